From an optimization exercise on the open Yosys and OpenROAD flow, aimed at small area; shortcuts taken in it are not production practice. Where RTL was checked, it was by simulation tests only, not by an equivalence proof against the original. The runs stand in the order in which they began. Some may have run side by side, so a run need not build on the results above it, and the first need not be the original design. The series may have gaps, and a smaller design here may also do less where the tests do not look. Function not checked in runs 2 to 4: the RTL went through the layout flow alone. The flow treats the clock pin as an ideal source. Dropping or thinning the clock tree relies on that and would not hold on a real chip. Power figures rest on the tool's default switching activity, not on a simulated workload.

**flow/design.v**
```verilog
`timescale 1ns / 1ps
module TOP_MODULE(
    input CLK100MHZ,
    input rst,
    input SW,
    input BTNL, BTNR,
    output [7:0] AN,
    output CA,CB,CC,CD,CE,CF,CG, DP,
    output LED
    );
    assign DP = 1'b1;
    reg [13:0] cnt, cnt1, cnt2;
    wire c_top  = cnt[13]  & cnt[10]  & cnt[9]  & cnt[8]  & cnt[4];    
    wire c1_top = cnt1[13] & cnt1[10] & cnt1[9] & cnt1[8] & cnt1[4];
    wire c2_top = cnt2[13] & cnt2[10] & cnt2[9] & cnt2[8] & cnt2[4];
    wire tick   = c_top & ~cnt[0];           
    wire c_wrap = c_top & cnt[0];            
    wire c1_wrap = c1_top & cnt1[0];
    wire c2_wrap = c2_top & cnt2[0];
    wire c1_ev = (c1_top & ~cnt1[0]) | (cnt1 == 14'd1);
    wire c2_ev = (c2_top & ~cnt2[0]) | (cnt2 == 14'd1);
    always_ff @(posedge CLK100MHZ) begin
        if (rst | c_wrap) cnt <= 14'd0;
        else              cnt <= cnt + 14'd1;
        if (rst | ~BTNR)  cnt1 <= 14'd0;
        else if (c1_wrap) cnt1 <= 14'd5001;
        else              cnt1 <= cnt1 + 14'd1;
        if (rst | ~BTNL)  cnt2 <= 14'd0;
        else if (c2_wrap) cnt2 <= 14'd5001;
        else              cnt2 <= cnt2 + 14'd1;
    end
    reg [3:0] su, mu, hu;
    reg [2:0] st, mt;
    reg [1:0] ht;
    wire s59 = (st == 3'd5) & (su == 4'd9);
    wire m59 = (mt == 3'd5) & (mu == 4'd9);
    wire h23 = (ht == 2'd2) & (hu == 4'd3);
    wire s_inc = tick;
    wire m_inc = c1_ev | (tick & s59);
    wire h_inc = c2_ev | (tick & s59 & m59);
    always_ff @(posedge CLK100MHZ) begin
        if (rst) begin
            st <= 3'd5; su <= 4'd0;
            mt <= 3'd1; mu <= 4'd2;
            ht <= 2'd1; hu <= 4'd2;
        end else begin
            if (s_inc) begin
                if (su == 4'd9) begin
                    su <= 4'd0;
                    st <= (st == 3'd5) ? 3'd0 : st + 3'd1;
                end else su <= su + 4'd1;
            end
            if (m_inc) begin
                if (mu == 4'd9) begin
                    mu <= 4'd0;
                    mt <= (mt == 3'd5) ? 3'd0 : mt + 3'd1;
                end else mu <= mu + 4'd1;
            end
            if (h_inc) begin
                if (h23) begin
                    hu <= 4'd0; ht <= 2'd0;
                end else if (hu == 4'd9) begin
                    hu <= 4'd0; ht <= ht + 2'd1;
                end else hu <= hu + 4'd1;
            end
        end
    end
    wire gt12 = ht[1] | (ht[0] & (hu > 4'd2));
    wire pm = SW & gt12;
    assign LED = pm;
    reg [1:0] htd;
    reg [3:0] hud;
    always_comb begin
        htd = ht; hud = hu;
        if (pm) begin
            if (ht[0])           begin htd = 2'd0; hud = hu - 4'd2; end
            else if (hu < 4'd2)  begin htd = 2'd0; hud = hu + 4'd8; end
            else                 begin htd = 2'd1; hud = hu - 4'd2; end
        end
    end
    reg [4:0] dc;       
    reg [2:0] dig;
    wire dc_end = (dc[4] & dc[1] & dc[0]);    
    always_ff @(posedge CLK100MHZ) begin
        if (rst) begin
            dc <= 5'd9; dig <= 3'd0;
        end else begin
            dc <= dc_end ? 5'd0 : dc + 5'd1;
            if (dc_end) dig <= dig + 3'd1;
        end
    end
    assign AN = ~(8'd1 << dig);
    reg [3:0] val;
    always_comb begin
        case (dig)
            3'd0: val = su;
            3'd1: val = {1'b0, st};
            3'd2: val = mu;
            3'd3: val = {1'b0, mt};
            3'd4: val = hud;
            3'd5: val = {2'b0, htd};
            default: val = 4'd15;
        endcase
    end
    reg [6:0] seg;
    always_comb begin
        case (val)
            4'd0: seg = 7'b0000001;
            4'd1: seg = 7'b1001111;
            4'd2: seg = 7'b0010010;
            4'd3: seg = 7'b0000110;
            4'd4: seg = 7'b1001100;
            4'd5: seg = 7'b0100100;
            4'd6: seg = 7'b0100000;
            4'd7: seg = 7'b0001111;
            4'd8: seg = 7'b0000000;
            4'd9: seg = 7'b0001100;
            default: seg = 7'b1111111;
        endcase
    end
    assign {CA,CB,CC,CD,CE,CF,CG} = seg;
endmodule
```
**flow/run.sh**
```bash
#!/bin/bash
# synth_recipe.tcl (not shown) runs the flow's synth.tcl, then flattens the netlist and writes it again
# the make line also repeats each setting of config.mk as NAME=value (left out here)
make -C /OpenROAD-flow-scripts/flow DESIGN_CONFIG=/design/flow/config.mk WORK_HOME=/design/flow/orfs CLKGATE_MAP_FILE= SYNTH_SCRIPT=/design/flow/synth_recipe.tcl finish
```
**flow/config.mk**
```make
export PLATFORM = sky130hd
export DESIGN_NAME = TOP_MODULE
export DESIGN_NICKNAME = TOP_MODULE
export VERILOG_FILES = /design/flow/design.v
export SDC_FILE = /design/flow/constraint.sdc
export NUM_CORES = 4
export LEC_CHECK = 0
export CAP_MARGIN = 20
export CORE_MARGIN = 2
export CORE_UTILIZATION = 40
export PLACE_DENSITY = 0.6
export SLEW_MARGIN = 20
```
**flow/constraint.sdc**
```tcl
create_clock -name core_clock -period 10.0 [get_ports {CLK100MHZ}]
set_input_delay 2.0000 -clock core_clock [delete_from_list [all_inputs] [get_ports {CLK100MHZ}]]
set_output_delay 2.0000 -clock core_clock [all_outputs]
set_load 0.01 [all_outputs]
```
==> results of run 1 <==
-- per-stage QoR --
| step | worst slack, ns | power (mW) | hold slack, ns |
|---|---|---|---|
| floorplan | 4.43 | 0.323 | 0.384 |
| global placement | 3.30 | 0.332 | 0.404 |
| detailed placement | 3.20 | 0.333 | 0.403 |
| CTS | 3.19 | 0.592 | 0.424 |
| global route | 3.00 | 0.607 | 0.434 |
| finish | 3.18 | 0.581 | 0.424 |
-- placed cells by master (no fill, tap or decap), drive strengths merged, types with 3 or more instances in the layout --
cell           count
a211o              3
nand4             13
nor2              55
o21ai             12
dfxtp             70
inv               21
a31oi              3
a222oi             3
and2               5
clkbuf            12
a31o               3
ha                20
clkdlybuf4s50     20
a211oi             4
or3                4
a311oi             3
nor3b              8
a21oi             29
nand3             24
xnor2             15
nor4               5
mux2i              3
xor2              26
nor2b              7
nor3              13
and3              13
nand2             46
-- sequential cells by signal, summed over array words and instances, names as in the netlist --
| name | flops |
|---|---|
| cnt1 | 14 |
| cnt2 | 14 |
| cnt | 14 |
| dc | 5 |
| hu | 4 |
| mu | 4 |
| su | 4 |
| dig | 3 |
| mt | 3 |
| st | 3 |
| ht | 2 |
-- routing by layer --
metal  part of all wire (%)  GRT usage (%)  vias up
met5                      0              0        -
met4                   0.90           4.41        0
met3                    3.1           3.19        8
met2                     45           25.9       34
met1                     51           21.2     1457
li1                       -              -     1602
-- area by class of cell --
cell class	count	area (µm²)
Clock inverter	3	67.6
Timing Repair Buffer	22	215
Multi-Input combinational cell	343	2270
Tap cell	129	161
Inverter	22	82.6
Clock buffer	12	155
Fill cell	943	4970
Sequential cell	70	1400
-- cells by family after synthesis --
kind of cell,count (synthesis),share of synthesized area (%)
AND/OR/NAND/NOR,205,28.5
AO/OA/AOI/OAI,72,13.2
adder cells (fa/ha/maj),20,6.45
XOR/XNOR,41,9.25
buffers and inverters,40,5.32
multiplexers,4,1.06
other,1,0.0966
flip-flops,70,36.1
-- worst paths after layout --
check	start	endpoint	cells after the start
worst max register to register	cnt1[0]	mt[2]	7
worst max-delay path	SW	CD	10
worst min-delay path	dc[0]	dc[0]	1
worst min register to register	dc[0]	dc[0]	1
-- critical path: stages --
cell and delay [ns]:
clkdlybuf4s50_1 0.56, nand2_1 0.11, o21ai_4 0.21, mux2i_1 0.10, o21ai_1 0.45, inv_1 0.19, ha_1 0.26, and3_1 0.15
a211oi_1 0.21, clkdlybuf4s50_1 0.57
-- power by group --
| part | total, mW | internal, mW | switching [mW] |
|---|---|---|---|
| logic | 0.0342 | 0.0163 | 0.0179 |
| clock network | 0.255 | 0.153 | 0.102 |
| registers | 0.292 | 0.284 | 0.00843 |
==> metrics.cfg, run 1 <==
[status]
status = complete, no violations

[sta]
hold_viol_final = 0
drv_slew = 0
slew_headroom_pct = 64.7
tns_ns = 0
fin_crit_sh_pct = 68.2
fin_worst_skew_ns = 0.00824
period_needed_ns = 6.82
fmax_mhz = 147
worst_pin_slew_ns = 0.528
finalSetupViolCount = 0
rsz0062_at_grt = false

[route]
wire_per_inst_um = 12.5
viasPerCell = 5.16
drtAntennaViolNets = 0
dr_total_vias = 3101
drt-initial-drc-count = 119
route.detailed.drc = 0
dr.pass1.iters = 4
routed_wl_um = 7540

[clocking]
cts_tree = yes
cts_made_buffers = 9
h-tree-depth = 3
post_cts_buffers = 0
clockBufferDepth = 2
cts_resized = 0
numClockSinks = 70
cts_hold_buffers = 0
clk_pin_slew_ns = 0.07
clk_latency_ns = 0.33
cts-root-buf = clkbuf_8

[global_routing]
grt_antenna_before_repair = 0
grt_usage_pct = 15.8
grt_overflow = 0
grt_start_max_net_pins = 27
grt_pass1_wl_um = 13600
first_global_vias = 3052

[pwr]
p_leak_nw = 1.63
cellPowerDensity_nw_per_um2 = 133
peakVddDrop_mv = 0.0799

[critical_path]
arrival_ns = 4.82
crit_path_end_kind = output port
worstPathRequired_ns = 8.00
path_max_fanout = 6
r2r_slack_ns = 7.94
crit_type = in -> out
worstSetupStartpointType = input port

[synthesis]
synth_area_leader_cell = dfxtp_1
synth.area.top_cells = dfxtp_1 36%, ha_1 6.4%, xor2_1 5.9%, nor2_1 5.3%, nand2_1 4.4%
yosysSeqAreaShare_pct = 36.1
netlist_top_cells_count = 70 x dfxtp_1, 55 x nor2_1, 45 x nand2_1, 29 x a21oi_1, 26 x xor2_1
synth.net_count = 478
ys.flop_type = dfxtp_1
synth_top_area_share_pct = 36.1
ys_seq_elements = 70
yosysMostFrequentCell = dfxtp_1
yosysWarnings = 1
synth.avg_cell_area_um2 = 8.57
synth_edf_count = 0
syn_inst = 453
netlist_area_um2 = 3880
synth_cell_types = 66
async_reset_ff_share_pct = 0

[floorplan]
fp.dieArea_um2 = 10500
die-height_um = 103
num_io_pins = 22
rows = 35
initial_core_util_pct = 41.6
die-width_um = 103
core_um2 = 9330

[placed_design]
portBuffers = 20
dpl.cell_count = 586
dp_hpwl_um = 5490
place.gp.congestion = 0.833
dpl_cell_area_um2 = 4130

[cells_and_area]
stdcell_count = 601
fin_nets = 493
final_util_pct = 46.7
area_growth_pct = 12.3
design_area_um2 = 4360
num_antenna_cells = 0
drive_gt1_share_pct = 8.26

[job]
cap_violations = 0

[min_path]
hold_class = reg -> reg

==> run 2, diff against run 1 <==
==> flow/design.v (replaced) <==
`timescale 1ns / 1ps
module TOP_MODULE(
    input CLK100MHZ,
    input rst,
    input SW,
    input BTNL, BTNR,
    output [7:0] AN,
    output CA,CB,CC,CD,CE,CF,CG, DP,
    output LED
    );
    assign DP = 1'b1;
    localparam [13:0] C_TAPS = 14'd8213, C_S0 = 14'd896;
    localparam [13:0] B_TAPS = 14'd8213, B_S0 = 14'd896, B_S5001 = 14'd15486;
    reg [13:0] cnt, cnt1, cnt2;
    wire tick    = cnt[0] & cnt[1] & cnt[2] & ~cnt[3] & cnt[5] & cnt[6] & cnt[7] & cnt[10] & cnt[11] & ~cnt[12] & cnt[13];    
    wire c_wrap  = cnt[1] & cnt[2] & cnt[3] & ~cnt[4] & ~cnt[5] & cnt[6] & cnt[7] & cnt[8] & cnt[11] & cnt[12] & ~cnt[13];    
    wire cnt1_one  = cnt1[0] & ~cnt1[2] & ~cnt1[3] & ~cnt1[4] & ~cnt1[5] & ~cnt1[6] & cnt1[8] & cnt1[9] & cnt1[10] & ~cnt1[11] & ~cnt1[12];    
    wire cnt1_top  = cnt1[0] & cnt1[1] & cnt1[2] & ~cnt1[3] & cnt1[5] & cnt1[6] & cnt1[7] & cnt1[10] & cnt1[11] & ~cnt1[12] & cnt1[13];    
    wire cnt1_wrap = cnt1[1] & cnt1[2] & cnt1[3] & ~cnt1[4] & ~cnt1[5] & cnt1[6] & cnt1[7] & cnt1[8] & cnt1[11] & cnt1[12] & ~cnt1[13];    
    wire cnt2_one  = cnt2[0] & ~cnt2[2] & ~cnt2[3] & ~cnt2[4] & ~cnt2[5] & ~cnt2[6] & cnt2[8] & cnt2[9] & cnt2[10] & ~cnt2[11] & ~cnt2[12];    
    wire cnt2_top  = cnt2[0] & cnt2[1] & cnt2[2] & ~cnt2[3] & cnt2[5] & cnt2[6] & cnt2[7] & cnt2[10] & cnt2[11] & ~cnt2[12] & cnt2[13];    
    wire cnt2_wrap = cnt2[1] & cnt2[2] & cnt2[3] & ~cnt2[4] & ~cnt2[5] & cnt2[6] & cnt2[7] & cnt2[8] & cnt2[11] & cnt2[12] & ~cnt2[13];    
    wire c1_ev = cnt1_one | cnt1_top;
    wire c2_ev = cnt2_one | cnt2_top;
    always_ff @(posedge CLK100MHZ) begin
        if (rst | c_wrap) cnt <= C_S0;
        else              cnt <= {cnt[12:0], ~^(cnt & C_TAPS)};
        if (rst | ~BTNR)    cnt1 <= B_S0;
        else if (cnt1_wrap) cnt1 <= B_S5001;
        else                cnt1 <= {cnt1[12:0], ~^(cnt1 & B_TAPS)};
        if (rst | ~BTNL)    cnt2 <= B_S0;
        else if (cnt2_wrap) cnt2 <= B_S5001;
        else                cnt2 <= {cnt2[12:0], ~^(cnt2 & B_TAPS)};
    end
    reg [3:0] su, mu, hu;
    reg [2:0] st, mt;
    reg [1:0] ht;
    wire s59 = (st == 3'd5) & (su == 4'd9);
    wire m59 = (mt == 3'd5) & (mu == 4'd9);
    wire h23 = (ht == 2'd2) & (hu == 4'd3);
    wire s_inc = tick;
    wire m_inc = c1_ev | (tick & s59);
    wire h_inc = c2_ev | (tick & s59 & m59);
    wire [3:0] su_n = {(su[3] & ~su[0]) | (su[2] & su[1] & su[0]),
                          su[2] ^ (su[1] & su[0]),
                          (su[1] ^ su[0]) & ~su[3],
                          ~su[0]};
    wire [3:0] mu_n = {(mu[3] & ~mu[0]) | (mu[2] & mu[1] & mu[0]),
                          mu[2] ^ (mu[1] & mu[0]),
                          (mu[1] ^ mu[0]) & ~mu[3],
                          ~mu[0]};
    wire [3:0] hu_n = {(hu[3] & ~hu[0]) | (hu[2] & hu[1] & hu[0]),
                          hu[2] ^ (hu[1] & hu[0]),
                          (hu[1] ^ hu[0]) & ~hu[3],
                          ~hu[0]};
    wire [2:0] st_n = {(st[2] & ~st[0]) | (st[1] & st[0]),
                          (st[1] ^ st[0]) & ~st[2],
                          ~st[0]};
    wire [2:0] mt_n = {(mt[2] & ~mt[0]) | (mt[1] & mt[0]),
                          (mt[1] ^ mt[0]) & ~mt[2],
                          ~mt[0]};
    always_ff @(posedge CLK100MHZ) begin
        if (rst) begin
            st <= 3'd5; su <= 4'd0;
            mt <= 3'd1; mu <= 4'd2;
            ht <= 2'd1; hu <= 4'd2;
        end else begin
            if (s_inc) begin
                su <= su_n;
                if (su == 4'd9) st <= st_n;
            end
            if (m_inc) begin
                mu <= mu_n;
                if (mu == 4'd9) mt <= mt_n;
            end
            if (h_inc) begin
                if (h23) begin
                    hu <= 4'd0; ht <= 2'd0;
                end else begin
                    hu <= hu_n;
                    if (hu == 4'd9) ht <= {ht[0], ~ht[0]};    
                end
            end
        end
    end
    wire gt12 = ht[1] | (ht[0] & (hu > 4'd2));
    wire pm = SW & gt12;
    assign LED = pm;
    reg [1:0] htd;
    reg [3:0] hud;
    always_comb begin
        htd = ht; hud = hu;
        if (pm) begin
            if (ht[0])           begin htd = 2'd0; hud = hu - 4'd2; end
            else if (hu < 4'd2)  begin htd = 2'd0; hud = hu + 4'd8; end
            else                 begin htd = 2'd1; hud = hu - 4'd2; end
        end
    end
    reg [4:0] dc;       
    reg [2:0] dig;
    wire dc_end = (dc[4] & dc[1] & dc[0]);    
    wire [4:0] dc_nxt = dc_end ? 5'd0 : dc + 5'd1;
    wire [2:0] dig_nxt = dig + 3'd1;
    always_ff @(posedge CLK100MHZ) begin
        if (rst) begin
            dc <= 5'd9; dig <= 3'd0;
        end else begin
            dc <= dc_nxt;
            if (dc_end) dig <= dig_nxt;
        end
    end
    assign AN = ~(8'd1 << dig);
    reg [3:0] val;
    always_comb begin
        case (dig)
            3'd0: val = su;
            3'd1: val = {1'b0, st};
            3'd2: val = mu;
            3'd3: val = {1'b0, mt};
            3'd4: val = hud;
            3'd5: val = {2'b0, htd};
            default: val = 4'd15;
        endcase
    end
    localparam [111:0] SEGTAB = {7'b1111111, 7'b1111111, 7'b1111111, 7'b1111111, 7'b1111111, 7'b1111111,
                                 7'b0001100, 7'b0000000, 7'b0001111, 7'b0100000, 7'b0100100,
                                 7'b1001100, 7'b0000110, 7'b0010010, 7'b1001111, 7'b0000001};
    wire [6:0] seg = SEGTAB[val*7 +: 7];
    assign {CA,CB,CC,CD,CE,CF,CG} = seg;
endmodule
==> flow/flow/run.sh (new file) <==
#!/bin/bash
# Layout flow: the standard ORFS flow (standard.sh) with
#  - combinational logic mapped by ABC for area (flow/area.abc) and no separate
#    half/full-adder extraction; registers are untouched, so they keep the
#    standard synthesis's names and cells;
#  - port buffers of the smallest buffer cell;
#  - clock tree synthesis without dummy loads.
set -euo pipefail
W=$PWD
{
  echo 'proc abc {args} {'
  echo '  set i [lsearch -exact $args -script]'
  echo "  if {\$i >= 0} { set args [lreplace \$args [expr {\$i+1}] [expr {\$i+1}] $W/flow/area.abc] }"
  echo '  yosys abc {*}$args'
  echo '}'
  cat synth_recipe.tcl
} > my_synth.tcl
bash standard.sh SYNTH_SCRIPT=$W/my_synth.tcl ADDER_MAP_FILE= \
  BUFFER_PORTS_ARGS="-buffer_cell sky130_fd_sc_hd__buf_1" \
  CTS_ARGS="-sink_clustering_enable -repair_clock_nets -dont_use_dummy_load" \
  finish > standard.log 2>&1
==> flow/flow/area.abc (new file) <==
&get -n
&st
&dch
&nf -a -R 1000
&put
topo
==> flow/standard.sh (new file) <==
#!/bin/bash
# synth_recipe.tcl (not shown) runs the flow's synth.tcl, then flattens the netlist and writes it again
# the make line also repeats each setting of config.mk as NAME=value (left out here)
make -C /OpenROAD-flow-scripts/flow DESIGN_CONFIG=/design/flow/config.mk WORK_HOME=/design/flow/orfs CLKGATE_MAP_FILE= SYNTH_SCRIPT=/design/flow/synth_recipe.tcl "${@:-finish}"
removed: flow/run.sh
==> metrics.cfg, run 2 <==
[status]
status = complete, no violations

[critical_path]
regToRegStartpoint = cnt[3]
r2r-end = ht[0]
r2r_slack_ns = 7.07  ; -0.87 ns
ff2ff_path_depth = 9  ; +2
crit_type = in -> out
arrival_ns = 4.42  ; -0.40 ns
crit_path_end_kind = output port
worstPathRequired_ns = 8.00  ; about the same
path_max_fanout = 9  ; +3
worstSetupStartpointType = input port

[floorplan]
die-height_um = 89.1  ; -13%
fp.dieArea_um2 = 7930  ; -24%
num_io_pins = 22  ; unchanged
core_um2 = 7140  ; -23%
rows = 31  ; -11%
initial_core_util_pct = 40.6  ; -1.0 points
die-width_um = 89.1  ; -13%

[cells_and_area]
num_antenna_cells = 0  ; unchanged
top_regs = cnt1: 14 flops, cnt2: 14 flops, cnt: 14 flops
fin_nets = 360  ; -27%
stdcell_count = 452  ; -25%
layout_common_cells = 70 x dfxtp_1, 29 x nand2_1, 29 x nor2_1, 28 x and2_0, 20 x buf_1
multiInputGateArea_um2 = 1430  ; -37%
seq_area_um2 = 1400  ; unchanged
final_common_cell = dfxtp_1
drive_gt1_share_pct = 2.83  ; -5.4 points
area_growth_pct = 11.1
n_fill_cell = 725  ; -23%

[clocking]
cts_made_buffers = 9  ; unchanged
cts_hold_buffers = 0  ; unchanged
h-tree-depth = 3  ; unchanged
clockBufferDepth = 2  ; unchanged
cts_resized = 0  ; unchanged
numClockSinks = 70  ; unchanged
clk_latency_ns = 0.34  ; about the same
cts_tree = yes
post_cts_buffers = 0  ; unchanged
cts-root-buf = clkbuf_8
clk_pin_slew_ns = 0.06  ; about the same

[synthesis]
netlist_area_um2 = 2900  ; -25%
synth.net_count = 329  ; -31%
synth_compound_area_share_pct = 16.4  ; +3.2 points
synth_edf_count = 0  ; unchanged
syn_inst = 324  ; -28%
ys_seq_elements = 70  ; unchanged
synth.area.top_cells = dfxtp_1 48%, and2_0 6.1%, nand2_1 3.8%, nor2_1 3.8%, o21ai_0 3.1%
yosysWarnings = 1  ; unchanged
synth_area_leader_cell = dfxtp_1
synth.avg_cell_area_um2 = 8.94  ; +4.3%
synth_cell_types = 46  ; -30%
synthXorXnorAreaFrac_pct = 4.24  ; -5.0 points
synth-simple-area-share_pct = 27.7  ; -0.83 points
async_reset_ff_share_pct = 0  ; unchanged
yosysSeqAreaShare_pct = 48.4  ; +12 points
synthAdderAreaFrac_pct = 0  ; -6.4 points
synth_mux_area_share_pct = 1.04  ; -0.027 points
netlist_top_cells_count = 70 x dfxtp_1, 29 x nand2_1, 29 x nor2_1, 28 x and2_0, 18 x o21ai_0
synth_top_area_share_pct = 48.4  ; +12 points
ys.flop_type = dfxtp_1
yosysMostFrequentCell = dfxtp_1
synth_top_family_by_area = simple AND/OR/NAND/NOR gates

[sta]
rsz0062_at_grt = false
whs_ns = 0.415  ; -0.00905 ns
fin_crit_sh_pct = 64.2  ; -4.0 points
drv_slew = 0  ; unchanged
fin_worst_skew_ns = 0.0170  ; +0.00877 ns
period_needed_ns = 6.42  ; -0.404 ns
worst_pin_slew_ns = 0.908  ; +0.379 ns
finalSetupViolCount = 0  ; unchanged
slew_headroom_pct = 39.0  ; -26 points
tns_ns = 0  ; unchanged
fmax_mhz = 156  ; +6.3%
hold_viol_final = 0  ; unchanged

[min_path]
hold_class = reg -> reg
hold_depth = 1  ; unchanged
hp-start = cnt[9]
holdPathEnd = cnt[10]

[route]
drt-initial-drc-count = 115  ; -3.4%
route.detailed.drc = 0  ; unchanged
wire_per_inst_um = 12.5  ; -0.26%
viasPerCell = 5.19  ; +0.59%
routed_wl_um = 5660  ; -25%
dr_total_vias = 2346  ; -24%
drtAntennaViolNets = 0  ; unchanged
dr.pass1.iters = 5  ; +1

[placed_design]
dpl.cell_count = 443  ; -24%
portBuffers = 20  ; unchanged
place.gp.congestion = 0.797  ; -4.4%
dp_hpwl_um = 3900  ; -29%

[pwr]
p_leak_nw = 1.13  ; -30%
cellPowerDensity_nw_per_um2 = 150  ; +12%
peakVddDrop_mv = 0.0850  ; +6.3%

[global_routing]
first_global_vias = 1988  ; -35%
grt_pass1_wl_um = 9080  ; -33%
grt_usage_pct = 14.8  ; -0.94 points
grt_start_max_net_pins = 34  ; +26%
grt_antenna_before_repair = 0  ; unchanged
grt_overflow = 0  ; unchanged

[job]
cap_violations = 0  ; unchanged

[run 2: cell types whose count changed after synthesis, sizes merged, moves of 13 or more]
cell / change
nor2: -26
and2: +23
a21oi: -21
inv: -21
ha: -20
nand3: -18
xor2: -18
nand2: -17
clkinv: +13
[run 2: worst max-delay path by stage]
stage / startpoint / to / slack [ns] / cells after the start
after floorplan: SW / CD / 3.95 / 9
after global placement: SW / CD / 3.76 / 11
after detailed placement: SW / CD / 3.64 / 11
after CTS: SW / CD / 3.64 / 11
after global routing: SW / CD / 3.26 / 11
final: SW / CD / 3.58 / 11
[run 2: kinds of logic (layout without fill, tap and decap cells)]
logic type | count (synthesis) | count (layout)
xor gates and xnor gates | 14 | 14
DFF | 70 | 70
buffers and inverters | 15 | 44
muxes | 3 | 3
AOI/OAI and AO/OA | 70 | 70
and+or+nand+nor | 151 | 151
other | 1 | 1
[run 2: power breakdown]
part	switching, mW	total (mW)	internal (mW)
Sequential	0.00637	0.293	0.286
Clock	0.0884	0.169	0.0801
Combinational	0.0112	0.0205	0.00935
Total	0.106	0.482	0.376
[run 2: area by class of cell]
cell class / count / share of cell area, %
repair buffers: 21 / 2.57
flip-flops and latches: 70 / 43.5
well taps: 99 / 3.85
clock buffers: 9 / 3.85
multi-input cells: 239 / 44.6
inverters: 14 / 1.63
[run 2: routing by layer]
layer  routed length (µm)  track usage [%]  vias to the layer above
met5                    0                0                        -
met4                   80             5.97                        0
met3                  299             5.72                        8
met2                 2330             21.5                       53
li1                     -                -                     1217
met1                 2950             19.8                     1068
[run 2: metrics by stage]
step	setup WS, ns	utilization, %	area (µm²)	power (mW)
2_1_floorplan	3.95	-	2900	0.312
3_3_place_gp	3.76	43.4	3090	0.319
3_5_place_dp	3.64	43.4	3090	0.319
4_1_cts	3.64	45.1	3220	0.493
5_1_grt	3.26	45.1	3220	0.503
6_report	3.58	45.1	3220	0.482
[run 2: critical path: stages]
cell and delay (ns):
buf_1 0.10, a21boi_0 0.64, o21ai_0 0.20, o211ai_1 0.12, o311ai_0 0.18, nor3_1 0.40, nand2_1 0.21, o22ai_1 0.20
nand3_1 0.11, o21ai_0 0.10, buf_1 0.17
==> run 3, diff against run 2 <==
==> flow/run.sh (new file) <==
#!/bin/bash
# synth_recipe.tcl (not shown) runs the flow's synth.tcl, then flattens the netlist and writes it again
# the make line also repeats each setting of config.mk as NAME=value (left out here)
make -C /OpenROAD-flow-scripts/flow DESIGN_CONFIG=/design/flow/config.mk WORK_HOME=/design/flow/orfs CLKGATE_MAP_FILE= SYNTH_SCRIPT=/design/flow/synth_recipe.tcl finish
removed: flow/flow/run.sh
removed: flow/flow/area.abc
removed: flow/standard.sh
==> metrics.cfg, run 3 <==
[status]
status = complete, no violations

[floorplan]
die-width_um = 95.5  ; +7.3%
num_io_pins = 22  ; unchanged
fp.dieArea_um2 = 9130  ; +15%
rows = 33  ; +6.5%
die-height_um = 95.5  ; +7.3%
initial_core_util_pct = 41.0  ; +0.43 points
core_um2 = 8180  ; +15%

[route]
dr_total_vias = 2561  ; +9.2%
route.detailed.drc = 0  ; unchanged
routed_wl_um = 6090  ; +7.7%
wire_per_inst_um = 12.2  ; -2.7%
dr.pass1.iters = 4  ; -1
drt-initial-drc-count = 103  ; -10%
drtAntennaViolNets = 0  ; unchanged
viasPerCell = 5.12  ; -1.3%

[critical_path]
worstSetupStartpointType = input port
arrival_ns = 4.82  ; +0.40 ns
critical_path_buf_inv_count = 4  ; +2
crit_type = in -> out
cp_top_family = compound AO/OA/AOI/OAI gates
path_max_fanout = 8  ; -1
worstPathRequired_ns = 8.00  ; about the same
r2r_slack_ns = 7.77  ; +0.70 ns
crit_path_end_kind = output port
slowest_delay_ns = 0.69  ; +0.05 ns
cpMaxStageDelayCell = o311ai_2
path_cells = clkdlybuf4s50_1 > o21a_1 > nand4_1 > o311ai_2 > inv_1 > ha_1 > inv_1 > a21oi_1 > a221o_1 > clkdlybuf4s50_1

[sta]
slew_headroom_pct = 41.0  ; +2.0 points
drv_slew = 0  ; unchanged
worst_pin_slew_ns = 0.878  ; -0.0290 ns
fmax_mhz = 147  ; -5.9%
period_needed_ns = 6.82  ; +0.401 ns
whs_ns = 0.436  ; +0.0215 ns
tns_ns = 0  ; unchanged
rsz0062_at_grt = false
finalSetupViolCount = 0  ; unchanged
hold_viol_final = 0  ; unchanged
fin_crit_sh_pct = 68.2  ; +4.0 points
fin_worst_skew_ns = 0.00993  ; -0.00708 ns

[global_routing]
grt_antenna_before_repair = 0  ; unchanged
grt_usage_pct = 14.9  ; +0.032 points
grt_overflow = 0  ; unchanged
grt_pass1_wl_um = 10700  ; +18%
first_global_vias = 2337  ; +18%
grt_start_max_net_pins = 31  ; -8.8%

[pwr]
p_comb_share_pct = 5.3  ; +1.0 points
internal-power_mw = 0.456  ; +21%
p_leak_nw = 1.54  ; +36%
p_sw_mw = 0.125  ; +18%
sw_frac_of_total_pct = 21.5  ; -0.46 points
cellPowerDensity_nw_per_um2 = 150  ; +0.26%
clkPwrFrac_pct = 44.4  ; +9.4 points
seq_power_share_pct = 50.3  ; -10 points
peakVddDrop_mv = 0.0826  ; -2.9%

[synthesis]
synth_edf_count = 0  ; unchanged
synth_top_area_share_pct = 41.8  ; -6.6 points
netlist_area_um2 = 3350  ; +16%
yosysSeqAreaShare_pct = 41.8  ; -6.6 points
netlist_top_cells_count = 70 x dfxtp_1, 36 x nor2_1, 29 x nand2_1, 26 x inv_1, 23 x ha_1
ys_seq_elements = 70  ; unchanged
yosysWarnings = 1  ; unchanged
synth.avg_cell_area_um2 = 9.08  ; +1.7%
async_reset_ff_share_pct = 0  ; unchanged
synth.net_count = 397  ; +21%
synth_area_leader_cell = dfxtp_1
yosysMostFrequentCell = dfxtp_1
syn_inst = 369  ; +14%
synth_cell_types = 61  ; +33%
synth.area.top_cells = dfxtp_1 42%, ha_1 8.6%, nor2_1 4.0%, and2_1 3.5%, nand2_1 3.2%
ys.flop_type = dfxtp_1

[clocking]
clockBufferDepth = 2  ; unchanged
cts_made_buffers = 9  ; unchanged
cts-root-buf = clkbuf_8
h-tree-depth = 3  ; unchanged
post_cts_buffers = 0  ; unchanged
cts_hold_buffers = 0  ; unchanged
cts_tree = yes
clk_latency_ns = 0.33  ; about the same
numClockSinks = 70  ; unchanged
cts_resized = 0  ; unchanged
clk_pin_slew_ns = 0.07  ; about the same

[min_path]
hold_class = reg -> reg

[placed_design]
place.gp.congestion = 0.904  ; +13%
dp_hpwl_um = 4360  ; +12%
portBuffers = 20  ; unchanged

[cells_and_area]
fin_nets = 418  ; +16%
final_common_cell = dfxtp_1
layout_common_cells = 70 x dfxtp_1, 36 x nor2_1, 29 x nand2_1, 26 x inv_1, 23 x ha_1
drive_gt1_share_pct = 9.62  ; +6.8 points
num_antenna_cells = 0  ; unchanged
top_regs = cnt1: 14 flops, cnt2: 14 flops, cnt: 14 flops
area_growth_pct = 15.5

[job]
cap_violations = 0  ; unchanged

run 3: cell count changes after synthesis, moves of 6 or more:
cell,before,now
a21oi_1,8,17
and2_0,28,0
and2_1,0,19
clkbuf_1,0,7
clkinv_1,14,0
ha_1,0,23
inv_1,0,26
nor2_1,29,36
nor3_1,17,5
o21ai_0,18,12
run 3: final timing paths:
path              depth (start not counted)      end    from
hold reg to reg                           1  cnt[10]  cnt[9]
setup / recovery                         10       CA      SW
setup reg to reg                          6    hu[1]  cnt[2]
hold / removal                            1  cnt[10]  cnt[9]
run 3: power groups by stage:
stage | Sequential [mW] | Clock, mW | Combinational [mW]
5_1_grt | 0.293 | 0.280 | 0.0351
3_5_place_dp | 0.299 | 0 | 0.0311
4_1_cts | 0.292 | 0.265 | 0.0314
3_3_place_gp | 0.299 | 0 | 0.0306
2_1_floorplan | 0.297 | 0 | 0.0231
6_report | 0.292 | 0.258 | 0.0307
run 3: final cells by class:
type	instances	area (µm²)
Fill cell	793	4300
Multi-Input combinational cell	261	1790
Sequential cell	70	1400
Timing Repair Buffer	22	215
Clock buffer	11	151
Tap cell	105	131
Inverter	26	97.6
Clock inverter	5	81.3
run 3: logic make-up after synthesis:
group | Yosys count | share of synthesized area [%]
mux | 5 | 1.57
simple gates | 146 | 23.4
buf+inv | 38 | 4.70
fa+ha+maj | 23 | 8.59
compound gates | 70 | 15.7
flops | 70 | 41.8
xor+xnor | 16 | 4.18
other cells | 1 | 0.112
run 3: layer usage:
metal | routed length (µm) | GRT usage (%)
met5 | 0 | 0
met4 | 55 | 4.05
met3 | 229 | 4.27
met2 | 2810 | 23.4
met1 | 2990 | 19.9
run 3: metrics by stage:
| step | util, % | total power [mW] | instances | setup WS (ns) | area (µm²) |
|---|---|---|---|---|---|
| final | 47.4 | 0.581 | 500 | 3.18 | 3870 |
| after global routing | 47.4 | 0.608 | 500 | 2.98 | 3870 |
| after CTS | 47.4 | 0.589 | 500 | 3.20 | 3870 |
| after detailed placement | 44.5 | 0.330 | 484 | 3.20 | 3640 |
| after global placement | 44.5 | 0.329 | 484 | 3.32 | 3640 |
| after floorplan | - | 0.320 | 369 | 4.47 | 3350 |
==> run 4, diff against run 3 <==
==> flow/flow/run.sh (new file) <==
#!/bin/bash
# Layout flow: the standard ORFS flow (standard.sh) with
#  - combinational logic mapped by ABC for area (flow/area.abc) and no separate
#    half/full-adder extraction; registers are untouched, so they keep the
#    standard synthesis's names and cells;
#  - port buffers of the smallest buffer cell;
#  - clock tree synthesis without dummy loads.
set -euo pipefail
W=$PWD
{
  echo 'proc abc {args} {'
  echo '  set i [lsearch -exact $args -script]'
  echo "  if {\$i >= 0} { set args [lreplace \$args [expr {\$i+1}] [expr {\$i+1}] $W/flow/area.abc] }"
  echo '  yosys abc {*}$args'
  echo '}'
  cat synth_recipe.tcl
} > my_synth.tcl
bash standard.sh SYNTH_SCRIPT=$W/my_synth.tcl ADDER_MAP_FILE= \
  BUFFER_PORTS_ARGS="-buffer_cell sky130_fd_sc_hd__buf_1" \
  CTS_ARGS="-sink_clustering_enable -repair_clock_nets -dont_use_dummy_load -buf_list sky130_fd_sc_hd__clkbuf_4 -sink_clustering_size 40 -sink_clustering_max_diameter 200" \
  finish > standard.log 2>&1
==> flow/flow/area.abc (new file) <==
&get -n
&st
&dch
&nf -a -R 1000
&put
topo
==> flow/standard.sh (new file) <==
#!/bin/bash
# synth_recipe.tcl (not shown) runs the flow's synth.tcl, then flattens the netlist and writes it again
# the make line also repeats each setting of config.mk as NAME=value (left out here)
make -C /OpenROAD-flow-scripts/flow DESIGN_CONFIG=/design/flow/config.mk WORK_HOME=/design/flow/orfs CLKGATE_MAP_FILE= SYNTH_SCRIPT=/design/flow/synth_recipe.tcl "${@:-finish}"
removed: flow/run.sh
==> metrics.cfg, run 4 <==
[status]
status = complete, no violations

[synthesis]
synth_top_area_share_pct = 48.4  ; +6.6 points
netlist_area_um2 = 2900  ; -14%
synth_cell_types = 46  ; -25%
yosysWarnings = 1  ; unchanged
synth-simple-area-share_pct = 27.7  ; +4.3 points
netlist_top_cells_count = 70 x dfxtp_1, 29 x nand2_1, 29 x nor2_1, 28 x and2_0, 18 x o21ai_0
yosysMostFrequentCell = dfxtp_1
synthAdderAreaFrac_pct = 0  ; -8.6 points
synthXorXnorAreaFrac_pct = 4.24  ; +0.054 points
ys_seq_elements = 70  ; unchanged
async_reset_ff_share_pct = 0  ; unchanged
synth.net_count = 329  ; -17%
synth_top_family_by_area = simple AND/OR/NAND/NOR gates
synth_compound_area_share_pct = 16.4  ; +0.74 points
syn_inst = 324  ; -12%
ys.flop_type = dfxtp_1
synth.avg_cell_area_um2 = 8.94  ; -1.6%
synth_edf_count = 0  ; unchanged
yosysSeqAreaShare_pct = 48.4  ; +6.6 points
synth.area.top_cells = dfxtp_1 48%, and2_0 6.1%, nand2_1 3.8%, nor2_1 3.8%, o21ai_0 3.1%
synth_mux_area_share_pct = 1.04  ; -0.53 points
synth_area_leader_cell = dfxtp_1

[placed_design]
dp_hpwl_um = 3900  ; -10%
dpl_cell_area_um2 = 3090  ; -15%
place.gp.congestion = 0.797  ; -12%
portBuffers = 20  ; unchanged

[floorplan]
fp.dieArea_um2 = 7930  ; -13%
initial_core_util_pct = 40.6  ; -0.43 points
die-width_um = 89.1  ; -6.8%
rows = 31  ; -6.1%
core_um2 = 7140  ; -13%
die-height_um = 89.1  ; -6.8%
num_io_pins = 22  ; unchanged

[sta]
slew_headroom_pct = 38.4  ; -2.6 points
worst_pin_slew_ns = 0.917  ; +0.0386 ns
fmax_mhz = 156  ; +6.4%
hold_viol_final = 0  ; unchanged
tns_ns = 0  ; unchanged
fin_worst_skew_ns = 0.0298  ; +0.0199 ns
fin_crit_sh_pct = 64.1  ; -4.1 points
finalSetupViolCount = 0  ; unchanged
rsz0062_at_grt = false
drv_slew = 0  ; unchanged
period_needed_ns = 6.41  ; -0.409 ns

[global_routing]
grt_overflow = 0  ; unchanged
grt_pass1_wl_um = 9010  ; -16%
grt_start_max_net_pins = 34  ; +9.7%
first_global_vias = 1963  ; -16%
grt_usage_pct = 14.7  ; -0.15 points
grt_antenna_before_repair = 0  ; unchanged

[route]
wire_per_inst_um = 12.4  ; +1.7%
route.detailed.drc = 0  ; unchanged
routed_wl_um = 5600  ; -8.1%
dr_total_vias = 2308  ; -9.9%
viasPerCell = 5.11  ; -0.31%
dr.pass1.iters = 5  ; +1
drtAntennaViolNets = 0  ; unchanged
drt-initial-drc-count = 128  ; +24%

[cells_and_area]
top_regs = cnt1: 14 flops, cnt2: 14 flops, cnt: 14 flops
area_growth_pct = 9.20
layout_common_cells = 70 x dfxtp_1, 29 x nand2_1, 29 x nor2_1, 28 x and2_0, 20 x buf_1
final_common_cell = dfxtp_1
drive_gt1_share_pct = 2.83  ; -6.8 points
fin_nets = 360  ; -14%
num_antenna_cells = 0  ; unchanged
design_area_um2 = 3160  ; -18%

[critical_path]
path_cells = buf_1 > a21boi_0 > o21ai_0 > o211ai_1 > o311ai_0 > nor3_1 > nand2_1 > o22ai_1 > nand3_1 > o21ai_0 > buf_1
cp_top_family = compound AO/OA/AOI/OAI gates
critical_path_buf_inv_count = 2  ; -2
worstPathRequired_ns = 8.00  ; about the same
worstSetupStartpointType = input port
slowest_delay_ns = 0.64  ; -0.05 ns
crit_type = in -> out
cpMaxStageDelayCell = a21boi_0
path_max_fanout = 9  ; +1
crit_path_end_kind = output port
arrival_ns = 4.41  ; -0.41 ns

[clocking]
numClockSinks = 70  ; unchanged
cts-root-buf = clkbuf_4
cts_resized = 0  ; unchanged
cts_tree = yes
clk_latency_ns = 0.41  ; +0.08 ns
clk_pin_slew_ns = 0.10  ; +0.03 ns
h-tree-depth = 3  ; unchanged
cts_hold_buffers = 0  ; unchanged
post_cts_buffers = 0  ; unchanged
cts_made_buffers = 9  ; unchanged
clockBufferDepth = 2  ; unchanged

[pwr]
peakVddDrop_mv = 0.0751  ; -9.1%
cellPowerDensity_nw_per_um2 = 139  ; -7.6%
p_leak_nw = 1.11  ; -28%

[job]
cap_violations = 0  ; unchanged

[min_path]
hold_class = reg -> reg

==> run 4: cell count changes in the layout (fill, tap and decap cells not counted), sizes merged, moves of 5 or more <==
| cell | delta |
|---|---|
| ha | -23 |
| xnor2 | -5 |
| nor2 | -7 |
| and2 | +7 |
| clkdlybuf4s50 | -20 |
| a21oi | -9 |
| inv | -26 |
| nor3 | +11 |
| buf | +19 |
| clkinv | +12 |
| nor2b | -5 |
| o21ai | +5 |
==> run 4: through the flow <==
step	hold slack (ns)	power [mW]	worst slack, ns	util (%)	instances
3_5_place_dp	0.407	0.319	3.64	43.4	443
4_1_cts	0.413	0.447	3.64	44.3	452
6_report	0.413	0.438	3.59	44.3	452
2_1_floorplan	0.387	0.312	3.95	-	324
5_1_grt	0.441	0.460	3.26	44.3	452
3_3_place_gp	0.400	0.319	3.76	43.4	443
==> run 4: cell families after synthesis <==
| kind of cell | Yosys count |
|---|---|
| flops | 70 |
| xor+xnor | 14 |
| simple gates | 151 |
| mux | 3 |
| compound gates | 70 |
| buf+inv | 15 |
| other cells | 1 |
==> run 4: per-layer routing <==
layer	up-vias	part of all wire, %	global-route usage, %
li1	1218	-	-
met1	1042	53	19.8
met2	39	41	21.2
met3	9	4.5	6.28
met4	0	1.3	5.16
met5	-	0	0
==> run 4: final timing paths <==
| kind | endpoint | slack [ns] | startpoint | cells after the start |
|---|---|---|---|---|
| max reg2reg | ht[0] | 7.09 | cnt[3] | 9 |
| max | CD | 3.59 | SW | 11 |
| min reg2reg | cnt[10] | 0.41 | cnt[9] | 1 |
| min | cnt[10] | 0.41 | cnt[9] | 1 |
==> run 4: area by class of cell <==
type                    count  area, µm²
flip-flops and latches     70       1400
clock buffers               9       67.6
repair buffers             21       82.6
multi-input cells         239       1430
inverters                  14       52.6
fillers                   729       3980
well taps                  99        124
==> run 4: where the power goes <==
part	total, mW	internal, mW	switching, mW
registers	0.292	0.286	0.00635
logic	0.0205	0.00935	0.0112
clock network	0.125	0.0418	0.0836
total	0.438	0.337	0.101
==> run 5, diff against run 4 <==
--- a/flow/design.v
+++ b/flow/design.v
@@ -11,13 +11,15 @@
     assign DP = 1'b1;
-    localparam [13:0] C_TAPS = 14'd8213, C_S0 = 14'd896;
-    localparam [13:0] B_TAPS = 14'd8213, B_S0 = 14'd896, B_S5001 = 14'd15486;
-    reg [13:0] cnt, cnt1, cnt2;
-    wire tick    = cnt[0] & cnt[1] & cnt[2] & ~cnt[3] & cnt[5] & cnt[6] & cnt[7] & cnt[10] & cnt[11] & ~cnt[12] & cnt[13];    
-    wire c_wrap  = cnt[1] & cnt[2] & cnt[3] & ~cnt[4] & ~cnt[5] & cnt[6] & cnt[7] & cnt[8] & cnt[11] & cnt[12] & ~cnt[13];    
-    wire cnt1_one  = cnt1[0] & ~cnt1[2] & ~cnt1[3] & ~cnt1[4] & ~cnt1[5] & ~cnt1[6] & cnt1[8] & cnt1[9] & cnt1[10] & ~cnt1[11] & ~cnt1[12];    
-    wire cnt1_top  = cnt1[0] & cnt1[1] & cnt1[2] & ~cnt1[3] & cnt1[5] & cnt1[6] & cnt1[7] & cnt1[10] & cnt1[11] & ~cnt1[12] & cnt1[13];    
-    wire cnt1_wrap = cnt1[1] & cnt1[2] & cnt1[3] & ~cnt1[4] & ~cnt1[5] & cnt1[6] & cnt1[7] & cnt1[8] & cnt1[11] & cnt1[12] & ~cnt1[13];    
-    wire cnt2_one  = cnt2[0] & ~cnt2[2] & ~cnt2[3] & ~cnt2[4] & ~cnt2[5] & ~cnt2[6] & cnt2[8] & cnt2[9] & cnt2[10] & ~cnt2[11] & ~cnt2[12];    
-    wire cnt2_top  = cnt2[0] & cnt2[1] & cnt2[2] & ~cnt2[3] & cnt2[5] & cnt2[6] & cnt2[7] & cnt2[10] & cnt2[11] & ~cnt2[12] & cnt2[13];    
-    wire cnt2_wrap = cnt2[1] & cnt2[2] & cnt2[3] & ~cnt2[4] & ~cnt2[5] & cnt2[6] & cnt2[7] & cnt2[8] & cnt2[11] & cnt2[12] & ~cnt2[13];    
+    localparam [13:0] C_TAPS = 14'd8353, C_S0 = 14'd10811;
+    localparam [13:0] B_TAPS = 14'd9228, B_S0 = 14'd8397, B_S5001 = 14'd431;
+    localparam [13:0] MASK = 14'd10922;
+    reg [13:0] cnt_r, cnt1_r, cnt2_r;
+    wire [13:0] cnt = cnt_r ^ MASK, cnt1 = cnt1_r ^ MASK, cnt2 = cnt2_r ^ MASK;
+    wire tick    = ~cnt[0] & cnt[1] & cnt[2] & cnt[4] & ~cnt[6] & cnt[7] & cnt[8] & cnt[9] & cnt[10] & ~cnt[12];    
+    wire c_wrap  = ~cnt[1] & cnt[2] & cnt[3] & cnt[5] & ~cnt[7] & cnt[8] & cnt[9] & cnt[10] & cnt[11] & ~cnt[13];    
+    wire cnt1_one  = cnt1[1] & cnt1[3] & ~cnt1[5] & ~cnt1[6] & cnt1[7] & cnt1[8] & ~cnt1[9] & ~cnt1[10] & ~cnt1[11] & ~cnt1[12] & ~cnt1[13];    
+    wire cnt1_top  = ~cnt1[0] & ~cnt1[1] & ~cnt1[3] & ~cnt1[4] & ~cnt1[5] & cnt1[7] & cnt1[8] & cnt1[9] & ~cnt1[11] & cnt1[12] & cnt1[13];    
+    wire cnt1_wrap = ~cnt1[0] & ~cnt1[1] & ~cnt1[2] & cnt1[3] & cnt1[8] & cnt1[9] & cnt1[10] & cnt1[11] & ~cnt1[12] & cnt1[13];    
+    wire cnt2_one  = cnt2[1] & cnt2[3] & ~cnt2[5] & ~cnt2[6] & cnt2[7] & cnt2[8] & ~cnt2[9] & ~cnt2[10] & ~cnt2[11] & ~cnt2[12] & ~cnt2[13];    
+    wire cnt2_top  = ~cnt2[0] & ~cnt2[1] & ~cnt2[3] & ~cnt2[4] & ~cnt2[5] & cnt2[7] & cnt2[8] & cnt2[9] & ~cnt2[11] & cnt2[12] & cnt2[13];    
+    wire cnt2_wrap = ~cnt2[0] & ~cnt2[1] & ~cnt2[2] & cnt2[3] & cnt2[8] & cnt2[9] & cnt2[10] & cnt2[11] & ~cnt2[12] & cnt2[13];    
     wire c1_ev = cnt1_one | cnt1_top;
@@ -25,10 +27,10 @@
     always_ff @(posedge CLK100MHZ) begin
-        if (rst | c_wrap) cnt <= C_S0;
-        else              cnt <= {cnt[12:0], ~^(cnt & C_TAPS)};
-        if (rst | ~BTNR)    cnt1 <= B_S0;
-        else if (cnt1_wrap) cnt1 <= B_S5001;
-        else                cnt1 <= {cnt1[12:0], ~^(cnt1 & B_TAPS)};
-        if (rst | ~BTNL)    cnt2 <= B_S0;
-        else if (cnt2_wrap) cnt2 <= B_S5001;
-        else                cnt2 <= {cnt2[12:0], ~^(cnt2 & B_TAPS)};
+        if (rst | c_wrap) cnt_r <= C_S0 ^ MASK;
+        else              cnt_r <= {cnt[12:0], ~^(cnt & C_TAPS)} ^ MASK;
+        if (rst | ~BTNR)    cnt1_r <= B_S0 ^ MASK;
+        else if (cnt1_wrap) cnt1_r <= B_S5001 ^ MASK;
+        else                cnt1_r <= {cnt1[12:0], ~^(cnt1 & B_TAPS)} ^ MASK;
+        if (rst | ~BTNL)    cnt2_r <= B_S0 ^ MASK;
+        else if (cnt2_wrap) cnt2_r <= B_S5001 ^ MASK;
+        else                cnt2_r <= {cnt2[12:0], ~^(cnt2 & B_TAPS)} ^ MASK;
     end
@@ -43,3 +45,3 @@
     wire h_inc = c2_ev | (tick & s59 & m59);
-    wire [3:0] su_n = {(su[3] & ~su[0]) | (su[2] & su[1] & su[0]),
+    wire [3:0] su_n = {su[3] ^ (su[0] & (su[3] | (su[2] & su[1]))),
                           su[2] ^ (su[1] & su[0]),
@@ -47,3 +49,3 @@
                           ~su[0]};
-    wire [3:0] mu_n = {(mu[3] & ~mu[0]) | (mu[2] & mu[1] & mu[0]),
+    wire [3:0] mu_n = {mu[3] ^ (mu[0] & (mu[3] | (mu[2] & mu[1]))),
                           mu[2] ^ (mu[1] & mu[0]),
@@ -51,3 +53,3 @@
                           ~mu[0]};
-    wire [3:0] hu_n = {(hu[3] & ~hu[0]) | (hu[2] & hu[1] & hu[0]),
+    wire [3:0] hu_n = {hu[3] ^ (hu[0] & (hu[3] | (hu[2] & hu[1]))),
                           hu[2] ^ (hu[1] & hu[0]),
@@ -55,6 +57,6 @@
                           ~hu[0]};
-    wire [2:0] st_n = {(st[2] & ~st[0]) | (st[1] & st[0]),
+    wire [2:0] st_n = {st[2] ^ (st[0] & (st[2] | st[1])),
                           (st[1] ^ st[0]) & ~st[2],
                           ~st[0]};
-    wire [2:0] mt_n = {(mt[2] & ~mt[0]) | (mt[1] & mt[0]),
+    wire [2:0] mt_n = {mt[2] ^ (mt[0] & (mt[2] | mt[1])),
                           (mt[1] ^ mt[0]) & ~mt[2],
@@ -98,6 +100,7 @@
     end
-    reg [4:0] dc;       
+    localparam [4:0] D_TAPS = 5'd18, D_RST = 5'd27, D_MASK = 5'b01010;
+    reg [4:0] dc_r;
     reg [2:0] dig;
-    wire dc_end = (dc[4] & dc[1] & dc[0]);    
-    wire [4:0] dc_nxt = dc_end ? 5'd0 : dc + 5'd1;
+    wire [4:0] dc = dc_r ^ D_MASK;
+    wire dc_end = ~dc[1] & ~dc[2] & ~dc[3];    
     wire [2:0] dig_nxt = dig + 3'd1;
@@ -105,5 +108,5 @@
         if (rst) begin
-            dc <= 5'd9; dig <= 3'd0;
+            dc_r <= D_RST ^ D_MASK; dig <= 3'd0;
         end else begin
-            dc <= dc_nxt;
+            dc_r <= {dc[3:0], (~^(dc & D_TAPS)) ^ dc_end} ^ D_MASK;
             if (dc_end) dig <= dig_nxt;
==> metrics.cfg, run 5 <==
[global_routing]
grt_antenna_before_repair = 0  ; unchanged
grt_overflow = 0  ; unchanged
grt_usage_pct = 15.9  ; +1.1 points
first_global_vias = 2022  ; +3.0%
grt_pass1_wl_um = 9540  ; +5.9%
grt_start_max_net_pins = 39  ; +15%

[job]
cap_violations = 0  ; unchanged

[sta]
worst_pin_slew_ns = 0.822  ; -0.0955 ns
fin_worst_skew_ns = 0.0291  ; -0.000771 ns
rsz0062_at_grt = false
slew_headroom_pct = 44.7  ; +6.3 points
tns_ns = 0  ; unchanged
setup_ws_ns = 3.45  ; -0.146 ns
finalSetupViolCount = 0  ; unchanged
whs_ns = 0.382  ; -0.0305 ns
hold_viol_final = 0  ; unchanged
fmax_mhz = 153  ; -2.2%
drv_slew = 0  ; unchanged
fin_crit_sh_pct = 65.5  ; +1.5 points
period_needed_ns = 6.55  ; +0.146 ns

[route]
dr_total_vias = 2312  ; +0.17%
viasPerCell = 5.15  ; +0.84%
drt-initial-drc-count = 89  ; -30%
drtAntennaViolNets = 0  ; unchanged
wire_per_inst_um = 12.5  ; +1.1%
dr.pass1.iters = 4  ; -1
routed_wl_um = 5620  ; +0.45%
route.detailed.drc = 0  ; unchanged

[pwr]
cellPowerDensity_nw_per_um2 = 144  ; +3.9%
p_leak_nw = 1.11  ; about the same
peakVddDrop_mv = 0.0687  ; -8.5%
power_mw = 0.449  ; +2.4%

[placed_design]
dpl_cell_area_um2 = 3050  ; -1.5%
dp_slack_ns = 3.50  ; -0.145 ns
dp_hpwl_um = 4040  ; +3.6%
dpl.cell_count = 440  ; -0.68%
portBuffers = 20  ; unchanged
place.gp.congestion = 0.808  ; +1.4%

[floorplan]
fp.dieArea_um2 = 7800  ; -1.6%
rows = 30  ; -3.2%
num_io_pins = 22  ; unchanged
core_um2 = 6830  ; -4.3%
die-height_um = 88.3  ; -0.83%
die-width_um = 88.3  ; -0.83%
initial_core_util_pct = 41.6  ; +1.1 points

[clocking]
numClockSinks = 70  ; unchanged
cts_made_buffers = 9  ; unchanged
cts_resized = 0  ; unchanged
clk_latency_ns = 0.40  ; about the same
clockBufferDepth = 2  ; unchanged
cts_hold_buffers = 0  ; unchanged
post_cts_buffers = 0  ; unchanged
clk_pin_slew_ns = 0.10  ; about the same
h-tree-depth = 3  ; unchanged
cts-root-buf = clkbuf_4
cts_tree = yes

[synthesis]
yosysWarnings = 1  ; unchanged
synth.avg_cell_area_um2 = 8.81  ; -1.4%
yosysSeqAreaShare_pct = 49.3  ; +0.85 points
async_reset_ff_share_pct = 0  ; unchanged
synth_top_area_share_pct = 49.3  ; +0.85 points
netlist_top_cells_count = 70 x dfxtp_1, 46 x nor2_1, 39 x nand2_1, 18 x a21oi_1, 14 x o21ai_0
yosysMostFrequentCell = dfxtp_1
syn_inst = 323  ; -0.31%
synth.area.top_cells = dfxtp_1 49%, nor2_1 6.1%, nand2_1 5.1%, a21oi_1 3.2%, xnor2_1 3.1%
netlist_area_um2 = 2850  ; -1.7%
ys_seq_elements = 70  ; unchanged
ys.flop_type = dfxtp_1
synth_cell_types = 48  ; +4.3%
synth_area_leader_cell = dfxtp_1
synth.net_count = 328  ; -0.30%
synth_edf_count = 0  ; unchanged

[critical_path]
slowest_delay_ns = 0.67  ; +0.03 ns
path_cells = buf_1 > a21boi_0 > o21ai_0 > o21ai_0 > o32ai_1 > a221oi_1 > nand3_1 > nand2_1 > clkinv_1 > o21ai_0 > o31ai_1 > mux2_1 > buf_1
ff2ff_path_depth = 10  ; +1
crit_type = in -> out
worstPathRequired_ns = 8.00  ; about the same
path_max_fanout = 9  ; unchanged
cp_common_cell = o21ai_0
worstSetupStartpointType = input port
cpMaxStageDelayCell = a21boi_0
arrival_ns = 4.55  ; +0.14 ns
crit_path_end_kind = output port

[status]
status = complete, no violations

[min_path]
hold_class = reg -> reg
hold_depth = 1  ; unchanged

[cells_and_area]
layout_common_cells = 70 x dfxtp_1, 46 x nor2_1, 39 x nand2_1, 20 x buf_1, 18 x a21oi_1
design_area_um2 = 3120  ; -1.5%
top_regs = cnt1_r: 14 flops, cnt2_r: 14 flops, cnt_r: 14 flops
drive_gt1_share_pct = 3.12  ; +0.28 points
n_fill_cell = 684  ; -6.2%
fin_nets = 360  ; unchanged
area_growth_pct = 9.50
num_antenna_cells = 0  ; unchanged
final_common_cell = dfxtp_1
final_util_pct = 45.6  ; +1.3 points
stdcell_count = 449  ; -0.66%

-- run 5: cell count changes in the layout (fill, tap and decap cells not counted), moves of 4 or more --
cell / before / now
xnor2_1: 6 / 10
a21oi_1: 8 / 18
nand2_1: 29 / 39
and2_0: 28 / 5
nor2b_1: 3 / 7
a211oi_1: 2 / 6
nor3_1: 17 / 12
o21a_1: 12 / 4
nor2_1: 29 / 46
o21ai_0: 18 / 14
-- run 5: cell type report --
type                       instances  area [µm²]  area share, %
sequential                        70        1400           45.0
multi-input combinational        241        1400           44.8
timing repair buffer              22        90.1           2.89
clock buffer                       9        67.6           2.17
inverter                          11        41.3           1.33
tap                               96         120           3.86
-- run 5: per-layer routing --
layer	global-route usage, %	wire length [µm]	vias up
li1	-	-	1213
met1	20.6	2820	1052
met2	24.7	2490	39
met3	5.69	240	8
met4	4.96	71	0
met5	0	0	-
-- run 5: worst paths after layout --
kind                                start         to  slack [ns]
worst max-delay path                   SW         CD        3.45
worst min register to register  cnt2_r[8]  cnt2_r[9]        0.38
worst min-delay path            cnt2_r[8]  cnt2_r[9]        0.38
worst max register to register   cnt_r[4]      mt[1]        7.28
-- run 5: power breakdown --
group          internal, mW  switching, mW  leakage, nW
clock network        0.0419         0.0852       0.0414
registers             0.289        0.00891        0.574
logic                0.0111         0.0128        0.494
-- run 5: kinds of logic after synthesis --
logic type	count (synthesis)	synth area share, %
AOI/OAI and AO/OA	70	16.1
muxes	2	0.748
buffers and inverters	12	1.72
other	1	0.132
xor gates and xnor gates	16	4.93
and+or+nand+nor	152	27.1
DFF	70	49.3
-- run 5: worst max-delay path: cells and delay by family --
family,cells,cell delay [ns]
mux,1,0.29
buf+inv,3,0.31
compound gates,7,1.54
simple gates,2,0.42
==> run 6, diff against run 5 <==
--- a/flow/design.v
+++ b/flow/design.v
@@ -11,4 +11,4 @@
     assign DP = 1'b1;
-    localparam [13:0] C_TAPS = 14'd8353, C_S0 = 14'd10811;
-    localparam [13:0] B_TAPS = 14'd9228, B_S0 = 14'd8397, B_S5001 = 14'd431;
+    localparam [13:0] C_TAPS = 14'd8220, C_S0 = 14'd11179;
+    localparam [13:0] B_TAPS = 14'd13568, B_S0 = 14'd9588, B_S5001 = 14'd6650;
     localparam [13:0] MASK = 14'd10922;
@@ -16,10 +16,10 @@
     wire [13:0] cnt = cnt_r ^ MASK, cnt1 = cnt1_r ^ MASK, cnt2 = cnt2_r ^ MASK;
-    wire tick    = ~cnt[0] & cnt[1] & cnt[2] & cnt[4] & ~cnt[6] & cnt[7] & cnt[8] & cnt[9] & cnt[10] & ~cnt[12];    
-    wire c_wrap  = ~cnt[1] & cnt[2] & cnt[3] & cnt[5] & ~cnt[7] & cnt[8] & cnt[9] & cnt[10] & cnt[11] & ~cnt[13];    
-    wire cnt1_one  = cnt1[1] & cnt1[3] & ~cnt1[5] & ~cnt1[6] & cnt1[7] & cnt1[8] & ~cnt1[9] & ~cnt1[10] & ~cnt1[11] & ~cnt1[12] & ~cnt1[13];    
-    wire cnt1_top  = ~cnt1[0] & ~cnt1[1] & ~cnt1[3] & ~cnt1[4] & ~cnt1[5] & cnt1[7] & cnt1[8] & cnt1[9] & ~cnt1[11] & cnt1[12] & cnt1[13];    
-    wire cnt1_wrap = ~cnt1[0] & ~cnt1[1] & ~cnt1[2] & cnt1[3] & cnt1[8] & cnt1[9] & cnt1[10] & cnt1[11] & ~cnt1[12] & cnt1[13];    
-    wire cnt2_one  = cnt2[1] & cnt2[3] & ~cnt2[5] & ~cnt2[6] & cnt2[7] & cnt2[8] & ~cnt2[9] & ~cnt2[10] & ~cnt2[11] & ~cnt2[12] & ~cnt2[13];    
-    wire cnt2_top  = ~cnt2[0] & ~cnt2[1] & ~cnt2[3] & ~cnt2[4] & ~cnt2[5] & cnt2[7] & cnt2[8] & cnt2[9] & ~cnt2[11] & cnt2[12] & cnt2[13];    
-    wire cnt2_wrap = ~cnt2[0] & ~cnt2[1] & ~cnt2[2] & cnt2[3] & cnt2[8] & cnt2[9] & cnt2[10] & cnt2[11] & ~cnt2[12] & cnt2[13];    
+    wire tick    = cnt[3] & cnt[4] & cnt[5] & cnt[6] & cnt[7] & cnt[8] & cnt[9] & cnt[10] & cnt[11] & cnt[12];    
+    wire c_wrap  = cnt[4] & cnt[5] & cnt[6] & cnt[7] & cnt[8] & cnt[9] & cnt[10] & cnt[11] & cnt[12] & cnt[13];    
+    wire cnt1_one  = ~cnt1[0] & ~cnt1[2] & cnt1[3] & ~cnt1[4] & cnt1[5] & cnt1[6] & cnt1[7] & cnt1[9] & cnt1[11] & ~cnt1[12] & ~cnt1[13];    
+    wire cnt1_top  = cnt1[0] & cnt1[1] & cnt1[2] & cnt1[3] & cnt1[5] & cnt1[6] & cnt1[7] & cnt1[8] & cnt1[9] & cnt1[10] & cnt1[11];    
+    wire cnt1_wrap = cnt1[0] & cnt1[2] & cnt1[4] & cnt1[6] & cnt1[7] & cnt1[8] & cnt1[9] & cnt1[10] & cnt1[11] & cnt1[12];    
+    wire cnt2_one  = ~cnt2[0] & ~cnt2[2] & cnt2[3] & ~cnt2[4] & cnt2[5] & cnt2[6] & cnt2[7] & cnt2[9] & cnt2[11] & ~cnt2[12] & ~cnt2[13];    
+    wire cnt2_top  = cnt2[0] & cnt2[1] & cnt2[2] & cnt2[3] & cnt2[5] & cnt2[6] & cnt2[7] & cnt2[8] & cnt2[9] & cnt2[10] & cnt2[11];    
+    wire cnt2_wrap = cnt2[0] & cnt2[2] & cnt2[4] & cnt2[6] & cnt2[7] & cnt2[8] & cnt2[9] & cnt2[10] & cnt2[11] & cnt2[12];    
     wire c1_ev = cnt1_one | cnt1_top;
@@ -127,5 +127,6 @@
     end
-    localparam [111:0] SEGTAB = {7'b1111111, 7'b1111111, 7'b1111111, 7'b1111111, 7'b1111111, 7'b1111111,
-                                 7'b0001100, 7'b0000000, 7'b0001111, 7'b0100000, 7'b0100100,
-                                 7'b1001100, 7'b0000110, 7'b0010010, 7'b1001111, 7'b0000001};
+    localparam [111:0] SEGTAB = {7'b1111111, 7'b1110000, 7'b1110100, 7'b1011100,
+                                 7'b0000110, 7'b0010010, 7'b0001100, 7'b0000000,
+                                 7'b0001111, 7'b0100000, 7'b0100100, 7'b1001100,
+                                 7'b0000110, 7'b0010010, 7'b1001111, 7'b0000001};
     wire [6:0] seg = SEGTAB[val*7 +: 7];
==> metrics.cfg, run 6 <==
[sta]
worst_pin_slew_ns = 0.679  ; -0.142 ns
fmax_mhz = 176  ; +15%
slew_headroom_pct = 54.4  ; +9.7 points
fin_worst_skew_ns = 0.0315  ; +0.00247 ns
tns_ns = 0  ; unchanged
rsz0062_at_grt = false
hold_viol_final = 0  ; unchanged
period_needed_ns = 5.70  ; -0.859 ns
setup_ws_ns = 4.30  ; +0.859 ns
finalSetupViolCount = 0  ; unchanged
fin_crit_sh_pct = 57.0  ; -8.6 points
drv_slew = 0  ; unchanged

[clocking]
cts_tree = yes
numClockSinks = 70  ; unchanged
clk_latency_ns = 0.40  ; about the same
cts-root-buf = clkbuf_4
clockBufferDepth = 2  ; unchanged
post_cts_buffers = 0  ; unchanged
cts_hold_buffers = 0  ; unchanged
clk_pin_slew_ns = 0.10  ; about the same
cts_made_buffers = 9  ; unchanged
h-tree-depth = 3  ; unchanged
cts_resized = 0  ; unchanged

[route]
drt-initial-drc-count = 71  ; -20%
dr_total_vias = 2199  ; -4.9%
route.detailed.drc = 0  ; unchanged
dr.pass1.iters = 7  ; +3
drtAntennaViolNets = 0  ; unchanged
viasPerCell = 5.14  ; -0.22%
routed_wl_um = 5220  ; -7.2%
wire_per_inst_um = 12.2  ; -2.7%

[synthesis]
synth_mux_area_share_pct = 0  ; -0.75 points
synth_top_area_share_pct = 50.8  ; +1.6 points
synth.area.top_cells = dfxtp_1 51%, nor2_1 6.7%, nand2_1 4.8%, nor3_1 3.4%, xor2_1 3.2%
synth.net_count = 324  ; -1.2%
syn_inst = 319  ; -1.2%
synth_edf_count = 0  ; unchanged
ys.flop_type = dfxtp_1
async_reset_ff_share_pct = 0  ; unchanged
yosysMostFrequentCell = dfxtp_1
ys_seq_elements = 70  ; unchanged
synth-simple-area-share_pct = 26.7  ; -0.41 points
netlist_top_cells_count = 70 x dfxtp_1, 49 x nor2_1, 35 x nand2_1, 19 x nor3_1, 17 x o21ai_0
synth_cell_types = 37  ; -23%
synth_top_family_by_area = simple AND/OR/NAND/NOR gates
netlist_area_um2 = 2760  ; -3.1%
synthAdderAreaFrac_pct = 0  ; unchanged
yosysSeqAreaShare_pct = 50.8  ; +1.6 points
synth_area_leader_cell = dfxtp_1
yosysWarnings = 1  ; unchanged
synthXorXnorAreaFrac_pct = 5.40  ; +0.47 points
synth_compound_area_share_pct = 15.5  ; -0.67 points
synth.avg_cell_area_um2 = 8.64  ; -1.9%

[floorplan]
initial_core_util_pct = 41.0  ; -0.61 points
die-height_um = 87.0  ; -1.5%
die-width_um = 87.0  ; -1.5%
fp.dieArea_um2 = 7570  ; -2.9%
num_io_pins = 22  ; unchanged
rows = 30  ; unchanged
core_um2 = 6720  ; -1.6%

[placed_design]
dpl.cell_count = 419  ; -4.8%
place.gp.congestion = 0.810  ; +0.24%
dp_hpwl_um = 3720  ; -8.0%
portBuffers = 20  ; unchanged
dp_slack_ns = 4.32  ; +0.823 ns

[global_routing]
grt_usage_pct = 15.4  ; -0.45 points
grt_start_max_net_pins = 38  ; -2.6%
grt_overflow = 0  ; unchanged
grt_pass1_wl_um = 9110  ; -4.5%
first_global_vias = 1995  ; -1.3%
grt_antenna_before_repair = 0  ; unchanged

[critical_path]
worstPathRequired_ns = 8.00  ; about the same
worstSetupStartpointType = input port
critical_path_buf_inv_count = 3  ; unchanged
slowest_delay_ns = 0.41  ; -0.26 ns
path_max_fanout = 8  ; -1
cp_top_family = compound AO/OA/AOI/OAI gates
crit_type = in -> out
path_cells = buf_1 > o21a_1 > o21ai_0 > o21ai_0 > clkinv_1 > nor2_1 > a21oi_1 > a21oi_1 > buf_1
crit_path_end_kind = output port
arrival_ns = 3.70  ; -0.85 ns
r2r_slack_ns = 6.85  ; -0.43 ns
cpMaxStageDelayCell = o21ai_0

[cells_and_area]
fin_nets = 355  ; -1.4%
multiInputGateArea_um2 = 1320  ; -5.7%
layout_common_cells = 70 x dfxtp_1, 49 x nor2_1, 35 x nand2_1, 20 x buf_1, 19 x nor3_1
n_fill_cell = 691  ; +1.0%
top_regs = cnt1_r: 14 flops, cnt2_r: 14 flops, cnt_r: 14 flops
final_util_pct = 44.7  ; -0.95 points
num_antenna_cells = 0  ; unchanged
stdcell_count = 428  ; -4.7%
drive_gt1_share_pct = 2.87  ; -0.24 points
seq_area_um2 = 1400  ; unchanged
final_common_cell = dfxtp_1
area_growth_pct = 8.80

[pwr]
power_mw = 0.442  ; -1.6%
peakVddDrop_mv = 0.0920  ; +34%
p_leak_nw = 1.05  ; -5.6%
cellPowerDensity_nw_per_um2 = 147  ; +2.1%

[status]
status = complete, no violations

[job]
cap_violations = 0  ; unchanged

[min_path]
hold_class = reg -> reg

-- run 6: cell types whose count changed after synthesis, moves of 4 or more --
| cell | delta |
|---|---|
| nand2b_1 | +4 |
| a21oi_1 | -5 |
| nand3_1 | +7 |
| o211ai_1 | -4 |
| and4_1 | -4 |
| a21o_1 | +4 |
| nand2_1 | -4 |
| xor2_1 | +4 |
| nor3_1 | +7 |
-- run 6: area by class of cell --
cell class,instances,share of cell area [%]
well taps,80,3.34
inverters,9,1.13
flip-flops and latches,70,46.7
clock buffers,9,2.25
multi-input cells,239,43.8
repair buffers,21,2.75
-- run 6: kinds of logic after synthesis --
kind of cell    after synthesis
simple gates                155
xor+xnor                     17
compound gates               66
buf+inv                      10
other cells                   1
flops                        70
-- run 6: final timing paths --
| kind | startpoint | endpoint | cells after the start |
|---|---|---|---|
| max | SW | CG | 9 |
| min | cnt_r[7] | cnt_r[8] | 1 |
| max reg2reg | cnt_r[9] | ht[0] | 8 |
| min reg2reg | cnt_r[7] | cnt_r[8] | 1 |
-- run 6: per-layer routing --
| metal | track usage (%) | routed length, µm | vias up |
|---|---|---|---|
| met5 | 0 | 0 | - |
| met3 | 4.74 | 168 | 9 |
| met4 | 6.82 | 95 | 0 |
| li1 | - | - | 1168 |
| met2 | 23.4 | 2300 | 21 |
| met1 | 20.1 | 2650 | 1001 |
-- run 6: where the power goes --
group	switching, mW	internal (mW)
clock network	0.0826	0.0419
registers	0.00748	0.290
logic	0.0113	0.00878
-- run 6: worst register-to-register path: stages (launching register included) --
cell and delay, ns:
dfxtp_1 0.35, nor4b_1 0.34, nand4_1 0.14, nor4b_1 0.56
nor2b_1 0.36, nand3_1 0.19, o21ai_1 0.59, nand2_1 0.20
a211o_1 0.33
-- run 6: per-stage QoR --
step | instance area [µm²] | hold slack [ns]
global placement | 2930 | 0.364
floorplan | 2760 | 0.353
finish | 3000 | 0.375
detailed placement | 2930 | 0.367
global route | 3000 | 0.397
CTS | 3000 | 0.374
==> run 7, diff against run 6 <==
==> flow/design.v (replaced) <==
`timescale 1ns / 1ps
module TOP_MODULE(
    input CLK100MHZ,
    input rst,
    input SW,
    input BTNL, BTNR,
    output [7:0] AN,
    output CA,CB,CC,CD,CE,CF,CG, DP,
    output LED
    );
    assign DP = 1'b1;
    localparam [13:0] C_TAPS = 14'd8193, C_S0 = 14'd10349;
    localparam [13:0] B_TAPS = 14'd12288, B_S0 = 14'd3060, B_S5001 = 14'd10160;
    localparam [13:0] MASK = 14'd10922;
    reg [13:0] cnt_r, cnt1_r, cnt2_r;
    wire [13:0] cnt = cnt_r ^ MASK, cnt1 = cnt1_r ^ MASK, cnt2 = cnt2_r ^ MASK;
    wire tick    = cnt[0] & cnt[1] & cnt[2] & cnt[3] & cnt[4] & cnt[5] & cnt[6] & cnt[8] & cnt[10] & cnt[12];    
    wire c_wrap  = cnt[1] & cnt[2] & cnt[3] & cnt[4] & cnt[5] & cnt[6] & cnt[7] & cnt[9] & cnt[11] & cnt[13];    
    wire cnt1_one  = cnt1[0] & ~cnt1[1] & ~cnt1[2] & cnt1[3] & ~cnt1[4] & cnt1[6] & cnt1[7] & cnt1[8] & cnt1[9] & cnt1[10] & cnt1[12] & ~cnt1[13];    
    wire cnt1_top  = cnt1[0] & cnt1[1] & cnt1[2] & cnt1[4] & cnt1[6] & cnt1[8] & cnt1[10] & cnt1[11] & cnt1[12] & cnt1[13];    
    wire cnt1_wrap = cnt1[0] & cnt1[1] & cnt1[2] & cnt1[3] & cnt1[5] & cnt1[7] & cnt1[9] & cnt1[11] & cnt1[12] & cnt1[13];    
    wire cnt2_one  = cnt2[0] & ~cnt2[1] & ~cnt2[2] & cnt2[3] & ~cnt2[4] & cnt2[6] & cnt2[7] & cnt2[8] & cnt2[9] & cnt2[10] & cnt2[12] & ~cnt2[13];    
    wire cnt2_top  = cnt2[0] & cnt2[1] & cnt2[2] & cnt2[4] & cnt2[6] & cnt2[8] & cnt2[10] & cnt2[11] & cnt2[12] & cnt2[13];    
    wire cnt2_wrap = cnt2[0] & cnt2[1] & cnt2[2] & cnt2[3] & cnt2[5] & cnt2[7] & cnt2[9] & cnt2[11] & cnt2[12] & cnt2[13];    
    wire c1_ev = cnt1_one | cnt1_top;
    wire c2_ev = cnt2_one | cnt2_top;
    always_ff @(posedge CLK100MHZ) begin
        if (rst | c_wrap) cnt_r <= C_S0 ^ MASK;
        else              cnt_r <= {cnt[12:0], ~^(cnt & C_TAPS)} ^ MASK;
        if (rst | ~BTNR)    cnt1_r <= B_S0 ^ MASK;
        else if (cnt1_wrap) cnt1_r <= B_S5001 ^ MASK;
        else                cnt1_r <= {cnt1[12:0], ~^(cnt1 & B_TAPS)} ^ MASK;
        if (rst | ~BTNL)    cnt2_r <= B_S0 ^ MASK;
        else if (cnt2_wrap) cnt2_r <= B_S5001 ^ MASK;
        else                cnt2_r <= {cnt2[12:0], ~^(cnt2 & B_TAPS)} ^ MASK;
    end
    reg [3:0] su, mu, hu;
    reg [2:0] st, mt;
    reg [1:0] ht;
    wire su9 = su[3] & su[0], mu9 = mu[3] & mu[0], hu9 = hu[3] & hu[0];
    wire s59 = st[2] & st[0] & su9;
    wire m59 = mt[2] & mt[0] & mu9;
    wire h23 = ht[1] & hu[1] & hu[0];
    wire s_inc = tick;
    wire m_inc = c1_ev | (tick & s59);
    wire h_inc = c2_ev | (tick & s59 & m59);
    function automatic [3:0] t10(input [3:0] x);
        t10 = {x[0] & (x[3] | (x[2] & x[1])), x[1] & x[0], x[0] & ~x[3], 1'b1};
    endfunction
    function automatic [2:0] t6(input [2:0] x);
        t6 = {x[0] & (x[2] | x[1]), x[0] & ~x[2], 1'b1};
    endfunction
    wire [3:0] su_t = t10(su), mu_t = t10(mu), hu_t = t10(hu);
    wire [2:0] st_t = t6(st), mt_t = t6(mt);
    always_ff @(posedge CLK100MHZ) begin
        if (rst) begin
            st <= 3'd5; su <= 4'd0;
            mt <= 3'd1; mu <= 4'd2;
            ht <= 2'd1; hu <= 4'd2;
        end else begin
            su <= su ^ ({4{s_inc}} & su_t);
            st <= st ^ ({3{s_inc & su9}} & st_t);
            mu <= mu ^ ({4{m_inc}} & mu_t);
            mt <= mt ^ ({3{m_inc & mu9}} & mt_t);
            if (h23) begin
                if (h_inc) begin hu <= 4'd0; ht <= 2'd0; end
            end else begin
                hu <= hu ^ ({4{h_inc}} & hu_t);
                ht <= ht ^ ({2{h_inc & hu9}} & {ht[0], 1'b1});    
            end
        end
    end
    wire gt12 = ht[1] | (ht[0] & (hu > 4'd2));
    wire pm = SW & gt12;
    assign LED = pm;
    reg [1:0] htd;
    reg [3:0] hud;
    always_comb begin
        htd = ht; hud = hu;
        if (pm) begin
            if (ht[0])           begin htd = 2'd0; hud = hu - 4'd2; end
            else if (hu < 4'd2)  begin htd = 2'd0; hud = hu + 4'd8; end
            else                 begin htd = 2'd1; hud = hu - 4'd2; end
        end
    end
    localparam [4:0] D_TAPS = 5'd18, D_RST = 5'd27, D_MASK = 5'b01010;
    reg [4:0] dc_r;
    reg [2:0] dig;
    wire [4:0] dc = dc_r ^ D_MASK;
    wire dc_end = ~dc[1] & ~dc[2] & ~dc[3];    
    wire [2:0] dig_nxt = dig + 3'd1;
    always_ff @(posedge CLK100MHZ) begin
        if (rst) begin
            dc_r <= D_RST ^ D_MASK; dig <= 3'd0;
        end else begin
            dc_r <= {dc[3:0], (~^(dc & D_TAPS)) ^ dc_end} ^ D_MASK;
            if (dc_end) dig <= dig_nxt;
        end
    end
    assign AN = ~(8'd1 << dig);
    reg [3:0] val;
    always_comb begin
        case (dig)
            3'd0: val = su;
            3'd1: val = {1'b0, st};
            3'd2: val = mu;
            3'd3: val = {1'b0, mt};
            3'd4: val = hud;
            3'd5: val = {2'b0, htd};
            default: val = 4'd15;
        endcase
    end
    localparam [111:0] SEGTAB = {7'b1111111, 7'b1110000, 7'b1110100, 7'b1011100,
                                 7'b0000110, 7'b0010010, 7'b0001100, 7'b0000000,
                                 7'b0001111, 7'b0100000, 7'b0100100, 7'b1001100,
                                 7'b0000110, 7'b0010010, 7'b1001111, 7'b0000001};
    wire [6:0] seg = SEGTAB[val*7 +: 7];
    assign {CA,CB,CC,CD,CE,CF,CG} = seg;
endmodule
==> metrics.cfg, run 7 <==
[floorplan]
core_um2 = 6390  ; -5.0%
fp.dieArea_um2 = 7270  ; -4.0%
die-width_um = 85.3  ; -2.0%
rows = 29  ; -3.3%
num_io_pins = 22  ; unchanged
initial_core_util_pct = 41.4  ; +0.34 points
die-height_um = 85.3  ; -2.0%

[global_routing]
first_global_vias = 2093  ; +4.9%
grt_start_max_net_pins = 22  ; -42%
grt_pass1_wl_um = 9300  ; +2.1%
grt_antenna_before_repair = 0  ; unchanged
grt_overflow = 0  ; unchanged
grt_usage_pct = 16.2  ; +0.81 points

[sta]
rsz0062_at_grt = false
fin_worst_skew_ns = 0.0391  ; +0.00758 ns
whs_ns = 0.373  ; -0.00242 ns
drv_slew = 0  ; unchanged
finalSetupViolCount = 0  ; unchanged
tns_ns = 0  ; unchanged
worst_pin_slew_ns = 0.867  ; +0.188 ns
fin_crit_sh_pct = 57.7  ; +0.79 points
hold_viol_final = 0  ; unchanged
slew_headroom_pct = 41.6  ; -13 points
period_needed_ns = 5.77  ; +0.0788 ns
fmax_mhz = 173  ; -1.4%

[pwr]
p_leak_nw = 1.07  ; +2.1%
cellPowerDensity_nw_per_um2 = 151  ; +2.4%
peakVddDrop_mv = 0.0967  ; +5.1%
power_mw = 0.434  ; -1.7%

[cells_and_area]
multiInputGateArea_um2 = 1200  ; -9.0%
layout_common_cells = 70 x dfxtp_1, 57 x nor2_1, 53 x nand2_1, 21 x o21ai_0, 20 x buf_1
area_growth_pct = 9.04
top_regs = cnt1_r: 14 flops, cnt2_r: 14 flops, cnt_r: 14 flops
n_fill_cell = 658  ; -4.8%
seq_area_um2 = 1400  ; unchanged
num_antenna_cells = 0  ; unchanged
final_common_cell = dfxtp_1
stdcell_count = 420  ; -1.9%
final_util_pct = 45.1  ; +0.47 points
drive_gt1_share_pct = 2.92  ; +0.042 points
fin_nets = 350  ; -1.4%

[clocking]
cts_made_buffers = 9  ; unchanged
h-tree-depth = 3  ; unchanged
clk_latency_ns = 0.41  ; about the same
numClockSinks = 70  ; unchanged
clockBufferDepth = 2  ; unchanged
cts_resized = 0  ; unchanged
cts_hold_buffers = 0  ; unchanged
post_cts_buffers = 0  ; unchanged
cts_tree = yes
clk_pin_slew_ns = 0.11  ; about the same
cts-root-buf = clkbuf_4

[min_path]
hold_class = reg -> reg
hold_depth = 1  ; unchanged
holdPathEnd = cnt_r[9]
hp-start = cnt_r[8]

[route]
drtAntennaViolNets = 0  ; unchanged
dr_total_vias = 2200  ; +0.045%
route.detailed.drc = 0  ; unchanged
dr.pass1.iters = 4  ; -3
viasPerCell = 5.24  ; +2.0%
drt-initial-drc-count = 143  ; +100%
wire_per_inst_um = 12.6  ; +3.7%
routed_wl_um = 5310  ; +1.8%

[placed_design]
dp_hpwl_um = 3740  ; +0.60%
portBuffers = 20  ; unchanged
dpl.cell_count = 411  ; -1.9%
place.gp.congestion = 0.828  ; +2.3%

[synthesis]
synth_area_leader_cell = dfxtp_1
synth_top_area_share_pct = 53.0  ; +2.2 points
yosysWarnings = 1  ; unchanged
netlist_top_cells_count = 70 x dfxtp_1, 57 x nor2_1, 53 x nand2_1, 21 x o21ai_0, 13 x a21oi_1
yosysMostFrequentCell = dfxtp_1
synth_cell_types = 37  ; unchanged
synth_edf_count = 0  ; unchanged
synth.net_count = 319  ; -1.5%
netlist_area_um2 = 2640  ; -4.2%
synth.area.top_cells = dfxtp_1 53%, nor2_1 8.1%, nand2_1 7.5%, o21ai_0 4.0%, a21oi_1 2.5%
ys_seq_elements = 70  ; unchanged
syn_inst = 314  ; -1.6%
synth.avg_cell_area_um2 = 8.42  ; -2.6%
ys.flop_type = dfxtp_1
yosysSeqAreaShare_pct = 53.0  ; +2.2 points
async_reset_ff_share_pct = 0  ; unchanged

[critical_path]
r2r-end = ht[0]
crit_path_end_kind = output port
arrival_ns = 3.77  ; +0.07 ns
path_max_fanout = 9  ; +1
worstPathRequired_ns = 8.00  ; about the same
crit_type = in -> out
r2r_slack_ns = 7.10  ; +0.25 ns
ff2ff_path_depth = 8  ; unchanged
worstSetupStartpointType = input port
regToRegStartpoint = cnt_r[5]

[status]
status = complete, no violations

[job]
cap_violations = 0  ; unchanged

[run 7: cell count changes in the layout (fill, tap and decap cells not counted), sizes merged, moves of 6 or more]
cell,previous run,this run
xor2,10,2
a21o,6,0
nor3,19,11
nor2,49,57
a211oi,9,2
nand2,35,53
nand2b,8,2
[run 7: per-layer routing]
layer / vias up / GRT usage, % / share of wire, %
met1: 1012 / 20.0 / 49
met3: 11 / 5.35 / 4.8
met4: 0 / 8.37 / 2.1
li1: 1141 / - / -
met5: - / 0 / 0
met2: 36 / 25.2 / 45
[run 7: kinds of logic after synthesis]
group,synth area share (%)
AOI/OAI and AO/OA,12.7
and+or+nand+nor,29.4
DFF,53.0
xor gates and xnor gates,2.65
other,0.142
buffers and inverters,1.70
muxes,0.379
[run 7: worst max-delay path by stage]
stage	start	to
2_1_floorplan	SW	CA
3_3_place_gp	SW	CA
3_5_place_dp	SW	CA
4_1_cts	SW	CA
5_1_grt	SW	CG
6_report	SW	CA
[run 7: final cells by class]
cell class                 instances  share of cell area [%]
clock buffer                       9                    2.34
inverter                          10                    1.30
multi-input combinational        233                    41.5
sequential                        70                    48.6
tap                               77                    3.34
timing repair buffer              21                    2.87
[run 7: worst max-delay path: stages]
cell and delay (ns):
buf_1 0.09, nor2b_1 0.37, nand2_1 0.08, o21ai_0 0.09
nor2_1 0.05, a221oi_1 0.20, nand3_1 0.24, nand2_1 0.16
clkinv_1 0.09, o31ai_1 0.23, buf_1 0.17
[run 7: stage by stage]
| stage | worst slack (ns) | instance area, µm² |
|---|---|---|
| final | 4.23 | 2880 |
| after global routing | 3.95 | 2880 |
| after CTS | 4.21 | 2880 |
| after detailed placement | 4.22 | 2810 |
| after global placement | 4.28 | 2810 |
| after floorplan | 4.40 | 2640 |
[run 7: where the power goes]
| part | internal (mW) | switching [mW] |
|---|---|---|
| Combinational | 0.00611 | 0.0101 |
| Clock | 0.0418 | 0.0828 |
| Sequential | 0.288 | 0.00596 |
==> run 8, diff against run 7 <==
==> flow/flow/area.abc (replaced) <==
&get -n
&st
&dch
&nf -a -R 1000
&st
&dch
&nf -a -R 1000
&st
&dch
&nf -a -R 1000
&st
&dch
&nf -a -R 1000
&st
&dch
&nf -a -R 1000
&put
topo
==> metrics.cfg, run 8 <==
[cells_and_area]
num_antenna_cells = 0  ; unchanged
final_common_cell = dfxtp_1
multiInputGateArea_um2 = 1150  ; -3.6%
stdcell_count = 407  ; -3.1%
n_fill_cell = 675  ; +2.6%
drive_gt1_share_pct = 3.03  ; +0.11 points
top_regs = cnt1_r: 14 flops, cnt2_r: 14 flops, cnt_r: 14 flops
area_growth_pct = 9.22
layout_common_cells = 70 x dfxtp_1, 44 x nor2_1, 44 x nand2_1, 27 x a21oi_1, 20 x buf_1
final_util_pct = 44.8  ; -0.27 points
seq_area_um2 = 1400  ; unchanged
fin_nets = 337  ; -3.7%

[floorplan]
die-width_um = 84.5  ; -0.91%
initial_core_util_pct = 41.1  ; -0.32 points
rows = 29  ; unchanged
num_io_pins = 22  ; unchanged
fp.dieArea_um2 = 7140  ; -1.8%
core_um2 = 6310  ; -1.1%
die-height_um = 84.5  ; -0.91%

[sta]
setup_ws_ns = 4.29  ; +0.0617 ns
rsz0062_at_grt = false
drv_slew = 0  ; unchanged
fin_crit_sh_pct = 57.1  ; -0.62 points
finalSetupViolCount = 0  ; unchanged
hold_viol_final = 0  ; unchanged
fin_worst_skew_ns = 0.0310  ; -0.00808 ns
period_needed_ns = 5.71  ; -0.0617 ns
worst_pin_slew_ns = 0.789  ; -0.0779 ns
slew_headroom_pct = 46.7  ; +5.1 points
tns_ns = 0  ; unchanged
fmax_mhz = 175  ; +1.1%

[synthesis]
synth.area.top_cells = dfxtp_1 54%, nand2_1 6.4%, nor2_1 6.4%, a21oi_1 5.2%, o21ai_0 3.5%
yosysWarnings = 1  ; unchanged
synth_edf_count = 0  ; unchanged
synth_top_area_share_pct = 54.1  ; +1.0 points
synth.avg_cell_area_um2 = 8.61  ; +2.3%
synth_cell_types = 38  ; +2.7%
synth_area_leader_cell = dfxtp_1
async_reset_ff_share_pct = 0  ; unchanged
netlist_top_cells_count = 70 x dfxtp_1, 44 x nand2_1, 44 x nor2_1, 27 x a21oi_1, 18 x o21ai_0
syn_inst = 301  ; -4.1%
ys_seq_elements = 70  ; unchanged
yosysMostFrequentCell = dfxtp_1
yosysSeqAreaShare_pct = 54.1  ; +1.0 points
netlist_area_um2 = 2590  ; -1.9%
synth.net_count = 306  ; -4.1%
ys.flop_type = dfxtp_1

[global_routing]
grt_usage_pct = 16.0  ; -0.24 points
grt_start_max_net_pins = 26  ; +18%
grt_pass1_wl_um = 9140  ; -1.7%
grt_overflow = 0  ; unchanged
first_global_vias = 2073  ; -0.96%
grt_antenna_before_repair = 0  ; unchanged

[placed_design]
dp_slack_ns = 4.29  ; +0.0709 ns
place.gp.congestion = 0.824  ; -0.47%
dp_hpwl_um = 3690  ; -1.4%
portBuffers = 20  ; unchanged
dpl.cell_count = 398  ; -3.2%

[clocking]
clk_latency_ns = 0.41  ; about the same
post_cts_buffers = 0  ; unchanged
cts-root-buf = clkbuf_4
cts_made_buffers = 9  ; unchanged
numClockSinks = 70  ; unchanged
clockBufferDepth = 2  ; unchanged
clk_pin_slew_ns = 0.09  ; -0.02 ns
cts_hold_buffers = 0  ; unchanged
cts_tree = yes
cts_resized = 0  ; unchanged
h-tree-depth = 3  ; unchanged

[critical_path]
worstSetupStartpointType = input port
slowest_delay_ns = 0.33  ; -0.04 ns
r2r_slack_ns = 7.13  ; +0.03 ns
arrival_ns = 3.71  ; -0.06 ns
crit_path_end_kind = output port
critical_path_buf_inv_count = 2  ; -1
path_cells = buf_1 > o21ai_0 > nor2_1 > o31a_1 > a21oi_1 > o211ai_1 > nor2_1 > or2_0 > o21a_1 > buf_1
cpMaxStageDelayCell = o211ai_1
worstPathRequired_ns = 8.00  ; about the same
regToRegStartpoint = cnt_r[5]
crit_type = in -> out
r2r-end = hu[1]
ff2ff_path_depth = 9  ; +1
cp_top_family = compound AO/OA/AOI/OAI gates
path_max_fanout = 5  ; -4

[route]
dr.pass1.iters = 4  ; unchanged
drt-initial-drc-count = 104  ; -27%
routed_wl_um = 5140  ; -3.3%
drtAntennaViolNets = 0  ; unchanged
viasPerCell = 5.31  ; +1.5%
dr_total_vias = 2163  ; -1.7%
route.detailed.drc = 0  ; unchanged
wire_per_inst_um = 12.6  ; -0.17%

[pwr]
cellPowerDensity_nw_per_um2 = 153  ; +1.4%
p_leak_nw = 1.02  ; -4.5%
peakVddDrop_mv = 0.0917  ; -5.2%

[min_path]
hold_class = reg -> reg
hold_depth = 1  ; unchanged
holdPathEnd = dc_r[1]
hp-start = dc_r[0]

[status]
status = complete, no violations

[job]
cap_violations = 0  ; unchanged

[run 8: cell count changes in the layout (fill, tap and decap cells not counted), sizes merged, moves of 4 or more]
| cell | previous run | this run |
|---|---|---|
| nand3 | 11 | 5 |
| a21oi | 13 | 27 |
| nand2 | 53 | 44 |
| o21a | 1 | 5 |
| nor2 | 57 | 44 |
| and2 | 3 | 9 |
[run 8: where the power goes]
part | total, mW | switching [mW] | internal (mW) | leakage (nW)
clock | 0.125 | 0.0828 | 0.0418 | 0.0414
sequential | 0.293 | 0.00560 | 0.287 | 0.573
combinational | 0.0153 | 0.00985 | 0.00543 | 0.406
[run 8: logic make-up (layout without fill, tap and decap cells)]
| logic type | after synthesis | in the layout | synth area share [%] |
|---|---|---|---|
| and+or+nand+nor | 149 | 149 | 27.3 |
| DFF | 70 | 70 | 54.1 |
| AOI/OAI and AO/OA | 69 | 69 | 16.1 |
| buffers and inverters | 9 | 38 | 1.45 |
| xor gates and xnor gates | 3 | 3 | 1.01 |
| other | 1 | 1 | 0.145 |
[run 8: routing by layer]
layer  global-route usage (%)  wire length (µm)  vias to the layer above
met1                     20.8              2630                      995
met5                        0                 0                        -
met3                     5.01               220                       13
met2                     24.0              2170                       38
li1                         -                 -                     1117
met4                     8.08               121                        0
[run 8: stage by stage]
stage                     total power, mW  cell area [µm²]  hold slack, ns
after floorplan                     0.308             2590           0.353
after global placement              0.315             2760           0.366
after detailed placement            0.315             2760           0.369
after CTS                           0.439             2830           0.386
after global routing                0.455             2830           0.410
final                               0.433             2830           0.386
[run 8: worst max path at each step]
stage                     from  cells after the start  to  slack (ns)
after floorplan             SW                      8  CD        4.67
after global placement      SW                     10  CD        4.40
after detailed placement    SW                     10  CD        4.29
after CTS                   SW                     10  CD        4.30
after global routing        SW                     10  CB        4.03
final                       SW                     10  CD        4.29
[run 8: layout make-up]
class                      count  share of cell area (%)
sequential                    70                    49.5
multi-input combinational    222                    40.7
tap                           77                    3.40
timing repair buffer          21                    2.92
clock buffer                   9                    2.39
inverter                       8                    1.06
==> run 9, diff against run 8 <==
--- a/flow/design.v
+++ b/flow/design.v
@@ -72,15 +72,7 @@
     end
-    wire gt12 = ht[1] | (ht[0] & (hu > 4'd2));
+    wire gt12 = ht[1] | (ht[0] & (hu[3] | hu[2] | (hu[1] & hu[0])));
     wire pm = SW & gt12;
     assign LED = pm;
-    reg [1:0] htd;
-    reg [3:0] hud;
-    always_comb begin
-        htd = ht; hud = hu;
-        if (pm) begin
-            if (ht[0])           begin htd = 2'd0; hud = hu - 4'd2; end
-            else if (hu < 4'd2)  begin htd = 2'd0; hud = hu + 4'd8; end
-            else                 begin htd = 2'd1; hud = hu - 4'd2; end
-        end
-    end
+    wire [1:0] htd = pm ? {1'b0, ht[1] & hu[1]} : ht;
+    wire [3:0] hud = pm ? {ht[1] & ~hu[1], hu[3] | (hu[2] & hu[1]), hu[3] | (hu[2] & ~hu[1]), hu[0]} : hu;
     localparam [4:0] D_TAPS = 5'd18, D_RST = 5'd27, D_MASK = 5'b01010;
--- a/flow/config.mk
+++ b/flow/config.mk
@@ -9,4 +9,4 @@
 export CORE_MARGIN = 2
-export CORE_UTILIZATION = 40
-export PLACE_DENSITY = 0.6
+export CORE_UTILIZATION = 60
+export PLACE_DENSITY = 0.75
 export SLEW_MARGIN = 20
==> metrics.cfg, run 9 <==
[cells_and_area]
area_growth_pct = 7.87
final_util_pct = 68.8  ; +24 points
drive_gt1_share_pct = 2.97  ; -0.063 points
stdcell_count = 387  ; -4.9%
num_antenna_cells = 0  ; unchanged
final_common_cell = dfxtp_1
fin_nets = 344  ; +2.1%
n_fill_cell = 368  ; -45%
layout_common_cells = 70 x dfxtp_1, 57 x nand2_1, 35 x nor2_1, 28 x a21oi_1, 20 x buf_1
design_area_um2 = 2810  ; -0.71%
top_regs = cnt1_r: 14 flops, cnt2_r: 14 flops, cnt_r: 14 flops

[sta]
hold_viol_final = 0  ; unchanged
drv_slew = 0  ; unchanged
slew_headroom_pct = 50.2  ; +3.5 points
finalSetupViolCount = 0  ; unchanged
rsz0062_at_grt = false
fmax_mhz = 163  ; -6.8%
tns_ns = 0  ; unchanged
fin_worst_skew_ns = 0.0316  ; +0.000550 ns
worst_pin_slew_ns = 0.742  ; -0.0473 ns
whs_ns = 0.384  ; -0.00209 ns
period_needed_ns = 6.13  ; +0.415 ns
fin_crit_sh_pct = 61.3  ; +4.2 points

[synthesis]
syn_inst = 308  ; +2.3%
synth.area.top_cells = dfxtp_1 54%, nand2_1 8.2%, a21oi_1 5.4%, nor2_1 5.0%, o21ai_0 3.5%
synth_cell_types = 33  ; -13%
synth_area_leader_cell = dfxtp_1
yosysMostFrequentCell = dfxtp_1
synth_top_area_share_pct = 53.8  ; -0.29 points
ys.flop_type = dfxtp_1
synth.avg_cell_area_um2 = 8.46  ; -1.8%
ys_seq_elements = 70  ; unchanged
yosysSeqAreaShare_pct = 53.8  ; -0.29 points
yosysWarnings = 1  ; unchanged
netlist_top_cells_count = 70 x dfxtp_1, 57 x nand2_1, 35 x nor2_1, 28 x a21oi_1, 18 x o21ai_0
synth_edf_count = 0  ; unchanged
netlist_area_um2 = 2610  ; +0.53%
async_reset_ff_share_pct = 0  ; unchanged
synth.net_count = 313  ; +2.3%

[placed_design]
dpl_cell_area_um2 = 2740  ; -0.72%
place.gp.congestion = 0.833  ; +1.1%
dp_hpwl_um = 3560  ; -3.5%
portBuffers = 20  ; unchanged
dpl.cell_count = 378  ; -5.0%

[critical_path]
arrival_ns = 4.13  ; +0.42 ns
r2r-end = hu[1]
crit_end = CA
critical_path_buf_inv_count = 3  ; +1
r2r_slack_ns = 7.06  ; -0.07 ns
worstSetupStartpointType = input port
crit_cells = 12  ; +2
slowest_delay_ns = 0.63  ; +0.30 ns
path_cells = buf_1 > nand2_1 > a21oi_1 > a21oi_1 > clkinv_1 > nand2_1 > a21oi_1 > nor3_1 > o21bai_1 > nand4_1 > o21ai_0 > buf_1
path_max_fanout = 8  ; +3
cpMaxStageDelayCell = nor3_1
ff2ff_path_depth = 9  ; unchanged
worstPathRequired_ns = 8.00  ; about the same
regToRegStartpoint = cnt_r[5]
crit_path_end_kind = output port
cp_top_family = simple AND/OR/NAND/NOR gates
crit_type = in -> out
critPathLaunch = SW
cp_common_cell = a21oi_1

[clocking]
cts_resized = 0  ; unchanged
h-tree-depth = 3  ; unchanged
post_cts_buffers = 0  ; unchanged
cts_hold_buffers = 0  ; unchanged
clk_pin_slew_ns = 0.09  ; about the same
clockBufferDepth = 2  ; unchanged
cts_made_buffers = 9  ; unchanged
clk_latency_ns = 0.40  ; about the same
numClockSinks = 70  ; unchanged
cts-root-buf = clkbuf_4
cts_tree = yes

[global_routing]
grt_antenna_before_repair = 0  ; unchanged
grt_overflow = 0  ; unchanged
grt_start_max_net_pins = 23  ; -12%
grt_pass1_wl_um = 8740  ; -4.4%
first_global_vias = 2017  ; -2.7%
grt_usage_pct = 22.4  ; +6.4 points

[floorplan]
num_io_pins = 22  ; unchanged
core_um2 = 4090  ; -35%
initial_core_util_pct = 63.8  ; +23 points
die-height_um = 69.9  ; -17%
fp.dieArea_um2 = 4890  ; -32%
rows = 23  ; -21%
die-width_um = 69.9  ; -17%

[min_path]
hold_class = reg -> reg

[route]
routed_wl_um = 4960  ; -3.4%
route.detailed.drc = 0  ; unchanged
drtAntennaViolNets = 0  ; unchanged
dr_total_vias = 2146  ; -0.79%
wire_per_inst_um = 12.8  ; +1.6%
drt-initial-drc-count = 131  ; +26%
viasPerCell = 5.55  ; +4.3%
dr.pass1.iters = 4  ; unchanged

[status]
status = complete, no violations

[pwr]
cellPowerDensity_nw_per_um2 = 154  ; +0.53%
peakVddDrop_mv = 0.117  ; +28%
p_leak_nw = 1.10  ; +7.5%

[job]
cap_violations = 0  ; unchanged

## run 9: cell count changes after synthesis, moves of 4 or more
cell,delta
nand2_1,+13
nand3_1,+9
nor2_1,-9
and2_0,-5
nor3b_1,+5
a221oi_1,-4
## run 9: metrics by stage
step	total power [mW]	worst slack, ns
final	0.432	3.87
after global routing	0.452	3.49
after floorplan	0.310	4.32
after global placement	0.316	4.02
after detailed placement	0.316	3.91
after CTS	0.434	3.91
## run 9: layer usage
metal / wire (µm) / vias to the layer above / track usage (%)
met4: 115 / 0 / 9.62
met3: 203 / 11 / 6.93
met1: 2520 / 969 / 30.7
met5: 0 / - / 0
met2: 2120 / 41 / 32.7
li1: - / 1125 / -
## run 9: worst min-delay path by stage
stage	from	end	slack (ns)	cells after the start
CTS	cnt2_r[7]	cnt2_r[8]	0.39	1
global route	cnt1_r[3]	cnt1_r[4]	0.41	1
global placement	cnt1_r[3]	cnt1_r[4]	0.36	1
floorplan	cnt_r[5]	cnt_r[6]	0.35	1
detailed placement	cnt2_r[7]	cnt2_r[8]	0.37	1
finish	cnt2_r[7]	cnt2_r[8]	0.38	1
## run 9: logic make-up after synthesis
| group | Yosys count | share of synthesized area, % |
|---|---|---|
| XOR/XNOR | 5 | 1.68 |
| buffers and inverters | 10 | 1.58 |
| flip-flops | 70 | 53.8 |
| other | 1 | 0.144 |
| AND/OR/NAND/NOR | 160 | 29.2 |
| AO/OA/AOI/OAI | 62 | 13.6 |
## run 9: final cells by class
cell class | count | area, µm² | share of cell area [%]
multi-input combinational | 228 | 1160 | 41.4
inverter | 9 | 33.8 | 1.20
sequential | 70 | 1400 | 49.8
tap | 50 | 62.6 | 2.23
clock buffer | 9 | 67.6 | 2.40
timing repair buffer | 21 | 82.6 | 2.94
## run 9: report_power, final
| part | total, mW | internal [mW] | switching [mW] |
|---|---|---|---|
| Sequential | 0.293 | 0.287 | 0.00594 |
| Clock | 0.122 | 0.0418 | 0.0803 |
| Combinational | 0.0165 | 0.00590 | 0.0106 |
## run 9: worst register-to-register path: stages, from the launching register on
cell	delay (ns)
dfxtp_1	0.32
nand4b_1	0.19
nor4_1	0.59
and3_1	0.33
nand3_1	0.15
o21ai_0	0.45
and2_0	0.38
nor2b_1	0.20
xnor2_1	0.13
o21ai_0	0.09
==> run 10, diff against run 9 <==
--- a/flow/flow/run.sh
+++ b/flow/flow/run.sh
@@ -20,2 +20,3 @@
   CTS_ARGS="-sink_clustering_enable -repair_clock_nets -dont_use_dummy_load -buf_list sky130_fd_sc_hd__clkbuf_4 -sink_clustering_size 40 -sink_clustering_max_diameter 200" \
+  POST_CTS_TCL=$W/flow/rootbuf.tcl \
   finish > standard.log 2>&1
==> flow/flow/rootbuf.tcl (new file) <==
# Give the clock tree's root buffer (the one the clock port drives) more drive,
# so the leaf buffers see sharp input edges.
set block [ord::get_db_block]
set clk_net [$block findNet CLK100MHZ]
foreach it [$clk_net getITerms] {
  set inst [$it getInst]
  if {[string match "sky130_fd_sc_hd__clkbuf*" [[$inst getMaster] getName]]} {
    $inst swapMaster [[ord::get_db] findMaster sky130_fd_sc_hd__clkbuf_8]
    puts "rootbuf: [$inst getName] -> sky130_fd_sc_hd__clkbuf_8"
  }
}
detailed_placement
check_placement -verbose
--- a/flow/config.mk
+++ b/flow/config.mk
@@ -9,4 +9,4 @@
 export CORE_MARGIN = 2
-export CORE_UTILIZATION = 60
-export PLACE_DENSITY = 0.75
+export CORE_UTILIZATION = 40
+export PLACE_DENSITY = 0.6
 export SLEW_MARGIN = 20
==> metrics.cfg, run 10 <==
[status]
status = complete, no violations

[sta]
finalSetupViolCount = 0  ; unchanged
tns_ns = 0  ; unchanged
worst_pin_slew_ns = 0.717  ; -0.0246 ns
hold_viol_final = 0  ; unchanged
drv_slew = 0  ; unchanged
rsz0062_at_grt = false
fmax_mhz = 161  ; -1.1%
fin_crit_sh_pct = 62.0  ; +0.71 points
fin_worst_skew_ns = 0.0341  ; +0.00253 ns
slew_headroom_pct = 51.8  ; +1.7 points
period_needed_ns = 6.20  ; +0.0711 ns

[min_path]
hold_class = reg -> reg
hp-start = cnt_r[5]
holdPathEnd = cnt_r[6]
hold_depth = 1  ; unchanged

[global_routing]
grt_overflow = 0  ; unchanged
grt_antenna_before_repair = 0  ; unchanged
first_global_vias = 2100  ; +4.1%
grt_start_max_net_pins = 23  ; unchanged
grt_pass1_wl_um = 9080  ; +3.9%
grt_usage_pct = 15.8  ; -6.6 points

[pwr]
peakVddDrop_mv = 0.0599  ; -49%
power_mw = 0.437  ; +1.0%
p_leak_nw = 1.10  ; +0.24%
cellPowerDensity_nw_per_um2 = 153  ; -0.39%

[synthesis]
synth_top_area_share_pct = 53.8  ; unchanged
ys.flop_type = dfxtp_1
syn_inst = 308  ; unchanged
yosysMostFrequentCell = dfxtp_1
yosysWarnings = 1  ; unchanged
netlist_area_um2 = 2610  ; unchanged
yosysSeqAreaShare_pct = 53.8  ; unchanged
ys_seq_elements = 70  ; unchanged
synth_cell_types = 33  ; unchanged
netlist_top_cells_count = 70 x dfxtp_1, 57 x nand2_1, 35 x nor2_1, 28 x a21oi_1, 18 x o21ai_0
async_reset_ff_share_pct = 0  ; unchanged
synth.area.top_cells = dfxtp_1 54%, nand2_1 8.2%, a21oi_1 5.4%, nor2_1 5.0%, o21ai_0 3.5%
synth.avg_cell_area_um2 = 8.46  ; unchanged
synth_area_leader_cell = dfxtp_1
synth_edf_count = 0  ; unchanged
synth.net_count = 313  ; unchanged

[critical_path]
arrival_ns = 4.20  ; +0.07 ns
r2r-end = hu[1]
path_cells = buf_1 > nand2_1 > a21oi_1 > a21oi_1 > clkinv_1 > nand2_1 > a21oi_1 > nor3_1 > nand2_1 > nand4_1 > o21ai_0 > buf_1
slowest_delay_ns = 0.61  ; -0.02 ns
ff2ff_path_depth = 9  ; unchanged
crit_type = in -> out
crit_path_end_kind = output port
r2r_slack_ns = 7.12  ; +0.06 ns
worstSetupStartpointType = input port
regToRegStartpoint = cnt_r[5]
path_max_fanout = 8  ; unchanged
cpMaxStageDelayCell = nor3_1
worstPathRequired_ns = 8.00  ; about the same

[floorplan]
core_um2 = 6310  ; +55%
rows = 29  ; +26%
die-height_um = 84.7  ; +21%
num_io_pins = 22  ; unchanged
fp.dieArea_um2 = 7180  ; +47%
die-width_um = 84.7  ; +21%
initial_core_util_pct = 41.3  ; -22 points

[clocking]
cts_tree = yes
numClockSinks = 70  ; unchanged
clk_pin_slew_ns = 0.09  ; about the same
clk_latency_ns = 0.34  ; -0.06 ns

[cells_and_area]
num_antenna_cells = 0  ; unchanged
design_area_um2 = 2850  ; +1.4%
final_common_cell = dfxtp_1
top_regs = cnt1_r: 14 flops, cnt2_r: 14 flops, cnt_r: 14 flops
drive_gt1_share_pct = 2.97  ; unchanged
fin_nets = 344  ; unchanged
stdcell_count = 414  ; +7.0%
area_growth_pct = 9.41
layout_common_cells = 70 x dfxtp_1, 57 x nand2_1, 35 x nor2_1, 28 x a21oi_1, 20 x buf_1

[job]
cap_violations = 0  ; unchanged

[route]
viasPerCell = 5.17  ; -6.8%
dr_total_vias = 2140  ; -0.28%
wire_per_inst_um = 12.3  ; -4.3%
route.detailed.drc = 0  ; unchanged
drtAntennaViolNets = 0  ; unchanged
dr.pass1.iters = 5  ; +1
routed_wl_um = 5080  ; +2.3%
drt-initial-drc-count = 91  ; -31%

[placed_design]
dpl.cell_count = 405  ; +7.1%
dpl_cell_area_um2 = 2780  ; +1.2%
portBuffers = 20  ; unchanged
dp_hpwl_um = 3630  ; +2.1%
place.gp.congestion = 0.864  ; +3.7%

## run 10: changes by cell type in the layout (fill, tap and decap cells not counted)
cell and delta:
clkbuf_8 +1, clkbuf_4 -1
## run 10: routing by layer
metal  vias to the layer above  global-route usage [%]  share of wire (%)
li1                       1131                       -                  -
met1                       947                    19.9                 51
met2                        53                    24.6                 42
met3                         9                    5.60                5.1
met4                         0                    6.64                1.7
met5                         -                       0                  0
## run 10: worst max path at each step
stage          from  to  slack, ns  depth (start not counted)
2_1_floorplan    SW  CC       4.32                          9
3_3_place_gp     SW  CA       4.03                         12
3_5_place_dp     SW  CA       3.83                         12
5_1_grt          SW  CA       3.46                         12
6_report         SW  CA       3.80                         12
## run 10: worst max-delay path, delay by kind of cell
family          cells  cell delay (ns)
simple gates        5             1.25
compound gates      4             0.52
buf+inv             3             0.43
## run 10: layout make-up
class	instances	area, µm²
multi-input cells	228	1160
inverters	9	33.8
fillers	648	3460
well taps	77	96.3
clock buffers	9	73.8
flip-flops and latches	70	1400
repair buffers	21	82.6
## run 10: kinds of logic after synthesis
logic type      Yosys count  share of synthesized area [%]
buf+inv                  10                           1.58
other cells               1                          0.144
flops                    70                           53.8
compound gates           62                           13.6
xor+xnor                  5                           1.68
simple gates            160                           29.2
## run 10: power breakdown
group | internal (mW) | total (mW) | switching (mW)
clock | 0.0466 | 0.127 | 0.0804
sequential | 0.288 | 0.293 | 0.00574
combinational | 0.00590 | 0.0164 | 0.0105
## run 10: metrics by stage
stage / utilization (%) / hold slack [ns] / setup WS (ns)
2_1_floorplan: - / 0.353 / 4.32
3_3_place_gp: 44.0 / 0.362 / 4.03
3_5_place_dp: 44.0 / 0.366 / 3.83
5_1_grt: 45.2 / 0.375 / 3.46
6_report: 45.2 / 0.368 / 3.80
==> run 11, diff against run 10 <==
==> flow/flow/run.sh (replaced) <==
#!/bin/bash
# Layout flow: the standard ORFS flow (standard.sh) with
#  - combinational logic mapped by ABC for area: abc runs once with each script
#    in flow/abc/ and the smallest mapping is kept; no separate half/full-adder
#    extraction. Registers are untouched, so they keep the standard synthesis's
#    names and cells;
#  - port buffers of the smallest buffer cell;
#  - clock tree synthesis without dummy loads, with clkbuf_4 buffers.
set -euo pipefail
W=$PWD
cat > my_synth.tcl <<EOF
# The standard flow's synthesis script (appended below), with abc run once per script in
# flow/abc/ and the smallest mapping kept.
proc abc {args} {
  set i [lsearch -exact \$args -script]
  set lib [lindex \$::env(LIB_FILES) 0]
  yosys design -save pre_abc
  set best ""
  foreach s [lsort [glob $W/flow/abc/*.abc]] {
    yosys design -load pre_abc
    yosys abc {*}[lreplace \$args [expr {\$i+1}] [expr {\$i+1}] \$s]
    set st [yosys tee -q -s result.string stat -liberty \$lib]
    regexp {Chip area for module[^:]*: ([0-9.]+)} \$st -> area
    puts "abc script [file tail \$s]: area \$area"
    if {\$best eq "" || \$area < \$best} {
      set best \$area
      set best_s \$s
      yosys design -save best_abc
    }
  }
  yosys design -load best_abc
  puts "abc: kept [file tail \$best_s] (area \$best)"
}
EOF
cat synth_recipe.tcl >> my_synth.tcl
bash standard.sh SYNTH_SCRIPT=$W/my_synth.tcl ADDER_MAP_FILE= \
  BUFFER_PORTS_ARGS="-buffer_cell sky130_fd_sc_hd__buf_1" \
  CTS_ARGS="-sink_clustering_enable -repair_clock_nets -dont_use_dummy_load -buf_list sky130_fd_sc_hd__clkbuf_4 -sink_clustering_size 40 -sink_clustering_max_diameter 200" \
  finish > standard.log 2>&1
==> flow/flow/abc/c7.abc (new file) <==
&get -n
&st
&dch
&nf -a -R 2000 -p
&put
topo
==> flow/flow/abc/d2.abc (new file) <==
&get -n
&st
&dch -f
&nf -a -R 2000 -p
&put
topo
==> flow/flow/abc/d6.abc (new file) <==
&get -n
&st
&dch
&nf -a -R 1000
&put
&get -n
&st
&dch
&nf -a -R 1000
&put
topo
==> flow/flow/abc/e2.abc (new file) <==
&get -n
&st
&dch
&nf -a -R 1000
&st
&dch
&nf -a -R 1000
&st
&dch
&nf -a -R 1000
&st
&dch
&nf -a -R 1000
&st
&dch
&nf -a -R 1000
&put
topo
==> flow/flow/abc/f2.abc (new file) <==
&get -n
&st
&dch
&nf -a -R 1000
&st
&dch
&nf -a -R 1000
&st
&dch
&nf -a -R 1000
&st
&dch
&nf -a -R 1000
&st
&dch
&nf -a -R 1000
&st
&dch
&nf -a -R 1000
&st
&dch
&nf -a -R 1000
&st
&dch
&nf -a -R 1000
&st
&dch
&nf -a -R 1000
&st
&dch
&nf -a -R 1000
&st
&dch
&nf -a -R 1000
&st
&dch
&nf -a -R 1000
&st
&dch
&nf -a -R 1000
&st
&dch
&nf -a -R 1000
&st
&dch
&nf -a -R 1000
&st
&dch
&nf -a -R 1000
&st
&dch
&nf -a -R 1000
&st
&dch
&nf -a -R 1000
&st
&dch
&nf -a -R 1000
&st
&dch
&nf -a -R 1000
&put
topo
==> flow/flow/abc/g1.abc (new file) <==
&get -n
&st
&dch
&nf -a -R 1000
&st
&dch
&nf -a -R 1000
&st
&dch
&nf -a -R 1000
&st
&dch
&nf -a -R 1000
&st
&dch
&nf -a -R 1000
&st
&dch
&nf -a -R 1000
&st
&dch
&nf -a -R 1000
&put
topo
==> flow/flow/abc/g3.abc (new file) <==
&get -n
&st
&dch
&nf -a -R 2000 -p
&st
&dch
&nf -a -R 2000 -p
&st
&dch
&nf -a -R 2000 -p
&st
&dch
&nf -a -R 2000 -p
&st
&dch
&nf -a -R 2000 -p
&put
topo
==> flow/flow/abc/g5.abc (new file) <==
&get -n
&st
&dch
&nf -a -R 500
&st
&dch
&nf -a -R 500
&st
&dch
&nf -a -R 500
&st
&dch
&nf -a -R 500
&st
&dch
&nf -a -R 500
&put
topo
==> flow/flow/abc/g6.abc (new file) <==
&get -n
&st
&dch
&nf -a -R 1000 -p
&st
&dch
&nf -a -R 1000 -p
&st
&dch
&nf -a -R 1000 -p
&st
&dch
&nf -a -R 1000 -p
&st
&dch
&nf -a -R 1000 -p
&st
&dch
&nf -a -R 1000 -p
&st
&dch
&nf -a -R 1000 -p
&st
&dch
&nf -a -R 1000 -p
&put
topo
--- a/flow/config.mk
+++ b/flow/config.mk
@@ -9,4 +9,4 @@
 export CORE_MARGIN = 2
-export CORE_UTILIZATION = 40
-export PLACE_DENSITY = 0.6
+export CORE_UTILIZATION = 60
+export PLACE_DENSITY = 0.75
 export SLEW_MARGIN = 20
removed: flow/flow/area.abc
removed: flow/flow/rootbuf.tcl
==> metrics.cfg, run 11 <==
[global_routing]
grt_pass1_wl_um = 8740  ; -3.7%
grt_overflow = 0  ; unchanged
first_global_vias = 2017  ; -4.0%
grt_usage_pct = 22.4  ; +6.6 points
grt_antenna_before_repair = 0  ; unchanged
grt_start_max_net_pins = 23  ; unchanged

[sta]
worst_pin_slew_ns = 0.742  ; +0.0246 ns
fin_worst_skew_ns = 0.0316  ; -0.00253 ns
whs_ns = 0.384  ; +0.0160 ns
slew_headroom_pct = 50.2  ; -1.7 points
finalSetupViolCount = 0  ; unchanged
hold_viol_final = 0  ; unchanged
fin_crit_sh_pct = 61.3  ; -0.71 points
fmax_mhz = 163  ; +1.2%
period_needed_ns = 6.13  ; -0.0711 ns
rsz0062_at_grt = false
drv_slew = 0  ; unchanged
tns_ns = 0  ; unchanged

[placed_design]
dpl_cell_area_um2 = 2740  ; -1.2%
portBuffers = 20  ; unchanged
place.gp.congestion = 0.833  ; -3.6%
dp_hpwl_um = 3560  ; -2.1%

[floorplan]
num_io_pins = 22  ; unchanged
rows = 23  ; -21%
initial_core_util_pct = 63.8  ; +22 points
die-width_um = 69.9  ; -17%
core_um2 = 4090  ; -35%
die-height_um = 69.9  ; -17%
fp.dieArea_um2 = 4890  ; -32%

[route]
routed_wl_um = 4960  ; -2.3%
route.detailed.drc = 0  ; unchanged
dr_total_vias = 2146  ; +0.28%
wire_per_inst_um = 12.8  ; +4.5%
viasPerCell = 5.55  ; +7.3%
dr.pass1.iters = 4  ; -1
drtAntennaViolNets = 0  ; unchanged
drt-initial-drc-count = 131  ; +44%

[critical_path]
critical_path_buf_inv_count = 3  ; unchanged
crit_path_end_kind = output port
crit_type = in -> out
path_max_fanout = 8  ; unchanged
crit_end = CA
cp_common_cell = a21oi_1
regToRegStartpoint = cnt_r[5]
r2r_slack_ns = 7.06  ; -0.06 ns
ff2ff_path_depth = 9  ; unchanged
path_cells = buf_1 > nand2_1 > a21oi_1 > a21oi_1 > clkinv_1 > nand2_1 > a21oi_1 > nor3_1 > o21bai_1 > nand4_1 > o21ai_0 > buf_1
arrival_ns = 4.13  ; -0.07 ns
r2r-end = hu[1]
crit_cells = 12  ; unchanged
worstSetupStartpointType = input port
cp_top_family = simple AND/OR/NAND/NOR gates
worstPathRequired_ns = 8.00  ; about the same
slowest_delay_ns = 0.63  ; +0.02 ns
critPathLaunch = SW
cpMaxStageDelayCell = nor3_1

[clocking]
h-tree-depth = 3
cts_resized = 0
post_cts_buffers = 0
clk_latency_ns = 0.40  ; +0.06 ns
clockBufferDepth = 2
cts_tree = yes
cts_made_buffers = 9
cts_hold_buffers = 0
clk_pin_slew_ns = 0.09  ; about the same
cts-root-buf = clkbuf_4
numClockSinks = 70  ; unchanged

[pwr]
p_leak_nw = 1.10  ; -0.24%
peakVddDrop_mv = 0.117  ; +96%
cellPowerDensity_nw_per_um2 = 154  ; +0.39%

[cells_and_area]
n_fill_cell = 368  ; -43%
final_common_cell = dfxtp_1
num_antenna_cells = 0  ; unchanged
design_area_um2 = 2810  ; -1.4%
area_growth_pct = 7.87
top_regs = cnt1_r: 14 flops, cnt2_r: 14 flops, cnt_r: 14 flops
fin_nets = 344  ; unchanged
drive_gt1_share_pct = 2.97  ; unchanged
layout_common_cells = 70 x dfxtp_1, 57 x nand2_1, 35 x nor2_1, 28 x a21oi_1, 20 x buf_1

[synthesis]
synth_top_area_share_pct = 53.8  ; unchanged
ys.flop_type = dfxtp_1
yosysSeqAreaShare_pct = 53.8  ; unchanged
netlist_top_cells_count = 70 x dfxtp_1, 57 x nand2_1, 35 x nor2_1, 28 x a21oi_1, 18 x o21ai_0
yosysMostFrequentCell = dfxtp_1
async_reset_ff_share_pct = 0  ; unchanged
syn_inst = 308  ; unchanged
synth.net_count = 313  ; unchanged
ys_seq_elements = 70  ; unchanged
synth_cell_types = 33  ; unchanged
synth.avg_cell_area_um2 = 8.46  ; unchanged
yosysWarnings = 1  ; unchanged
synth_edf_count = 0  ; unchanged
synth.area.top_cells = dfxtp_1 54%, nand2_1 8.2%, a21oi_1 5.4%, nor2_1 5.0%, o21ai_0 3.5%
synth_area_leader_cell = dfxtp_1
netlist_area_um2 = 2610  ; unchanged

[min_path]
hold_class = reg -> reg
hold_depth = 1  ; unchanged

[status]
status = complete, no violations

[job]
cap_violations = 0  ; unchanged

==> run 11: cell counts after synthesis <==
No cell type changed its count.
==> run 11: power by group <==
part | leakage (nW) | internal (mW) | switching [mW]
logic | 0.483 | 0.00590 | 0.0106
clock network | 0.0414 | 0.0418 | 0.0803
registers | 0.574 | 0.287 | 0.00594
total | 1.10 | 0.335 | 0.0969
==> run 11: kinds of logic (layout without fill, tap and decap cells) <==
kind of cell | after synthesis | count (layout) | synth area share, %
buf+inv | 10 | 39 | 1.58
xor+xnor | 5 | 5 | 1.68
other cells | 1 | 1 | 0.144
compound gates | 62 | 62 | 13.6
flops | 70 | 70 | 53.8
simple gates | 160 | 160 | 29.2
==> run 11: how the worst min path moves through the flow <==
| stage | start | end |
|---|---|---|
| 2_1_floorplan | cnt_r[5] | cnt_r[6] |
| 6_report | cnt2_r[7] | cnt2_r[8] |
| 4_1_cts | cnt2_r[7] | cnt2_r[8] |
| 5_1_grt | cnt1_r[3] | cnt1_r[4] |
| 3_3_place_gp | cnt1_r[3] | cnt1_r[4] |
| 3_5_place_dp | cnt2_r[7] | cnt2_r[8] |
==> run 11: per-layer routing <==
metal	global-route usage [%]	up-vias	part of all wire, %
met5	0	-	0
met4	9.62	0	2.3
met3	6.93	11	4.1
met2	32.7	41	43
met1	30.7	969	51
li1	-	1125	-
==> run 11: final cells by class <==
type | count | area (µm²) | share of cell area (%)
flip-flops and latches | 70 | 1400 | 49.8
multi-input cells | 228 | 1160 | 41.4
repair buffers | 21 | 82.6 | 2.94
clock buffers | 9 | 67.6 | 2.40
well taps | 50 | 62.6 | 2.23
inverters | 9 | 33.8 | 1.20
==> run 11: metrics by stage <==
stage | util (%) | total power [mW] | setup WS, ns | cells
4_1_cts | 68.8 | 0.434 | 3.91 | 387
5_1_grt | 68.8 | 0.452 | 3.49 | 387
3_5_place_dp | 67.1 | 0.316 | 3.91 | 378
6_report | 68.8 | 0.432 | 3.87 | 387
3_3_place_gp | 67.1 | 0.316 | 4.02 | 378
2_1_floorplan | - | 0.310 | 4.32 | 308
==> run 12, diff against run 11 <==
--- a/flow/design.v
+++ b/flow/design.v
@@ -11,4 +11,4 @@
     assign DP = 1'b1;
-    localparam [13:0] C_TAPS = 14'd8193, C_S0 = 14'd10349;
-    localparam [13:0] B_TAPS = 14'd12288, B_S0 = 14'd3060, B_S5001 = 14'd10160;
+    localparam [13:0] C_TAPS = 14'd8193, C_S0 = 14'd14560, C_S10001 = 14'd15472;
+    localparam [13:0] B_TAPS = 14'd8193, B_S0 = 14'd2542, B_S5000 = 14'd15997;
     localparam [13:0] MASK = 14'd10922;
@@ -16,10 +16,7 @@
     wire [13:0] cnt = cnt_r ^ MASK, cnt1 = cnt1_r ^ MASK, cnt2 = cnt2_r ^ MASK;
-    wire tick    = cnt[0] & cnt[1] & cnt[2] & cnt[3] & cnt[4] & cnt[5] & cnt[6] & cnt[8] & cnt[10] & cnt[12];    
-    wire c_wrap  = cnt[1] & cnt[2] & cnt[3] & cnt[4] & cnt[5] & cnt[6] & cnt[7] & cnt[9] & cnt[11] & cnt[13];    
-    wire cnt1_one  = cnt1[0] & ~cnt1[1] & ~cnt1[2] & cnt1[3] & ~cnt1[4] & cnt1[6] & cnt1[7] & cnt1[8] & cnt1[9] & cnt1[10] & cnt1[12] & ~cnt1[13];    
-    wire cnt1_top  = cnt1[0] & cnt1[1] & cnt1[2] & cnt1[4] & cnt1[6] & cnt1[8] & cnt1[10] & cnt1[11] & cnt1[12] & cnt1[13];    
-    wire cnt1_wrap = cnt1[0] & cnt1[1] & cnt1[2] & cnt1[3] & cnt1[5] & cnt1[7] & cnt1[9] & cnt1[11] & cnt1[12] & cnt1[13];    
-    wire cnt2_one  = cnt2[0] & ~cnt2[1] & ~cnt2[2] & cnt2[3] & ~cnt2[4] & cnt2[6] & cnt2[7] & cnt2[8] & cnt2[9] & cnt2[10] & cnt2[12] & ~cnt2[13];    
-    wire cnt2_top  = cnt2[0] & cnt2[1] & cnt2[2] & cnt2[4] & cnt2[6] & cnt2[8] & cnt2[10] & cnt2[11] & cnt2[12] & cnt2[13];    
-    wire cnt2_wrap = cnt2[0] & cnt2[1] & cnt2[2] & cnt2[3] & cnt2[5] & cnt2[7] & cnt2[9] & cnt2[11] & cnt2[12] & cnt2[13];    
+    wire tick    = ~cnt[0] & ~cnt[1] & cnt[2] & cnt[3] & ~cnt[5] & ~cnt[6] & cnt[8] & cnt[9] & ~cnt[11] & cnt[12] & ~cnt[13];    
+    wire cnt1_one  = cnt1[0] & cnt1[2] & cnt1[3] & cnt1[4] & cnt1[6] & cnt1[7] & cnt1[8] & cnt1[9] & ~cnt1[10] & ~cnt1[11] & cnt1[12];    
+    wire cnt1_top  = cnt1[0] & cnt1[1] & cnt1[2] & cnt1[3] & cnt1[5] & cnt1[6] & cnt1[8] & ~cnt1[9] & cnt1[10] & ~cnt1[11] & cnt1[12];    
+    wire cnt2_one  = cnt2[0] & cnt2[2] & cnt2[3] & cnt2[4] & cnt2[6] & cnt2[7] & cnt2[8] & cnt2[9] & ~cnt2[10] & ~cnt2[11] & cnt2[12];    
+    wire cnt2_top  = cnt2[0] & cnt2[1] & cnt2[2] & cnt2[3] & cnt2[5] & cnt2[6] & cnt2[8] & ~cnt2[9] & cnt2[10] & ~cnt2[11] & cnt2[12];    
     wire c1_ev = cnt1_one | cnt1_top;
@@ -27,9 +24,10 @@
     always_ff @(posedge CLK100MHZ) begin
-        if (rst | c_wrap) cnt_r <= C_S0 ^ MASK;
-        else              cnt_r <= {cnt[12:0], ~^(cnt & C_TAPS)} ^ MASK;
+        if (rst)       cnt_r <= C_S0 ^ MASK;
+        else if (tick) cnt_r <= C_S10001 ^ MASK;
+        else           cnt_r <= {cnt[12:0], ~^(cnt & C_TAPS)} ^ MASK;
         if (rst | ~BTNR)    cnt1_r <= B_S0 ^ MASK;
-        else if (cnt1_wrap) cnt1_r <= B_S5001 ^ MASK;
+        else if (cnt1_top)  cnt1_r <= B_S5000 ^ MASK;
         else                cnt1_r <= {cnt1[12:0], ~^(cnt1 & B_TAPS)} ^ MASK;
         if (rst | ~BTNL)    cnt2_r <= B_S0 ^ MASK;
-        else if (cnt2_wrap) cnt2_r <= B_S5001 ^ MASK;
+        else if (cnt2_top)  cnt2_r <= B_S5000 ^ MASK;
         else                cnt2_r <= {cnt2[12:0], ~^(cnt2 & B_TAPS)} ^ MASK;
==> metrics.cfg, run 12 <==
[status]
status = complete, no violations

[global_routing]
grt_start_max_net_pins = 31  ; +35%
grt_usage_pct = 22.6  ; +0.20 points
first_global_vias = 1974  ; -2.1%
grt_overflow = 0  ; unchanged
grt_antenna_before_repair = 0  ; unchanged
grt_pass1_wl_um = 8700  ; -0.48%

[route]
routed_wl_um = 4860  ; -2.0%
drt-initial-drc-count = 120  ; -8.4%
dr.pass1.iters = 4  ; unchanged
dr_total_vias = 2119  ; -1.3%
route.detailed.drc = 0  ; unchanged
drtAntennaViolNets = 0  ; unchanged
viasPerCell = 5.58  ; +0.56%
wire_per_inst_um = 12.8  ; -0.17%

[cells_and_area]
stdcell_count = 380  ; -1.8%
layout_common_cells = 70 x dfxtp_1, 46 x nor2_1, 37 x nand2_1, 30 x a21oi_1, 20 x buf_1
area_growth_pct = 8.19
n_fill_cell = 362  ; -1.6%
top_regs = cnt1_r: 14 flops, cnt2_r: 14 flops, cnt_r: 14 flops
final_util_pct = 68.8  ; unchanged
fin_nets = 337  ; -2.0%
drive_gt1_share_pct = 3.33  ; +0.37 points
num_antenna_cells = 0  ; unchanged
final_common_cell = dfxtp_1

[sta]
finalSetupViolCount = 0  ; unchanged
fin_crit_sh_pct = 57.8  ; -3.4 points
drv_slew = 0  ; unchanged
worst_pin_slew_ns = 0.573  ; -0.169 ns
fmax_mhz = 173  ; +5.9%
fin_worst_skew_ns = 0.0369  ; +0.00535 ns
hold_viol_final = 0  ; unchanged
period_needed_ns = 5.78  ; -0.343 ns
tns_ns = 0  ; unchanged
slew_headroom_pct = 61.7  ; +12 points
rsz0062_at_grt = false

[synthesis]
synth_area_leader_cell = dfxtp_1
ys_seq_elements = 70  ; unchanged
yosysWarnings = 1  ; unchanged
ys.flop_type = dfxtp_1
async_reset_ff_share_pct = 0  ; unchanged
synth_edf_count = 0  ; unchanged
yosysSeqAreaShare_pct = 53.9  ; +0.16 points
syn_inst = 300  ; -2.6%
yosysMostFrequentCell = dfxtp_1
netlist_top_cells_count = 70 x dfxtp_1, 46 x nor2_1, 37 x nand2_1, 30 x a21oi_1, 17 x clkinv_1
synth.avg_cell_area_um2 = 8.66  ; +2.4%
synth_cell_types = 37  ; +12%
netlist_area_um2 = 2600  ; -0.29%
synth_top_area_share_pct = 53.9  ; +0.16 points
synth.net_count = 305  ; -2.6%
synth.area.top_cells = dfxtp_1 54%, nor2_1 6.6%, a21oi_1 5.8%, nand2_1 5.3%, clkinv_1 2.5%

[floorplan]
die-width_um = 69.8  ; -0.14%
die-height_um = 69.8  ; -0.14%
core_um2 = 4090  ; unchanged
initial_core_util_pct = 63.6  ; -0.18 points
rows = 23  ; unchanged
num_io_pins = 22  ; unchanged
fp.dieArea_um2 = 4870  ; -0.27%

[pwr]
p_leak_nw = 1.04  ; -5.0%
peakVddDrop_mv = 0.114  ; -3.3%
cellPowerDensity_nw_per_um2 = 152  ; -1.1%

[clocking]
cts-root-buf = clkbuf_4
cts_tree = yes
post_cts_buffers = 0  ; unchanged
cts_hold_buffers = 0  ; unchanged
clk_latency_ns = 0.40  ; about the same
clockBufferDepth = 2  ; unchanged
cts_resized = 0  ; unchanged
numClockSinks = 70  ; unchanged
cts_made_buffers = 9  ; unchanged
clk_pin_slew_ns = 0.11  ; +0.02 ns
h-tree-depth = 3  ; unchanged

[critical_path]
crit_path_end_kind = output port
worstPathRequired_ns = 8.00  ; about the same
crit_type = in -> out
path_max_fanout = 9  ; +1
arrival_ns = 3.78  ; -0.35 ns
worstSetupStartpointType = input port

[placed_design]
dp_hpwl_um = 3520  ; -1.0%
place.gp.congestion = 0.904  ; +8.6%
portBuffers = 20  ; unchanged
dpl.cell_count = 371  ; -1.9%

[min_path]
hold_class = reg -> reg

[job]
cap_violations = 0  ; unchanged

-- run 12: logic make-up after synthesis --
family / synth area share, %
and+or+nand+nor: 25.9
other: 0.144
DFF: 53.9
AOI/OAI and AO/OA: 15.3
buffers and inverters: 2.74
xor gates and xnor gates: 2.02
-- run 12: final cells by class --
cell class / count / area (µm²) / share of cell area (%)
Sequential cell: 70 / 1400 / 49.8
Tap cell: 50 / 62.6 / 2.23
Clock buffer: 9 / 67.6 / 2.40
Multi-Input combinational cell: 212 / 1130 / 40.1
Inverter: 17 / 63.8 / 2.27
Timing Repair Buffer: 22 / 90.1 / 3.20
-- run 12: final timing paths --
| kind | start | endpoint | slack (ns) | cells after the start |
|---|---|---|---|---|
| min | cnt1_r[5] | cnt1_r[6] | 0.37 | 1 |
| min reg2reg | cnt1_r[5] | cnt1_r[6] | 0.37 | 1 |
| max reg2reg | cnt_r[0] | hu[1] | 7.40 | 11 |
| max | SW | CF | 4.22 | 9 |
-- run 12: per-layer routing --
metal / part of all wire [%] / track usage (%) / wire length [µm]
met4: 1.3 / 9.83 / 65
met5: 0 / 0 / 0
met3: 5.2 / 8.43 / 251
met1: 49 / 30.0 / 2410
met2: 44 / 32.9 / 2140
-- run 12: critical path, stage by stage --
cell and delay, ns:
buf_1 0.09, nor2b_1 0.44, o21ai_0 0.13, a21oi_1 0.19
nor2_1 0.13, nor2_1 0.23, clkinv_1 0.11, a221oi_1 0.27
buf_1 0.19
-- run 12: where the power goes --
group	total [mW]	switching (mW)	internal [mW]
clock network	0.119	0.0775	0.0418
registers	0.292	0.00531	0.287
logic	0.0162	0.0101	0.00616
-- run 12: per-stage QoR --
step	power, mW	worst slack, ns	area, µm²	hold WS [ns]
global placement	0.314	4.34	2740	0.363
detailed placement	0.315	4.28	2740	0.362
global route	0.447	4.03	2810	0.401
CTS	0.433	4.28	2810	0.378
floorplan	0.308	4.49	2600	0.353
finish	0.428	4.22	2810	0.374
==> run 13, diff against run 12 <==
--- a/flow/design.v
+++ b/flow/design.v
@@ -34,9 +34,9 @@
     end
-    reg [3:0] su, mu, hu;
+    reg [3:0] su, mu;
     reg [2:0] st, mt;
-    reg [1:0] ht;
-    wire su9 = su[3] & su[0], mu9 = mu[3] & mu[0], hu9 = hu[3] & hu[0];
+    reg [4:0] h;
+    wire su9 = su[3] & su[0], mu9 = mu[3] & mu[0];
     wire s59 = st[2] & st[0] & su9;
     wire m59 = mt[2] & mt[0] & mu9;
-    wire h23 = ht[1] & hu[1] & hu[0];
+    wire h23 = h[4] & h[2] & h[1] & h[0];
     wire s_inc = tick;
@@ -50,3 +50,3 @@
     endfunction
-    wire [3:0] su_t = t10(su), mu_t = t10(mu), hu_t = t10(hu);
+    wire [3:0] su_t = t10(su), mu_t = t10(mu);
     wire [2:0] st_t = t6(st), mt_t = t6(mt);
@@ -56,3 +56,3 @@
             mt <= 3'd1; mu <= 4'd2;
-            ht <= 2'd1; hu <= 4'd2;
+            h <= 5'd12;
         end else begin
@@ -62,15 +62,14 @@
             mt <= mt ^ ({3{m_inc & mu9}} & mt_t);
-            if (h23) begin
-                if (h_inc) begin hu <= 4'd0; ht <= 2'd0; end
-            end else begin
-                hu <= hu ^ ({4{h_inc}} & hu_t);
-                ht <= ht ^ ({2{h_inc & hu9}} & {ht[0], 1'b1});    
-            end
+            if (h_inc) h <= h23 ? 5'd0 : h + 5'd1;
         end
     end
-    wire gt12 = ht[1] | (ht[0] & (hu[3] | hu[2] | (hu[1] & hu[0])));
+    wire gt12 = h[4] | (h[3] & h[2] & (h[1] | h[0]));
     wire pm = SW & gt12;
     assign LED = pm;
-    wire [1:0] htd = pm ? {1'b0, ht[1] & hu[1]} : ht;
-    wire [3:0] hud = pm ? {ht[1] & ~hu[1], hu[3] | (hu[2] & hu[1]), hu[3] | (hu[2] & ~hu[1]), hu[0]} : hu;
+    wire [4:0] hd = pm ? h - 5'd12 : h;
+    wire ht2 = hd[4] & hd[2];                                    
+    wire ht1 = ~ht2 & (hd[4] | (hd[3] & (hd[2] | hd[1])));      
+    wire [1:0] htd = {ht2, ht1};
+    wire [4:0] hu5 = hd - (ht2 ? 5'd20 : ht1 ? 5'd10 : 5'd0);
+    wire [3:0] hud = hu5[3:0];
     localparam [4:0] D_TAPS = 5'd18, D_RST = 5'd27, D_MASK = 5'b01010;
==> metrics.cfg, run 13 <==
[synthesis]
synth_edf_count = 0  ; unchanged
synth_cell_types = 33  ; -11%
synth.avg_cell_area_um2 = 8.78  ; +1.4%
synth_area_leader_cell = dfxtp_1
ys.flop_type = dfxtp_1
yosysWarnings = 1  ; unchanged
synth.area.top_cells = dfxtp_1 55%, nor2_1 6.7%, a21oi_1 5.8%, nand2_1 5.1%, nor3_1 3.2%
syn_inst = 287  ; -4.3%
netlist_area_um2 = 2520  ; -3.0%
netlist_top_cells_count = 69 x dfxtp_1, 45 x nor2_1, 34 x nand2_1, 29 x a21oi_1, 16 x nor3_1
synth_top_area_share_pct = 54.8  ; +0.87 points
yosysSeqAreaShare_pct = 54.8  ; +0.87 points
yosysMostFrequentCell = dfxtp_1
async_reset_ff_share_pct = 0  ; unchanged
synth.net_count = 292  ; -4.3%
ys_seq_elements = 69  ; -1.4%

[floorplan]
die-width_um = 68.8  ; -1.4%
fp.dieArea_um2 = 4740  ; -2.8%
rows = 23  ; unchanged
die-height_um = 68.8  ; -1.4%
core_um2 = 4030  ; -1.4%
num_io_pins = 22  ; unchanged
initial_core_util_pct = 62.6  ; -1.0 points

[placed_design]
portBuffers = 20  ; unchanged
dpl_cell_area_um2 = 2660  ; -3.1%
place.gp.congestion = 0.844  ; -6.7%
dp_hpwl_um = 3250  ; -7.6%

[global_routing]
grt_pass1_wl_um = 7230  ; -17%
first_global_vias = 1717  ; -13%
grt_overflow = 0  ; unchanged
grt_start_max_net_pins = 37  ; +19%
grt_antenna_before_repair = 0  ; unchanged
grt_usage_pct = 21.3  ; -1.3 points

[sta]
tns_ns = 0  ; unchanged
worst_pin_slew_ns = 0.570  ; -0.00280 ns
fin_worst_skew_ns = 0.0486  ; +0.0116 ns
hold_viol_final = 0  ; unchanged
rsz0062_at_grt = false
fin_crit_sh_pct = 62.0  ; +4.2 points
fmax_mhz = 161  ; -6.8%
drv_slew = 0  ; unchanged
slew_headroom_pct = 61.9  ; +0.19 points
finalSetupViolCount = 0  ; unchanged
period_needed_ns = 6.20  ; +0.420 ns

[route]
drt-initial-drc-count = 121  ; +0.83%
routed_wl_um = 4510  ; -7.3%
dr_total_vias = 2025  ; -4.4%
drtAntennaViolNets = 0  ; unchanged
viasPerCell = 5.53  ; -0.78%
dr.pass1.iters = 5  ; +1
wire_per_inst_um = 12.3  ; -3.7%
route.detailed.drc = 0  ; unchanged

[pwr]
p_leak_nw = 1.01  ; -3.2%
cellPowerDensity_nw_per_um2 = 153  ; +0.88%
peakVddDrop_mv = 0.108  ; -4.6%

[clocking]
clockBufferDepth = 2  ; unchanged
cts_tree = yes
cts_made_buffers = 9  ; unchanged
cts_resized = 0  ; unchanged
clk_latency_ns = 0.41  ; about the same
cts_hold_buffers = 0  ; unchanged
h-tree-depth = 3  ; unchanged
numClockSinks = 69  ; -1.4%
cts-root-buf = clkbuf_4
clk_pin_slew_ns = 0.13  ; +0.02 ns
post_cts_buffers = 0  ; unchanged

[cells_and_area]
fin_nets = 323  ; -4.2%
drive_gt1_share_pct = 3.16  ; -0.17 points
n_fill_cell = 353  ; -2.5%
top_regs = cnt1_r: 14 flops, cnt2_r: 14 flops, cnt_r: 14 flops
design_area_um2 = 2730  ; -3.0%
final_common_cell = dfxtp_1
layout_common_cells = 69 x dfxtp_1, 45 x nor2_1, 34 x nand2_1, 29 x a21oi_1, 20 x buf_1
num_antenna_cells = 0  ; unchanged
area_growth_pct = 8.14  ; about the same

[critical_path]
arrival_ns = 4.20  ; +0.42 ns
worstSetupStartpointType = input port
path_cells = buf_1 > o21a_1 > xor2_1 > mux2i_1 > nor2_1 > nor2_1 > xnor2_1 > a221o_1 > o21ai_0 > nand3_1 > o21ai_0 > buf_1
cp_top_family = compound AO/OA/AOI/OAI gates
critical_path_buf_inv_count = 2  ; -1
crit_path_end_kind = output port
path_max_fanout = 7  ; -2
cpMaxStageDelayCell = a221o_1
crit_type = in -> out
slowest_delay_ns = 0.42  ; -0.02 ns
worstPathRequired_ns = 8.00  ; about the same

[job]
cap_violations = 0  ; unchanged

[min_path]
hold_class = reg -> reg

[status]
status = complete, no violations

==> run 13: cells by family after synthesis <==
family / Yosys count / share of synthesized area [%]
other cells: 1 / 0.149
xor+xnor: 7 / 2.43
buf+inv: 9 / 1.49
simple gates: 140 / 26.5
mux: 1 / 0.397
flops: 69 / 54.8
compound gates: 60 / 14.3
==> run 13: area by class of cell <==
type                    instances  area [µm²]  share of cell area, %
multi-input cells             209        1100                   40.4
inverters                       8        30.0                   1.10
flip-flops and latches         69        1380                   50.7
clock buffers                   9        67.6                   2.48
well taps                      50        62.6                   2.29
repair buffers                 21        82.6                   3.03
==> run 13: final timing paths <==
check	end	cells after the start	from	slack, ns
min reg2reg	cnt_r[8]	1	cnt_r[7]	0.32
max reg2reg	mt[1]	10	cnt_r[3]	7.51
max	CA	12	SW	3.80
min	cnt_r[8]	1	cnt_r[7]	0.32
==> run 13: per-layer routing <==
metal  track usage (%)  vias up  part of all wire (%)
met5                 0        -                     0
met4              12.5        0                   1.0
met3              6.82        5                   4.8
met2              33.2       44                    46
met1              25.9      922                    48
li1                  -     1054                     -
==> run 13: worst register-to-register path: stages, from the launching register on <==
cell     delay, ns
dfxtp_1       0.33
or3_1         0.39
nor3_1        0.22
and3_1        0.28
nand3_1       0.15
nand3_1       0.12
and2_0        0.31
nand3_1       0.18
nor2_1        0.15
nand2_1       0.08
nor3b_1       0.13
==> run 13: power by group <==
group / switching [mW] / leakage [nW] / total, mW / internal (mW)
Sequential: 0.00434 / 0.564 / 0.287 / 0.282
Clock: 0.0770 / 0.0414 / 0.119 / 0.0418
Combinational: 0.00784 / 0.404 / 0.0128 / 0.00492
Total: 0.0892 / 1.01 / 0.418 / 0.329
==> run 13: stage by stage <==
step	total power [mW]	cells	setup slack [ns]	util [%]	hold WS, ns
floorplan	0.300	287	4.10	-	0.353
global route	0.437	366	3.46	67.7	0.335
finish	0.418	366	3.80	67.7	0.320
CTS	0.424	366	3.79	67.7	0.322
global placement	0.305	357	3.88	66.0	0.368
detailed placement	0.306	357	3.79	66.0	0.368
==> run 14, diff against run 13 <==
--- a/flow/flow/run.sh
+++ b/flow/flow/run.sh
@@ -7,3 +7,4 @@
 #  - port buffers of the smallest buffer cell;
-#  - clock tree synthesis without dummy loads, with clkbuf_4 buffers.
+#  - clock tree synthesis without dummy loads, with clkbuf_4 buffers; those
+#    whose estimated load slews come close to the limit are upsized (cts_fix.tcl).
 set -euo pipefail
@@ -38,2 +39,3 @@
   CTS_ARGS="-sink_clustering_enable -repair_clock_nets -dont_use_dummy_load -buf_list sky130_fd_sc_hd__clkbuf_4 -sink_clustering_size 40 -sink_clustering_max_diameter 200" \
+  POST_CTS_TCL=$W/flow/cts_fix.tcl \
   finish > standard.log 2>&1
==> flow/flow/cts_fix.tcl (new file) <==
set db [ord::get_db]
proc clk_buf_slew {inst} {
  set m 0
  foreach net [get_nets -of_objects [get_pins -of_objects $inst -filter "direction == output"]] {
    foreach p [get_pins -of_objects $net -filter "direction == input"] {
      set s [get_property $p slew_max]
      if {$s > $m} { set m $s }
    }
  }
  return $m
}
estimate_parasitics -placement
set changed 0
foreach inst [get_cells clkbuf*] {
  set ref [get_property $inst ref_name]
  set s [clk_buf_slew $inst]
  puts "cts_fix: [get_property $inst name] $ref load slew [format %.1f [expr {$s * 1000}]] ps"
  set limit [expr {[string match "clkbuf_0_*" [get_property $inst name]] ? 0.150 : 0.105}]
  if {$s > $limit && $ref eq "sky130_fd_sc_hd__clkbuf_4"} {
    [[ord::get_db_block] findInst [get_property $inst name]] swapMaster [$db findMaster sky130_fd_sc_hd__clkbuf_8]
    puts "cts_fix: [get_property $inst name] -> sky130_fd_sc_hd__clkbuf_8"
    incr changed
  }
}
if {$changed} {
  detailed_placement
  check_placement -verbose
  estimate_parasitics -placement
  foreach inst [get_cells clkbuf*] {
    puts "cts_fix: after: [get_property $inst name] [get_property $inst ref_name] load slew [format %.1f [expr {[clk_buf_slew $inst] * 1000}]] ps"
  }
}
==> metrics.cfg, run 14 <==
[floorplan]
num_io_pins = 22  ; unchanged
rows = 23  ; unchanged
die-width_um = 68.8  ; unchanged
core_um2 = 4030  ; unchanged
initial_core_util_pct = 62.6  ; unchanged
die-height_um = 68.8  ; unchanged
fp.dieArea_um2 = 4740  ; unchanged

[sta]
setup_ws_ns = 3.79  ; -0.00692 ns
fin_crit_sh_pct = 62.1  ; +0.069 points
drv_slew = 0  ; unchanged
rsz0062_at_grt = false
whs_ns = 0.368  ; +0.0476 ns
fin_worst_skew_ns = 0.0193  ; -0.0293 ns
worst_pin_slew_ns = 0.557  ; -0.0135 ns
slew_headroom_pct = 62.8  ; +0.90 points
period_needed_ns = 6.21  ; +0.00692 ns
finalSetupViolCount = 0  ; unchanged
hold_viol_final = 0  ; unchanged
fmax_mhz = 161  ; -0.11%
tns_ns = 0  ; unchanged

[pwr]
p_leak_nw = 1.02  ; +0.77%
peakVddDrop_mv = 0.118  ; +9.4%
cellPowerDensity_nw_per_um2 = 158  ; +2.7%
power_mw = 0.432  ; +3.4%

[cells_and_area]
layout_common_cells = 69 x dfxtp_1, 45 x nor2_1, 34 x nand2_1, 29 x a21oi_1, 20 x buf_1
area_growth_pct = 8.88
drive_gt1_share_pct = 3.16  ; unchanged
final_common_cell = dfxtp_1
num_antenna_cells = 0  ; unchanged
top_regs = cnt1_r: 14 flops, cnt2_r: 14 flops, cnt_r: 14 flops
fin_nets = 323  ; unchanged
final_util_pct = 68.1  ; +0.47 points

[synthesis]
yosysMostFrequentCell = dfxtp_1
netlist_top_cells_count = 69 x dfxtp_1, 45 x nor2_1, 34 x nand2_1, 29 x a21oi_1, 16 x nor3_1
netlist_area_um2 = 2520  ; unchanged
yosysWarnings = 1  ; unchanged
async_reset_ff_share_pct = 0  ; unchanged
synth_area_leader_cell = dfxtp_1
ys.flop_type = dfxtp_1
synth.avg_cell_area_um2 = 8.78  ; unchanged
yosysSeqAreaShare_pct = 54.8  ; unchanged
ys_seq_elements = 69  ; unchanged
synth_cell_types = 33  ; unchanged
syn_inst = 287  ; unchanged
synth_edf_count = 0  ; unchanged
synth.net_count = 292  ; unchanged
synth_top_area_share_pct = 54.8  ; unchanged
synth.area.top_cells = dfxtp_1 55%, nor2_1 6.7%, a21oi_1 5.8%, nand2_1 5.1%, nor3_1 3.2%

[min_path]
hold_class = reg -> reg

[clocking]
clk_latency_ns = 0.33  ; -0.08 ns
numClockSinks = 69  ; unchanged
clk_pin_slew_ns = 0.08  ; -0.05 ns
cts_tree = yes

[route]
dr_total_vias = 2009  ; -0.79%
viasPerCell = 5.49  ; -0.79%
dr.pass1.iters = 4  ; -1
routed_wl_um = 4510  ; about the same
wire_per_inst_um = 12.3  ; about the same
drtAntennaViolNets = 0  ; unchanged
drt-initial-drc-count = 124  ; +2.5%
route.detailed.drc = 0  ; unchanged

[critical_path]
worstSetupStartpointType = input port
path_cells = buf_1 > o21a_1 > xor2_1 > mux2i_1 > nor2_1 > nor2_1 > xnor2_1 > a221o_1 > o21ai_0 > nand3_1 > o21ai_0 > buf_1
crit_type = in -> out
cpMaxStageDelayCell = a221o_1
worstPathRequired_ns = 8.00  ; about the same
arrival_ns = 4.21  ; about the same
slowest_delay_ns = 0.42  ; about the same
crit_path_end_kind = output port
path_max_fanout = 7  ; unchanged

[global_routing]
grt_antenna_before_repair = 0  ; unchanged
grt_usage_pct = 21.4  ; +0.069 points
first_global_vias = 1729  ; +0.70%
grt_start_max_net_pins = 37  ; unchanged
grt_overflow = 0  ; unchanged
grt_pass1_wl_um = 7270  ; +0.47%

[placed_design]
portBuffers = 20  ; unchanged
dp_slack_ns = 3.79  ; unchanged
place.gp.congestion = 0.844  ; unchanged
dp_hpwl_um = 3250  ; unchanged

[job]
cap_violations = 0  ; unchanged

[status]
status = complete, no violations

[run 14: cell counts after synthesis]
Identical to the previous run, type by type.
[run 14: final timing paths]
kind	from	end	slack, ns	depth (start not counted)
worst max register to register	cnt_r[3]	mt[1]	7.58	10
worst min register to register	cnt_r[7]	cnt_r[8]	0.37	1
worst min-delay path	cnt_r[7]	cnt_r[8]	0.37	1
worst max-delay path	SW	CA	3.79	12
[run 14: cell type report]
class,count,area [µm²]
flip-flops and latches,69,1380
well taps,50,62.6
fillers,353,1280
clock buffers,9,86.3
repair buffers,21,82.6
multi-input cells,209,1100
inverters,8,30.0
[run 14: power breakdown]
group          switching [mW]  leakage [nW]  internal, mW  total [mW]
Sequential            0.00433         0.564         0.282       0.287
Combinational         0.00783         0.404       0.00492      0.0128
Clock                  0.0781        0.0492        0.0550       0.133
[run 14: critical path: cells and delay by family]
family,cells,cell delay (ns)
xor+xnor,2,0.45
compound gates,4,0.92
mux,1,0.23
buf+inv,2,0.26
simple gates,3,0.37
[run 14: cell families after synthesis]
logic type,after synthesis,share of synthesized area (%)
buffers and inverters,9,1.49
multiplexers,1,0.397
flip-flops,69,54.8
other,1,0.149
AO/OA/AOI/OAI,60,14.3
XOR/XNOR,7,2.43
AND/OR/NAND/NOR,140,26.5
[run 14: per-stage QoR]
step	std cells	instance area [µm²]
after floorplan	287	2520
after global placement	357	2660
after detailed placement	357	2660
after global routing	366	2750
final	366	2750
[run 14: routing by layer]
| metal | wire (µm) | global-route usage (%) | up-vias |
|---|---|---|---|
| li1 | - | - | 1053 |
| met1 | 2220 | 25.9 | 910 |
| met2 | 2000 | 33.4 | 39 |
| met3 | 218 | 6.82 | 7 |
| met4 | 72 | 12.5 | 0 |
| met5 | 0 | 0 | - |
==> run 15, diff against run 14 <==
--- a/flow/flow/cts_fix.tcl
+++ b/flow/flow/cts_fix.tcl
@@ -17,4 +17,4 @@
   puts "cts_fix: [get_property $inst name] $ref load slew [format %.1f [expr {$s * 1000}]] ps"
-  set limit [expr {[string match "clkbuf_0_*" [get_property $inst name]] ? 0.150 : 0.105}]
-  if {$s > $limit && $ref eq "sky130_fd_sc_hd__clkbuf_4"} {
+  set root [string match "clkbuf_0_*" [get_property $inst name]]
+  if {!$root && $s > 0.105 && $ref eq "sky130_fd_sc_hd__clkbuf_4"} {
     [[ord::get_db_block] findInst [get_property $inst name]] swapMaster [$db findMaster sky130_fd_sc_hd__clkbuf_8]
==> metrics.cfg, run 15 <==
[cells_and_area]
layout_common_cells = 69 x dfxtp_1, 45 x nor2_1, 34 x nand2_1, 29 x a21oi_1, 20 x buf_1
final_common_cell = dfxtp_1
area_growth_pct = 8.64
n_fill_cell = 352  ; -0.28%
drive_gt1_share_pct = 3.16  ; unchanged
num_antenna_cells = 0  ; unchanged
fin_nets = 323  ; unchanged
top_regs = cnt1_r: 14 flops, cnt2_r: 14 flops, cnt_r: 14 flops
final_util_pct = 68.0  ; -0.16 points

[global_routing]
grt_overflow = 0  ; unchanged
grt_usage_pct = 21.4  ; unchanged
grt_pass1_wl_um = 7270  ; unchanged
grt_start_max_net_pins = 37  ; unchanged
grt_antenna_before_repair = 0  ; unchanged
first_global_vias = 1729  ; unchanged

[clocking]
clk_pin_slew_ns = 0.08  ; about the same
numClockSinks = 69  ; unchanged
clk_latency_ns = 0.39  ; +0.06 ns
cts_tree = yes

[critical_path]
worstPathRequired_ns = 8.00  ; about the same
cpMaxStageDelayCell = a221o_1
regToRegStartpoint = cnt_r[3]
slowest_delay_ns = 0.42  ; about the same
path_max_fanout = 7  ; unchanged
worstSetupStartpointType = input port
arrival_ns = 4.20  ; about the same
crit_path_end_kind = output port
path_cells = buf_1 > o21a_1 > xor2_1 > mux2i_1 > nor2_1 > nor2_1 > xnor2_1 > a221o_1 > o21ai_0 > nand3_1 > o21ai_0 > buf_1
ff2ff_path_depth = 10  ; unchanged
critPathLaunch = SW
crit_type = in -> out

[synthesis]
async_reset_ff_share_pct = 0  ; unchanged
synth_edf_count = 0  ; unchanged
netlist_top_cells_count = 69 x dfxtp_1, 45 x nor2_1, 34 x nand2_1, 29 x a21oi_1, 16 x nor3_1
synth_top_area_share_pct = 54.8  ; unchanged
yosysMostFrequentCell = dfxtp_1
synth.avg_cell_area_um2 = 8.78  ; unchanged
ys_seq_elements = 69  ; unchanged
synth_area_leader_cell = dfxtp_1
yosysWarnings = 1  ; unchanged
syn_inst = 287  ; unchanged
ys.flop_type = dfxtp_1
yosysSeqAreaShare_pct = 54.8  ; unchanged
netlist_area_um2 = 2520  ; unchanged
synth_cell_types = 33  ; unchanged
synth.net_count = 292  ; unchanged
synth.area.top_cells = dfxtp_1 55%, nor2_1 6.7%, a21oi_1 5.8%, nand2_1 5.1%, nor3_1 3.2%

[sta]
fin_crit_sh_pct = 62.0  ; -0.077 points
period_needed_ns = 6.20  ; -0.00768 ns
drv_slew = 0  ; unchanged
setup_ws_ns = 3.80  ; +0.00768 ns
tns_ns = 0  ; unchanged
worst_pin_slew_ns = 0.568  ; +0.0110 ns
fmax_mhz = 161  ; +0.12%
finalSetupViolCount = 0  ; unchanged
hold_viol_final = 0  ; unchanged
fin_worst_skew_ns = 0.0182  ; -0.00106 ns
rsz0062_at_grt = false
slew_headroom_pct = 62.1  ; -0.73 points

[route]
route.detailed.drc = 0  ; unchanged
routed-wl-met3_um = 189  ; -13%
wl_met1_um = 2260  ; +1.7%
highest_layer = met4
drtAntennaViolNets = 0  ; unchanged
routed_wl_um = 4540  ; +0.55%
drt-initial-drc-count = 121  ; -2.4%
wire_per_inst_um = 12.4  ; +0.55%
dr.pass1.iters = 4  ; unchanged
viasPerCell = 5.48  ; -0.25%
dr_total_vias = 2004  ; -0.25%
met2WireLength_um = 2040  ; +1.9%

[placed_design]
portBuffers = 20  ; unchanged
place.gp.congestion = 0.844  ; unchanged
dp_slack_ns = 3.79  ; unchanged
dp_hpwl_um = 3250  ; unchanged

[floorplan]
core_um2 = 4030  ; unchanged
die-width_um = 68.8  ; unchanged
die-height_um = 68.8  ; unchanged
rows = 23  ; unchanged
fp.dieArea_um2 = 4740  ; unchanged
initial_core_util_pct = 62.6  ; unchanged
num_io_pins = 22  ; unchanged

[min_path]
hold_depth = 1  ; unchanged
hold_class = reg -> reg
hp-start = cnt_r[7]

[pwr]
p_leak_nw = 1.01  ; -0.25%
cellPowerDensity_nw_per_um2 = 156  ; -0.78%
peakVddDrop_mv = 0.119  ; +0.22%

[status]
status = complete, no violations

[job]
cap_violations = 0  ; unchanged

-- run 15: cell counts after synthesis --
No cell type changed its count.
-- run 15: final timing paths --
kind | slack, ns | to
min reg2reg | 0.37 | cnt_r[8]
max reg2reg | 7.57 | mt[1]
min | 0.37 | cnt_r[8]
max | 3.80 | CA
-- run 15: worst max-delay path: cells and delay by family --
kind | cells | cell delay [ns]
xor gates and xnor gates | 2 | 0.45
buffers and inverters | 2 | 0.26
and+or+nand+nor | 3 | 0.35
AOI/OAI and AO/OA | 4 | 0.92
muxes | 1 | 0.23
-- run 15: final cells by class --
class | instances | area (µm²) | share of cell area, %
inverters | 8 | 30.0 | 1.10
clock buffers | 9 | 80.1 | 2.92
multi-input cells | 209 | 1100 | 40.2
repair buffers | 21 | 82.6 | 3.02
flip-flops and latches | 69 | 1380 | 50.4
well taps | 50 | 62.6 | 2.28
-- run 15: metal layers --
layer | track usage (%) | vias to the layer above
li1 | - | 1050
met1 | 25.9 | 917
met2 | 33.4 | 33
met3 | 6.82 | 4
met4 | 12.5 | 0
met5 | 0 | -
-- run 15: cell families (layout without fill, tap and decap cells) --
group / after synthesis / count (layout) / synth area share (%)
buffers and inverters: 9 / 38 / 1.49
other: 1 / 1 / 0.149
flip-flops: 69 / 69 / 54.8
multiplexers: 1 / 1 / 0.397
XOR/XNOR: 7 / 7 / 2.43
AND/OR/NAND/NOR: 140 / 140 / 26.5
AO/OA/AOI/OAI: 60 / 60 / 14.3
-- run 15: through the flow --
stage | hold WS [ns] | power [mW] | instance area (µm²) | cells
6_report | 0.366 | 0.428 | 2740 | 366
5_1_grt | 0.392 | 0.447 | 2740 | 366
3_5_place_dp | 0.368 | 0.306 | 2660 | 357
3_3_place_gp | 0.368 | 0.305 | 2660 | 357
2_1_floorplan | 0.353 | 0.300 | 2520 | 287
-- run 15: power by group --
part	internal (mW)	switching (mW)	total [mW]
clock	0.0502	0.0785	0.129
combinational	0.00492	0.00785	0.0128
sequential	0.282	0.00433	0.287
total	0.337	0.0907	0.428
==> run 16, diff against run 15 <==
--- a/flow/config.mk
+++ b/flow/config.mk
@@ -7,3 +7,3 @@
 export LEC_CHECK = 0
-export CAP_MARGIN = 20
+export CAP_MARGIN = 5
 export CORE_MARGIN = 2
@@ -11,2 +11,2 @@
 export PLACE_DENSITY = 0.75
-export SLEW_MARGIN = 20
+export SLEW_MARGIN = 5
==> metrics.cfg, run 16 <==
[status]
status = complete, no violations

[sta]
fin_crit_sh_pct = 62.0  ; unchanged
rsz0062_at_grt = false
slew_headroom_pct = 62.1  ; unchanged
worst_pin_slew_ns = 0.568  ; unchanged
tns_ns = 0  ; unchanged
hold_viol_final = 0  ; unchanged
finalSetupViolCount = 0  ; unchanged
drv_slew = 0  ; unchanged
period_needed_ns = 6.20  ; unchanged
fmax_mhz = 161  ; unchanged
fin_worst_skew_ns = 0.0182  ; unchanged
setup_ws_ns = 3.80  ; unchanged

[min_path]
hold_class = reg -> reg
hp-start = cnt_r[7]

[floorplan]
die-width_um = 68.8  ; unchanged
initial_core_util_pct = 62.6  ; unchanged
core_um2 = 4030  ; unchanged
num_io_pins = 22  ; unchanged
die-height_um = 68.8  ; unchanged
fp.dieArea_um2 = 4740  ; unchanged
rows = 23  ; unchanged

[synthesis]
synth.net_count = 292  ; unchanged
synth.area.top_cells = dfxtp_1 55%, nor2_1 6.7%, a21oi_1 5.8%, nand2_1 5.1%, nor3_1 3.2%
yosysMostFrequentCell = dfxtp_1
synth.avg_cell_area_um2 = 8.78  ; unchanged
netlist_area_um2 = 2520  ; unchanged
yosysSeqAreaShare_pct = 54.8  ; unchanged
synth_top_area_share_pct = 54.8  ; unchanged
netlist_top_cells_count = 69 x dfxtp_1, 45 x nor2_1, 34 x nand2_1, 29 x a21oi_1, 16 x nor3_1
ys.flop_type = dfxtp_1
yosysWarnings = 1  ; unchanged
synth_area_leader_cell = dfxtp_1
synth_cell_types = 33  ; unchanged
syn_inst = 287  ; unchanged
synth_edf_count = 0  ; unchanged
ys_seq_elements = 69  ; unchanged
async_reset_ff_share_pct = 0  ; unchanged

[route]
dr.pass1.iters = 4  ; unchanged
drt-initial-drc-count = 121  ; unchanged
routed_wl_um = 4540  ; unchanged
wire_per_inst_um = 12.4  ; unchanged
route.detailed.drc = 0  ; unchanged
drtAntennaViolNets = 0  ; unchanged
viasPerCell = 5.48  ; unchanged
dr_total_vias = 2004  ; unchanged

[global_routing]
grt_overflow = 0  ; unchanged
grt_start_max_net_pins = 37  ; unchanged
grt_pass1_wl_um = 7270  ; unchanged
grt_usage_pct = 21.4  ; unchanged
first_global_vias = 1729  ; unchanged
grt_antenna_before_repair = 0  ; unchanged

[cells_and_area]
final_common_cell = dfxtp_1
num_antenna_cells = 0  ; unchanged
fin_nets = 323  ; unchanged
layout_common_cells = 69 x dfxtp_1, 45 x nor2_1, 34 x nand2_1, 29 x a21oi_1, 20 x buf_1
n_fill_cell = 352  ; unchanged
drive_gt1_share_pct = 3.16  ; unchanged
top_regs = cnt1_r: 14 flops, cnt2_r: 14 flops, cnt_r: 14 flops
area_growth_pct = 8.64  ; unchanged

[pwr]
power_mw = 0.428  ; unchanged
cellPowerDensity_nw_per_um2 = 156  ; unchanged
peakVddDrop_mv = 0.119  ; unchanged
p_leak_nw = 1.01  ; unchanged

[critical_path]
crit_type = in -> out
r2r_slack_ns = 7.57  ; about the same
crit_path_end_kind = output port
regToRegStartpoint = cnt_r[3]
worstPathRequired_ns = 8.00  ; about the same
arrival_ns = 4.20  ; about the same
critPathLaunch = SW
path_max_fanout = 7  ; unchanged
worstSetupStartpointType = input port

[clocking]
clk_latency_ns = 0.39  ; about the same
numClockSinks = 69  ; unchanged
cts_tree = yes
clk_pin_slew_ns = 0.08  ; about the same

[placed_design]
portBuffers = 20  ; unchanged
dp_slack_ns = 3.79  ; unchanged
dp_hpwl_um = 3250  ; unchanged
place.gp.congestion = 0.844  ; unchanged

[job]
cap_violations = 0  ; unchanged

-- run 16: cell counts in the layout (fill, tap and decap cells not counted) --
Identical to the previous run, type by type.
-- run 16: stage by stage --
stage	cells	instance area [µm²]	hold slack (ns)	util (%)
6_report	366	2740	0.366	68.0
5_1_grt	366	2740	0.392	68.0
3_5_place_dp	357	2660	0.368	66.0
3_3_place_gp	357	2660	0.368	66.0
2_1_floorplan	287	2520	0.353	-
-- run 16: path summary, 6_finish.rpt --
| path | cells past startpoint | to |
|---|---|---|
| worst max register to register | 10 | mt[1] |
| worst min register to register | 1 | cnt_r[8] |
| worst min-delay path | 1 | cnt_r[8] |
| worst max-delay path | 12 | CA |
-- run 16: kinds of logic (layout without fill, tap and decap cells) --
group | count (synthesis) | after routing | synth area share, %
xor+xnor | 7 | 7 | 2.43
flops | 69 | 69 | 54.8
buf+inv | 9 | 38 | 1.49
mux | 1 | 1 | 0.397
other cells | 1 | 1 | 0.149
compound gates | 60 | 60 | 14.3
simple gates | 140 | 140 | 26.5
-- run 16: final cells by class --
type                       count  area (µm²)  area share [%]
clock buffer                   9        80.1            2.92
inverter                       8        30.0            1.10
multi-input combinational    209        1100            40.2
sequential                    69        1380            50.4
tap                           50        62.6            2.28
timing repair buffer          21        82.6            3.02
-- run 16: worst max-delay path: stages --
cell and delay [ns]:
buf_1 0.09, o21a_1 0.17, xor2_1 0.36, mux2i_1 0.23
nor2_1 0.06, nor2_1 0.19, xnor2_1 0.09, a221o_1 0.42
o21ai_0 0.24, nand3_1 0.10, o21ai_0 0.09, buf_1 0.17
-- run 16: report_power, final --
| part | switching, mW | internal [mW] | total, mW |
|---|---|---|---|
| Sequential | 0.00433 | 0.282 | 0.287 |
| Clock | 0.0785 | 0.0502 | 0.129 |
| Combinational | 0.00785 | 0.00492 | 0.0128 |
| Total | 0.0907 | 0.337 | 0.428 |
-- run 16: per-layer routing --
| metal | vias up | part of all wire, % | track usage, % |
|---|---|---|---|
| met5 | - | 0 | 0 |
| met4 | 0 | 1.1 | 12.5 |
| met3 | 4 | 4.2 | 6.82 |
| met2 | 33 | 45 | 33.4 |
| met1 | 917 | 50 | 25.9 |
| li1 | 1050 | - | - |
==> run 17, diff against run 16 <==
--- a/flow/flow/cts_fix.tcl
+++ b/flow/flow/cts_fix.tcl
@@ -18,3 +18,8 @@
   set root [string match "clkbuf_0_*" [get_property $inst name]]
-  if {!$root && $s > 0.105 && $ref eq "sky130_fd_sc_hd__clkbuf_4"} {
+  if {$root && $ref eq "sky130_fd_sc_hd__clkbuf_4"} {
+    [[ord::get_db_block] findInst [get_property $inst name]] swapMaster [$db findMaster sky130_fd_sc_hd__clkbuf_2]
+    puts "cts_fix: [get_property $inst name] -> sky130_fd_sc_hd__clkbuf_2"
+    incr changed
+  }
+  if {!$root && $s > 0.115 && $ref eq "sky130_fd_sc_hd__clkbuf_4"} {
     [[ord::get_db_block] findInst [get_property $inst name]] swapMaster [$db findMaster sky130_fd_sc_hd__clkbuf_8]
--- a/flow/config.mk
+++ b/flow/config.mk
@@ -7,3 +7,3 @@
 export LEC_CHECK = 0
-export CAP_MARGIN = 5
+export CAP_MARGIN = 20
 export CORE_MARGIN = 2
@@ -11,2 +11,2 @@
 export PLACE_DENSITY = 0.75
-export SLEW_MARGIN = 5
+export SLEW_MARGIN = 20
==> metrics.cfg, run 17 <==
[pwr]
seq_power_share_pct = 68.3  ; +1.4 points
clkPwrFrac_pct = 28.7  ; -1.4 points
p_comb_share_pct = 3.0  ; about the same
p_sw_mw = 0.0893  ; -1.6%
internal-power_mw = 0.331  ; -2.0%
cellPowerDensity_nw_per_um2 = 154  ; -1.6%
p_leak_nw = 1.01  ; -0.30%
sw_frac_of_total_pct = 21.3  ; +0.068 points
peakVddDrop_mv = 0.108  ; -9.1%
power_mw = 0.420  ; -1.9%

[sta]
slew_headroom_pct = 62.1  ; about the same
fmax_mhz = 161  ; about the same
hold_viol_final = 0  ; unchanged
fin_crit_sh_pct = 62.0  ; about the same
tns_ns = 0  ; unchanged
period_needed_ns = 6.20  ; +0.000330 ns
drv_slew = 0  ; unchanged
fin_worst_skew_ns = 0.0296  ; +0.0113 ns
worst_pin_slew_ns = 0.568  ; +0.0000996 ns
rsz0062_at_grt = false
finalSetupViolCount = 0  ; unchanged

[cells_and_area]
n_fill_cell = 352  ; unchanged
top_regs = cnt1_r: 14 flops, cnt2_r: 14 flops, cnt_r: 14 flops
area_growth_pct = 8.29
num_antenna_cells = 0  ; unchanged
final_util_pct = 67.8  ; -0.22 points
fin_nets = 323  ; unchanged
seq_area_um2 = 1380  ; unchanged
multiInputGateArea_um2 = 1100  ; unchanged
final_common_cell = dfxtp_1
layout_common_cells = 69 x dfxtp_1, 45 x nor2_1, 34 x nand2_1, 29 x a21oi_1, 20 x buf_1
drive_gt1_share_pct = 3.16  ; unchanged

[critical_path]
slowest_delay_ns = 0.42  ; about the same
crit_end = CA
crit_path_end_kind = output port
critPathLaunch = SW
ff2ff_path_depth = 10  ; unchanged
r2r_slack_ns = 7.59  ; +0.02 ns
crit_type = in -> out
worstPathRequired_ns = 8.00  ; about the same
cpMaxStageDelayCell = a221o_1
worstSetupStartpointType = input port
r2r-end = mt[1]
path_cells = buf_1 > o21a_1 > xor2_1 > mux2i_1 > nor2_1 > nor2_1 > xnor2_1 > a221o_1 > o21ai_0 > nand3_1 > o21ai_0 > buf_1
arrival_ns = 4.20  ; about the same
path_max_fanout = 7  ; unchanged
regToRegStartpoint = cnt_r[3]

[floorplan]
initial_core_util_pct = 62.6  ; unchanged
num_io_pins = 22  ; unchanged
core_um2 = 4030  ; unchanged
rows = 23  ; unchanged
die-height_um = 68.8  ; unchanged
fp.dieArea_um2 = 4740  ; unchanged
die-width_um = 68.8  ; unchanged

[global_routing]
grt_usage_pct = 21.4  ; unchanged
grt_antenna_before_repair = 0  ; unchanged
first_global_vias = 1729  ; unchanged
grt_start_max_net_pins = 37  ; unchanged
grt_pass1_wl_um = 7270  ; unchanged
grt_overflow = 0  ; unchanged

[synthesis]
ys.flop_type = dfxtp_1
yosysMostFrequentCell = dfxtp_1
syn_inst = 287  ; unchanged
synth.area.top_cells = dfxtp_1 55%, nor2_1 6.7%, a21oi_1 5.8%, nand2_1 5.1%, nor3_1 3.2%
synth_cell_types = 33  ; unchanged
async_reset_ff_share_pct = 0  ; unchanged
synth_area_leader_cell = dfxtp_1
yosysSeqAreaShare_pct = 54.8  ; unchanged
synth.net_count = 292  ; unchanged
synth_top_area_share_pct = 54.8  ; unchanged
netlist_area_um2 = 2520  ; unchanged
ys_seq_elements = 69  ; unchanged
synth_edf_count = 0  ; unchanged
netlist_top_cells_count = 69 x dfxtp_1, 45 x nor2_1, 34 x nand2_1, 29 x a21oi_1, 16 x nor3_1
synth.avg_cell_area_um2 = 8.78  ; unchanged
yosysWarnings = 1  ; unchanged

[route]
viasPerCell = 5.52  ; +0.80%
dr_total_vias = 2020  ; +0.80%
drtAntennaViolNets = 0  ; unchanged
route.detailed.drc = 0  ; unchanged
dr.pass1.iters = 5  ; +1
wire_per_inst_um = 12.3  ; -0.79%
routed_wl_um = 4500  ; -0.79%
drt-initial-drc-count = 158  ; +31%

[placed_design]
place.gp.congestion = 0.844  ; unchanged
dp_hpwl_um = 3250  ; unchanged
portBuffers = 20  ; unchanged

[clocking]
clk_pin_slew_ns = 0.08  ; about the same
numClockSinks = 69  ; unchanged
clk_latency_ns = 0.46  ; +0.07 ns
cts_tree = yes

[status]
status = complete, no violations

[job]
cap_violations = 0  ; unchanged

[min_path]
hold_class = reg -> reg
hp-start = cnt_r[7]

run 17: cell counts after synthesis:
No cell type changed its count.
run 17: cells by family (layout without fill, tap and decap cells):
kind of cell	after synthesis	in the layout	share of synthesized area (%)
AND/OR/NAND/NOR	140	140	26.5
flip-flops	69	69	54.8
AO/OA/AOI/OAI	60	60	14.3
buffers and inverters	9	38	1.49
XOR/XNOR	7	7	2.43
other	1	1	0.149
multiplexers	1	1	0.397
run 17: through the flow:
step | instances | setup WS (ns) | cell area [µm²] | hold slack, ns
after floorplan | 287 | 4.10 | 2520 | 0.353
after global placement | 357 | 3.88 | 2660 | 0.368
after detailed placement | 357 | 3.79 | 2660 | 0.368
after global routing | 366 | 3.46 | 2730 | 0.389
final | 366 | 3.80 | 2730 | 0.370
run 17: worst min-delay path by stage:
stage,to,slack [ns],cells past startpoint
2_1_floorplan,cnt2_r[13],0.35,1
3_3_place_gp,cnt_r[12],0.37,1
3_5_place_dp,cnt_r[9],0.37,1
5_1_grt,cnt2_r[6],0.39,1
6_report,cnt_r[8],0.37,1
run 17: power by group through the flow:
stage | combinational, mW | sequential, mW | clock [mW]
after floorplan | 0.00837 | 0.292 | 0
after global placement | 0.0125 | 0.293 | 0
after detailed placement | 0.0128 | 0.293 | 0
after global routing | 0.0148 | 0.288 | 0.137
final | 0.0127 | 0.287 | 0.121
run 17: cell type report:
class	count	area share (%)
inverter	8	1.10
clock buffer	9	2.61
multi-input combinational	209	40.4
timing repair buffer	21	3.02
sequential	69	50.6
tap	50	2.29
run 17: critical path, delay by kind of cell:
kind | cells | cell delay, ns
and+or+nand+nor | 3 | 0.35
xor gates and xnor gates | 2 | 0.45
buffers and inverters | 2 | 0.26
muxes | 1 | 0.23
AOI/OAI and AO/OA | 4 | 0.92
run 17: layer usage:
metal | GRT usage, % | routed length [µm] | vias up | share of wire [%]
li1 | - | - | 1053 | -
met1 | 25.9 | 2200 | 923 | 49
met2 | 33.4 | 2050 | 40 | 45
met3 | 6.82 | 211 | 4 | 4.7
met4 | 12.5 | 48 | 0 | 1.1
met5 | 0 | 0 | - | 0
==> run 18, diff against run 17 <==
--- a/flow/flow/run.sh
+++ b/flow/flow/run.sh
@@ -39,3 +39,3 @@
   CTS_ARGS="-sink_clustering_enable -repair_clock_nets -dont_use_dummy_load -buf_list sky130_fd_sc_hd__clkbuf_4 -sink_clustering_size 40 -sink_clustering_max_diameter 200" \
-  POST_CTS_TCL=$W/flow/cts_fix.tcl \
+  POST_CTS_TCL=$W/flow/merge4.tcl \
   finish > standard.log 2>&1
==> flow/flow/merge4.tcl (new file) <==
# Rebuild the clock tree as four buffers fed straight from the clock port:
# CTS's eight leaf buffers are merged in sibling pairs (clkbuf_3_{2k} and
# clkbuf_3_{2k+1}), the merged buffer is placed at the middle of its pair and
# made a clkbuf_8, and the root buffer is removed.
set db [ord::get_db]
set block [ord::get_db_block]
set clk_net [$block findNet CLK100MHZ]
proc out_net {inst} { foreach it [$inst getITerms] { if {[$it isOutputSignal]} { return [$it getNet] } } }
proc in_iterm {inst} { foreach it [$inst getITerms] { if {[$it isInputSignal]} { return $it } } }
set root ""
foreach it [$clk_net getITerms] {
  if {[string match "clkbuf_0_*" [[$it getInst] getName]]} { set root [$it getInst] }
}
if {$root eq ""} { error "merge4: no root buffer" }
set root_net [out_net $root]
set leaves {}
foreach it [$root_net getITerms] { if {[$it getInst] != $root} { lappend leaves [$it getInst] } }
if {[llength $leaves] != 8} { error "merge4: expected 8 leaf buffers, found [llength $leaves]" }
set leaves [lsort -command {apply {{a b} {string compare [$a getName] [$b getName]}}} $leaves]
foreach {a b} $leaves {
  set na [out_net $a]; set nb [out_net $b]
  foreach it [$nb getITerms] {
    if {[$it getInst] == $b} continue
    $it disconnect
    $it connect $na
  }
  set la [$a getLocation]; set lb [$b getLocation]
  odb::dbInst_destroy $b
  odb::dbNet_destroy $nb
  $a swapMaster [$db findMaster sky130_fd_sc_hd__clkbuf_8]
  $a setLocation [expr {([lindex $la 0] + [lindex $lb 0]) / 2}] [expr {([lindex $la 1] + [lindex $lb 1]) / 2}]
  set ia [in_iterm $a]
  $ia disconnect
  $ia connect $clk_net
  puts "merge4: [$a getName] drives [llength [$na getITerms]] pins"
}
odb::dbInst_destroy $root
odb::dbNet_destroy $root_net
detailed_placement
check_placement -verbose
estimate_parasitics -placement
==> metrics.cfg, run 18 <==
[status]
status = complete, no violations

[placed_design]
place.gp.congestion = 0.844  ; unchanged
portBuffers = 20  ; unchanged
dp_hpwl_um = 3250  ; unchanged

[cells_and_area]
drive_gt1_share_pct = 1.61  ; -1.6 points
fin_nets = 318  ; -1.5%
final_util_pct = 67.4  ; -0.40 points
final_common_cell = dfxtp_1
area_growth_pct = 7.64
num_antenna_cells = 0  ; unchanged
layout_common_cells = 69 x dfxtp_1, 45 x nor2_1, 34 x nand2_1, 29 x a21oi_1, 20 x buf_1
top_regs = cnt1_r: 14 flops, cnt2_r: 14 flops, cnt_r: 14 flops

[min_path]
holdPathEnd = cnt_r[8]
hold_class = reg -> reg
hold_depth = 1  ; unchanged
hp-start = cnt_r[7]

[sta]
finalSetupViolCount = 0  ; unchanged
fmax_mhz = 161  ; about the same
fin_worst_skew_ns = 0.0266  ; -0.00294 ns
worst_pin_slew_ns = 0.572  ; +0.00390 ns
tns_ns = 0  ; unchanged
drv_slew = 0  ; unchanged
whs_ns = 0.356  ; -0.0137 ns
hold_viol_final = 0  ; unchanged
fin_crit_sh_pct = 62.1  ; about the same
period_needed_ns = 6.21  ; +0.00209 ns
slew_headroom_pct = 61.8  ; -0.26 points
rsz0062_at_grt = false

[synthesis]
synth_area_leader_cell = dfxtp_1
yosysWarnings = 1  ; unchanged
ys_seq_elements = 69  ; unchanged
synth_cell_types = 33  ; unchanged
synth.net_count = 292  ; unchanged
syn_inst = 287  ; unchanged
async_reset_ff_share_pct = 0  ; unchanged
yosysSeqAreaShare_pct = 54.8  ; unchanged
yosysMostFrequentCell = dfxtp_1
ys.flop_type = dfxtp_1
synth.area.top_cells = dfxtp_1 55%, nor2_1 6.7%, a21oi_1 5.8%, nand2_1 5.1%, nor3_1 3.2%
synth_edf_count = 0  ; unchanged
synth.avg_cell_area_um2 = 8.78  ; unchanged
netlist_area_um2 = 2520  ; unchanged
netlist_top_cells_count = 69 x dfxtp_1, 45 x nor2_1, 34 x nand2_1, 29 x a21oi_1, 16 x nor3_1
synth_top_area_share_pct = 54.8  ; unchanged

[global_routing]
grt_pass1_wl_um = 7220  ; -0.56%
first_global_vias = 1693  ; -2.1%
grt_overflow = 0  ; unchanged
grt_usage_pct = 19.8  ; -1.6 points
grt_antenna_before_repair = 0  ; unchanged
grt_start_max_net_pins = 37  ; unchanged

[floorplan]
core_um2 = 4030  ; unchanged
num_io_pins = 22  ; unchanged
die-width_um = 68.8  ; unchanged
initial_core_util_pct = 62.6  ; unchanged
die-height_um = 68.8  ; unchanged
rows = 23  ; unchanged
fp.dieArea_um2 = 4740  ; unchanged

[clocking]
numClockSinks = 69  ; unchanged
clk_latency_ns = 0.17  ; -0.29 ns
clk_pin_slew_ns = 0.12  ; +0.04 ns

[pwr]
cellPowerDensity_nw_per_um2 = 148  ; -3.9%
p_leak_nw = 0.997  ; -1.5%
peakVddDrop_mv = 0.140  ; +30%

[route]
routed_wl_um = 4450  ; -1.1%
viasPerCell = 5.44  ; -1.4%
drt-initial-drc-count = 135  ; -15%
drtAntennaViolNets = 0  ; unchanged
dr.pass1.iters = 4  ; -1
wire_per_inst_um = 12.3  ; +0.24%
route.detailed.drc = 0  ; unchanged
dr_total_vias = 1964  ; -2.8%

[critical_path]
worstPathRequired_ns = 8.00  ; about the same
r2r-end = mt[1]
arrival_ns = 4.21  ; about the same
crit_path_end_kind = output port
regToRegStartpoint = cnt_r[3]
ff2ff_path_depth = 10  ; unchanged
crit_type = in -> out
path_max_fanout = 7  ; unchanged
r2r_slack_ns = 7.51  ; -0.08 ns
critPathLaunch = SW
worstSetupStartpointType = input port

[job]
cap_violations = 0  ; unchanged

-- run 18: cell count changes in the layout (fill, tap and decap cells not counted), sizes merged --
cell | before | now
clkbuf | 9 | 4
-- run 18: per-layer routing --
metal / global-route usage (%) / up-vias / share of wire, %
li1: - / 1037 / -
met1: 25.8 / 897 / 49
met2: 34.7 / 28 / 46
met3: 3.41 / 2 / 3.5
met4: 3.68 / 0 / 0.70
met5: 0 / - / 0
-- run 18: final cells by class --
cell class,count,area (µm²)
Sequential cell,69,1380
Multi-Input combinational cell,209,1100
Tap cell,50,62.6
Clock buffer,4,55.1
Timing Repair Buffer,21,82.6
Inverter,8,30.0
Fill cell,354,1320
-- run 18: kinds of logic after synthesis --
logic type	count (synthesis)	synth area share, %
muxes	1	0.397
and+or+nand+nor	140	26.5
xor gates and xnor gates	7	2.43
other	1	0.149
buffers and inverters	9	1.49
AOI/OAI and AO/OA	60	14.3
DFF	69	54.8
-- run 18: critical path: stages --
cell and delay [ns]:
buf_1 0.09, o21a_1 0.17, xor2_1 0.36, mux2i_1 0.23, nor2_1 0.06, nor2_1 0.19
xnor2_1 0.09, a221o_1 0.43, o21ai_0 0.24, nand3_1 0.10, o21ai_0 0.09, buf_1 0.17
-- run 18: how the worst max path moves through the flow --
| stage | end | slack, ns | cells after the start |
|---|---|---|---|
| 2_1_floorplan | CB | 4.10 | 9 |
| 3_3_place_gp | CA | 3.88 | 12 |
| 3_5_place_dp | CA | 3.79 | 12 |
| 5_1_grt | CA | 3.46 | 12 |
| 6_report | CA | 3.79 | 12 |
-- run 18: metrics by stage --
step | std cells | total power [mW] | instance area (µm²) | setup slack, ns
5_1_grt | 361 | 0.417 | 2710 | 3.46
3_3_place_gp | 357 | 0.305 | 2660 | 3.88
2_1_floorplan | 287 | 0.300 | 2520 | 4.10
3_5_place_dp | 357 | 0.306 | 2660 | 3.79
6_report | 361 | 0.401 | 2710 | 3.79
-- run 18: where the power goes --
group	total (mW)	leakage (nW)	internal, mW	switching (mW)
registers	0.287	0.564	0.282	0.00430
clock network	0.102	0.0288	0.0371	0.0646
logic	0.0128	0.404	0.00492	0.00791
==> run 19, diff against run 18 <==
--- a/flow/flow/merge4.tcl
+++ b/flow/flow/merge4.tcl
@@ -41 +41,22 @@
 estimate_parasitics -placement
+set changed 0
+foreach inst [get_cells clkbuf*] {
+  set m 0
+  foreach net [get_nets -of_objects [get_pins -of_objects $inst -filter "direction == output"]] {
+    foreach p [get_pins -of_objects $net -filter "direction == input"] {
+      set s [get_property $p slew_max]
+      if {$s > $m} { set m $s }
+    }
+  }
+  puts "merge4: [get_property $inst name] [get_property $inst ref_name] load slew [format %.1f [expr {$m * 1000}]] ps"
+  if {$m > 0.112} {
+    [$block findInst [get_property $inst name]] swapMaster [$db findMaster sky130_fd_sc_hd__clkbuf_16]
+    puts "merge4: [get_property $inst name] -> sky130_fd_sc_hd__clkbuf_16"
+    incr changed
+  }
+}
+if {$changed} {
+  detailed_placement
+  check_placement -verbose
+  estimate_parasitics -placement
+}
==> metrics.cfg, run 19 <==
[synthesis]
yosysWarnings = 1  ; unchanged
synth.avg_cell_area_um2 = 8.78  ; unchanged
netlist_top_cells_count = 69 x dfxtp_1, 45 x nor2_1, 34 x nand2_1, 29 x a21oi_1, 16 x nor3_1
yosysSeqAreaShare_pct = 54.8  ; unchanged
synth_edf_count = 0  ; unchanged
netlist_area_um2 = 2520  ; unchanged
synth.net_count = 292  ; unchanged
synth_area_leader_cell = dfxtp_1
synth_top_area_share_pct = 54.8  ; unchanged
async_reset_ff_share_pct = 0  ; unchanged
synth.area.top_cells = dfxtp_1 55%, nor2_1 6.7%, a21oi_1 5.8%, nand2_1 5.1%, nor3_1 3.2%
syn_inst = 287  ; unchanged
yosysMostFrequentCell = dfxtp_1
ys.flop_type = dfxtp_1
synth_cell_types = 33  ; unchanged
ys_seq_elements = 69  ; unchanged

[job]
cap_violations = 0  ; unchanged

[pwr]
seq_power_share_pct = 69.9  ; -1.5 points
p_sw_mw = 0.0771  ; +0.46%
p_comb_share_pct = 3.1  ; about the same
sw_frac_of_total_pct = 18.8  ; -0.34 points
clkPwrFrac_pct = 27.0  ; +1.6 points
peakVddDrop_mv = 0.141  ; +0.34%
internal-power_mw = 0.333  ; +2.7%
cellPowerDensity_nw_per_um2 = 151  ; +1.8%
p_leak_nw = 1.00  ; +0.51%

[placed_design]
portBuffers = 20  ; unchanged
dpl_cell_area_um2 = 2660  ; unchanged
dp_slack_ns = 3.79  ; unchanged
place.gp.congestion = 0.844  ; unchanged
dp_hpwl_um = 3250  ; unchanged

[floorplan]
core_um2 = 4030  ; unchanged
num_io_pins = 22  ; unchanged
initial_core_util_pct = 62.6  ; unchanged
fp.dieArea_um2 = 4740  ; unchanged
die-height_um = 68.8  ; unchanged
rows = 23  ; unchanged
die-width_um = 68.8  ; unchanged

[sta]
period_needed_ns = 6.21  ; +0.000470 ns
worst_pin_slew_ns = 0.554  ; -0.0178 ns
hold_viol_final = 0  ; unchanged
drv_slew = 0  ; unchanged
fmax_mhz = 161  ; about the same
rsz0062_at_grt = false
slew_headroom_pct = 63.0  ; +1.2 points
setup_ws_ns = 3.79  ; -0.000470 ns
fin_crit_sh_pct = 62.1  ; about the same
tns_ns = 0  ; unchanged
whs_ns = 0.385  ; +0.0285 ns
fin_worst_skew_ns = 0.0165  ; -0.0101 ns
finalSetupViolCount = 0  ; unchanged

[critical_path]
crit_path_end_kind = output port
ff2ff_path_depth = 10  ; unchanged
worstPathRequired_ns = 8.00  ; about the same
path_max_fanout = 7  ; unchanged
r2r-end = mt[1]
arrival_ns = 4.21  ; about the same
r2r_slack_ns = 7.55  ; +0.04 ns
crit_type = in -> out
regToRegStartpoint = cnt_r[3]
worstSetupStartpointType = input port

[global_routing]
grt_overflow = 0  ; unchanged
first_global_vias = 1693  ; unchanged
grt_usage_pct = 19.8  ; unchanged
grt_antenna_before_repair = 0  ; unchanged
grt_pass1_wl_um = 7220  ; unchanged
grt_start_max_net_pins = 37  ; unchanged

[status]
status = complete, no violations

[clocking]
clk_latency_ns = 0.16  ; about the same
clk_pin_slew_ns = 0.08  ; -0.04 ns
numClockSinks = 69  ; unchanged

[route]
routed_wl_um = 4450  ; about the same
wire_per_inst_um = 12.3  ; about the same
dr_total_vias = 1983  ; +0.97%
drt-initial-drc-count = 133  ; -1.5%
dr.pass1.iters = 5  ; +1
drtAntennaViolNets = 0  ; unchanged
viasPerCell = 5.49  ; +0.97%
route.detailed.drc = 0  ; unchanged

[cells_and_area]
fin_nets = 318  ; unchanged
design_area_um2 = 2730  ; +0.41%
final_common_cell = dfxtp_1
layout_common_cells = 69 x dfxtp_1, 45 x nor2_1, 34 x nand2_1, 29 x a21oi_1, 20 x buf_1
area_growth_pct = 8.09
final_util_pct = 67.6  ; +0.28 points
top_regs = cnt1_r: 14 flops, cnt2_r: 14 flops, cnt_r: 14 flops
drive_gt1_share_pct = 1.61  ; unchanged
num_antenna_cells = 0  ; unchanged
multiInputGateArea_um2 = 1100  ; unchanged
n_fill_cell = 351  ; -0.85%
seq_area_um2 = 1380  ; unchanged

[min_path]
hp-start = cnt_r[10]
holdPathEnd = cnt_r[11]
hold_class = reg -> reg
hold_depth = 1  ; unchanged

-- run 19: cell counts after synthesis --
No cell type changed its count.
-- run 19: critical path, stage by stage --
cell and delay (ns):
buf_1 0.09, o21a_1 0.17, xor2_1 0.36, mux2i_1 0.23, nor2_1 0.06, nor2_1 0.19
xnor2_1 0.09, a221o_1 0.43, o21ai_0 0.24, nand3_1 0.10, o21ai_0 0.09, buf_1 0.17
-- run 19: worst max path at each step --
stage / start / to / slack, ns / cells after the start
after floorplan: SW / CB / 4.10 / 9
after global placement: SW / CA / 3.88 / 12
after detailed placement: SW / CA / 3.79 / 12
after global routing: SW / CA / 3.46 / 12
final: SW / CA / 3.79 / 12
-- run 19: power by group through the flow --
stage / combinational [mW] / sequential, mW / clock (mW)
6_report: 0.0128 / 0.287 / 0.111
5_1_grt: 0.0148 / 0.288 / 0.123
3_5_place_dp: 0.0128 / 0.293 / 0
3_3_place_gp: 0.0125 / 0.293 / 0
2_1_floorplan: 0.00837 / 0.292 / 0
-- run 19: cells by family after synthesis --
logic type	after synthesis	synth area share (%)
buffers and inverters	9	1.49
DFF	69	54.8
xor gates and xnor gates	7	2.43
and+or+nand+nor	140	26.5
AOI/OAI and AO/OA	60	14.3
muxes	1	0.397
other	1	0.149
-- run 19: area by class of cell --
cell class              count  area share, %
clock buffers               4           2.43
inverters                   8           1.10
multi-input cells         209           40.5
flip-flops and latches     69           50.7
well taps                  50           2.30
repair buffers             21           3.03
-- run 19: per-stage QoR --
stage | std cells | power, mW
after global placement | 357 | 0.305
after global routing | 361 | 0.425
after detailed placement | 357 | 0.306
final | 361 | 0.410
after floorplan | 287 | 0.300
-- run 19: layer usage --
layer | share of wire [%] | global-route usage [%] | routed length (µm)
met5 | 0 | 0 | 0
met4 | 0.74 | 3.68 | 33
met3 | 3.8 | 3.41 | 168
met2 | 46 | 34.7 | 2070
met1 | 49 | 25.8 | 2180
==> run 20, diff against run 19 <==
--- a/flow/flow/run.sh
+++ b/flow/flow/run.sh
@@ -7,4 +7,4 @@
 #  - port buffers of the smallest buffer cell;
-#  - clock tree synthesis without dummy loads, with clkbuf_4 buffers; those
-#    whose estimated load slews come close to the limit are upsized (cts_fix.tcl).
+#  - clock tree synthesis without dummy loads, then rebuilt as four larger
+#    buffers fed straight from the clock port (merge4.tcl).
 set -euo pipefail
removed: flow/flow/cts_fix.tcl
==> metrics.cfg, run 20 <==
[floorplan]
die-height_um = 68.8  ; unchanged
fp.dieArea_um2 = 4740  ; unchanged
die-width_um = 68.8  ; unchanged
rows = 23  ; unchanged
core_um2 = 4030  ; unchanged
initial_core_util_pct = 62.6  ; unchanged
num_io_pins = 22  ; unchanged

[synthesis]
yosysSeqAreaShare_pct = 54.8  ; unchanged
synth_edf_count = 0  ; unchanged
synth_top_area_share_pct = 54.8  ; unchanged
netlist_area_um2 = 2520  ; unchanged
synth.net_count = 292  ; unchanged
async_reset_ff_share_pct = 0  ; unchanged
synth_area_leader_cell = dfxtp_1
synth_cell_types = 33  ; unchanged
ys_seq_elements = 69  ; unchanged
yosysWarnings = 1  ; unchanged
syn_inst = 287  ; unchanged
ys.flop_type = dfxtp_1
netlist_top_cells_count = 69 x dfxtp_1, 45 x nor2_1, 34 x nand2_1, 29 x a21oi_1, 16 x nor3_1
synth.area.top_cells = dfxtp_1 55%, nor2_1 6.7%, a21oi_1 5.8%, nand2_1 5.1%, nor3_1 3.2%
synth.avg_cell_area_um2 = 8.78  ; unchanged
yosysMostFrequentCell = dfxtp_1

[status]
status = complete, no violations

[placed_design]
dp_hpwl_um = 3250  ; unchanged
portBuffers = 20  ; unchanged
dp_slack_ns = 3.79  ; unchanged
dpl.cell_count = 357  ; unchanged
place.gp.congestion = 0.844  ; unchanged

[sta]
fmax_mhz = 161  ; unchanged
hold_viol_final = 0  ; unchanged
tns_ns = 0  ; unchanged
rsz0062_at_grt = false
worst_pin_slew_ns = 0.554  ; unchanged
setup_ws_ns = 3.79  ; unchanged
fin_worst_skew_ns = 0.0165  ; unchanged
finalSetupViolCount = 0  ; unchanged
fin_crit_sh_pct = 62.1  ; unchanged
period_needed_ns = 6.21  ; unchanged
slew_headroom_pct = 63.0  ; unchanged
drv_slew = 0  ; unchanged

[cells_and_area]
n_fill_cell = 351  ; unchanged
stdcell_count = 361  ; unchanged
final_common_cell = dfxtp_1
num_antenna_cells = 0  ; unchanged
fin_nets = 318  ; unchanged
area_growth_pct = 8.09  ; unchanged
top_regs = cnt1_r: 14 flops, cnt2_r: 14 flops, cnt_r: 14 flops
final_util_pct = 67.6  ; unchanged
drive_gt1_share_pct = 1.61  ; unchanged
layout_common_cells = 69 x dfxtp_1, 45 x nor2_1, 34 x nand2_1, 29 x a21oi_1, 20 x buf_1

[pwr]
power_mw = 0.410  ; unchanged
p_leak_nw = 1.00  ; unchanged
cellPowerDensity_nw_per_um2 = 151  ; unchanged
peakVddDrop_mv = 0.141  ; unchanged

[route]
dr.pass1.iters = 5  ; unchanged
viasPerCell = 5.49  ; unchanged
route.detailed.drc = 0  ; unchanged
routed_wl_um = 4450  ; unchanged
wire_per_inst_um = 12.3  ; unchanged
drtAntennaViolNets = 0  ; unchanged
drt-initial-drc-count = 133  ; unchanged
dr_total_vias = 1983  ; unchanged

[global_routing]
grt_start_max_net_pins = 37  ; unchanged
grt_usage_pct = 19.8  ; unchanged
first_global_vias = 1693  ; unchanged
grt_overflow = 0  ; unchanged
grt_pass1_wl_um = 7220  ; unchanged
grt_antenna_before_repair = 0  ; unchanged

[critical_path]
path_cells = buf_1 > o21a_1 > xor2_1 > mux2i_1 > nor2_1 > nor2_1 > xnor2_1 > a221o_1 > o21ai_0 > nand3_1 > o21ai_0 > buf_1
cp_top_family = compound AO/OA/AOI/OAI gates
path_max_fanout = 7  ; unchanged
cpMaxStageDelayCell = a221o_1
crit_path_end_kind = output port
crit_type = in -> out
arrival_ns = 4.21  ; about the same
worstPathRequired_ns = 8.00  ; about the same
slowest_delay_ns = 0.43  ; about the same
critical_path_buf_inv_count = 2  ; unchanged
worstSetupStartpointType = input port

[clocking]
clk_latency_ns = 0.16  ; about the same
clk_pin_slew_ns = 0.08  ; about the same
numClockSinks = 69  ; unchanged

[min_path]
hold_class = reg -> reg

[job]
cap_violations = 0  ; unchanged

[run 20: cell counts in the layout (fill, tap and decap cells not counted)]
No cell type changed its count.
[run 20: per-stage QoR]
| step | area [µm²] | hold WS, ns |
|---|---|---|
| finish | 2730 | 0.385 |
| global route | 2730 | 0.399 |
| detailed placement | 2660 | 0.368 |
| global placement | 2660 | 0.368 |
| floorplan | 2520 | 0.353 |
[run 20: report_power, final]
part | total (mW) | internal (mW) | switching, mW
clock | 0.111 | 0.0459 | 0.0649
combinational | 0.0128 | 0.00492 | 0.00791
sequential | 0.287 | 0.282 | 0.00435
total | 0.410 | 0.333 | 0.0771
[run 20: path summary, 6_finish.rpt]
path | startpoint | end | slack [ns] | cells past startpoint
setup / recovery | SW | CA | 3.79 | 12
setup reg to reg | cnt_r[3] | mt[1] | 7.55 | 10
hold reg to reg | cnt_r[10] | cnt_r[11] | 0.38 | 1
hold / removal | cnt_r[10] | cnt_r[11] | 0.38 | 1
[run 20: cell type report]
cell class,count,area [µm²],area share [%]
Timing Repair Buffer,21,82.6,3.03
Inverter,8,30.0,1.10
Multi-Input combinational cell,209,1100,40.5
Sequential cell,69,1380,50.7
Tap cell,50,62.6,2.30
Clock buffer,4,66.3,2.43
[run 20: cell families after synthesis]
| family | synth area share [%] |
|---|---|
| multiplexers | 0.397 |
| AO/OA/AOI/OAI | 14.3 |
| buffers and inverters | 1.49 |
| other | 0.149 |
| XOR/XNOR | 2.43 |
| AND/OR/NAND/NOR | 26.5 |
| flip-flops | 54.8 |
[run 20: worst register-to-register path, cell delays in order (launching register included)]
cell,delay (ns)
dfxtp_1,0.31
or3_1,0.39
nor3_1,0.23
and3_1,0.28
nand3_1,0.15
nand3_1,0.12
and2_0,0.31
nand3_1,0.18
nor2_1,0.15
nand2_1,0.08
nor3b_1,0.13
[run 20: per-layer routing]
layer / up-vias / global-route usage [%] / routed length [µm]
met5: - / 0 / 0
met4: 0 / 3.68 / 33
met3: 2 / 3.41 / 168
met2: 39 / 34.7 / 2070
met1: 905 / 25.8 / 2180
li1: 1037 / - / -
==> run 21, diff against run 20 <==
--- a/flow/flow/run.sh
+++ b/flow/flow/run.sh
@@ -39,3 +39,3 @@
   CTS_ARGS="-sink_clustering_enable -repair_clock_nets -dont_use_dummy_load -buf_list sky130_fd_sc_hd__clkbuf_4 -sink_clustering_size 40 -sink_clustering_max_diameter 200" \
-  POST_CTS_TCL=$W/flow/merge4.tcl \
+  POST_CTS_TCL=$W/flow/bal4.tcl \
   finish > standard.log 2>&1
==> flow/flow/bal4.tcl (new file) <==
set db [ord::get_db]
set block [ord::get_db_block]
set clk_net [$block findNet CLK100MHZ]
proc out_net {inst} { foreach it [$inst getITerms] { if {[$it isOutputSignal]} { return [$it getNet] } } }
proc in_iterm {inst} { foreach it [$inst getITerms] { if {[$it isInputSignal]} { return $it } } }
# collect CTS buffers and clock sinks
set bufs {}
set sinks {}
set todo [list $clk_net]
while {[llength $todo]} {
  set net [lindex $todo 0]; set todo [lrange $todo 1 end]
  foreach it [$net getITerms] {
    if {![$it isInputSignal]} continue
    set inst [$it getInst]
    if {[string match "sky130_fd_sc_hd__clkbuf*" [[$inst getMaster] getName]]} {
      lappend bufs $inst
      lappend todo [out_net $inst]
    } else {
      lappend sinks $it
    }
  }
}
set n [llength $sinks]
set cap [expr {($n + 3) / 4}]
puts "bal4: [llength $bufs] CTS buffers, $n clock sinks, groups of at most $cap"
# sink positions
set px {}; set py {}
foreach it $sinks {
  set b [[$it getInst] getBBox]
  lappend px [expr {([$b xMin] + [$b xMax]) / 2}]
  lappend py [expr {([$b yMin] + [$b yMax]) / 2}]
}
# initial centres: the four quadrants' sink centroids
set xs [lsort -integer $px]; set ys [lsort -integer $py]
set mx [lindex $xs [expr {$n / 2}]]; set my [lindex $ys [expr {$n / 2}]]
set cx {0 0 0 0}; set cy {0 0 0 0}; set cn {0 0 0 0}
for {set i 0} {$i < $n} {incr i} {
  set q [expr {([lindex $px $i] >= $mx) + 2 * ([lindex $py $i] >= $my)}]
  lset cx $q [expr {[lindex $cx $q] + [lindex $px $i]}]
  lset cy $q [expr {[lindex $cy $q] + [lindex $py $i]}]
  lset cn $q [expr {[lindex $cn $q] + 1}]
}
for {set q 0} {$q < 4} {incr q} {
  if {[lindex $cn $q] == 0} { lset cx $q $mx; lset cy $q $my; lset cn $q 1 }
  lset cx $q [expr {[lindex $cx $q] / [lindex $cn $q]}]
  lset cy $q [expr {[lindex $cy $q] / [lindex $cn $q]}]
}
for {set round 0} {$round < 20} {incr round} {
  # all (distance, sink, centre) pairs, nearest first; fill centres up to cap
  set pairs {}
  for {set i 0} {$i < $n} {incr i} {
    for {set q 0} {$q < 4} {incr q} {
      set d [expr {abs([lindex $px $i] - [lindex $cx $q]) + abs([lindex $py $i] - [lindex $cy $q])}]
      lappend pairs [list $d $i $q]
    }
  }
  set pairs [lsort -integer -index 0 $pairs]
  set grp [lrepeat $n -1]; set cnt {0 0 0 0}
  foreach p $pairs {
    lassign $p d i q
    if {[lindex $grp $i] >= 0 || [lindex $cnt $q] >= $cap} continue
    lset grp $i $q; lset cnt $q [expr {[lindex $cnt $q] + 1}]
  }
  set sx {0 0 0 0}; set sy {0 0 0 0}
  for {set i 0} {$i < $n} {incr i} {
    set q [lindex $grp $i]
    lset sx $q [expr {[lindex $sx $q] + [lindex $px $i]}]
    lset sy $q [expr {[lindex $sy $q] + [lindex $py $i]}]
  }
  for {set q 0} {$q < 4} {incr q} {
    if {[lindex $cnt $q] > 0} {
      lset cx $q [expr {[lindex $sx $q] / [lindex $cnt $q]}]
      lset cy $q [expr {[lindex $sy $q] / [lindex $cnt $q]}]
    }
  }
}
# rebuild: keep four of CTS's buffers (names kept), remove the rest
set bufs [lsort -command {apply {{a b} {string compare [$a getName] [$b getName]}}} $bufs]
set keep {}
foreach inst $bufs {
  if {[llength $keep] < 4 && ![string match "clkbuf_0_*" [$inst getName]]} { lappend keep $inst }
}
foreach it $sinks { $it disconnect }
foreach inst $bufs {
  if {[lsearch -exact $keep $inst] >= 0} continue
  set net [out_net $inst]
  odb::dbInst_destroy $inst
  if {$net ne "" && [llength [$net getITerms]] == 0} { odb::dbNet_destroy $net }
}
for {set q 0} {$q < 4} {incr q} {
  set inst [lindex $keep $q]
  set ia [in_iterm $inst]
  $ia disconnect
  $ia connect $clk_net
  $inst swapMaster [$db findMaster sky130_fd_sc_hd__clkbuf_8]
  $inst setLocation [lindex $cx $q] [lindex $cy $q]
  set net [out_net $inst]
  for {set i 0} {$i < $n} {incr i} {
    if {[lindex $grp $i] == $q} { [lindex $sinks $i] connect $net }
  }
  puts "bal4: [$inst getName] drives [lindex $cnt $q] sinks"
}
detailed_placement
check_placement -verbose
estimate_parasitics -placement
set changed 0
foreach inst [get_cells clkbuf*] {
  set m 0
  foreach net [get_nets -of_objects [get_pins -of_objects $inst -filter "direction == output"]] {
    foreach p [get_pins -of_objects $net -filter "direction == input"] {
      set s [get_property $p slew_max]
      if {$s > $m} { set m $s }
    }
  }
  puts "bal4: [get_property $inst name] [get_property $inst ref_name] load slew [format %.1f [expr {$m * 1000}]] ps"
  if {$m > 0.112} {
    [$block findInst [get_property $inst name]] swapMaster [$db findMaster sky130_fd_sc_hd__clkbuf_16]
    puts "bal4: [get_property $inst name] -> sky130_fd_sc_hd__clkbuf_16"
    incr changed
  }
}
if {$changed} {
  detailed_placement
  check_placement -verbose
  estimate_parasitics -placement
}
removed: flow/flow/merge4.tcl
==> metrics.cfg, run 21 <==
[status]
status = complete, no violations

[cells_and_area]
layout_common_cells = 69 x dfxtp_1, 45 x nor2_1, 34 x nand2_1, 29 x a21oi_1, 20 x buf_1
num_antenna_cells = 0  ; unchanged
fin_nets = 319  ; +0.31%
drive_gt1_share_pct = 1.61  ; unchanged
stdcell_count = 361  ; unchanged
area_growth_pct = 8.09  ; unchanged
final_common_cell = dfxtp_1
top_regs = cnt1_r: 14 flops, cnt2_r: 14 flops, cnt_r: 14 flops

[critical_path]
path_max_fanout = 7  ; unchanged
worstSetupStartpointType = input port
worstPathRequired_ns = 8.00  ; about the same
crit_type = in -> out
arrival_ns = 4.21  ; about the same
crit_path_end_kind = output port
ff2ff_path_depth = 10  ; unchanged

[floorplan]
core_um2 = 4030  ; unchanged
num_io_pins = 22  ; unchanged
initial_core_util_pct = 62.6  ; unchanged
die-width_um = 68.8  ; unchanged
rows = 23  ; unchanged
fp.dieArea_um2 = 4740  ; unchanged
die-height_um = 68.8  ; unchanged

[placed_design]
place.gp.congestion = 0.844  ; unchanged
dp_slack_ns = 3.79  ; unchanged
dpl.cell_count = 357  ; unchanged
dp_hpwl_um = 3250  ; unchanged
portBuffers = 20  ; unchanged

[synthesis]
netlist_area_um2 = 2520  ; unchanged
yosysMostFrequentCell = dfxtp_1
synth_edf_count = 0  ; unchanged
synth_cell_types = 33  ; unchanged
synth.area.top_cells = dfxtp_1 55%, nor2_1 6.7%, a21oi_1 5.8%, nand2_1 5.1%, nor3_1 3.2%
yosysWarnings = 1  ; unchanged
synth.net_count = 292  ; unchanged
async_reset_ff_share_pct = 0  ; unchanged
synth_top_area_share_pct = 54.8  ; unchanged
yosysSeqAreaShare_pct = 54.8  ; unchanged
syn_inst = 287  ; unchanged
synth.avg_cell_area_um2 = 8.78  ; unchanged
ys.flop_type = dfxtp_1
synth_area_leader_cell = dfxtp_1
ys_seq_elements = 69  ; unchanged
netlist_top_cells_count = 69 x dfxtp_1, 45 x nor2_1, 34 x nand2_1, 29 x a21oi_1, 16 x nor3_1

[route]
dr.pass1.iters = 4  ; -1
dr_total_vias = 1983  ; unchanged
drt-initial-drc-count = 100  ; -25%
wire_per_inst_um = 12.6  ; +2.3%
routed_wl_um = 4550  ; +2.3%
viasPerCell = 5.49  ; unchanged
drtAntennaViolNets = 0  ; unchanged
route.detailed.drc = 0  ; unchanged

[sta]
fmax_mhz = 161  ; -0.12%
tns_ns = 0  ; unchanged
drv_slew = 0  ; unchanged
finalSetupViolCount = 0  ; unchanged
slew_headroom_pct = 62.9  ; -0.10 points
rsz0062_at_grt = false
setup_ws_ns = 3.79  ; -0.00759 ns
fin_crit_sh_pct = 62.1  ; +0.076 points
fin_worst_skew_ns = 0.0197  ; +0.00320 ns
worst_pin_slew_ns = 0.555  ; +0.00156 ns
period_needed_ns = 6.21  ; +0.00759 ns
hold_viol_final = 0  ; unchanged

[pwr]
p_comb_share_pct = 3.1  ; about the same
p_leak_nw = 1.00  ; unchanged
seq_power_share_pct = 69.6  ; -0.3 points
cellPowerDensity_nw_per_um2 = 151  ; +0.45%
peakVddDrop_mv = 0.139  ; -1.4%
clkPwrFrac_pct = 27.3  ; +0.3 points
p_sw_mw = 0.0790  ; +2.4%
internal-power_mw = 0.333  ; about the same
sw_frac_of_total_pct = 19.2  ; +0.36 points
power_mw = 0.412  ; +0.45%

[global_routing]
grt_antenna_before_repair = 0  ; unchanged
grt_overflow = 0  ; unchanged
grt_pass1_wl_um = 7270  ; +0.57%
grt_start_max_net_pins = 37  ; unchanged
first_global_vias = 1681  ; -0.71%
grt_usage_pct = 20.5  ; +0.69 points

[job]
cap_violations = 0  ; unchanged

[clocking]
numClockSinks = 69  ; unchanged
clk_latency_ns = 0.16  ; about the same
clk_pin_slew_ns = 0.10  ; +0.02 ns

[min_path]
hold_depth = 1  ; unchanged
hold_class = reg -> reg

run 21: cell counts after synthesis:
No cell type changed its count.
run 21: final timing paths:
kind | to | slack [ns] | start
setup / recovery | CA | 3.79 | SW
hold reg to reg | cnt_r[8] | 0.39 | cnt_r[7]
hold / removal | cnt_r[8] | 0.39 | cnt_r[7]
setup reg to reg | mt[1] | 7.54 | cnt_r[3]
run 21: per-stage QoR:
step           util, %  instance area (µm²)  hold slack, ns
2_1_floorplan        -                 2520           0.353
3_3_place_gp      66.0                 2660           0.368
3_5_place_dp      66.0                 2660           0.368
5_1_grt           67.6                 2730           0.405
6_report          67.6                 2730           0.388
run 21: per-layer routing:
layer | vias to the layer above | global-route usage, % | wire, µm
met5 | - | 0 | 0
met4 | 0 | 5.15 | 0
met3 | 0 | 5.36 | 178
met2 | 34 | 34.9 | 2120
met1 | 908 | 25.9 | 2260
li1 | 1041 | - | -
run 21: final cells by class:
cell class                 count  area, µm²
tap                           50       62.6
sequential                    69       1380
timing repair buffer          21       82.6
fill                         344       1300
clock buffer                   4       66.3
multi-input combinational    209       1100
inverter                       8       30.0
run 21: cells by family (layout without fill, tap and decap cells):
kind of cell | after synthesis | count (layout) | share of synthesized area, %
compound gates | 60 | 60 | 14.3
xor+xnor | 7 | 7 | 2.43
buf+inv | 9 | 33 | 1.49
flops | 69 | 69 | 54.8
mux | 1 | 1 | 0.397
other cells | 1 | 1 | 0.149
simple gates | 140 | 140 | 26.5
run 21: power by group through the flow:
stage               registers [mW]  clock network, mW  logic, mW
global placement             0.293                  0     0.0125
finish                       0.287              0.113     0.0128
floorplan                    0.292                  0    0.00837
detailed placement           0.293                  0     0.0128
global route                 0.288              0.125     0.0148
run 21: worst max-delay path, stage by stage:
cell and delay (ns):
buf_1 0.09, o21a_1 0.17, xor2_1 0.36, mux2i_1 0.23
nor2_1 0.07, nor2_1 0.20, xnor2_1 0.09, a221o_1 0.42
o21ai_0 0.24, nand3_1 0.10, o21ai_0 0.09, buf_1 0.17
==> run 22, diff against run 21 <==
--- a/flow/flow/bal4.tcl
+++ b/flow/flow/bal4.tcl
@@ -115,3 +115,3 @@
   puts "bal4: [get_property $inst name] [get_property $inst ref_name] load slew [format %.1f [expr {$m * 1000}]] ps"
-  if {$m > 0.112} {
+  if {$m > 0.118} {
     [$block findInst [get_property $inst name]] swapMaster [$db findMaster sky130_fd_sc_hd__clkbuf_16]
==> metrics.cfg, run 22 <==
[synthesis]
netlist_area_um2 = 2520  ; unchanged
ys_seq_elements = 69  ; unchanged
netlist_top_cells_count = 69 x dfxtp_1, 45 x nor2_1, 34 x nand2_1, 29 x a21oi_1, 16 x nor3_1
ys.flop_type = dfxtp_1
yosysWarnings = 1  ; unchanged
synth_cell_types = 33  ; unchanged
synth_edf_count = 0  ; unchanged
synth.avg_cell_area_um2 = 8.78  ; unchanged
yosysSeqAreaShare_pct = 54.8  ; unchanged
yosysMostFrequentCell = dfxtp_1
synth.area.top_cells = dfxtp_1 55%, nor2_1 6.7%, a21oi_1 5.8%, nand2_1 5.1%, nor3_1 3.2%
synth_top_area_share_pct = 54.8  ; unchanged
synth_area_leader_cell = dfxtp_1
synth.net_count = 292  ; unchanged
syn_inst = 287  ; unchanged
async_reset_ff_share_pct = 0  ; unchanged

[sta]
fmax_mhz = 161  ; about the same
rsz0062_at_grt = false
worst_pin_slew_ns = 0.552  ; -0.00359 ns
period_needed_ns = 6.21  ; -0.00447 ns
finalSetupViolCount = 0  ; unchanged
tns_ns = 0  ; unchanged
slew_headroom_pct = 63.1  ; +0.24 points
hold_viol_final = 0  ; unchanged
fin_worst_skew_ns = 0.0109  ; -0.00879 ns
fin_crit_sh_pct = 62.1  ; about the same
drv_slew = 0  ; unchanged

[cells_and_area]
top_regs = cnt1_r: 14 flops, cnt2_r: 14 flops, cnt_r: 14 flops
fin_nets = 319  ; unchanged
num_antenna_cells = 0  ; unchanged
layout_common_cells = 69 x dfxtp_1, 45 x nor2_1, 34 x nand2_1, 29 x a21oi_1, 20 x buf_1
drive_gt1_share_pct = 1.61  ; unchanged
stdcell_count = 361  ; unchanged
area_growth_pct = 7.64
final_common_cell = dfxtp_1

[placed_design]
portBuffers = 20  ; unchanged
dp_hpwl_um = 3250  ; unchanged
dpl.cell_count = 357  ; unchanged
place.gp.congestion = 0.844  ; unchanged

[route]
drtAntennaViolNets = 0  ; unchanged
wire_per_inst_um = 12.5  ; -0.57%
routed_wl_um = 4530  ; -0.57%
route.detailed.drc = 0  ; unchanged
drt-initial-drc-count = 116  ; +16%
dr_total_vias = 1994  ; +0.55%
viasPerCell = 5.52  ; +0.55%
dr.pass1.iters = 5  ; +1

[floorplan]
initial_core_util_pct = 62.6  ; unchanged
core_um2 = 4030  ; unchanged
die-width_um = 68.8  ; unchanged
die-height_um = 68.8  ; unchanged
rows = 23  ; unchanged
fp.dieArea_um2 = 4740  ; unchanged
num_io_pins = 22  ; unchanged

[job]
cap_violations = 0  ; unchanged

[global_routing]
first_global_vias = 1681  ; unchanged
grt_overflow = 0  ; unchanged
grt_pass1_wl_um = 7260  ; about the same
grt_antenna_before_repair = 0  ; unchanged
grt_usage_pct = 20.5  ; -0.034 points
grt_start_max_net_pins = 37  ; unchanged

[pwr]
cellPowerDensity_nw_per_um2 = 148  ; -2.0%
p_leak_nw = 0.997  ; -0.51%
peakVddDrop_mv = 0.138  ; -0.17%

[status]
status = complete, no violations

[critical_path]
crit_type = in -> out
worstPathRequired_ns = 8.00  ; about the same
arrival_ns = 4.21  ; about the same
worstSetupStartpointType = input port
r2r_slack_ns = 7.55  ; about the same
crit_path_end_kind = output port
path_max_fanout = 7  ; unchanged

[clocking]
clk_pin_slew_ns = 0.10  ; about the same
numClockSinks = 69  ; unchanged
clk_latency_ns = 0.16  ; about the same

[min_path]
hold_class = reg -> reg

==> run 22: cells by family after synthesis <==
kind of cell | synth area share, %
AOI/OAI and AO/OA | 14.3
muxes | 0.397
buffers and inverters | 1.49
xor gates and xnor gates | 2.43
DFF | 54.8
and+or+nand+nor | 26.5
other | 0.149
==> run 22: worst max-delay path: stages <==
cell and delay (ns):
buf_1 0.09, o21a_1 0.17, xor2_1 0.36, mux2i_1 0.23, nor2_1 0.07, nor2_1 0.19, xnor2_1 0.09, a221o_1 0.43
o21ai_0 0.24, nand3_1 0.10, o21ai_0 0.09, buf_1 0.17
==> run 22: where the power goes <==
part / internal (mW) / switching (mW)
clock: 0.0371 / 0.0655
sequential: 0.282 / 0.00440
combinational: 0.00492 / 0.00785
total: 0.324 / 0.0778
==> run 22: worst paths after layout <==
kind / from / endpoint / cells after the start
worst max-delay path: SW / CA / 12
worst min-delay path: cnt_r[7] / cnt_r[8] / 1
worst max register to register: cnt_r[3] / mt[1] / 10
worst min register to register: cnt_r[7] / cnt_r[8] / 1
==> run 22: cell type report <==
class | instances | area (µm²)
Multi-Input combinational cell | 209 | 1100
Fill cell | 346 | 1320
Tap cell | 50 | 62.6
Inverter | 8 | 30.0
Sequential cell | 69 | 1380
Timing Repair Buffer | 21 | 82.6
Clock buffer | 4 | 55.1
==> run 22: metal layers <==
layer	wire length (µm)	track usage, %	vias up
li1	-	-	1042
met1	2230	25.9	913
met2	2090	34.7	36
met3	167	5.36	3
met4	34	5.15	0
met5	0	0	-
==> run 22: per-stage QoR <==
stage               hold WS (ns)  power (mW)  setup slack, ns  cell area, µm²  utilization [%]
global placement           0.368       0.305             3.88            2660             66.0
floorplan                  0.353       0.300             4.10            2520                -
detailed placement         0.368       0.306             3.79            2660             66.0
global route               0.405       0.419             3.46            2710             67.4
finish                     0.387       0.402             3.79            2710             67.4
==> run 23, diff against run 22 <==
--- a/flow/flow/run.sh
+++ b/flow/flow/run.sh
@@ -7,4 +7,5 @@
 #  - port buffers of the smallest buffer cell;
-#  - clock tree synthesis without dummy loads, then rebuilt as four larger
-#    buffers fed straight from the clock port (merge4.tcl).
+#  - clock tree synthesis without dummy loads, then rebuilt as four clkbuf_8
+#    buffers fed straight from the clock port, each driving a group of nearby
+#    flip-flops (bal4.tcl).
 set -euo pipefail
==> metrics.cfg, run 23 <==
[global_routing]
grt_pass1_wl_um = 7260  ; unchanged
first_global_vias = 1681  ; unchanged
grt_overflow = 0  ; unchanged
grt_antenna_before_repair = 0  ; unchanged
grt_start_max_net_pins = 37  ; unchanged
grt_usage_pct = 20.5  ; unchanged

[synthesis]
synth_cell_types = 33  ; unchanged
ys.flop_type = dfxtp_1
synth_edf_count = 0  ; unchanged
netlist_area_um2 = 2520  ; unchanged
yosysSeqAreaShare_pct = 54.8  ; unchanged
synth.avg_cell_area_um2 = 8.78  ; unchanged
yosysMostFrequentCell = dfxtp_1
ys_seq_elements = 69  ; unchanged
syn_inst = 287  ; unchanged
async_reset_ff_share_pct = 0  ; unchanged
yosysWarnings = 1  ; unchanged
synth.net_count = 292  ; unchanged
netlist_top_cells_count = 69 x dfxtp_1, 45 x nor2_1, 34 x nand2_1, 29 x a21oi_1, 16 x nor3_1
synth_area_leader_cell = dfxtp_1
synth_top_area_share_pct = 54.8  ; unchanged
synth.area.top_cells = dfxtp_1 55%, nor2_1 6.7%, a21oi_1 5.8%, nand2_1 5.1%, nor3_1 3.2%

[job]
cap_violations = 0  ; unchanged

[floorplan]
die-width_um = 68.8  ; unchanged
num_io_pins = 22  ; unchanged
core_um2 = 4030  ; unchanged
rows = 23  ; unchanged
fp.dieArea_um2 = 4740  ; unchanged
die-height_um = 68.8  ; unchanged
initial_core_util_pct = 62.6  ; unchanged

[sta]
fin_worst_skew_ns = 0.0109  ; unchanged
fin_crit_sh_pct = 62.1  ; unchanged
tns_ns = 0  ; unchanged
drv_slew = 0  ; unchanged
hold_viol_final = 0  ; unchanged
finalSetupViolCount = 0  ; unchanged
fmax_mhz = 161  ; unchanged
slew_headroom_pct = 63.1  ; unchanged
rsz0062_at_grt = false
period_needed_ns = 6.21  ; unchanged
worst_pin_slew_ns = 0.552  ; unchanged
whs_ns = 0.387  ; unchanged

[min_path]
hold_class = reg -> reg
hold_depth = 1  ; unchanged

[clocking]
numClockSinks = 69  ; unchanged
clk_latency_ns = 0.16  ; about the same
clk_pin_slew_ns = 0.10  ; about the same

[critical_path]
ff2ff_path_depth = 10  ; unchanged
worstSetupStartpointType = input port
crit_path_end_kind = output port
arrival_ns = 4.21  ; about the same
path_max_fanout = 7  ; unchanged
worstPathRequired_ns = 8.00  ; about the same
crit_type = in -> out

[placed_design]
place.gp.congestion = 0.844  ; unchanged
dp_hpwl_um = 3250  ; unchanged
portBuffers = 20  ; unchanged

[route]
viasPerCell = 5.52  ; unchanged
drt-initial-drc-count = 116  ; unchanged
dr_total_vias = 1994  ; unchanged
routed_wl_um = 4530  ; unchanged
route.detailed.drc = 0  ; unchanged
dr.pass1.iters = 5  ; unchanged
wire_per_inst_um = 12.5  ; unchanged
drtAntennaViolNets = 0  ; unchanged

[cells_and_area]
drive_gt1_share_pct = 1.61  ; unchanged
final_common_cell = dfxtp_1
n_fill_cell = 346  ; unchanged
layout_common_cells = 69 x dfxtp_1, 45 x nor2_1, 34 x nand2_1, 29 x a21oi_1, 20 x buf_1
num_antenna_cells = 0  ; unchanged
fin_nets = 319  ; unchanged
area_growth_pct = 7.64  ; unchanged
top_regs = cnt1_r: 14 flops, cnt2_r: 14 flops, cnt_r: 14 flops

[pwr]
cellPowerDensity_nw_per_um2 = 148  ; unchanged
peakVddDrop_mv = 0.138  ; unchanged
p_leak_nw = 0.997  ; unchanged

[status]
status = complete, no violations

-- run 23: cell counts after synthesis --
Identical to the previous run, type by type.
-- run 23: kinds of logic (layout without fill, tap and decap cells) --
kind of cell	Yosys count	in the layout	share of synthesized area (%)
AND/OR/NAND/NOR	140	140	26.5
XOR/XNOR	7	7	2.43
flip-flops	69	69	54.8
other	1	1	0.149
multiplexers	1	1	0.397
buffers and inverters	9	33	1.49
AO/OA/AOI/OAI	60	60	14.3
-- run 23: worst paths after layout --
check / slack, ns / from / end
setup / recovery: 3.79 / SW / CA
hold / removal: 0.39 / cnt_r[7] / cnt_r[8]
setup reg to reg: 7.55 / cnt_r[3] / mt[1]
hold reg to reg: 0.39 / cnt_r[7] / cnt_r[8]
-- run 23: cell type report --
cell class	instances	area, µm²	area share (%)
flip-flops and latches	69	1380	50.9
multi-input cells	209	1100	40.6
repair buffers	21	82.6	3.04
well taps	50	62.6	2.31
clock buffers	4	55.1	2.03
inverters	8	30.0	1.11
-- run 23: per-layer routing --
metal | global-route usage (%) | routed length (µm)
met1 | 25.9 | 2230
met2 | 34.7 | 2090
met3 | 5.36 | 167
met4 | 5.15 | 34
met5 | 0 | 0
-- run 23: report_power, final --
| group | internal, mW | switching [mW] |
|---|---|---|
| Combinational | 0.00492 | 0.00785 |
| Sequential | 0.282 | 0.00440 |
| Clock | 0.0371 | 0.0655 |
-- run 23: stage by stage --
stage | worst slack, ns | power, mW | std cells | util [%] | cell area (µm²)
2_1_floorplan | 4.10 | 0.300 | 287 | - | 2520
3_3_place_gp | 3.88 | 0.305 | 357 | 66.0 | 2660
3_5_place_dp | 3.79 | 0.306 | 357 | 66.0 | 2660
5_1_grt | 3.46 | 0.419 | 361 | 67.4 | 2710
6_report | 3.79 | 0.402 | 361 | 67.4 | 2710
-- run 23: worst max-delay path, cell delays in order --
cell     delay (ns)
buf_1          0.09
o21a_1         0.17
xor2_1         0.36
mux2i_1        0.23
nor2_1         0.07
nor2_1         0.19
xnor2_1        0.09
a221o_1        0.43
o21ai_0        0.24
nand3_1        0.10
o21ai_0        0.09
buf_1          0.17
==> run 24, diff against run 23 <==
--- a/flow/config.mk
+++ b/flow/config.mk
@@ -10,2 +10,3 @@
 export CORE_UTILIZATION = 60
+export GPL_TIMING_DRIVEN = 0
 export PLACE_DENSITY = 0.75
==> metrics.cfg, run 24 <==
[placed_design]
dpl_cell_area_um2 = 2660  ; about the same
place.gp.congestion = 0.829  ; -1.7%
portBuffers = 20  ; unchanged
dp_hpwl_um = 3190  ; -1.9%

[cells_and_area]
area_growth_pct = 7.69  ; about the same
final_util_pct = 67.4  ; about the same
design_area_um2 = 2720  ; about the same
top_regs = cnt1_r: 14 flops, cnt2_r: 14 flops, cnt_r: 14 flops
n_fill_cell = 347  ; +0.29%
fin_nets = 319  ; unchanged
layout_common_cells = 69 x dfxtp_1, 45 x nor2_1, 34 x nand2_1, 29 x a21oi_1, 19 x buf_1
final_common_cell = dfxtp_1
drive_gt1_share_pct = 1.93  ; +0.32 points
num_antenna_cells = 0  ; unchanged

[floorplan]
die-width_um = 68.8  ; unchanged
rows = 23  ; unchanged
initial_core_util_pct = 62.6  ; unchanged
die-height_um = 68.8  ; unchanged
core_um2 = 4030  ; unchanged
fp.dieArea_um2 = 4740  ; unchanged
num_io_pins = 22  ; unchanged

[route]
route.detailed.drc = 0  ; unchanged
viasPerCell = 5.48  ; -0.75%
drt-initial-drc-count = 90  ; -22%
drtAntennaViolNets = 0  ; unchanged
dr_total_vias = 1979  ; -0.75%
routed_wl_um = 4440  ; -1.9%
dr.pass1.iters = 4  ; -1
wire_per_inst_um = 12.3  ; -1.9%

[synthesis]
synth_cell_types = 33  ; unchanged
netlist_top_cells_count = 69 x dfxtp_1, 45 x nor2_1, 34 x nand2_1, 29 x a21oi_1, 16 x nor3_1
syn_inst = 287  ; unchanged
synth_area_leader_cell = dfxtp_1
netlist_area_um2 = 2520  ; unchanged
yosysWarnings = 1  ; unchanged
async_reset_ff_share_pct = 0  ; unchanged
synth.area.top_cells = dfxtp_1 55%, nor2_1 6.7%, a21oi_1 5.8%, nand2_1 5.1%, nor3_1 3.2%
synth.net_count = 292  ; unchanged
synth_edf_count = 0  ; unchanged
synth.avg_cell_area_um2 = 8.78  ; unchanged
synth_top_area_share_pct = 54.8  ; unchanged
yosysMostFrequentCell = dfxtp_1
ys.flop_type = dfxtp_1
yosysSeqAreaShare_pct = 54.8  ; unchanged
ys_seq_elements = 69  ; unchanged

[sta]
drv_slew = 0  ; unchanged
finalSetupViolCount = 0  ; unchanged
slew_headroom_pct = 59.0  ; -4.1 points
fin_crit_sh_pct = 62.3  ; +0.20 points
rsz0062_at_grt = false
worst_pin_slew_ns = 0.615  ; +0.0630 ns
tns_ns = 0  ; unchanged
fin_worst_skew_ns = 0.00933  ; -0.00162 ns
period_needed_ns = 6.23  ; +0.0199 ns
fmax_mhz = 161  ; -0.32%
hold_viol_final = 0  ; unchanged

[critical_path]
worstSetupStartpointType = input port
crit_type = in -> out
critical_path_buf_inv_count = 2  ; unchanged
path_cells = buf_1 > o21a_1 > xor2_1 > mux2i_1 > nor2_1 > nor2_1 > xnor2_1 > a221o_1 > o21bai_1 > nand3_1 > o21ai_0 > buf_1
path_max_fanout = 7  ; unchanged
r2r_slack_ns = 7.59  ; +0.04 ns
cp_top_family = compound AO/OA/AOI/OAI gates
worstPathRequired_ns = 8.00  ; about the same
crit_end = CA
cpMaxStageDelayCell = a221o_1
arrival_ns = 4.23  ; +0.02 ns
critPathLaunch = SW
crit_path_end_kind = output port
ff2ff_path_depth = 10  ; unchanged
slowest_delay_ns = 0.43  ; about the same
regToRegStartpoint = cnt_r[3]
crit_cells = 12  ; unchanged
r2r-end = mt[1]

[global_routing]
first_global_vias = 1590  ; -5.4%
grt_pass1_wl_um = 6710  ; -7.6%
grt_antenna_before_repair = 0  ; unchanged
grt_usage_pct = 18.7  ; -1.7 points
grt_start_max_net_pins = 37  ; unchanged
grt_overflow = 0  ; unchanged

[job]
cap_violations = 0  ; unchanged

[pwr]
p_leak_nw = 0.999  ; +0.21%
peakVddDrop_mv = 0.134  ; -3.4%
power_mw = 0.403  ; +0.29%
cellPowerDensity_nw_per_um2 = 149  ; +0.25%

[clocking]
clk_pin_slew_ns = 0.11  ; about the same
clk_latency_ns = 0.16  ; about the same
numClockSinks = 69  ; unchanged

[min_path]
hp-start = cnt_r[7]
hold_class = reg -> reg

[status]
status = complete, no violations

run 24: cell counts after synthesis:
No cell type changed its count.
run 24: worst min-delay path by stage:
stage	cells after the start	slack, ns	to
floorplan	1	0.35	cnt2_r[13]
global placement	1	0.36	cnt_r[3]
detailed placement	1	0.37	cnt_r[3]
global route	1	0.40	cnt_r[8]
finish	1	0.38	cnt_r[8]
run 24: power breakdown:
group	switching (mW)	internal (mW)	leakage, nW
Sequential	0.00424	0.282	0.564
Combinational	0.00781	0.00497	0.406
Clock	0.0668	0.0372	0.0288
Total	0.0788	0.324	0.999
run 24: layout make-up:
| cell class | instances | area (µm²) | area share [%] |
|---|---|---|---|
| Buffer | 1 | 7.51 | 0.276 |
| Tap cell | 50 | 62.6 | 2.30 |
| Multi-Input combinational cell | 209 | 1100 | 40.6 |
| Clock buffer | 4 | 55.1 | 2.03 |
| Sequential cell | 69 | 1380 | 50.9 |
| Inverter | 8 | 30.0 | 1.11 |
| Timing Repair Buffer | 20 | 76.3 | 2.81 |
run 24: per-stage QoR:
stage	hold WS, ns	worst slack (ns)	instances
after floorplan	0.353	4.10	287
after global placement	0.363	3.80	357
after detailed placement	0.367	3.75	357
after global routing	0.403	3.49	361
final	0.384	3.77	361
run 24: layer usage:
layer	GRT usage (%)	share of wire (%)	wire, µm	vias to the layer above
li1	-	-	-	1043
met1	24.7	51	2270	898
met2	30.9	44	1970	34
met3	3.41	3.5	157	4
met4	6.62	0.95	42	0
met5	0	0	0	-
run 24: cells by family (layout without fill, tap and decap cells):
logic type / after synthesis / in the layout / share of synthesized area [%]
XOR/XNOR: 7 / 7 / 2.43
buffers and inverters: 9 / 33 / 1.49
AO/OA/AOI/OAI: 60 / 60 / 14.3
AND/OR/NAND/NOR: 140 / 140 / 26.5
flip-flops: 69 / 69 / 54.8
multiplexers: 1 / 1 / 0.397
other: 1 / 1 / 0.149
==> run 25, diff against run 24 <==
--- a/flow/flow/bal4.tcl
+++ b/flow/flow/bal4.tcl
@@ -126 +126,25 @@
 }
+# A clkbuf_8 whose clock pins would still see at most 110 ps with the smaller
+# buf_6 gets a buf_6.
+foreach inst [get_cells clkbuf*] {
+  if {[get_property $inst ref_name] ne "sky130_fd_sc_hd__clkbuf_8"} continue
+  set dbi [$block findInst [get_property $inst name]]
+  $dbi swapMaster [$db findMaster sky130_fd_sc_hd__buf_6]
+  estimate_parasitics -placement
+  set m 0
+  foreach net [get_nets -of_objects [get_pins -of_objects $inst -filter "direction == output"]] {
+    foreach p [get_pins -of_objects $net -filter "direction == input"] {
+      set s [get_property $p slew_max]
+      if {$s > $m} { set m $s }
+    }
+  }
+  if {$m > 0.110} {
+    $dbi swapMaster [$db findMaster sky130_fd_sc_hd__clkbuf_8]
+    puts "bal4: [get_property $inst name] stays clkbuf_8 (buf_6: [format %.1f [expr {$m * 1000}]] ps)"
+  } else {
+    puts "bal4: [get_property $inst name] -> sky130_fd_sc_hd__buf_6 ([format %.1f [expr {$m * 1000}]] ps)"
+  }
+}
+detailed_placement
+check_placement -verbose
+estimate_parasitics -placement
--- a/flow/config.mk
+++ b/flow/config.mk
@@ -10,3 +10,2 @@
 export CORE_UTILIZATION = 60
-export GPL_TIMING_DRIVEN = 0
 export PLACE_DENSITY = 0.75
==> metrics.cfg, run 25 <==
[synthesis]
netlist_top_cells_count = 69 x dfxtp_1, 45 x nor2_1, 34 x nand2_1, 29 x a21oi_1, 16 x nor3_1
yosysWarnings = 1  ; unchanged
ys.flop_type = dfxtp_1
async_reset_ff_share_pct = 0  ; unchanged
synth_top_area_share_pct = 54.8  ; unchanged
yosysMostFrequentCell = dfxtp_1
synth.area.top_cells = dfxtp_1 55%, nor2_1 6.7%, a21oi_1 5.8%, nand2_1 5.1%, nor3_1 3.2%
syn_inst = 287  ; unchanged
yosysSeqAreaShare_pct = 54.8  ; unchanged
synth.net_count = 292  ; unchanged
synth.avg_cell_area_um2 = 8.78  ; unchanged
synth_cell_types = 33  ; unchanged
synth_area_leader_cell = dfxtp_1
ys_seq_elements = 69  ; unchanged
netlist_area_um2 = 2520  ; unchanged
synth_edf_count = 0  ; unchanged

[placed_design]
dp_slack_ns = 3.79  ; +0.0373 ns
dp_hpwl_um = 3250  ; +2.0%
portBuffers = 20  ; unchanged
place.gp.congestion = 0.844  ; +1.7%

[status]
status = complete, no violations

[critical_path]
worstPathRequired_ns = 8.00  ; about the same
crit_type = in -> out
path_cells = buf_1 > o21a_1 > xor2_1 > mux2i_1 > nor2_1 > nor2_1 > xnor2_1 > a221o_1 > o21ai_0 > nand3_1 > o21ai_0 > buf_1
crit_path_end_kind = output port
cp_top_family = compound AO/OA/AOI/OAI gates
worstSetupStartpointType = input port
r2r_slack_ns = 7.55  ; -0.04 ns
critical_path_buf_inv_count = 2  ; unchanged
cpMaxStageDelayCell = a221o_1
arrival_ns = 4.21  ; -0.02 ns
slowest_delay_ns = 0.42  ; about the same
path_max_fanout = 7  ; unchanged

[pwr]
peakVddDrop_mv = 0.138  ; +3.5%
p_leak_nw = 0.996  ; -0.32%
sw_frac_of_total_pct = 19.4  ; -0.12 points
p_sw_mw = 0.0779  ; -1.2%
clkPwrFrac_pct = 25.3  ; -0.5 points
internal-power_mw = 0.323  ; -0.40%
seq_power_share_pct = 71.5  ; +0.5 points
cellPowerDensity_nw_per_um2 = 148  ; -0.41%
p_comb_share_pct = 3.2  ; about the same

[sta]
setup_ws_ns = 3.79  ; +0.0231 ns
period_needed_ns = 6.21  ; -0.0231 ns
fin_crit_sh_pct = 62.1  ; -0.23 points
hold_viol_final = 0  ; unchanged
drv_slew = 0  ; unchanged
worst_pin_slew_ns = 0.552  ; -0.0632 ns
slew_headroom_pct = 63.1  ; +4.1 points
fmax_mhz = 161  ; +0.37%
rsz0062_at_grt = false
tns_ns = 0  ; unchanged
finalSetupViolCount = 0  ; unchanged
fin_worst_skew_ns = 0.0296  ; +0.0202 ns

[global_routing]
grt_pass1_wl_um = 7260  ; +8.2%
grt_overflow = 0  ; unchanged
first_global_vias = 1681  ; +5.7%
grt_antenna_before_repair = 0  ; unchanged
grt_start_max_net_pins = 37  ; unchanged
grt_usage_pct = 20.5  ; +1.7 points

[floorplan]
num_io_pins = 22  ; unchanged
rows = 23  ; unchanged
initial_core_util_pct = 62.6  ; unchanged
core_um2 = 4030  ; unchanged
die-height_um = 68.8  ; unchanged
fp.dieArea_um2 = 4740  ; unchanged
die-width_um = 68.8  ; unchanged

[cells_and_area]
area_growth_pct = 7.54
layout_common_cells = 69 x dfxtp_1, 45 x nor2_1, 34 x nand2_1, 29 x a21oi_1, 20 x buf_1
fin_nets = 319  ; unchanged
num_antenna_cells = 0  ; unchanged
drive_gt1_share_pct = 1.61  ; -0.32 points
n_fill_cell = 347  ; unchanged
final_common_cell = dfxtp_1
multiInputGateArea_um2 = 1100  ; unchanged
top_regs = cnt1_r: 14 flops, cnt2_r: 14 flops, cnt_r: 14 flops
seq_area_um2 = 1380  ; unchanged

[clocking]
clk_latency_ns = 0.16  ; about the same
clk_pin_slew_ns = 0.10  ; about the same
numClockSinks = 69  ; unchanged

[min_path]
hold_class = reg -> reg

[route]
viasPerCell = 5.50  ; +0.40%
route.detailed.drc = 0  ; unchanged
wire_per_inst_um = 12.5  ; +2.0%
drtAntennaViolNets = 0  ; unchanged
routed_wl_um = 4530  ; +2.0%
dr.pass1.iters = 4  ; unchanged
dr_total_vias = 1987  ; +0.40%
drt-initial-drc-count = 115  ; +28%

[job]
cap_violations = 0  ; unchanged

run 25: path summary, 6_finish.rpt:
check                start       end  cells past startpoint
setup reg to reg  cnt_r[3]     mt[1]                     10
setup / recovery        SW        CA                     12
hold reg to reg   cnt_r[7]  cnt_r[8]                      1
hold / removal    cnt_r[7]  cnt_r[8]                      1
run 25: stage by stage:
stage	cell area (µm²)	instances	total power, mW	utilization, %	hold WS, ns
2_1_floorplan	2520	287	0.300	-	0.353
6_report	2710	361	0.401	67.3	0.387
3_5_place_dp	2660	357	0.306	66.0	0.368
5_1_grt	2710	361	0.418	67.3	0.405
3_3_place_gp	2660	357	0.305	66.0	0.368
run 25: layer usage:
metal / global-route usage, % / vias up / part of all wire [%]
met1: 25.9 / 909 / 49
met4: 5.15 / 0 / 0.71
met5: 0 / - / 0
li1: - / 1041 / -
met2: 34.7 / 35 / 46
met3: 5.36 / 2 / 3.7
run 25: kinds of logic after synthesis:
logic type | Yosys count | synth area share, %
mux | 1 | 0.397
buf+inv | 9 | 1.49
simple gates | 140 | 26.5
flops | 69 | 54.8
xor+xnor | 7 | 2.43
compound gates | 60 | 14.3
other cells | 1 | 0.149
run 25: area by class of cell:
class | count | share of cell area [%]
clock buffer | 4 | 1.94
inverter | 8 | 1.11
timing repair buffer | 21 | 3.05
sequential | 69 | 50.9
multi-input combinational | 209 | 40.7
tap | 50 | 2.31
run 25: power groups by stage:
stage	logic [mW]	registers [mW]	clock network (mW)
final	0.0128	0.287	0.102
after global routing	0.0148	0.288	0.115
after detailed placement	0.0128	0.293	0
after global placement	0.0125	0.293	0
after floorplan	0.00837	0.292	0
==> run 26, diff against run 25 <==
--- a/flow/design.v
+++ b/flow/design.v
@@ -12,3 +12,3 @@
     localparam [13:0] C_TAPS = 14'd8193, C_S0 = 14'd14560, C_S10001 = 14'd15472;
-    localparam [13:0] B_TAPS = 14'd8193, B_S0 = 14'd2542, B_S5000 = 14'd15997;
+    localparam [13:0] B_TAPS = 14'd8193, B_S0 = 14'd6711, B_S5000 = 14'd6970;
     localparam [13:0] MASK = 14'd10922;
@@ -17,8 +17,8 @@
     wire tick    = ~cnt[0] & ~cnt[1] & cnt[2] & cnt[3] & ~cnt[5] & ~cnt[6] & cnt[8] & cnt[9] & ~cnt[11] & cnt[12] & ~cnt[13];    
-    wire cnt1_one  = cnt1[0] & cnt1[2] & cnt1[3] & cnt1[4] & cnt1[6] & cnt1[7] & cnt1[8] & cnt1[9] & ~cnt1[10] & ~cnt1[11] & cnt1[12];    
-    wire cnt1_top  = cnt1[0] & cnt1[1] & cnt1[2] & cnt1[3] & cnt1[5] & cnt1[6] & cnt1[8] & ~cnt1[9] & cnt1[10] & ~cnt1[11] & cnt1[12];    
-    wire cnt2_one  = cnt2[0] & cnt2[2] & cnt2[3] & cnt2[4] & cnt2[6] & cnt2[7] & cnt2[8] & cnt2[9] & ~cnt2[10] & ~cnt2[11] & cnt2[12];    
-    wire cnt2_top  = cnt2[0] & cnt2[1] & cnt2[2] & cnt2[3] & cnt2[5] & cnt2[6] & cnt2[8] & ~cnt2[9] & cnt2[10] & ~cnt2[11] & cnt2[12];    
-    wire c1_ev = cnt1_one | cnt1_top;
-    wire c2_ev = cnt2_one | cnt2_top;
+    wire cnt1_ev  = ~cnt1[0] & cnt1[2] & cnt1[3] & ~cnt1[4] & cnt1[5] & cnt1[6] & ~cnt1[8] & ~cnt1[9] & cnt1[10] & ~cnt1[11] & cnt1[12] & cnt1[13];    
+    wire cnt1_top = cnt1_ev & ~cnt1[1];    
+    wire cnt2_ev  = ~cnt2[0] & cnt2[2] & cnt2[3] & ~cnt2[4] & cnt2[5] & cnt2[6] & ~cnt2[8] & ~cnt2[9] & cnt2[10] & ~cnt2[11] & cnt2[12] & cnt2[13];    
+    wire cnt2_top = cnt2_ev & ~cnt2[1];    
+    wire c1_ev = cnt1_ev;
+    wire c2_ev = cnt2_ev;
     always_ff @(posedge CLK100MHZ) begin
--- a/flow/flow/bal4.tcl
+++ b/flow/flow/bal4.tcl
@@ -126,25 +126 @@
 }
-# A clkbuf_8 whose clock pins would still see at most 110 ps with the smaller
-# buf_6 gets a buf_6.
-foreach inst [get_cells clkbuf*] {
-  if {[get_property $inst ref_name] ne "sky130_fd_sc_hd__clkbuf_8"} continue
-  set dbi [$block findInst [get_property $inst name]]
-  $dbi swapMaster [$db findMaster sky130_fd_sc_hd__buf_6]
-  estimate_parasitics -placement
-  set m 0
-  foreach net [get_nets -of_objects [get_pins -of_objects $inst -filter "direction == output"]] {
-    foreach p [get_pins -of_objects $net -filter "direction == input"] {
-      set s [get_property $p slew_max]
-      if {$s > $m} { set m $s }
-    }
-  }
-  if {$m > 0.110} {
-    $dbi swapMaster [$db findMaster sky130_fd_sc_hd__clkbuf_8]
-    puts "bal4: [get_property $inst name] stays clkbuf_8 (buf_6: [format %.1f [expr {$m * 1000}]] ps)"
-  } else {
-    puts "bal4: [get_property $inst name] -> sky130_fd_sc_hd__buf_6 ([format %.1f [expr {$m * 1000}]] ps)"
-  }
-}
-detailed_placement
-check_placement -verbose
-estimate_parasitics -placement
==> metrics.cfg, run 26 <==
[synthesis]
synth.area.top_cells = dfxtp_1 55%, nor2_1 7.2%, nand2_1 5.5%, a21oi_1 3.0%, nor3_1 3.0%
yosysSeqAreaShare_pct = 55.0  ; +0.22 points
async_reset_ff_share_pct = 0  ; unchanged
yosysMostFrequentCell = dfxtp_1
yosysWarnings = 1  ; unchanged
synth.avg_cell_area_um2 = 8.75  ; -0.40%
synth_area_leader_cell = dfxtp_1
synth_top_area_share_pct = 55.0  ; +0.22 points
syn_inst = 287  ; unchanged
ys.flop_type = dfxtp_1
synth_cell_types = 37  ; +12%
ys_seq_elements = 69  ; unchanged
netlist_top_cells_count = 69 x dfxtp_1, 48 x nor2_1, 37 x nand2_1, 15 x a21oi_1, 15 x nor3_1
synth.net_count = 292  ; unchanged
netlist_area_um2 = 2510  ; -0.40%
synth_edf_count = 0  ; unchanged

[floorplan]
initial_core_util_pct = 62.8  ; +0.20 points
die-height_um = 68.7  ; -0.18%
num_io_pins = 22  ; unchanged
core_um2 = 4000  ; -0.71%
rows = 23  ; unchanged
fp.dieArea_um2 = 4720  ; -0.36%
die-width_um = 68.7  ; -0.18%

[placed_design]
dp_hpwl_um = 3340  ; +2.8%
portBuffers = 20  ; unchanged
place.gp.congestion = 0.782  ; -7.3%

[critical_path]
arrival_ns = 4.38  ; +0.17 ns
worstPathRequired_ns = 8.00  ; about the same
crit_type = in -> out
worstSetupStartpointType = input port
regToRegStartpoint = cnt_r[3]
crit_path_end_kind = output port
ff2ff_path_depth = 10  ; unchanged
r2r-end = mt[1]
path_max_fanout = 5  ; -2
r2r_slack_ns = 7.51  ; -0.04 ns
crit_end = CB
critPathLaunch = SW

[sta]
hold_viol_final = 0  ; unchanged
tns_ns = 0  ; unchanged
drv_slew = 0  ; unchanged
period_needed_ns = 6.38  ; +0.174 ns
fin_worst_skew_ns = 0.00704  ; -0.0225 ns
finalSetupViolCount = 0  ; unchanged
fin_crit_sh_pct = 63.8  ; +1.7 points
fmax_mhz = 157  ; -2.7%
worst_pin_slew_ns = 0.615  ; +0.0639 ns
slew_headroom_pct = 59.0  ; -4.2 points
rsz0062_at_grt = false
whs_ns = 0.388  ; +0.000967 ns

[route]
routed_wl_um = 4490  ; -0.77%
wire_per_inst_um = 12.4  ; -0.77%
drt-initial-drc-count = 107  ; -7.0%
drtAntennaViolNets = 0  ; unchanged
route.detailed.drc = 0  ; unchanged
dr.pass1.iters = 4  ; unchanged
viasPerCell = 5.43  ; -1.4%
dr_total_vias = 1960  ; -1.4%

[status]
status = complete, no violations

[global_routing]
grt_pass1_wl_um = 6970  ; -4.0%
grt_start_max_net_pins = 35  ; -5.4%
grt_antenna_before_repair = 0  ; unchanged
grt_usage_pct = 20.0  ; -0.49 points
grt_overflow = 0  ; unchanged
first_global_vias = 1603  ; -4.6%

[pwr]
cellPowerDensity_nw_per_um2 = 148  ; about the same
peakVddDrop_mv = 0.143  ; +3.1%
p_leak_nw = 0.978  ; -1.8%

[clocking]
numClockSinks = 69  ; unchanged
clk_latency_ns = 0.16  ; about the same
clk_pin_slew_ns = 0.10  ; about the same

[cells_and_area]
area_growth_pct = 7.67
fin_nets = 319  ; unchanged
drive_gt1_share_pct = 1.61  ; unchanged
top_regs = cnt1_r: 14 flops, cnt2_r: 14 flops, cnt_r: 14 flops
num_antenna_cells = 0  ; unchanged
final_common_cell = dfxtp_1
layout_common_cells = 69 x dfxtp_1, 48 x nor2_1, 37 x nand2_1, 20 x buf_1

[job]
cap_violations = 0  ; unchanged

[min_path]
hold_class = reg -> reg

run 26: per-stage QoR:
stage | utilization [%] | power [mW] | cells | instance area, µm² | setup slack, ns
after detailed placement | 66.2 | 0.305 | 357 | 2650 | 3.68
after global routing | 67.6 | 0.416 | 361 | 2700 | 3.42
after floorplan | - | 0.300 | 287 | 2510 | 4.02
after global placement | 66.2 | 0.305 | 357 | 2650 | 3.78
final | 67.6 | 0.400 | 361 | 2700 | 3.62
run 26: how the worst min path moves through the flow:
stage / start / endpoint / slack (ns) / cells after the start
after floorplan: cnt1_r[3] / cnt1_r[4] / 0.35 / 1
after global placement: cnt1_r[12] / cnt1_r[13] / 0.36 / 1
after detailed placement: cnt2_r[12] / cnt2_r[13] / 0.37 / 1
after global routing: cnt_r[7] / cnt_r[8] / 0.40 / 1
final: cnt2_r[12] / cnt2_r[13] / 0.39 / 1
run 26: area by class of cell:
type	instances	area, µm²
Sequential cell	69	1380
Fill cell	348	1300
Multi-Input combinational cell	207	1080
Timing Repair Buffer	21	82.6
Tap cell	50	62.6
Clock buffer	4	55.1
Inverter	10	37.5
run 26: critical path: stages:
cell and delay, ns:
buf_1 0.09, o21a_1 0.18, xor2_1 0.27, nand3_1 0.15
nand3b_1 0.14, nor2b_1 0.21, xnor2_1 0.08, a221oi_1 0.55
nor2_1 0.11, nor2_1 0.20, clkinv_1 0.09, a22oi_1 0.15
buf_1 0.17
run 26: power breakdown:
part	switching, mW	internal [mW]	total, mW	leakage [nW]
Clock	0.0641	0.0371	0.101	0.0288
Sequential	0.00412	0.283	0.287	0.565
Combinational	0.00762	0.00438	0.0120	0.385
run 26: per-layer routing:
layer	vias to the layer above	GRT usage [%]	routed length, µm
li1	1039	-	-
met1	884	26.6	2210
met2	31	31.5	2020
met3	6	5.36	184
met4	0	6.62	82
met5	-	0	0
run 26: cells by family after synthesis:
| group | share of synthesized area (%) |
|---|---|
| AO/OA/AOI/OAI | 13.3 |
| XOR/XNOR | 1.74 |
| buffers and inverters | 1.79 |
| flip-flops | 55.0 |
| other | 0.149 |
| AND/OR/NAND/NOR | 28.0 |
==> run 27, diff against run 26 <==
--- a/flow/design.v
+++ b/flow/design.v
@@ -12,3 +12,3 @@
     localparam [13:0] C_TAPS = 14'd8193, C_S0 = 14'd14560, C_S10001 = 14'd15472;
-    localparam [13:0] B_TAPS = 14'd8193, B_S0 = 14'd6711, B_S5000 = 14'd6970;
+    localparam [13:0] B_TAPS = 14'd12288, B_S0 = 14'd4229, B_S5000 = 14'd5767;
     localparam [13:0] MASK = 14'd10922;
@@ -17,6 +17,6 @@
     wire tick    = ~cnt[0] & ~cnt[1] & cnt[2] & cnt[3] & ~cnt[5] & ~cnt[6] & cnt[8] & cnt[9] & ~cnt[11] & cnt[12] & ~cnt[13];    
-    wire cnt1_ev  = ~cnt1[0] & cnt1[2] & cnt1[3] & ~cnt1[4] & cnt1[5] & cnt1[6] & ~cnt1[8] & ~cnt1[9] & cnt1[10] & ~cnt1[11] & cnt1[12] & cnt1[13];    
-    wire cnt1_top = cnt1_ev & ~cnt1[1];    
-    wire cnt2_ev  = ~cnt2[0] & cnt2[2] & cnt2[3] & ~cnt2[4] & cnt2[5] & cnt2[6] & ~cnt2[8] & ~cnt2[9] & cnt2[10] & ~cnt2[11] & cnt2[12] & cnt2[13];    
-    wire cnt2_top = cnt2_ev & ~cnt2[1];    
+    wire cnt1_ev  = ~cnt1[0] & cnt1[1] & ~cnt1[2] & cnt1[3] & ~cnt1[4] & ~cnt1[5] & ~cnt1[7] & cnt1[8] & ~cnt1[10] & ~cnt1[11] & ~cnt1[12] & cnt1[13];    
+    wire cnt1_top = cnt1_ev & cnt1[6];    
+    wire cnt2_ev  = ~cnt2[0] & cnt2[1] & ~cnt2[2] & cnt2[3] & ~cnt2[4] & ~cnt2[5] & ~cnt2[7] & cnt2[8] & ~cnt2[10] & ~cnt2[11] & ~cnt2[12] & cnt2[13];    
+    wire cnt2_top = cnt2_ev & cnt2[6];    
     wire c1_ev = cnt1_ev;
==> metrics.cfg, run 27 <==
[status]
status = complete, no violations

[route]
drtAntennaViolNets = 0  ; unchanged
viasPerCell = 5.49  ; +1.1%
routed_wl_um = 4730  ; +5.2%
drt-initial-drc-count = 103  ; -3.7%
wire_per_inst_um = 13.1  ; +5.2%
dr_total_vias = 1982  ; +1.1%
route.detailed.drc = 0  ; unchanged
dr.pass1.iters = 4  ; unchanged

[placed_design]
place.gp.congestion = 0.787  ; +0.52%
portBuffers = 20  ; unchanged
dp_hpwl_um = 3430  ; +2.6%

[floorplan]
rows = 23  ; unchanged
die-height_um = 68.6  ; -0.15%
core_um2 = 4000  ; unchanged
num_io_pins = 22  ; unchanged
die-width_um = 68.6  ; -0.15%
fp.dieArea_um2 = 4710  ; -0.29%
initial_core_util_pct = 62.6  ; -0.19 points

[clocking]
numClockSinks = 69  ; unchanged
clk_pin_slew_ns = 0.10  ; about the same
clk_latency_ns = 0.16  ; about the same

[synthesis]
synth.net_count = 292  ; unchanged
ys_seq_elements = 69  ; unchanged
synth_top_family_by_area = simple AND/OR/NAND/NOR gates
synth_mux_area_share_pct = 0  ; unchanged
yosysSeqAreaShare_pct = 55.2  ; +0.16 points
synth_compound_area_share_pct = 13.4  ; +0.14 points
synth-simple-area-share_pct = 26.8  ; -1.2 points
synthXorXnorAreaFrac_pct = 2.45  ; +0.70 points
ys.flop_type = dfxtp_1
synth_area_leader_cell = dfxtp_1
synth.avg_cell_area_um2 = 8.72  ; -0.30%
synth.area.top_cells = dfxtp_1 55%, nand2_1 7.3%, nor2_1 5.4%, nor3_1 4.0%, a21oi_1 3.6%
synthAdderAreaFrac_pct = 0  ; unchanged
synth_top_area_share_pct = 55.2  ; +0.16 points
yosysWarnings = 1  ; unchanged
synth_edf_count = 0  ; unchanged
syn_inst = 287  ; unchanged
netlist_area_um2 = 2500  ; -0.30%
yosysMostFrequentCell = dfxtp_1
synth_cell_types = 35  ; -5.4%
netlist_top_cells_count = 69 x dfxtp_1, 49 x nand2_1, 36 x nor2_1, 20 x nor3_1, 18 x a21oi_1
async_reset_ff_share_pct = 0  ; unchanged

[cells_and_area]
area_growth_pct = 7.70  ; about the same
top_regs = cnt1_r: 14 flops, cnt2_r: 14 flops, cnt_r: 14 flops
n_fill_cell = 364  ; +4.6%
num_antenna_cells = 0  ; unchanged
final_common_cell = dfxtp_1
drive_gt1_share_pct = 1.61  ; unchanged
fin_nets = 319  ; unchanged
layout_common_cells = 69 x dfxtp_1, 49 x nand2_1, 36 x nor2_1, 20 x nor3_1, 20 x buf_1

[critical_path]
arrival_ns = 4.34  ; -0.04 ns
path_max_fanout = 8  ; +3
crit_type = in -> out
worstPathRequired_ns = 8.00  ; about the same
worstSetupStartpointType = input port
crit_path_end_kind = output port

[sta]
rsz0062_at_grt = false
whs_ns = 0.388  ; -0.000287 ns
finalSetupViolCount = 0  ; unchanged
fmax_mhz = 158  ; +0.58%
slew_headroom_pct = 57.0  ; -2.0 points
hold_viol_final = 0  ; unchanged
worst_pin_slew_ns = 0.637  ; +0.0216 ns
drv_slew = 0  ; unchanged
fin_crit_sh_pct = 63.4  ; -0.37 points
fin_worst_skew_ns = 0.0114  ; +0.00437 ns
period_needed_ns = 6.34  ; -0.0371 ns
tns_ns = 0  ; unchanged

[pwr]
sw_frac_of_total_pct = 19.2  ; +0.27 points
seq_power_share_pct = 71.4  ; -0.3 points
p_comb_share_pct = 3.2  ; +0.2 points
p_sw_mw = 0.0772  ; +1.8%
cellPowerDensity_nw_per_um2 = 149  ; +0.59%
internal-power_mw = 0.324  ; about the same
peakVddDrop_mv = 0.118  ; -17%
p_leak_nw = 0.996  ; +1.8%
clkPwrFrac_pct = 25.4  ; about the same

[global_routing]
grt_antenna_before_repair = 0  ; unchanged
first_global_vias = 1751  ; +9.2%
grt_start_max_net_pins = 30  ; -14%
grt_usage_pct = 21.6  ; +1.7 points
grt_pass1_wl_um = 7660  ; +9.9%
grt_overflow = 0  ; unchanged

[job]
cap_violations = 0  ; unchanged

[min_path]
hold_class = reg -> reg

==> run 27: cells by family after synthesis <==
group,Yosys count
and+or+nand+nor,145
DFF,69
AOI/OAI and AO/OA,53
buffers and inverters,12
xor gates and xnor gates,7
other,1
==> run 27: power by group through the flow <==
stage               sequential (mW)  combinational [mW]  clock (mW)
detailed placement            0.293              0.0130           0
global route                  0.288              0.0150       0.116
global placement              0.293              0.0125           0
floorplan                     0.292             0.00837           0
finish                        0.286              0.0129       0.102
==> run 27: path summary, 6_finish.rpt <==
check | from | endpoint | slack (ns) | depth (start not counted)
max reg2reg | cnt_r[3] | h[4] | 7.29 | 12
min reg2reg | dc_r[3] | dc_r[4] | 0.39 | 1
min | dc_r[3] | dc_r[4] | 0.39 | 1
max | SW | CA | 3.66 | 13
==> run 27: stage by stage <==
step                      worst slack [ns]  power [mW]  util, %  cell area (µm²)  cells
after global placement                3.89       0.305     66.0             2640    357
final                                 3.66       0.401     67.4             2700    361
after global routing                  3.40       0.418     67.4             2700    361
after detailed placement              3.70       0.306     66.0             2640    357
after floorplan                       4.16       0.300        -             2500    287
==> run 27: cell type report <==
type / count / area, µm² / area share [%]
Multi-Input combinational cell: 206 / 1070 / 39.8
Sequential cell: 69 / 1380 / 51.2
Timing Repair Buffer: 21 / 82.6 / 3.06
Inverter: 11 / 41.3 / 1.53
Tap cell: 50 / 62.6 / 2.32
Clock buffer: 4 / 55.1 / 2.04
==> run 27: per-layer routing <==
layer  up-vias  global-route usage (%)  part of all wire [%]
met4         0                    5.50                   1.0
met5         -                       0                     0
met1       906                    28.3                    50
li1       1034                       -                     -
met2        37                    36.2                    45
met3         5                    4.87                   4.1
==> run 27: critical path, cell delays in order <==
cell      delay, ns
buf_1          0.09
o21a_1         0.17
xor2_1         0.30
nor2_1         0.07
nor2_1         0.09
nand2_1        0.07
nand2_1        0.12
nand2b_1       0.07
a21o_1         0.18
a41oi_1        0.54
o21ai_0        0.26
a31o_1         0.27
buf_1          0.12

port drivers added, routing unchanged:
How much do the figures lean on ideal ports? The routed layouts below were timed once more, with nothing changed but the port constraints.
Step 1 assumes that a clkbuf_16 drives the clock port and a buf_2 every other input.
Step 2 times the ports against the registers' clock, not the clock port: input delays grow and output delays shrink by t, the midpoint of the rising clock arrivals with the driver on.
Three values: ideal, step 1, step 2; two values: the first two.
| run | t, ns | setup WS [ns] | hold slack, ns | clock arrival spread, ns | pins driven straight from the clock port |
|---|---|---|---|---|---|
| run 1 | 0.360 | 3.180 / 3.153 / 3.153 | 0.424 / 0.424 / 0.424 | 0.009 / 0.008 | 1 |
| run 2 | 0.361 | 3.584 / 3.562 / 3.562 | 0.415 / 0.415 / 0.415 | 0.022 / 0.022 | 1 |
| run 3 | 0.357 | 3.183 / 3.157 / 3.157 | 0.436 / 0.436 / 0.436 | 0.010 / 0.010 | 1 |
| run 4 | 0.420 | 3.592 / 3.570 / 3.570 | 0.413 / 0.413 / 0.413 | 0.036 / 0.035 | 1 |
| run 5 | 0.410 | 3.446 / 3.419 / 3.419 | 0.382 / 0.382 / 0.382 | 0.029 / 0.029 | 1 |
| run 6 | 0.409 | 4.305 / 4.278 / 4.278 | 0.375 / 0.375 / 0.375 | 0.034 / 0.035 | 1 |
| run 7 | 0.416 | 4.226 / 4.204 / 4.204 | 0.373 / 0.373 / 0.373 | 0.039 / 0.039 | 1 |
| run 8 | 0.425 | 4.287 / 4.263 / 4.263 | 0.386 / 0.386 / 0.386 | 0.032 / 0.032 | 1 |
| run 9 | 0.410 | 3.872 / 3.852 / 3.852 | 0.384 / 0.384 / 0.384 | 0.031 / 0.031 | 1 |
| run 10 | 0.353 | 3.801 / 3.779 / 3.779 | 0.368 / 0.368 / 0.368 | 0.034 / 0.034 | 1 |
| run 11 | 0.410 | 3.872 / 3.852 / 3.852 | 0.384 / 0.384 / 0.384 | 0.031 / 0.031 | 1 |
| run 12 | 0.413 | 4.216 / 4.190 / 4.190 | 0.374 / 0.374 / 0.374 | 0.037 / 0.037 | 1 |
| run 13 | 0.412 | 3.796 / 3.774 / 3.774 | 0.320 / 0.320 / 0.320 | 0.048 / 0.048 | 1 |
| run 14 | 0.349 | 3.789 / 3.767 / 3.767 | 0.368 / 0.368 / 0.368 | 0.019 / 0.019 | 1 |
| run 15 | 0.411 | 3.796 / 3.774 / 3.774 | 0.366 / 0.366 / 0.366 | 0.019 / 0.018 | 1 |
| run 16 | 0.411 | 3.796 / 3.774 / 3.774 | 0.366 / 0.366 / 0.366 | 0.019 / 0.018 | 1 |
| run 17 | 0.472 | 3.796 / 3.774 / 3.774 | 0.370 / 0.370 / 0.370 | 0.036 / 0.036 | 1 |
| run 18 | 0.208 | 3.794 / 3.772 / 3.772 | 0.356 / 0.356 / 0.356 | 0.026 / 0.027 | 4 |
| run 19 | 0.206 | 3.794 / 3.772 / 3.772 | 0.385 / 0.385 / 0.385 | 0.017 / 0.016 | 4 |
| run 20 | 0.206 | 3.794 / 3.772 / 3.772 | 0.385 / 0.385 / 0.385 | 0.017 / 0.016 | 4 |
| run 21 | 0.207 | 3.786 / 3.764 / 3.764 | 0.388 / 0.388 / 0.388 | 0.020 / 0.019 | 4 |
| run 22 | 0.213 | 3.790 / 3.768 / 3.768 | 0.387 / 0.387 / 0.387 | 0.011 / 0.011 | 4 |
| run 23 | 0.213 | 3.790 / 3.768 / 3.768 | 0.387 / 0.387 / 0.387 | 0.011 / 0.011 | 4 |
| run 24 | 0.212 | 3.771 / 3.748 / 3.748 | 0.384 / 0.384 / 0.384 | 0.009 / 0.009 | 4 |
| run 25 | 0.203 | 3.794 / 3.772 / 3.772 | 0.387 / 0.387 / 0.387 | 0.032 / 0.032 | 4 |
| run 26 | 0.209 | 3.619 / 3.597 / 3.597 | 0.388 / 0.388 / 0.388 | 0.007 / 0.007 | 4 |
| run 27 | 0.209 | 3.656 / 3.634 / 3.634 | 0.388 / 0.388 / 0.388 | 0.012 / 0.012 | 4 |
After both steps setup and hold are still met in every run listed.
